This design comes from an exercise in tuning for small area on the open sky130 flow, not from production work.
At most, simulation tests tie the RTL to the original design; equivalence was not proved.
The runs stand in the order in which they began. Some may have run side by side, so a run need not build on the results above it, and the first need not be the original design.
The series may have gaps, and a smaller design here may also do less where the tests do not look.
The RTL of runs 15, 17 and 19 was laid out without a check of its function.
Power and IR drop assume default switching activity.

<file path="run.sh">
#!/bin/bash
# synth_recipe.tcl (not shown) runs the flow's synth.tcl, then flattens the netlist and writes it again
# the make line also repeats each setting of config.mk as NAME=value (left out here)
make -C /OpenROAD-flow-scripts/flow DESIGN_CONFIG=/design/flow/config.mk WORK_HOME=/design/flow/orfs CLKGATE_MAP_FILE= SYNTH_SCRIPT=/design/flow/synth_recipe.tcl finish
</file>
<file path="config.mk">
export PLATFORM = sky130hd
export DESIGN_NAME = main_module
export DESIGN_NICKNAME = main_module
export VERILOG_FILES = /design/flow/design.v
export SDC_FILE = /design/flow/constraint.sdc
export NUM_CORES = 4
export LEC_CHECK = 0
export ABC_AREA = 1
export CAP_MARGIN = 20
export CORE_MARGIN = 2
export CORE_UTILIZATION = 40
export PLACE_DENSITY = 0.6
export SLEW_MARGIN = 20
</file>
<file path="constraint.sdc">
create_clock -name core_clock -period 14.0 [get_ports {clk}]
set_input_delay 2.8000 -clock core_clock [delete_from_list [all_inputs] [get_ports {clk}]]
set_output_delay 2.8000 -clock core_clock [all_outputs]
set_load 0.01 [all_outputs]
</file>
<file path="design.v">
`timescale 1ns / 1ps
module Sobel(
	 input fclk,
	 input rst,
    input [15:0] iaddress,
    input [7:0] idata,
    output reg [15:0] oaddress,
	 output reg [7:0]odata
    );
	 reg [7:0]KMap[2:0][2:0];
	 reg [1:0]counter;
	 reg signed [8:0]Gx;
	 reg signed [8:0]Gy;
	 always@(posedge fclk)begin
		if(rst)
			counter <= 0;
		else
			counter <= counter + 1;
	 end
	 always@(posedge fclk)begin
		if(rst)begin
			oaddress <= 0;
		end
		else begin
		case(counter)
			(2'd0):begin 
				oaddress <= (iaddress - 224) + 1;
				{KMap[0][2] , KMap[0][1] , KMap[0][0]} <= {KMap[0][1] , KMap[0][0] , idata};
			end
			(2'd1):begin 
				oaddress <= iaddress + 1;
				{KMap[1][2] , KMap[1][1] , KMap[1][0]} <= {KMap[1][1] , KMap[1][0] , idata};
			end
			(2'd2):begin 
				oaddress <= (iaddress + 224) + 1;
				{KMap[2][2] , KMap[2][1] , KMap[2][0]} <= {KMap[2][1] , KMap[2][0] , idata};
			end
			(2'd3):begin 
				odata <= odata_n;
			end
		endcase
		end
	 end
	 reg signed [8:0] gx_n;
	 reg signed [8:0] gy_n;
	 reg [7:0] odata_n;
	 always@(*)begin
		gx_n = (KMap[0][0] - KMap[0][2] + 2*KMap[1][0] - 2*KMap[1][2] + KMap[2][0] - KMap[2][2])/9;
		gy_n = (KMap[0][0] - KMap[2][0] + 2*KMap[0][1] - 2*KMap[2][1] + KMap[0][2] - KMap[2][2])/9;
		odata_n = (((gx_n < 0)?(-1*gx_n):(gx_n)) + ((gy_n < 0)?(-1*gy_n):(gy_n))) / 2;
	 end
endmodule
`timescale 1ns / 1ps
module VGA_SYNC(
	 input  sclk,				 
	 input  rst,				 
	 input  ce,				 
	 input  enable,			 
    output [9:0] X_PIX,				 
    output [9:0] Y_PIX,				 
    output Video_On,			 
    output reg HSync,				 
    output reg VSync,				 
	 input sel
    );
	 reg [10:0] HCounter;
	 reg [10:0] VCounter;
	 reg H_Video_On;
	 reg V_Video_On;
	 reg [9:0] xres;
	 reg [9:0] yres;
	 reg [5:0] xfporch;
	 reg [5:0] yfporch;
	 reg [7:0] xspulse;
	 reg [7:0] yspulse;
	 reg [6:0] xbporch;
	 reg [6:0] ybporch;
	 always@(posedge sclk)begin
		if(rst)
			HSync <= 1;
		else if(ce)begin
		if((HCounter >= (xres + xfporch) && HCounter < (xres + xfporch + xspulse)) || (!enable))
			HSync <= 0;
		else
			HSync <= 1;
		end
	 end
	 always@(posedge sclk)begin
		if(rst)
			VSync <= 1;
		else if(ce)begin
		if((VCounter >= (yres + yfporch) && VCounter < (yres + yfporch + yspulse)) || (!enable))
			VSync <= 0;
		else
			VSync <= 1;
		end
	 end
	 always@(posedge sclk)begin
		if(rst)
			H_Video_On <= 1;
		else if(ce)begin
		if(enable)begin
			if(HCounter < xres)
				H_Video_On <= 1;
			else
				H_Video_On <= 0;
		end
		else
			H_Video_On <= 0;
		end
	 end
	 always@(posedge sclk)begin
		if(rst)
			V_Video_On <= 1;
		else if(ce)begin
		if(enable)begin
			if(VCounter < yres)
				V_Video_On <= 1;
			else
				V_Video_On <= 0;
		end
		else
			V_Video_On <= 0;
		end
	 end
	 assign Video_On = H_Video_On & V_Video_On;
	 assign X_PIX = HCounter;
	 assign Y_PIX = VCounter;
	 reg [10:0] hc_n;
	 reg [10:0] vc_n;
	 always@(*)begin
		hc_n = HCounter;
		vc_n = VCounter;
		if(enable)begin
			hc_n = hc_n + 1;
			if(hc_n == xres + xfporch + xspulse + xbporch)begin
				hc_n = 0;
				vc_n = vc_n + 1;
			end
			if(vc_n == yres + yfporch + yspulse + ybporch)
				vc_n = 0;
		end
		else begin
			hc_n = 0;
			vc_n = 0;
		end
	 end
	 always@(posedge sclk)begin
		if(rst)begin
			HCounter <= 0;
			VCounter <= 0;
		end
		else if(ce)begin
			HCounter <= hc_n;
			VCounter <= vc_n;
		end
	 end
	 always@(posedge sclk)begin
		if(sel == 0)begin
			 xres <= 639;
			 xfporch <= 16;
			 xspulse <= 96;
			 xbporch <= 48;
			 yres <= 479;
			 yfporch <= 11;
			 yspulse <= 2;
			 ybporch <= 31;
		end
		else begin
			 xres <= 799;
			 xfporch <= 40;
			 xspulse <= 128;
			 xbporch <= 88;
			 yres <= 599;
			 yfporch <= 1;
			 yspulse <= 4;
			 ybporch <= 23;
		end
	 end
endmodule
`timescale 1ns / 1ps
module Pixel_Generator(
    input EDOC,
	 input data,
	 input [0:9] X_PIX,
	 input [0:9] Y_PIX,
    input Video_On,
    input clk,
	 input rst,
	 input ce,
	 output reg [15:0] address,
    output reg [1:0] R,
    output reg [1:0] G,
    output reg [1:0] B,
	 input sel
    );
	 reg [9:0] xres;
	 reg [9:0] yres;
	 parameter black = 6'b000000 , red = 6'b110000 , green = 6'b001100 , blue = 6'b000011;
	 always@(*)begin
		if(Video_On)begin
			if(X_PIX > ((xres - yres)/2) && X_PIX <= xres - ((xres - yres)/2))begin
				if((X_PIX >= ((xres/2) - 112)) && (X_PIX < ((xres/2) + 112)) && (Y_PIX >= ((yres/2) - 112)) && (Y_PIX < ((yres/2) + 112)))begin
					{R[0] , G[0] , B[0]} = {data , data , data};
					{R[1] , G[1] , B[1]} = {data , data , data};
				end
				else begin
					{R[0] , G[0] , B[0]} = 3'b000;
					{R[1] , G[1] , B[1]} = 3'b000;
				end
			end
			else begin
				{R , G , B} = black;
			end
		end
		else begin
			{R , G , B} = black;
		end
	 end
	 always@(posedge clk)begin
		if(rst)
			address <= 0;
		else if(ce)begin
		if(Video_On)begin
			if((X_PIX >= ((xres/2) - 112) && X_PIX < ((xres/2) + 112)) && (Y_PIX >= ((yres/2) - 112) && Y_PIX < ((yres/2) + 112)))
				address <= ((Y_PIX - ((yres/2) - 112)) * 224) + (X_PIX - ((xres/2) - 112));
			else
			address <= 0;
		end
		else begin
			address <= 0;
		end
		end
	 end
	 always@(posedge clk)begin
		if(sel == 0)begin
			xres <= 640;
			yres <= 480;
		end
		else begin
			xres <= 800;
			yres <= 600;
		end
	 end
endmodule
`timescale 1ns / 1ps
module VGA_controller(
	 input[7:0] Data,
    input vclk,
	 input rst,
	 input ce,
	 output[15:0] Address,
    output [1:0] R,
    output [1:0] G,
    output [1:0] B,
    output HSync,
    output VSync,
	 input DIP
    );
	 wire data;
	 wire [9:0]X_PIX;
	 wire [9:0]Y_PIX;
	 wire enable;
	 wire Video_On;
	 wire External_Data_Control;
	 assign External_Data_Control = 1'b0;
	 VGA_SYNC VGA_Sync (
		 .sclk(vclk),
		 .rst(rst),
		 .ce(ce),
		 .enable(enable),
		 .X_PIX(X_PIX),
		 .Y_PIX(Y_PIX),
		 .Video_On(Video_On),
		 .HSync(HSync),
		 .VSync(VSync),
		 .sel(DIP)
		 );
	 Pixel_Generator Pix_Gen (
		 .EDOC(External_Data_Control),
		 .data(data),
		 .X_PIX(X_PIX),
		 .Y_PIX(Y_PIX),
		 .Video_On(Video_On),
		 .clk(vclk),
		 .rst(rst),
		 .ce(ce),
		 .address(Address),
		 .R(R),
		 .G(G),
		 .B(B),
		 .sel(DIP)
		 );
	 assign data = (Data > 100);
	 assign enable = 1;
endmodule
`timescale 1ns / 1ps
module main_module(
	 input clk,
	 input rst,
	 input DIP,
    output [15:0] ROM_Address,
    input  [7:0]  ROM_Data,
    output VGA_VSync,
    output VGA_HSync,
    output [1:0]	VGA_R,
    output [1:0]	VGA_G,
    output [1:0]	VGA_B
    );
	 wire [15:0]SAddress;
	 wire [15:0]VAddress;
	 wire [7:0]SData;
	 wire [7:0]VData;
	 reg [1:0] phase;
	 always@(posedge clk)begin
		if(rst)
			phase <= 0;
		else
			phase <= phase + 1;
	 end
	 wire pix_ce = (phase == 2'd3);
	 assign ROM_Address = SAddress;
	 assign SData = ROM_Data;
	 VGA_controller VGA_Interface (
		 .Data(VData), 
		 .vclk(clk),
		 .rst(rst),
		 .ce(pix_ce),
		 .Address(VAddress), 
		 .R(VGA_R),
		 .G(VGA_G),
		 .B(VGA_B),
		 .HSync(VGA_HSync),
		 .VSync(VGA_VSync),
		 .DIP(DIP)
    );
	 Sobel calculator (
		 .fclk(clk),
		 .rst(rst),
		 .iaddress(VAddress),
		 .idata(SData),
		 .oaddress(SAddress),
		 .odata(VData)
    );
endmodule
</file>
==> impl_results.md, run 1 <==
* Global route overflow at 0
* Initial drt markers at 715
* Count leader, synth: nand2_1
* Post-cts resize count at 0
* Period minus WS final at 12.67 ns
* Synthesized area per cell at 7.45 µm²
* Clk Tree Root Cell: clkbuf_16
* Top area cells in the synthesized netlist: edfxtp_1, ha_1, nand2_1
* Die width at 205 µm
* GR peak layer: met2
* Via count at 13800
* TNS Setup at 0 ns
* Worst Hold Class: register to register
* Seq/Total Area, Yosys at 0.229
* Worst hold path endpoint: calculator.KMap[3][4]$_DFFE_PP_
* Largest net degree at the start of global routing at 41
* RSZ-0062 raised after global routing: false
* Starting Density at 0.405
* Layout cells sized above 1 at 0.0938
* Final Hold Vio Count at 0
* Critical Path Sink Type: register
* Met3 Resource Use GR at 0.0317
* Slew Limit Fails at 0
* Ys flop type: edfxtp_1
* Syn. warnings at 5
* # IOs at 35
* RR Startpoint: calculator.KMap[2][0]$_DFFE_PP_
* Vias in the first global route at 13700
* Post-synth top area cell: edfxtp_1
* Critical path depth at 91
* Final wirelength at 38.1 mm
* Clk slew on worst S/H paths at 0.06 ns
* Area delta synth->final at 10.1%
* Crit-path max cell delay at 0.50 ns
* WHS Path Cells at 0
* Buf+Inv Stages, Crit Path at 9
* Final nets at 2490
* Worst reg-to-reg path cell count at 91
* Hold path startpoint: calculator.KMap[4][4]$_DFFE_PP_
* Yosys reg bits at 144
* DRC at 0
* WL/cell at 13.8 µm
* GRT Total Usage at 0.191
* Clock Path Buffers at 2
* Row count at 73
* Worst slew pin tran at 0.777 ns
* Gpl congestion at 0.885
* CORE AREA at 0.0397 mm²
* MaxCap Viol Count at 0
* Chip height at 205 µm
* Drt first pass iters at 5
* Fill count at 4046
* TritonCTS clock tree: yes
* Met1 Use GR at 0.236
* Top cell type's share of synthesized area at 0.149
* Slowest CP cell: fa_1
* CP most frequent cell: nand2_1
* Initial antenna violation count at 0
* Outcome: no timing/DRC/antenna violations
* Fin Clk Skew at 0.0111 ns
* # diodes at 0
* Antenna Violating Nets Remaining at 0
* CP Max Fanout at 15
* Clock tree sinks at 144
* CTS Hold Bufs at 0
* Number of synthesized flops with an enable pin at 80
* Share of flip-flops with an asynchronous set or reset at 0
* # setup viols final at 0
* Syn Std Cell Area at 0.0161 mm²
* Final worst path period share at 0.905
* First-pass GRT wire length at 64.7 mm
* CP startpoint kind: register
* Reg2Reg Setup Slack at 1.33 ns
* Required time of the critical path at 14.22 ns
* Clock Latency Late Sink at 0.47 ns
* Max Clock Freq at 0.0789 GHz
* Met2 Usage GRT at 0.342
* Vias per std cell at 4.98
* CP arrival at 12.89 ns
* Critical path type: register to register
* Final HPWL DP at 30.5 mm
* Count of input and output buffers at 34
* Cells after Synth at 2160
* CTS buffer count at 17
* Setup repair bufs after CTS at 0
* Delay-heaviest family, CP: simple AND/OR/NAND/NOR gates
* H-tree depth at 4
* Library cells used by synthesis at 66
* Worst r2r dst: calculator.odata[6]$_DFFE_PP_
* Synth cell count leaders: nand2_1, inv_1, ha_1, nor2_1, nand3_1
* Die area at 0.0419 mm²
* Relative slew slack at 0.478
==> worst reg2reg max path, delay by kind of cell, from the launching register on <==
family          cells  cell delay, ns
buf+inv             9            0.61
fa+ha+maj          10            3.42
xor+xnor            4            0.68
simple gates       60            5.83
flops               1            0.47
compound gates      8            1.36
==> cell families (layout without fill, tap and decap cells) <==
kind of cell             Yosys count  after routing  share of synthesized area
buffers and inverters            426            470                      0.101
AND/OR/NAND/NOR                  915            915                      0.270
AO/OA/AOI/OAI                    304            304                      0.110
multiplexers                       2              2                    0.00171
XOR/XNOR                         116            116                     0.0631
adder cells (fa/ha/maj)          251            251                      0.224
flip-flops                       144            144                      0.229
other                              2             38                   0.000466
==> worst max-delay path by stage <==
stage / start / to / slack [ns]
final: calculator.KMap[2][0]$_DFFE_PP_ / calculator.odata[6]$_DFFE_PP_ / 1.33
after global routing: calculator.KMap[2][2]$_DFFE_PP_ / calculator.odata[7]$_DFFE_PP_ / 0.07
after CTS: calculator.KMap[2][0]$_DFFE_PP_ / calculator.odata[7]$_DFFE_PP_ / 1.08
after detailed placement: calculator.KMap[2][0]$_DFFE_PP_ / calculator.odata[7]$_DFFE_PP_ / 1.15
after global placement: calculator.KMap[2][0]$_DFFE_PP_ / calculator.odata[7]$_DFFE_PP_ / 1.31
after floorplan: calculator.KMap[8][0]$_DFFE_PP_ / calculator.odata[7]$_DFFE_PP_ / 2.79
==> flip-flops by register name, indices dropped and copies added (netlist names) <==
| name | flops |
|---|---|
| VGA_Interface.VGA_Sync.H_Video_On | 1 |
| calculator.counter | 2 |
| VGA_Interface.VGA_Sync.xres | 1 |
| calculator.KMap | 72 |
| calculator.oaddress | 16 |
| VGA_Interface.Pix_Gen.address | 16 |
| VGA_Interface.VGA_Sync.VSync | 1 |
| calculator.odata | 8 |
| VGA_Interface.VGA_Sync.HSync | 1 |
| VGA_Interface.Pix_Gen.yres | 1 |
| VGA_Interface.VGA_Sync.V_Video_On | 1 |
| VGA_Interface.VGA_Sync.VCounter | 11 |
| VGA_Interface.VGA_Sync.HCounter | 11 |
| phase | 2 |
==> routing by layer <==
| metal | vias to the layer above | share of wire |
|---|---|---|
| met5 | - | 0 |
| met4 | 0 | 0.014 |
| met3 | 28 | 0.027 |
| met2 | 171 | 0.50 |
| met1 | 6437 | 0.46 |
| li1 | 7144 | - |
==> area by class of cell <==
cell class,count,area [µm²],share of cell area
multi-input combinational,1626,10900,0.618
sequential,144,3680,0.208
timing repair buffer,41,388,0.0219
clock inverter,12,113,0.00636
clock buffer,19,433,0.0244
inverter,398,1500,0.0845
tap,525,657,0.0371
==> placed cells by master (no fill, tap or decap), types with 25 or more instances in the layout <==
master | netlist | final
ha_1 | 188 | 187
nor2_1 | 164 | 160
nand2_2 | 47 | 47
nand3_1 | 139 | 139
o21ai_0 | 75 | 74
dfxtp_1 | 64 | 64
nand4_1 | 38 | 38
nor3_1 | 25 | 25
clkdlybuf4s50_1 | 0 | 33
xor2_1 | 89 | 89
edfxtp_1 | 80 | 80
fa_1 | 63 | 63
xnor2_1 | 27 | 27
inv_1 | 349 | 349
a21oi_1 | 135 | 135
nand2_1 | 417 | 416
inv_2 | 44 | 44
conb_1 | 2 | 38
==> metrics by stage <==
step	setup WS (ns)	instance area [µm²]	utilization	instances	hold WS, ns
after CTS	1.08	17700	0.446	2765	0.413
final	1.33	17700	0.446	2765	0.412
after floorplan	2.79	16200	-	2196	0.399
after global placement	1.31	17200	0.432	2734	0.401
after detailed placement	1.15	17200	0.432	2734	0.405
after global routing	0.0714	17700	0.446	2765	0.421
Power of run 1 is left out: the tool's default activity adds up to more than one toggle a clock period on the data nets, which glitch-free logic cannot reach.
==> run 2, diff against run 1 <==
==> design.v (replaced) <==
`timescale 1ns / 1ps
module main_module(
    input clk,
    input rst,
    input DIP,
    output [15:0] ROM_Address,
    input  [7:0]  ROM_Data,
    output VGA_VSync,
    output VGA_HSync,
    output [1:0] VGA_R,
    output [1:0] VGA_G,
    output [1:0] VGA_B
    );
    reg [1:0] ph;
    always @(posedge clk)
        if (rst) ph <= 0; else ph <= ph + 1;
    wire ce = (ph == 2'd3);
    reg sel;
    always @(posedge clk) sel <= DIP;
    reg [10:0] H, V;
    reg HS, VS, HVO, VVO;
    wire [10:0] hmax = sel ? 11'd1055 : 11'd799;
    wire [10:0] vmax = sel ? 11'd627  : 11'd523;
    wire [10:0] h1 = H + 1'b1;
    wire hw = (h1 == hmax);
    wire [10:0] hn = hw ? 11'd0 : h1;
    wire [10:0] v1 = hw ? V + 1'b1 : V;
    wire [10:0] vn = (v1 == vmax) ? 11'd0 : v1;
    wire hs_n = sel ? (H >= 11'd839 && H < 11'd967) : (H >= 11'd655 && H < 11'd751);
    wire vs_n = sel ? (V >= 11'd600 && V < 11'd604) : (V >= 11'd490 && V < 11'd492);
    wire hvo_n = H < (sel ? 11'd799 : 11'd639);
    wire vvo_n = V < (sel ? 11'd599 : 11'd479);
    always @(posedge clk)
        if (rst) begin
            H <= 0; V <= 0; HS <= 1; VS <= 1; HVO <= 1; VVO <= 1;
        end else if (ce) begin
            H <= hn; V <= vn; HS <= ~hs_n; VS <= ~vs_n; HVO <= hvo_n; VVO <= vvo_n;
        end
    assign VGA_HSync = HS;
    assign VGA_VSync = VS;
    wire [9:0] X = H[9:0];
    wire [9:0] Y = V[9:0];
    wire winx = sel ? (X >= 10'd288 && X < 10'd512) : (X >= 10'd208 && X < 10'd432);
    wire winy = sel ? (Y >= 10'd188 && Y < 10'd412) : (Y >= 10'd128 && Y < 10'd352);
    wire win = HVO & VVO & winx & winy;
    reg f1, f2, m1, m2, rflag;
    always @(posedge clk) begin
        rflag <= rst;
        if (rst) begin
            f1 <= 0; f2 <= 0;
        end else if (ce) begin
            f1 <= win; f2 <= f1; m1 <= sel; m2 <= m1;
        end
    end
    wire p0s = (ph == 2'd0);
    wire f = p0s ? f2 : f1;
    wire m = p0s ? m2 : m1;
    wire [7:0] xs = m ? 8'd32 : 8'd208;      
    wire [7:0] ys = m ? 8'd188 : 8'd128;
    wire [7:0] xx = X[7:0] - xs - p0s;
    wire [7:0] yy = Y[7:0] - ys;
    wire [15:0] koff = (ph == 2'd1) ? 16'hFF20 : (ph == 2'd2) ? 16'd0 : 16'd224;
    wire [15:0] fa = yy * 16'd224 + xx + koff;
    assign ROM_Address = rflag ? 16'd0 : f ? fa : (16'd1 + koff);
    reg [7:0] p0, p1, p2, q1, q2;
    reg litp, lit;
    wire [7:0] q0 = ROM_Data;
    wire [11:0] Sx = 12'd3 * p0 - 12'd3 * p2 + q0 - q2;
    wire [11:0] Sy = p0 - q0 + 12'd2 * p1 - 12'd2 * q1 + p2 - q2;
    wire nx = Sx[11], ny = Sy[11];
    wire inx = (Sx >= 12'hF00) && (Sx <= 12'hF08);
    wire iny = (Sy >= 12'hF00) && (Sy <= 12'hF08);
    wire [9:0] P = ny ? Sx[9:0] : Sy[9:0];
    wire [5:0] rr = P[2:0] - P[5:3] + P[8:6] - P[9];
    wire [5:0] rr2 = rr[5] ? rr + 6'd9 : (rr >= 6'd9) ? rr - 6'd9 : rr;
    wire [12:0] Z = {Sx[11], Sx} + {Sy[11], Sy} + 13'd742 - rr2;
    wire lit_n = (nx & ny) ? ~(inx & iny) : (nx ^ ny) ? ~Z[12] : 1'b0;
    always @(posedge clk) begin
        if (!rst) begin
            if (ph == 2'd0) begin p0 <= ROM_Data; p1 <= p0; p2 <= p1; end
            if (ph == 2'd2) begin litp <= lit_n; q1 <= ROM_Data; q2 <= q1; end
            if (ph == 2'd3) lit <= litp;
        end
    end
    wire on = win & lit;
    assign VGA_R = {on, on};
    assign VGA_G = {on, on};
    assign VGA_B = {on, on};
endmodule
==> run 2 against run 1 <==
Against the previous run:
- first-iteration DRC count fell by 38%
- core utilization rose by 0.37 points
- hold slack improved by 0.033 ns
- critical path depth fell by 38
- critical path type is now input pin to register
- register-to-register slack improved by 3.4 ns
- synthesized cell count fell by 43%
==> impl_results.md, run 2 <==
* Clk slew on worst S/H paths at 0.06 ns
* Largest net degree at the start of global routing at 40
* Crit-path max cell delay at 0.52 ns
* CP Max Fanout at 17
* TNS Setup at 0 ns
* CTS buffer count at 9
* Yosys reg bits at 76
* Critical path type: input pin to register
* Final wirelength at 20.5 mm
* Vias per std cell at 4.82
* Worst hold slack at 0.445 ns
* Slowest CP cell: clkdlybuf4s50_1
* CP most frequent cell: nand2_1
* Ys flop type: edfxtp_1
* Global route overflow at 0
* DRC at 0
* Setup repair bufs after CTS at 0
* Top area cells in the synthesized netlist: ha_1, edfxtp_1, fa_1
* Final Hold Vio Count at 0
* Slew Limit Fails at 0
* Initial antenna violation count at 0
* Max Clock Freq at 0.0852 GHz
* Fill count at 2412
* Starting Density at 0.411
* Chip height at 160 µm
* Gpl congestion at 0.909
* Clk Tree Root Cell: clkbuf_16
* Fin Clk Skew at 0.00776 ns
* Drt first pass iters at 5
* # IOs at 35
* Post-cts resize count at 0
* Required time of the critical path at 14.10 ns
* Syn Std Cell Area at 0.00969 mm²
* Count of input and output buffers at 34
* Post-synthesis simple-gate area fraction at 0.183
* Post-synth top area cell: ha_1
* RR Startpoint: p0[0]$_DFFE_PP_
* # setup viols final at 0
* Largest family of logic cells by synthesized area: adder cells
* Row count at 56
* Library cells used by synthesis at 51
* Clock tree sinks at 76
* H-tree depth at 3
* Number of synthesized flops with an enable pin at 44
* WL/cell at 13.0 µm
* Period minus WS final at 11.73 ns
* Area delta synth->final at 9.51%
* Relative slew slack at 0.553
* Clock Path Buffers at 2
* Final nets at 1476
* Via count at 7612
* Antenna Violating Nets Remaining at 0
* Post-synthesis compound-gate area fraction at 0.107
* Top cell type's share of synthesized area at 0.186
* Most frequent cells in the layout: inv_1, nand2_1, ha_1
* CORE AREA at 0.0236 mm²
* Worst Hold Class: register to register
* CP startpoint kind: input pin
* Cell Area, Placed at 0.0103 mm²
* Multiplexer share of the synthesized area at 0
* Multi-input logic area at 0.00657 mm²
* Worst r2r dst: litp$_DFFE_PP_
* Layout cells sized above 1 at 0.0460
* First-pass GRT wire length at 36.0 mm
* Cells after Synth at 1232
* Synth Area in XOR/XNOR at 0.0660
* Outcome: no timing/DRC/antenna violations
* CP arrival at 11.83 ns
* Die width at 160 µm
* Synthesized area per cell at 7.87 µm²
* Synth cell count leaders: inv_1, nand2_1, ha_1, a21oi_1, nor2_1
* Crit path to: litp$_DFFE_PP_
* Die area at 0.0255 mm²
* Seq/Total Area, Yosys at 0.202
* Reg2Reg Setup Slack at 4.71 ns
* Crit path launch: ROM_Data[0]
* TritonCTS clock tree: yes
* Share of flip-flops with an asynchronous set or reset at 0
* Initial drt markers at 446
* Critical Path Sink Type: register
* Worst reg-to-reg path cell count at 53
* Worst slew pin tran at 0.663 ns
* Syn. warnings at 1
* Sequential cell area at 0.00196 mm²
* MaxCap Viol Count at 0
* Final worst path period share at 0.838
* RSZ-0062 raised after global routing: false
* Fin area at 0.0106 mm²
* Count leader, synth: inv_1
* Clock Latency Late Sink at 0.35 ns
* Synth Area in Adders at 0.322
* CTS Hold Bufs at 0
* WHS Path Cells at 0
* GRT Total Usage at 0.170
* Commonest non-fill, non-tap cell in the layout: inv_1
* Final HPWL DP at 16.6 mm
* # diodes at 0
* Vias in the first global route at 7737
[run 2: changes by cell type in the layout (fill, tap and decap cells not counted), sizes merged, moves of 32 or more]
| cell | change |
|---|---|
| dfxtp | -32 |
| conb | -38 |
| xor2 | -38 |
| nor2 | -95 |
| nand2 | -268 |
| o21ai | -43 |
| inv | -128 |
| nand3 | -98 |
| edfxtp | -36 |
| ha | -44 |
| a21oi | -44 |
[run 2: worst min-delay path by stage]
stage	start	to
3_3_place_gp	m1$_DFFE_PP_	m2$_DFFE_PP_
6_report	litp$_DFFE_PP_	lit$_DFFE_PP_
5_1_grt	m1$_DFFE_PP_	m2$_DFFE_PP_
2_1_floorplan	litp$_DFFE_PP_	lit$_DFFE_PP_
3_5_place_dp	litp$_DFFE_PP_	lit$_DFFE_PP_
4_1_cts	m1$_DFFE_PP_	m2$_DFFE_PP_
[run 2: logic make-up after synthesis]
logic type               after synthesis
AO/OA/AOI/OAI                        183
XOR/XNOR                              73
adder cells (fa/ha/maj)              210
buffers and inverters                297
flip-flops                            76
AND/OR/NAND/NOR                      393
[run 2: area by class of cell]
| cell class | count | area share |
|---|---|---|
| Inverter | 270 | 0.0955 |
| Tap cell | 319 | 0.0376 |
| Sequential cell | 76 | 0.185 |
| Multi-Input combinational cell | 859 | 0.619 |
| Clock buffer | 10 | 0.0216 |
| Clock inverter | 6 | 0.00601 |
| Timing Repair Buffer | 39 | 0.0356 |
[run 2: metrics by stage]
step	cells	setup slack, ns	utilization
floorplan	1232	3.27	-
CTS	1579	2.27	0.450
finish	1579	2.27	0.450
detailed placement	1563	1.92	0.437
global route	1579	1.34	0.450
global placement	1563	2.20	0.437
[run 2: critical path: cells and delay by family]
kind,cells,cell delay [ns]
compound gates,11,1.67
buf+inv,7,1.09
fa+ha+maj,10,3.25
simple gates,21,2.39
xor+xnor,4,0.60
[run 2: per-layer routing]
| layer | routed length, µm | vias up | track usage |
|---|---|---|---|
| li1 | - | 3983 | - |
| met1 | 9900 | 3512 | 0.224 |
| met3 | 623 | 22 | 0.0244 |
| met4 | 340 | 0 | 0.0455 |
| met2 | 9640 | 95 | 0.292 |
| met5 | 0 | - | 0 |
Power of run 2 is left out for the same reason.
==> run 3, diff against run 2 <==
==> design.v (replaced) <==
`timescale 1ns / 1ps
module rca #(parameter W = 8) (input [W-1:0] a, input [W-1:0] b, input ci, output [W-1:0] s);
    wire [W:0] c;
    assign c[0] = ci;
    genvar i;
    generate for (i = 0; i < W; i = i + 1) begin : g
        assign s[i] = a[i] ^ b[i] ^ c[i];
        assign c[i+1] = (a[i] & b[i]) | (c[i] & (a[i] ^ b[i]));
    end endgenerate
endmodule
module main_module(
    input clk,
    input rst,
    input DIP,
    output [15:0] ROM_Address,
    input  [7:0]  ROM_Data,
    output VGA_VSync,
    output VGA_HSync,
    output [1:0] VGA_R,
    output [1:0] VGA_G,
    output [1:0] VGA_B
    );
    function ge11;
        input [10:0] x;
        input [10:0] k;
        integer i;
        reg c;
        begin
            c = 1'b1;
            for (i = 0; i < 11; i = i + 1)
                c = k[i] ? (x[i] & c) : (x[i] | c);
            ge11 = c;
        end
    endfunction
    reg [1:0] ph;
    always @(posedge clk)
        if (rst) ph <= 0; else ph <= ph + 1'b1;
    wire ce = ph[1] & ph[0];
    reg sel;
    always @(posedge clk) sel <= DIP;
    reg [10:0] H, V;
    reg HS, VS, HVO, VVO;
    wire hw = sel ? (H == 11'd1054) : (H == 11'd798);           
    wire vw = sel ? (hw ? (V == 11'd626) : (V == 11'd627))
                  : (hw ? (V == 11'd522) : (V == 11'd523));     
    wire [11:0] hc;
    wire [11:0] vc;
    wire [10:0] hi, vi;
    assign hc[0] = ce;
    assign vc[0] = ce & hw;
    genvar gi;
    generate for (gi = 0; gi < 11; gi = gi + 1) begin : cnt
        assign hi[gi] = H[gi] ^ hc[gi];
        assign hc[gi+1] = H[gi] & hc[gi];
        assign vi[gi] = V[gi] ^ vc[gi];
        assign vc[gi+1] = V[gi] & vc[gi];
    end endgenerate
    wire hclr = rst | (ce & hw);
    wire vclr = rst | (ce & vw);
    wire hs_n = sel ? (ge11(H, 11'd839) & ~ge11(H, 11'd967)) : (ge11(H, 11'd655) & ~ge11(H, 11'd751));
    wire vs_n = sel ? (ge11(V, 11'd600) & ~ge11(V, 11'd604)) : (ge11(V, 11'd490) & ~ge11(V, 11'd492));
    wire hvo_n = sel ? ~ge11(H, 11'd799) : ~ge11(H, 11'd639);
    wire vvo_n = sel ? ~ge11(V, 11'd599) : ~ge11(V, 11'd479);
    always @(posedge clk) begin
        H <= hclr ? 11'd0 : hi;
        V <= vclr ? 11'd0 : vi;
        if (rst) begin
            HS <= 1; VS <= 1; HVO <= 1; VVO <= 1;
        end else if (ce) begin
            HS <= ~hs_n; VS <= ~vs_n; HVO <= hvo_n; VVO <= vvo_n;
        end
    end
    assign VGA_HSync = HS;
    assign VGA_VSync = VS;
    wire [10:0] X = {1'b0, H[9:0]};
    wire [10:0] Y = {1'b0, V[9:0]};
    wire winx = sel ? (ge11(X, 11'd288) & ~ge11(X, 11'd512)) : (ge11(X, 11'd208) & ~ge11(X, 11'd432));
    wire winy = sel ? (ge11(Y, 11'd188) & ~ge11(Y, 11'd412)) : (ge11(Y, 11'd128) & ~ge11(Y, 11'd352));
    wire win = HVO & VVO & winx & winy;
    reg f1, f2, m1, m2, rflag;
    always @(posedge clk) begin
        rflag <= rst;
        if (rst) begin
            f1 <= 0; f2 <= 0;
        end else if (ce) begin
            f1 <= win; f2 <= f1; m1 <= sel; m2 <= m1;
        end
    end
    wire p0s = ~ph[1] & ~ph[0];
    wire f = p0s ? f2 : f1;
    wire m = p0s ? m2 : m1;
    wire [7:0] xk = m ? (p0s ? 8'd223 : 8'd224) : (p0s ? 8'd47 : 8'd48);
    wire [7:0] xx;
    rca #(8) u_xx (.a(H[7:0]), .b(xk), .ci(1'b0), .s(xx));
    wire km = (ph == 2'd1);           
    wire kp = ph[1] & ph[0] | p0s;    
    wire [7:0] yb = V[7:0] ^ {~m, 7'd0};                
    wire [7:0] yk = m ? 8'd68 : 8'd0;
    wire [7:0] yy;
    rca #(8) u_yy (.a(yb), .b(yk), .ci(1'b0), .s(yy));
    wire [8:0] z;
    rca #(9) u_z (.a({1'b0, yy}), .b({9{km}}), .ci(kp), .s(z));
    wire [10:0] w;
    rca #(11) u_w (.a({z[7:0], xx[7:5]}), .b(~{{2{z[8]}}, z}), .ci(1'b1), .s(w));
    wire [15:0] fa = {w, xx[4:0]};
    wire [15:0] fz = km ? 16'hFF21 : kp ? 16'd225 : 16'd1;
    assign ROM_Address = rflag ? 16'd0 : f ? fa : fz;
    reg [7:0] p0;
    reg [9:0] e1, e2;
    reg [8:0] d1, d2;
    reg litp, lit;
    wire [7:0] q0 = ROM_Data;
    wire [8:0] d0;
    rca #(9) u_d0 (.a({1'b0, p0}), .b(~{1'b0, q0}), .ci(1'b1), .s(d0));
    wire [9:0] e0;
    rca #(10) u_e0 (.a({p0, 2'b00}), .b(~{d0[8], d0}), .ci(1'b1), .s(e0));
    wire [10:0] Sx;
    rca #(11) u_sx (.a({1'b0, e0}), .b(~{1'b0, e2}), .ci(1'b1), .s(Sx));
    wire [10:0] ya = {{2{d0[8]}}, d0};
    wire [10:0] yb2 = {d1[8], d1, 1'b0};
    wire [10:0] yc = {{2{d2[8]}}, d2};
    wire [10:0] ys_ = ya ^ yb2 ^ yc;
    wire [10:0] yc_ = (ya & yb2) | (ya & yc) | (yb2 & yc);
    wire [10:0] Sy;
    rca #(11) u_sy (.a(ys_), .b({yc_[9:0], 1'b0}), .ci(1'b0), .s(Sy));
    wire [11:0] M;
    rca #(12) u_m (.a({Sx[10], Sx}), .b({Sy[10], Sy}), .ci(1'b0), .s(M));
    wire nx = Sx[10], ny = Sy[10];
    wire inx = (Sx[10:4] == 7'b1110000) & (~Sx[3] | (Sx[2:0] == 3'd0));
    wire iny = (Sy[10:4] == 7'b1110000) & (~Sy[3] | (Sy[2:0] == 3'd0));
    wire [8:0] P = ny ? Sx[8:0] : Sy[8:0];
    wire [4:0] rr = {2'b00, P[2:0]} - {2'b00, P[5:3]} + {2'b00, P[8:6]};
    wire [3:0] t = rr[4] ? rr[3:0] + 4'd9 : (rr >= 5'd9) ? rr[3:0] - 4'd9 : rr[3:0];
    wire [10:0] mlo = M[10:0];
    wire mge742 = M[11] ? (mlo[10] & ge11(mlo, 11'h51A)) : 1'b1;
    wire mge734 = M[11] ? (mlo[10] & ge11(mlo, 11'h522)) : 1'b1;
    wire [1:0] kk = M[2:1] + 2'd3;
    wire tok = (t <= {kk, 1'b0});
    wire lit_n = (nx & ny) ? ~(inx & iny) : (nx ^ ny) ? (mge734 | (mge742 & tok)) : 1'b0;
    always @(posedge clk) begin
        if (!rst) begin
            if (ph == 2'd0) p0 <= ROM_Data;
            if (ph == 2'd2) begin litp <= lit_n; e1 <= e0; e2 <= e1; d1 <= d0; d2 <= d1; end
            if (ph == 2'd3) lit <= litp;
        end
    end
    wire on = win & lit;
    assign VGA_R = {on, on};
    assign VGA_G = {on, on};
    assign VGA_B = {on, on};
endmodule
==> run 3 against run 2 <==
Against the previous run:
- still clean
- design area shrank 34%
- register-to-register slack improved by 0.20 ns
- sequential share of layout area rose by 11 points
- wire length decreased by 43%
- flip-flop and latch count grew 4
- non-clock buffer count fell by 4
- via count decreased by 46%
- final cell count down 46%
- synthesized cell count down 49%
- critical endpoint unchanged
- largest cell class unchanged
==> impl_results.md, run 3 <==
* Outcome: no timing/DRC/antenna violations
* Worst Hold Class: register to register
* Seq/Total Area, Yosys at 0.337
* TritonCTS clock tree: yes
* Worst slew pin tran at 0.835 ns
* # setup viols final at 0
* Gpl congestion at 0.873
* Final Hold Vio Count at 0
* Setup repair bufs after CTS at 0
* CP arrival at 11.66 ns
* Max Clock Freq at 0.0864 GHz
* Most frequent cells in the layout: inv_1, fa_1, nand2_1
* Vias per std cell at 4.81
* MaxCap Viol Count at 0
* GRT Total Usage at 0.157
* Area delta synth->final at 13.0%
* Initial drt markers at 234
* Die width at 128 µm
* Yosys reg bits at 80
* Final wirelength at 11.8 mm
* Syn Std Cell Area at 0.00618 mm²
* Largest net degree at the start of global routing at 38
* Top cell type's share of synthesized area at 0.249
* Post-cts resize count at 0
* Synth cell count leaders: inv_1, fa_1, nand2_1, nor2_1, ha_1
* Critical Path Sink Type: register
* TNS Setup at 0 ns
* # IOs at 35
* Commonest non-fill, non-tap cell in the layout: inv_1
* CTS Hold Bufs at 0
* Clock Latency Late Sink at 0.34 ns
* Via count at 4124
* Slew Limit Fails at 0
* Required time of the critical path at 14.09 ns
* Drt first pass iters at 4
* Row count at 45
* Final HPWL DP at 9.54 mm
* Cells after Synth at 630
* Crit-path max cell delay at 0.61 ns
* CORE AREA at 0.0151 mm²
* RSZ-0062 raised after global routing: false
* Fill count at 1398
* First-pass GRT wire length at 20.4 mm
* Initial antenna violation count at 0
* Chip height at 128 µm
* # diodes at 0
* Die area at 0.0165 mm²
* Layout cells sized above 1 at 0.0403
* DRC at 0
* Ys flop type: edfxtp_1
* Starting Density at 0.408
* CP startpoint kind: input pin
* Library cells used by synthesis at 43
* Top area cells in the synthesized netlist: fa_1, edfxtp_1, dfxtp_1
* Post-synth top area cell: fa_1
* Synthesized area per cell at 9.82 µm²
* H-tree depth at 3
* Fin Clk Skew at 0.00842 ns
* CTS buffer count at 9
* Count leader, synth: inv_1
* Clock Path Buffers at 2
* Multi-input logic area at 0.00342 mm²
* Clk Tree Root Cell: clkbuf_16
* Slowest CP cell: fa_1
* Share of flip-flops with an asynchronous set or reset at 0
* Syn. warnings at 1
* Number of synthesized flops with an enable pin at 48
* Sequential cell area at 0.00208 mm²
* Final nets at 802
* Count of input and output buffers at 34
* Vias in the first global route at 4337
* Clk slew on worst S/H paths at 0.06 ns
* Critical path type: input pin to register
* Final worst path period share at 0.827
* Relative slew slack at 0.441
* Clock tree sinks at 80
* Period minus WS final at 11.58 ns
* CP Max Fanout at 12
* Global route overflow at 0
* Antenna Violating Nets Remaining at 0
* CP most frequent cell: fa_1
* WL/cell at 13.7 µm
-- run 3: layer usage --
layer / part of all wire / GRT usage / vias up
li1: - / - / 2028
met3: 0.042 / 0.0362 / 16
met4: 0.016 / 0.0478 / 0
met1: 0.47 / 0.208 / 2011
met2: 0.47 / 0.260 / 69
met5: 0 / 0 / -
-- run 3: final timing paths --
kind                   start               to  slack (ns)  cells past startpoint
min reg2reg  e1[9]$_DFFE_PP_  e2[9]$_DFFE_PP_        0.42                      0
max              ROM_Data[0]   litp$_DFFE_PP_        2.42                     39
min          e1[9]$_DFFE_PP_  e2[9]$_DFFE_PP_        0.42                      0
max reg2reg  p0[0]$_DFFE_PP_   litp$_DFFE_PP_        4.91                     39
-- run 3: cells by family (layout without fill, tap and decap cells) --
kind of cell,count (synthesis),count (layout),share of synthesized area
AND/OR/NAND/NOR,185,185,0.131
buffers and inverters,171,211,0.112
adder cells (fa/ha/maj),126,126,0.348
flip-flops,80,80,0.337
AO/OA/AOI/OAI,54,54,0.0516
XOR/XNOR,13,13,0.0184
multiplexers,1,1,0.00162
-- run 3: final cells by class --
cell class,instances,area share
flip-flops and latches,80,0.298
clock inverters,6,0.00716
inverters,160,0.0867
multi-input cells,379,0.489
clock buffers,10,0.0328
repair buffers,35,0.0527
well taps,188,0.0337
-- run 3: critical path, delay by kind of cell --
kind,cells,cell delay (ns)
XOR/XNOR,1,0.16
adder cells (fa/ha/maj),17,6.35
buffers and inverters,7,0.87
AND/OR/NAND/NOR,10,0.97
AO/OA/AOI/OAI,4,0.51
-- run 3: metrics by stage --
step                setup slack (ns)  hold slack (ns)  std cells   util  cell area, µm²
floorplan                       3.15            0.400        630      -            6180
global placement                2.29            0.401        841  0.441            6680
detailed placement              2.08            0.405        841  0.441            6680
CTS                             2.43            0.418        857  0.459            6960
global route                    1.81            0.426        858  0.461            6990
finish                          2.42            0.415        858  0.461            6990
Power of run 3 is not shown: the default activity estimate is doubtful for this run.
==> run 4, diff against run 3 <==
==> flow/run.sh (new file) <==
#!/bin/bash
# Standard layout, with the smallest buffer on the ports and a lean clock tree.
export BUFFER_PORTS_ARGS="-buffer_cell sky130_fd_sc_hd__buf_1"
export CTS_ARGS="-sink_clustering_enable -repair_clock_nets -buf_list sky130_fd_sc_hd__clkbuf_8 -dont_use_dummy_load"
bash standard.sh > standard.log 2>&1
==> standard.sh (new file) <==
#!/bin/bash
# synth_recipe.tcl (not shown) runs the flow's synth.tcl, then flattens the netlist and writes it again
# the make line also repeats each setting of config.mk as NAME=value (left out here)
make -C /OpenROAD-flow-scripts/flow DESIGN_CONFIG=/design/flow/config.mk WORK_HOME=/design/flow/orfs CLKGATE_MAP_FILE= SYNTH_SCRIPT=/design/flow/synth_recipe.tcl "${@:-finish}"
removed: run.sh
==> run 4 against run 3 <==
Against the previous run:
- still clean
- final cell count down 0.82%
- flip-flop and latch count unchanged
- hold slack better by 0.0063 ns
- global-route usage down 0.23 points
- design area down 5.3%
- count of clock-buffer cells in the layout down 1
- via count down 0.70%
- wire length down 0.70%
- clock skew up 0.0082 ns
- worst setup slack better by 0.41 ns
- non-clock buffer count unchanged
- fmax up 3.6%
- critical endpoint unchanged
==> impl_results.md, run 4 <==
* Reg2Reg Setup Slack at 4.89 ns
* Worst slew pin tran at 0.791 ns
* Hold path startpoint: e1[9]$_DFFE_PP_
* RR Startpoint: p0[0]$_DFFE_PP_
* Count of input and output buffers at 34
* TNS Setup at 0 ns
* Top cell type's share of synthesized area at 0.249
* Synthesized area per cell at 9.82 µm²
* Starting Density at 0.408
* Library cells used by synthesis at 43
* TritonCTS clock tree: yes
* Final wirelength at 11.7 mm
* Largest net degree at the start of global routing at 38
* # IOs at 35
* # diodes at 0
* Die area at 0.0165 mm²
* Yosys reg bits at 80
* Fin Clk Skew at 0.0166 ns
* Gpl congestion at 0.849
* Via count at 4095
* Layout cells sized above 1 at 0.0377
* CTS Hold Bufs at 0
* Synth cell count leaders: inv_1, fa_1, nand2_1, nor2_1, ha_1
* Slew Limit Fails at 0
* Post-synth top area cell: fa_1
* Ys flop type: edfxtp_1
* Final nets at 802
* Final HPWL DP at 9.57 mm
* Clock tree sinks at 80
* Syn. warnings at 1
* Drt first pass iters at 5
* Vias in the first global route at 4253
* Final worst path period share at 0.798
* Post-Layout Cell Count at 851
* # setup viols final at 0
* Final Hold Vio Count at 0
* Outcome: no timing/DRC/antenna violations
* First-pass GRT wire length at 20.0 mm
* Clock Path Buffers at 2
* Crit-path max cell delay at 0.60 ns
* Setup repair bufs after CTS at 0
* Worst reg-to-reg path cell count at 39
* WHS Path Cells at 0
* Critical Path Sink Type: register
* Clk Tree Root Cell: clkbuf_8
* Inst Count DP at 841
* Clock Latency Late Sink at 0.35 ns
* CP most frequent cell: fa_1
* MaxCap Viol Count at 0
* Period minus WS final at 11.17 ns
* Critical path type: input pin to register
* Initial drt markers at 245
* Top area cells in the synthesized netlist: fa_1, edfxtp_1, dfxtp_1
* Chip height at 128 µm
* H-tree depth at 3
* Die width at 128 µm
* Vias per std cell at 4.81
* WL/cell at 13.7 µm
* Worst Hold Class: register to register
* Slowest CP cell: fa_1
* Setup Slack @ Placement at 2.45 ns
* Required time of the critical path at 14.11 ns
* Row count at 45
* Syn Std Cell Area at 0.00618 mm²
* Count leader, synth: inv_1
* Relative slew slack at 0.471
* Final WS setup at 2.83 ns
* Share of flip-flops with an asynchronous set or reset at 0
* Area delta synth->final at 7.02%
* RSZ-0062 raised after global routing: false
* Initial antenna violation count at 0
* Antenna Violating Nets Remaining at 0
* Number of synthesized flops with an enable pin at 48
* CORE AREA at 0.0151 mm²
* DRC at 0
* Max Clock Freq at 0.0895 GHz
* Clk slew on worst S/H paths at 0.08 ns
* Seq/Total Area, Yosys at 0.337
* Post-cts resize count at 0
* Global route overflow at 0
* CP startpoint kind: input pin
* CP Max Fanout at 12
* Cells after Synth at 630
* Most frequent cells in the layout: inv_1, fa_1, nand2_1
* CTS buffer count at 9
* CP arrival at 11.28 ns
* GRT Total Usage at 0.155
* Commonest non-fill, non-tap cell in the layout: inv_1
* Worst hold path endpoint: e2[9]$_DFFE_PP_
* Worst r2r dst: litp$_DFFE_PP_
[run 4: cell types whose count changed in the layout (fill, tap and decap cells not counted), sizes merged]
cell,previous run,this run
buf,1,35
clkdlybuf4s50,34,0
clkinv,7,2
bufinv,1,0
clkbuf,10,9
[run 4: per-stage QoR]
| step | hold WS [ns] | cell area [µm²] | utilization |
|---|---|---|---|
| detailed placement | 0.405 | 6470 | 0.427 |
| finish | 0.422 | 6620 | 0.437 |
| floorplan | 0.400 | 6180 | - |
| global route | 0.431 | 6620 | 0.437 |
| CTS | 0.422 | 6590 | 0.435 |
| global placement | 0.401 | 6470 | 0.427 |
[run 4: worst max path at each step]
stage / start / endpoint / slack [ns] / cells past startpoint
after floorplan: ROM_Data[0] / litp$_DFFE_PP_ / 3.15 / 39
after global placement: ROM_Data[0] / litp$_DFFE_PP_ / 2.67 / 41
after detailed placement: ROM_Data[0] / litp$_DFFE_PP_ / 2.45 / 39
after CTS: ROM_Data[0] / litp$_DFFE_PP_ / 2.83 / 39
after global routing: ROM_Data[0] / litp$_DFFE_PP_ / 2.23 / 41
final: ROM_Data[0] / litp$_DFFE_PP_ / 2.83 / 39
[run 4: logic make-up after synthesis]
logic type | Yosys count | synth area share
AOI/OAI and AO/OA | 54 | 0.0516
buffers and inverters | 171 | 0.112
DFF | 80 | 0.337
and+or+nand+nor | 185 | 0.131
muxes | 1 | 0.00162
adders and majority gates | 126 | 0.348
xor gates and xnor gates | 13 | 0.0184
[run 4: worst max-delay path, delay by kind of cell]
kind                     cells  cell delay, ns
AND/OR/NAND/NOR             10            0.96
adder cells (fa/ha/maj)     17            6.36
XOR/XNOR                     1            0.14
AO/OA/AOI/OAI                4            0.54
buffers and inverters        7            0.48
[run 4: layer usage]
layer,track usage,part of all wire,vias up,wire (µm)
met1,0.208,0.47,2004,5530
li1,-,-,2020,-
met5,0,0,-,0
met3,0.0324,0.028,6,332
met2,0.256,0.49,65,5700
met4,0.0433,0.0097,0,113
[run 4: layout make-up]
class / instances / area, µm²
inverter: 160 / 606
sequential: 80 / 2080
timing repair buffer: 35 / 155
multi-input combinational: 379 / 3420
fill: 1432 / 8530
tap: 188 / 235
clock buffer: 9 / 124
Power of run 4 is not shown: the default activity estimate is doubtful for this run.
==> run 5, diff against run 4 <==
==> flow/run.sh (replaced) <==
#!/bin/bash
# Standard layout, with the smallest buffer on the ports and a lean clock tree.
export BUFFER_PORTS_ARGS="-buffer_cell sky130_fd_sc_hd__buf_1"
export CTS_ARGS="-sink_clustering_enable -repair_clock_nets -buf_list sky130_fd_sc_hd__clkbuf_8 -sink_clustering_size 30 -dont_use_dummy_load"
bash standard.sh > standard.log 2>&1
==> run 5 against run 4 <==
Against the previous run:
- still clean
- non-clock buffer count unchanged
- flip-flop and latch count unchanged
- first-iteration DRC count unchanged
- die area stayed put
- design area stayed put
- wire length is the same
- count of clock-buffer cells in the layout did not move
- fmax stayed put
- critical path depth did not move
- critical path type unchanged
==> impl_results.md, run 5 <==
* Outcome: no timing/DRC/antenna violations
* Clock Latency Late Sink at 0.35 ns
* Worst r2r dst: litp$_DFFE_PP_
* WL/cell at 13.7 µm
* Syn. warnings at 1
* Count leader, synth: inv_1
* Synth Area in XOR/XNOR at 0.0184
* Final nets at 802
* Row count at 45
* Via count at 4095
* TritonCTS clock tree: yes
* Largest family of logic cells by synthesized area: adder cells
* Clock Path Buffers at 2
* Slowest CP cell: fa_1
* Top cell type's share of synthesized area at 0.249
* Multi-input logic area at 0.00342 mm²
* Library cells used by synthesis at 43
* Final HPWL DP at 9.57 mm
* Synth cell count leaders: inv_1, fa_1, nand2_1, nor2_1, ha_1
* Synthesized area per cell at 9.82 µm²
* # setup viols final at 0
* Largest net degree at the start of global routing at 38
* Reg2Reg Setup Slack at 4.89 ns
* CP most frequent cell: fa_1
* Required time of the critical path at 14.11 ns
* Post-synthesis simple-gate area fraction at 0.131
* Gpl congestion at 0.849
* RSZ-0062 raised after global routing: false
* Fill count at 1432
* Starting Density at 0.408
* Delay-heaviest family, CP: adder cells
* First-pass GRT wire length at 20.0 mm
* Commonest non-fill, non-tap cell in the layout: inv_1
* Yosys reg bits at 80
* Seq/Total Area, Yosys at 0.337
* Die area at 0.0165 mm²
* Drt first pass iters at 5
* Layout cells sized above 1 at 0.0377
* Worst Hold Class: register to register
* Initial drt markers at 245
* Area delta synth->final at 7.02%
* Global route overflow at 0
* CP startpoint kind: input pin
* Clk slew on worst S/H paths at 0.08 ns
* Crit path launch: ROM_Data[0]
* Chip height at 128 µm
* CP Max Fanout at 12
* Share of flip-flops with an asynchronous set or reset at 0
* Die width at 128 µm
* Crit-path max cell delay at 0.60 ns
* Vias in the first global route at 4253
* Final worst path period share at 0.798
* Final Hold Vio Count at 0
* Initial antenna violation count at 0
* Number of synthesized flops with an enable pin at 48
* RR Startpoint: p0[0]$_DFFE_PP_
* Buf+Inv Stages, Crit Path at 7
* Worst reg-to-reg path cell count at 39
* Worst slew pin tran at 0.791 ns
* Post-synth top area cell: fa_1
* Fin Clk Skew at 0.0166 ns
* CORE AREA at 0.0151 mm²
* # diodes at 0
* TNS Setup at 0 ns
* Post-cts resize count at 0
* Slew Limit Fails at 0
* H-tree depth at 3
* Max Clock Freq at 0.0895 GHz
* Sequential cell area at 0.00208 mm²
* CTS Hold Bufs at 0
* Synth Area in Adders at 0.348
* Relative slew slack at 0.471
* Period minus WS final at 11.17 ns
* CTS buffer count at 9
* Antenna Violating Nets Remaining at 0
* Critical path depth at 39
* Multiplexer share of the synthesized area at 0.00162
* Clk Tree Root Cell: clkbuf_8
* Post-synthesis compound-gate area fraction at 0.0516
* CP arrival at 11.28 ns
* Crit path to: litp$_DFFE_PP_
* # IOs at 35
* Ys flop type: edfxtp_1
* Critical Path Sink Type: register
* Vias per std cell at 4.81
* GRT Total Usage at 0.155
* Final wirelength at 11.7 mm
* Clock tree sinks at 80
* MaxCap Viol Count at 0
* Critical path type: input pin to register
* Top area cells in the synthesized netlist: fa_1, edfxtp_1, dfxtp_1
* Cells after Synth at 630
* DRC at 0
* Count of input and output buffers at 34
* Most frequent cells in the layout: inv_1, fa_1, nand2_1
* Syn Std Cell Area at 0.00618 mm²
* Setup repair bufs after CTS at 0
-- run 5: cell counts after synthesis --
Identical to the previous run, type by type.
-- run 5: cell families (layout without fill, tap and decap cells) --
family	Yosys count	in the layout
buffers and inverters	171	204
DFF	80	80
AOI/OAI and AO/OA	54	54
muxes	1	1
xor gates and xnor gates	13	13
and+or+nand+nor	185	185
adders and majority gates	126	126
-- run 5: worst min path at each step --
stage	start	endpoint	cells past startpoint
after floorplan	e1[1]$_DFFE_PP_	e2[1]$_DFFE_PP_	0
after global placement	e1[1]$_DFFE_PP_	e2[1]$_DFFE_PP_	0
after detailed placement	e1[9]$_DFFE_PP_	e2[9]$_DFFE_PP_	0
after CTS	e1[9]$_DFFE_PP_	e2[9]$_DFFE_PP_	0
after global routing	e1[3]$_DFFE_PP_	e2[3]$_DFFE_PP_	0
final	e1[9]$_DFFE_PP_	e2[9]$_DFFE_PP_	0
-- run 5: metrics by stage --
stage          area, µm²  setup slack, ns  instances  utilization  hold WS, ns
6_report            6620             2.83        851        0.437        0.422
3_5_place_dp        6470             2.45        841        0.427        0.405
5_1_grt             6620             2.23        851        0.437        0.431
3_3_place_gp        6470             2.67        841        0.427        0.401
4_1_cts             6590             2.83        850        0.435        0.422
2_1_floorplan       6180             3.15        630            -        0.400
-- run 5: metal layers --
metal,GRT usage,routed length [µm]
met1,0.208,5530
met5,0,0
met2,0.256,5700
met3,0.0324,332
met4,0.0433,113
-- run 5: cell type report --
| cell class | count | share of cell area |
|---|---|---|
| Clock buffer | 9 | 0.0187 |
| Tap cell | 188 | 0.0355 |
| Inverter | 160 | 0.0915 |
| Multi-Input combinational cell | 379 | 0.516 |
| Timing Repair Buffer | 35 | 0.0234 |
| Sequential cell | 80 | 0.315 |
Power of run 5 is not shown: the default activity estimate is doubtful for this run.
==> run 6, diff against run 5 <==
--- a/config.mk
+++ b/config.mk
@@ -5,7 +5,7 @@
 export SDC_FILE = /design/flow/constraint.sdc
 export NUM_CORES = 4
 export LEC_CHECK = 0
-export ABC_AREA = 1
+export ABC_AREA = 0
 export CAP_MARGIN = 20
 export CORE_MARGIN = 2
 export CORE_UTILIZATION = 40
==> run 6 against run 5 <==
Against the previous run:
- still clean
- sequential share of layout area up 0.69 points
- clock skew is 0.013 ns higher
- non-clock buffer count did not move
- design area down 2.2%
- synthesized cell count is 12% lower
- critical path type unchanged
==> impl_results.md, run 6 <==
* Final Hold Vio Count at 0
* TritonCTS clock tree: yes
* Top cell type's share of synthesized area at 0.255
* Relative slew slack at 0.358
* Slowest CP cell: xnor2_2
* Row count at 44
* Required time of the critical path at 14.10 ns
* Buf+Inv Stages, Crit Path at 4
* Critical path type: input pin to register
* Final HPWL DP at 9.48 mm
* RSZ-0062 raised after global routing: false
* Ys flop type: edfxtp_1
* Largest net degree at the start of global routing at 38
* Cell Area, Placed at 0.00632 mm²
* Met2 wire len at 6.30 mm
* Gpl congestion at 0.811
* Fin Clk Skew at 0.0299 ns
* Crit-path max cell delay at 0.64 ns
* CTS Hold Bufs at 0
* Final nets at 720
* WL/cell at 15.2 µm
* Syn Std Cell Area at 0.00604 mm²
* Uppermost layer routed: met4
* Most frequent cells in the layout: inv_1, fa_1, ha_1
* Share of flip-flops with an asynchronous set or reset at 0
* CORE AREA at 0.0146 mm²
* Met1 WL at 4.96 mm
* CP startpoint kind: input pin
* GRT Total Usage at 0.156
* Met3 wire len at 237 µm
* Via count at 3827
* Clk slew on worst S/H paths at 0.08 ns
* Count leader, synth: inv_1
* Post-Layout Cell Count at 765
* Cells after Synth at 552
* Post-synthesis compound-gate area fraction at 0.0787
* Worst Hold Class: register to register
* CP Max Fanout at 19
* Largest family of logic cells by synthesized area: adder cells
* Final worst path period share at 0.853
* Post-synth top area cell: fa_1
* Drt first pass iters at 4
* Library cells used by synthesis at 48
* Slew Limit Fails at 0
* # diodes at 0
* Die width at 127 µm
* Yosys reg bits at 80
* Max Clock Freq at 0.0837 GHz
* Top area cells in the synthesized netlist: fa_1, edfxtp_1, dfxtp_1
* Clock Path Buffers at 2
* H-tree depth at 3
* Synth Area in Adders at 0.357
* Initial antenna violation count at 0
* First-pass GRT wire length at 19.7 mm
* Number of synthesized flops with an enable pin at 48
* Outcome: no timing/DRC/antenna violations
* Clock Latency Late Sink at 0.37 ns
* Die area at 0.0161 mm²
* Antenna Violating Nets Remaining at 0
* Period minus WS final at 11.95 ns
* Multiplexer share of the synthesized area at 0.00518
* Inst Count DP at 755
* Synth Area in XOR/XNOR at 0.0274
* Fin area at 0.00648 mm²
* Clk Tree Root Cell: clkbuf_8
* Critical Path Sink Type: register
* Post-cts resize count at 0
* # IOs at 35
* Vias in the first global route at 4079
* Worst slew pin tran at 0.959 ns
* DRC at 0
* Vias per std cell at 5.00
* Clock tree sinks at 80
* TNS Setup at 0 ns
* Global route overflow at 0
* MaxCap Viol Count at 0
* Post-synthesis simple-gate area fraction at 0.111
* Final wirelength at 11.6 mm
* CTS buffer count at 9
* Delay-heaviest family, CP: adder cells
* Commonest non-fill, non-tap cell in the layout: inv_1
* CP most frequent cell: fa_1
* Starting Density at 0.412
* CP arrival at 12.05 ns
* Syn. warnings at 1
* Seq/Total Area, Yosys at 0.345
* Synthesized area per cell at 10.9 µm²
* Area delta synth->final at 7.25%
* Initial drt markers at 188
* # setup viols final at 0
* Count of input and output buffers at 34
* Setup repair bufs after CTS at 0
* Chip height at 127 µm
* Synth cell count leaders: inv_1, fa_1, ha_1, edfxtp_1
* Fill count at 1377
* Layout cells sized above 1 at 0.0310
run 6: changes by cell type in the layout (fill, tap and decap cells not counted), sizes merged, moves of 6 or more:
cell / before / now
a21oi: 13 / 29
nand3: 25 / 14
and2: 0 / 23
inv: 158 / 101
nand2: 67 / 27
a31oi: 2 / 8
o21ai: 27 / 12
nor2: 69 / 32
run 6: worst paths after layout:
kind	from	end	slack, ns	cells past startpoint
setup / recovery	ROM_Data[0]	litp$_DFFE_PP_	2.05	32
hold reg to reg	e1[6]$_DFFE_PP_	e2[6]$_DFFE_PP_	0.42	0
hold / removal	e1[6]$_DFFE_PP_	e2[6]$_DFFE_PP_	0.42	0
setup reg to reg	p0[0]$_DFFE_PP_	litp$_DFFE_PP_	4.12	32
run 6: area by class of cell:
| type | instances | area (µm²) | share of cell area |
|---|---|---|---|
| inverters | 101 | 379 | 0.0585 |
| flip-flops and latches | 80 | 2080 | 0.321 |
| clock buffers | 9 | 124 | 0.0191 |
| well taps | 184 | 230 | 0.0355 |
| multi-input cells | 356 | 3510 | 0.541 |
| repair buffers | 35 | 155 | 0.0240 |
run 6: cells by family after synthesis:
family,Yosys count
XOR/XNOR,18
AO/OA/AOI/OAI,77
adder cells (fa/ha/maj),126
buffers and inverters,116
multiplexers,3
AND/OR/NAND/NOR,132
flip-flops,80
run 6: routing by layer:
metal / vias up / track usage
li1: 1876 / -
met1: 1905 / 0.189
met2: 36 / 0.286
met3: 10 / 0.0316
met4: 0 / 0.0388
met5: - / 0
run 6: through the flow:
stage / hold WS, ns / setup slack [ns] / util
final: 0.415 / 2.05 / 0.442
after global placement: 0.401 / 1.96 / 0.432
after global routing: 0.425 / 1.54 / 0.442
after CTS: 0.417 / 2.00 / 0.440
after detailed placement: 0.405 / 1.61 / 0.432
after floorplan: 0.400 / 2.44 / -
Power of run 6 is not shown: the default activity estimate is doubtful for this run.
==> run 7, diff against run 6 <==
--- a/design.v
+++ b/design.v
@@ -89,40 +89,41 @@
     wire p0s = ~ph[1] & ~ph[0];
     wire f = p0s ? f2 : f1;
     wire m = p0s ? m2 : m1;
+    wire km = ~ph[1] & ph[0];         
+    wire kz = ph[1] & ~ph[0];         
     wire [7:0] xk = m ? (p0s ? 8'd223 : 8'd224) : (p0s ? 8'd47 : 8'd48);
     wire [7:0] xx;
     rca #(8) u_xx (.a(H[7:0]), .b(xk), .ci(1'b0), .s(xx));
-    wire km = (ph == 2'd1);           
-    wire kp = ph[1] & ph[0] | p0s;    
-    wire [7:0] yb = V[7:0] ^ {~m, 7'd0};                
-    wire [7:0] yk = m ? 8'd68 : 8'd0;
-    wire [7:0] yy;
-    rca #(8) u_yy (.a(yb), .b(yk), .ci(1'b0), .s(yy));
-    wire [8:0] z;
-    rca #(9) u_z (.a({1'b0, yy}), .b({9{km}}), .ci(kp), .s(z));
+    wire [7:0] yk = m ? (km ? 8'd67 : kz ? 8'd68 : 8'd69) : (km ? 8'd127 : kz ? 8'd128 : 8'd129);
+    wire [7:0] z;
+    rca #(8) u_z (.a(V[7:0]), .b(yk), .ci(1'b0), .s(z));
+    wire zs = km & (&z);
     wire [10:0] w;
-    rca #(11) u_w (.a({z[7:0], xx[7:5]}), .b(~{{2{z[8]}}, z}), .ci(1'b1), .s(w));
+    rca #(11) u_w (.a({z, xx[7:5]}), .b(~{{3{zs}}, z}), .ci(1'b1), .s(w));
     wire [15:0] fa = {w, xx[4:0]};
-    wire [15:0] fz = km ? 16'hFF21 : kp ? 16'd225 : 16'd1;
+    wire [15:0] fz = km ? 16'hFF21 : kz ? 16'd1 : 16'd225;
     assign ROM_Address = rflag ? 16'd0 : f ? fa : fz;
     reg [7:0] p0;
-    reg [9:0] e1, e2;
-    reg [8:0] d1, d2;
+    reg [7:0] e1, e2;
+    reg [8:0] u1, u2;
     reg litp, lit;
     wire [7:0] q0 = ROM_Data;
-    wire [8:0] d0;
-    rca #(9) u_d0 (.a({1'b0, p0}), .b(~{1'b0, q0}), .ci(1'b1), .s(d0));
+    wire [8:0] u0;                        
+    rca #(9) u_d0 (.a({1'b0, p0}), .b({1'b0, ~q0}), .ci(1'b1), .s(u0));
+    wire [8:0] d0 = {~u0[8], u0[7:0]};
     wire [9:0] e0;
     rca #(10) u_e0 (.a({p0, 2'b00}), .b(~{d0[8], d0}), .ci(1'b1), .s(e0));
+    wire [9:0] e2f = {e2, u2[1] ^ u2[0], u2[0]};
     wire [10:0] Sx;
-    rca #(11) u_sx (.a({1'b0, e0}), .b(~{1'b0, e2}), .ci(1'b1), .s(Sx));
-    wire [10:0] ya = {{2{d0[8]}}, d0};
-    wire [10:0] yb2 = {d1[8], d1, 1'b0};
-    wire [10:0] yc = {{2{d2[8]}}, d2};
-    wire [10:0] ys_ = ya ^ yb2 ^ yc;
-    wire [10:0] yc_ = (ya & yb2) | (ya & yc) | (yb2 & yc);
-    wire [10:0] Sy;
-    rca #(11) u_sy (.a(ys_), .b({yc_[9:0], 1'b0}), .ci(1'b0), .s(Sy));
+    rca #(11) u_sx (.a({1'b0, e0}), .b(~{1'b0, e2f}), .ci(1'b1), .s(Sx));
+    wire [9:0] ya = {1'b0, u0};
+    wire [9:0] yb2 = {u1, 1'b0};
+    wire [9:0] yc = {1'b0, u2};
+    wire [9:0] ys_ = ya ^ yb2 ^ yc;
+    wire [9:0] yc_ = (ya & yb2) | (ya & yc) | (yb2 & yc);
+    wire [10:0] Su;
+    rca #(11) u_sy (.a({1'b0, ys_}), .b({yc_, 1'b0}), .ci(1'b0), .s(Su));
+    wire [10:0] Sy = {~Su[10], Su[9:0]};
     wire [11:0] M;
     rca #(12) u_m (.a({Sx[10], Sx}), .b({Sy[10], Sy}), .ci(1'b0), .s(M));
     wire nx = Sx[10], ny = Sy[10];
@@ -140,7 +141,7 @@
     always @(posedge clk) begin
         if (!rst) begin
             if (ph == 2'd0) p0 <= ROM_Data;
-            if (ph == 2'd2) begin litp <= lit_n; e1 <= e0; e2 <= e1; d1 <= d0; d2 <= d1; end
+            if (ph == 2'd2) begin litp <= lit_n; e1 <= e0[9:2]; e2 <= e1; u1 <= u0; u2 <= u1; end
             if (ph == 2'd3) lit <= litp;
         end
     end
==> flow/run.sh (replaced) <==
#!/bin/bash
# Standard layout, with the smallest buffer on the ports and a lean clock tree.
export BUFFER_PORTS_ARGS="-buffer_cell sky130_fd_sc_hd__buf_1"
export CTS_ARGS="-sink_clustering_enable -repair_clock_nets -buf_list sky130_fd_sc_hd__clkbuf_8 -dont_use_dummy_load"
bash standard.sh > standard.log 2>&1
==> run 7 against run 6 <==
Against the previous run:
- fmax increased by 2.1%
- critical path depth is 1 higher
- count of clock-buffer cells in the layout did not move
- worst setup slack better by 0.25 ns
- core utilization is 0.41 points lower
- design area decreased by 1.7%
- via count fell by 1.6%
- non-clock buffer count down 1
==> impl_results.md, run 7 <==
* Post-cts resize count at 0
* Row count at 44
* Antenna Violating Nets Remaining at 0
* Critical path type: input pin to register
* Critical Path Sink Type: register
* H-tree depth at 3
* Worst r2r dst: litp$_DFFE_PP_
* Die width at 126 µm
* Clock Latency Late Sink at 0.36 ns
* Most frequent cells in the layout: inv_1, fa_1, ha_1
* Seq/Total Area, Yosys at 0.339
* Clock Path Buffers at 2
* Max Clock Freq at 0.0855 GHz
* DRC at 0
* First-pass GRT wire length at 18.6 mm
* Period minus WS final at 11.70 ns
* Count of input and output buffers at 34
* CP arrival at 11.85 ns
* Worst reg-to-reg path cell count at 33
* Commonest non-fill, non-tap cell in the layout: inv_1
* Final Hold Vio Count at 0
* Worst Hold Class: register to register
* Syn. warnings at 1
* # diodes at 0
* CORE AREA at 0.0145 mm²
* Crit path to: litp$_DFFE_PP_
* # IOs at 35
* Layout cells sized above 1 at 0.0453
* Share of flip-flops with an asynchronous set or reset at 0
* Clock tree sinks at 78
* Yosys reg bits at 78
* Gpl congestion at 0.851
* Initial antenna violation count at 0
* Reg2Reg Setup Slack at 4.33 ns
* Top area cells in the synthesized netlist: fa_1, edfxtp_1, dfxtp_1
* Via count at 3765
* Initial drt markers at 222
* Library cells used by synthesis at 54
* Worst slew pin tran at 1.01 ns
* GRT Total Usage at 0.145
* TritonCTS clock tree: yes
* Syn Std Cell Area at 0.00597 mm²
* CP Max Fanout at 9
* RSZ-0062 raised after global routing: false
* Global route overflow at 0
* Die area at 0.0159 mm²
* CP most frequent cell: fa_1
* Slowest CP cell: fa_1
* Vias in the first global route at 3870
* CP startpoint kind: input pin
* Synthesized area per cell at 11.0 µm²
* Clk slew on worst S/H paths at 0.08 ns
* Final HPWL DP at 8.81 mm
* Drt first pass iters at 4
* Ys flop type: edfxtp_1
* Starting Density at 0.411
* Post-synth top area cell: fa_1
* Required time of the critical path at 14.15 ns
* Count leader, synth: inv_1
* WL/cell at 14.5 µm
* Largest net degree at the start of global routing at 36
* CTS buffer count at 9
* Slew Limit Fails at 0
* MaxCap Viol Count at 0
* Vias per std cell at 4.97
* Clk Tree Root Cell: clkbuf_8
* RR Startpoint: p0[0]$_DFFE_PP_
* Multi-input logic area at 0.00346 mm²
* Sequential cell area at 0.00202 mm²
* Final worst path period share at 0.836
* Relative slew slack at 0.323
* Fill count at 1377
* Chip height at 126 µm
* Setup repair bufs after CTS at 0
* Area delta synth->final at 6.69%
* Synth cell count leaders: inv_1, fa_1, ha_1, edfxtp_1, nor2_1
* Crit-path max cell delay at 0.67 ns
* Top cell type's share of synthesized area at 0.242
* Fin Clk Skew at 0.0196 ns
* Final nets at 708
* Final wirelength at 11.0 mm
* Number of synthesized flops with an enable pin at 46
* Outcome: no timing/DRC/antenna violations
* Crit path launch: ROM_Data[0]
* # setup viols final at 0
* Cells after Synth at 545
* CTS Hold Bufs at 0
* TNS Setup at 0 ns
-- run 7: changes by cell type in the layout (fill, tap and decap cells not counted), moves of 3 or more --
cell     delta
nor3b_1     -3
nand3_1    -10
mux2i_1    +11
and2_1     -10
and2_4      +9
inv_1       +6
fa_1        -5
a31oi_1     -3
nor2_1      +3
nand2_1     -3
nor3_1      -4
-- run 7: logic make-up (layout without fill, tap and decap cells) --
family,Yosys count,after routing,share of synthesized area
adder cells (fa/ha/maj),121,121,0.344
buffers and inverters,121,150,0.0824
multiplexers,14,14,0.0237
flip-flops,78,78,0.339
AND/OR/NAND/NOR,122,122,0.110
XOR/XNOR,16,16,0.0235
AO/OA/AOI/OAI,73,73,0.0772
-- run 7: critical path: cells and delay by family --
| family | cells | cell delay, ns |
|---|---|---|
| fa+ha+maj | 17 | 6.55 |
| compound gates | 5 | 0.92 |
| buf+inv | 7 | 0.68 |
| simple gates | 2 | 0.57 |
| mux | 1 | 0.16 |
| xor+xnor | 1 | 0.16 |
-- run 7: through the flow --
| stage | setup slack [ns] | utilization | hold slack (ns) | cell area, µm² | cells |
|---|---|---|---|---|---|
| floorplan | 2.77 | - | 0.400 | 5970 | 545 |
| global placement | 2.38 | 0.430 | 0.403 | 6240 | 749 |
| detailed placement | 1.92 | 0.430 | 0.405 | 6240 | 749 |
| CTS | 2.27 | 0.438 | 0.411 | 6370 | 758 |
| global route | 1.83 | 0.438 | 0.415 | 6370 | 758 |
| finish | 2.30 | 0.438 | 0.410 | 6370 | 758 |
-- run 7: routing by layer --
layer  GRT usage  vias up  share of wire
met4      0.0465        0          0.014
met5           0        -              0
li1            -     1843              -
met2       0.231       61           0.47
met3      0.0255       11          0.028
met1       0.201     1850           0.49
-- run 7: layout make-up --
type / count / share of cell area
Timing Repair Buffer: 34 / 0.0200
Inverter: 107 / 0.0631
Sequential cell: 78 / 0.318
Clock buffer: 9 / 0.0195
Multi-Input combinational cell: 346 / 0.544
Tap cell: 184 / 0.0362
-- run 7: worst min path at each step --
stage                    startpoint         endpoint  slack (ns)  depth (start not counted)
CTS                 e1[5]$_DFFE_PP_  e2[5]$_DFFE_PP_        0.41                          0
floorplan           e1[0]$_DFFE_PP_  e2[0]$_DFFE_PP_        0.40                          0
finish              e1[5]$_DFFE_PP_  e2[5]$_DFFE_PP_        0.41                          0
global route        e1[5]$_DFFE_PP_  e2[5]$_DFFE_PP_        0.41                          0
global placement    e1[6]$_DFFE_PP_  e2[6]$_DFFE_PP_        0.40                          0
detailed placement  e1[4]$_DFFE_PP_  e2[4]$_DFFE_PP_        0.41                          0
Power of run 7 is not shown: the default activity estimate is doubtful for this run.
==> run 8, diff against run 7 <==
==> flow/run.sh (replaced) <==
#!/bin/bash
# Standard layout, with the smallest buffer on the ports and a lean clock tree.
export BUFFER_PORTS_ARGS="-buffer_cell sky130_fd_sc_hd__buf_1"
export CTS_ARGS="-sink_clustering_enable -repair_clock_nets -buf_list sky130_fd_sc_hd__clkbuf_8 -sink_clustering_size 40 -sink_clustering_max_diameter 300 -dont_use_dummy_load"
bash standard.sh > standard.log 2>&1
==> run 8 against run 7 <==
Against the previous run:
- still clean
- final cell count unchanged
- clock skew did not move
- sequential share of layout area stayed put
- critical path type unchanged
==> impl_results.md, run 8 <==
* Row count at 44
* Max Clock Freq at 0.0855 GHz
* CTS buffer count at 9
* Post-cts resize count at 0
* Seq/Total Area, Yosys at 0.339
* Outcome: no timing/DRC/antenna violations
* Final Hold Vio Count at 0
* Critical path type: input pin to register
* Top area cells in the synthesized netlist: fa_1, edfxtp_1, dfxtp_1
* Fin area at 0.00637 mm²
* Final worst path period share at 0.836
* Met2 Usage GRT at 0.231
* Setup repair bufs after CTS at 0
* RSZ-0062 raised after global routing: false
* Most frequent cells in the layout: inv_1, fa_1, ha_1
* Count leader, synth: inv_1
* TNS Setup at 0 ns
* Clock Path Buffers at 2
* CP most frequent cell: fa_1
* Cells after Synth at 545
* Clock Latency Late Sink at 0.36 ns
* CP arrival at 11.85 ns
* Clk Tree Root Cell: clkbuf_8
* Share of flip-flops with an asynchronous set or reset at 0
* Relative slew slack at 0.323
* GRT Total Usage at 0.145
* Vias in the first global route at 3870
* CTS Hold Bufs at 0
* Commonest non-fill, non-tap cell in the layout: inv_1
* Area delta synth->final at 6.69%
* Final wirelength at 11.0 mm
* Yosys reg bits at 78
* Synth cell count leaders: inv_1, fa_1, ha_1, edfxtp_1, nor2_1
* Post-synth top area cell: fa_1
* # setup viols final at 0
* Synthesized area per cell at 11.0 µm²
* First-pass GRT wire length at 18.6 mm
* Delay-heaviest family, CP: adder cells
* Met3 Resource Use GR at 0.0255
* Buf+Inv Stages, Crit Path at 7
* # diodes at 0
* Syn. warnings at 1
* Post-Layout Cell Count at 758
* Inst Count DP at 749
* Worst Hold Class: register to register
* Crit-path max cell delay at 0.67 ns
* Clock tree sinks at 78
* DRC at 0
* TritonCTS clock tree: yes
* Clk slew on worst S/H paths at 0.08 ns
* # IOs at 35
* Slowest CP cell: fa_1
* Drt first pass iters at 4
* Die area at 0.0159 mm²
* Library cells used by synthesis at 54
* Post-layout util at 0.438
* Period minus WS final at 11.70 ns
* Initial antenna violation count at 0
* GR peak layer: met2
* Top cell type's share of synthesized area at 0.242
* Gpl congestion at 0.851
* Final HPWL DP at 8.81 mm
* Worst slew pin tran at 1.01 ns
* Vias per std cell at 4.97
* Global route overflow at 0
* MaxCap Viol Count at 0
* Ys flop type: edfxtp_1
* CP startpoint kind: input pin
* Antenna Violating Nets Remaining at 0
* Layout cells sized above 1 at 0.0453
* CP Max Fanout at 9
* Initial drt markers at 222
* Die width at 126 µm
* WL/cell at 14.5 µm
* Fin Clk Skew at 0.0196 ns
* Count of input and output buffers at 34
* Number of synthesized flops with an enable pin at 46
* Chip height at 126 µm
* CORE AREA at 0.0145 mm²
* Cell Area, Placed at 0.00624 mm²
* Met1 Use GR at 0.201
* Critical Path Sink Type: register
* Slew Limit Fails at 0
* Required time of the critical path at 14.15 ns
* Final nets at 708
* H-tree depth at 3
* Via count at 3765
* Largest net degree at the start of global routing at 36
* Starting Density at 0.411
* Syn Std Cell Area at 0.00597 mm²
## run 8: cell counts after synthesis
No cell type changed its count.
## run 8: logic make-up after synthesis
| group | count (synthesis) | share of synthesized area |
|---|---|---|
| simple gates | 122 | 0.110 |
| buf+inv | 121 | 0.0824 |
| fa+ha+maj | 121 | 0.344 |
| flops | 78 | 0.339 |
| compound gates | 73 | 0.0772 |
| xor+xnor | 16 | 0.0235 |
| mux | 14 | 0.0237 |
## run 8: final timing paths
kind                    from         endpoint  slack [ns]  cells past startpoint
max              ROM_Data[0]   litp$_DFFE_PP_        2.30                     33
max reg2reg  p0[0]$_DFFE_PP_   litp$_DFFE_PP_        4.33                     33
min          e1[5]$_DFFE_PP_  e2[5]$_DFFE_PP_        0.41                      0
min reg2reg  e1[5]$_DFFE_PP_  e2[5]$_DFFE_PP_        0.41                      0
## run 8: stage by stage
step / hold slack, ns / worst slack (ns)
final: 0.410 / 2.30
after global routing: 0.415 / 1.83
after CTS: 0.411 / 2.27
after detailed placement: 0.405 / 1.92
after global placement: 0.403 / 2.38
after floorplan: 0.400 / 2.77
## run 8: per-layer routing
layer  up-vias  routed length (µm)
met5         -                   0
met4         0                 156
met3        11                 306
met2        61                5190
met1      1850                5320
li1       1843                   -
## run 8: final cells by class
type	instances	area (µm²)
clock buffer	9	124
fill	1377	8170
inverter	107	402
multi-input combinational	346	3460
sequential	78	2020
tap	184	230
timing repair buffer	34	128
Power of run 8 is not shown: the default activity estimate is doubtful for this run.
==> run 9, diff against run 8 <==
--- a/design.v
+++ b/design.v
@@ -130,13 +130,106 @@
     wire inx = (Sx[10:4] == 7'b1110000) & (~Sx[3] | (Sx[2:0] == 3'd0));
     wire iny = (Sy[10:4] == 7'b1110000) & (~Sy[3] | (Sy[2:0] == 3'd0));
     wire [8:0] P = ny ? Sx[8:0] : Sy[8:0];
-    wire [4:0] rr = {2'b00, P[2:0]} - {2'b00, P[5:3]} + {2'b00, P[8:6]};
-    wire [3:0] t = rr[4] ? rr[3:0] + 4'd9 : (rr >= 5'd9) ? rr[3:0] - 4'd9 : rr[3:0];
-    wire [10:0] mlo = M[10:0];
-    wire mge742 = M[11] ? (mlo[10] & ge11(mlo, 11'h51A)) : 1'b1;
-    wire mge734 = M[11] ? (mlo[10] & ge11(mlo, 11'h522)) : 1'b1;
-    wire [1:0] kk = M[2:1] + 2'd3;
-    wire tok = (t <= {kk, 1'b0});
+    wire [3:0] r1;
+    rca #(4) u_r1 (.a({1'b0, P[2:0]}), .b({1'b0, P[8:6]}), .ci(1'b0), .s(r1));
+    wire [4:0] D;                       
+    rca #(5) u_dd (.a({1'b0, r1}), .b(~{2'b00, P[5:3]}), .ci(1'b1), .s(D));
+    wire mge742 = M[11] ? ge11(M[10:0], 11'h51A) : 1'b1;
+    wire mge734 = M[11] ? ge11(M[10:0], 11'h522) : 1'b1;
+    reg tok;
+    always @(*) begin
+        case ({M[2:1], D})
+            {2'd0, 5'd25}: tok = 1;
+            {2'd0, 5'd26}: tok = 1;
+            {2'd0, 5'd27}: tok = 1;
+            {2'd0, 5'd28}: tok = 1;
+            {2'd0, 5'd29}: tok = 1;
+            {2'd0, 5'd30}: tok = 0;
+            {2'd0, 5'd31}: tok = 0;
+            {2'd0, 5'd0}: tok = 1;
+            {2'd0, 5'd1}: tok = 1;
+            {2'd0, 5'd2}: tok = 1;
+            {2'd0, 5'd3}: tok = 1;
+            {2'd0, 5'd4}: tok = 1;
+            {2'd0, 5'd5}: tok = 1;
+            {2'd0, 5'd6}: tok = 1;
+            {2'd0, 5'd7}: tok = 0;
+            {2'd0, 5'd8}: tok = 0;
+            {2'd0, 5'd9}: tok = 1;
+            {2'd0, 5'd10}: tok = 1;
+            {2'd0, 5'd11}: tok = 1;
+            {2'd0, 5'd12}: tok = 1;
+            {2'd0, 5'd13}: tok = 1;
+            {2'd0, 5'd14}: tok = 1;
+            {2'd1, 5'd25}: tok = 0;
+            {2'd1, 5'd26}: tok = 0;
+            {2'd1, 5'd27}: tok = 0;
+            {2'd1, 5'd28}: tok = 0;
+            {2'd1, 5'd29}: tok = 0;
+            {2'd1, 5'd30}: tok = 0;
+            {2'd1, 5'd31}: tok = 0;
+            {2'd1, 5'd0}: tok = 1;
+            {2'd1, 5'd1}: tok = 0;
+            {2'd1, 5'd2}: tok = 0;
+            {2'd1, 5'd3}: tok = 0;
+            {2'd1, 5'd4}: tok = 0;
+            {2'd1, 5'd5}: tok = 0;
+            {2'd1, 5'd6}: tok = 0;
+            {2'd1, 5'd7}: tok = 0;
+            {2'd1, 5'd8}: tok = 0;
+            {2'd1, 5'd9}: tok = 1;
+            {2'd1, 5'd10}: tok = 0;
+            {2'd1, 5'd11}: tok = 0;
+            {2'd1, 5'd12}: tok = 0;
+            {2'd1, 5'd13}: tok = 0;
+            {2'd1, 5'd14}: tok = 0;
+            {2'd2, 5'd25}: tok = 1;
+            {2'd2, 5'd26}: tok = 0;
+            {2'd2, 5'd27}: tok = 0;
+            {2'd2, 5'd28}: tok = 0;
+            {2'd2, 5'd29}: tok = 0;
+            {2'd2, 5'd30}: tok = 0;
+            {2'd2, 5'd31}: tok = 0;
+            {2'd2, 5'd0}: tok = 1;
+            {2'd2, 5'd1}: tok = 1;
+            {2'd2, 5'd2}: tok = 1;
+            {2'd2, 5'd3}: tok = 0;
+            {2'd2, 5'd4}: tok = 0;
+            {2'd2, 5'd5}: tok = 0;
+            {2'd2, 5'd6}: tok = 0;
+            {2'd2, 5'd7}: tok = 0;
+            {2'd2, 5'd8}: tok = 0;
+            {2'd2, 5'd9}: tok = 1;
+            {2'd2, 5'd10}: tok = 1;
+            {2'd2, 5'd11}: tok = 1;
+            {2'd2, 5'd12}: tok = 0;
+            {2'd2, 5'd13}: tok = 0;
+            {2'd2, 5'd14}: tok = 0;
+            {2'd3, 5'd25}: tok = 1;
+            {2'd3, 5'd26}: tok = 1;
+            {2'd3, 5'd27}: tok = 1;
+            {2'd3, 5'd28}: tok = 0;
+            {2'd3, 5'd29}: tok = 0;
+            {2'd3, 5'd30}: tok = 0;
+            {2'd3, 5'd31}: tok = 0;
+            {2'd3, 5'd0}: tok = 1;
+            {2'd3, 5'd1}: tok = 1;
+            {2'd3, 5'd2}: tok = 1;
+            {2'd3, 5'd3}: tok = 1;
+            {2'd3, 5'd4}: tok = 1;
+            {2'd3, 5'd5}: tok = 0;
+            {2'd3, 5'd6}: tok = 0;
+            {2'd3, 5'd7}: tok = 0;
+            {2'd3, 5'd8}: tok = 0;
+            {2'd3, 5'd9}: tok = 1;
+            {2'd3, 5'd10}: tok = 1;
+            {2'd3, 5'd11}: tok = 1;
+            {2'd3, 5'd12}: tok = 1;
+            {2'd3, 5'd13}: tok = 1;
+            {2'd3, 5'd14}: tok = 0;
+            default: tok = 1'b0;
+        endcase
+    end
     wire lit_n = (nx & ny) ? ~(inx & iny) : (nx ^ ny) ? (mge734 | (mge742 & tok)) : 1'b0;
     always @(posedge clk) begin
         if (!rst) begin
==> flow/run.sh (replaced) <==
#!/bin/bash
# Standard layout, with the smallest buffer on the ports and a lean clock tree.
export BUFFER_PORTS_ARGS="-buffer_cell sky130_fd_sc_hd__buf_1"
export CTS_ARGS="-sink_clustering_enable -repair_clock_nets -buf_list sky130_fd_sc_hd__clkbuf_8 -dont_use_dummy_load"
bash standard.sh > standard.log 2>&1
==> run 9 against run 8 <==
Against the previous run:
- core utilization up 0.38 points
- still clean
- critical path type unchanged
- flip-flop and latch count stayed put
- critical endpoint unchanged
- critical path depth fell by 5
- largest cell class unchanged
- worst setup slack gained 0.95 ns
- register-to-register slack improved by 0.98 ns
- wire length increased by 2.6%
==> impl_results.md, run 9 <==
* Post-synth top area cell: fa_1
* Relative slew slack at 0.332
* # setup viols final at 0
* Crit-path max cell delay at 0.49 ns
* Gpl congestion at 0.830
* Worst Hold Class: register to register
* PD cells at 180 mW/mm²
* CP startpoint kind: input pin
* Multi-input logic area at 0.00326 mm²
* Vias in the first global route at 3765
* Final Hold Vio Count at 0
* Required time of the critical path at 14.09 ns
* Die width at 124 µm
* # diodes at 0
* Drt first pass iters at 5
* Largest net degree at the start of global routing at 36
* Layout cells sized above 1 at 0.0313
* Setup repair bufs after CTS at 0
* MaxCap Viol Count at 0
* Worst slew pin tran at 0.998 ns
* Period minus WS final at 10.75 ns
* Clk Tree Root Cell: clkbuf_8
* WL/cell at 15.5 µm
* Cells after Synth at 515
* CTS buffer count at 9
* Critical path type: input pin to register
* Sequential cell area at 0.00202 mm²
* Clk slew on worst S/H paths at 0.07 ns
* Critical Path Sink Type: register
* Initial drt markers at 286
* # IOs at 35
* Syn. warnings at 1
* Synthesized area per cell at 11.1 µm²
* Top cell type's share of synthesized area at 0.258
* Yosys reg bits at 78
* GRT Total Usage at 0.161
* CP arrival at 10.85 ns
* Fin area at 0.00616 mm²
* Cell Area, Placed at 0.00601 mm²
* Clock tree sinks at 78
* Syn Std Cell Area at 0.00574 mm²
* Slew Limit Fails at 0
* Starting Density at 0.412
* Final worst path period share at 0.768
* Max Clock Freq at 0.0930 GHz
* Worst IR drop on VDD at 102 µV
* Row count at 43
* Most frequent cells in the layout: inv_1, fa_1, edfxtp_1
* Leakage power at 2.57 nW
* Via count at 3745
* Hold path startpoint: e1[7]$_DFFE_PP_
* Clock Latency Late Sink at 0.35 ns
* Fin Clk Skew at 0.0139 ns
* TNS Setup at 0 ns
* Global route overflow at 0
* RR Startpoint: p0[0]$_DFFE_PP_
* RSZ-0062 raised after global routing: false
* CP most frequent cell: fa_1
* Crit path launch: ROM_Data[0]
* Library cells used by synthesis at 56
* Commonest non-fill, non-tap cell in the layout: inv_1
* First-pass GRT wire length at 18.8 mm
* CP Max Fanout at 16
* Count leader, synth: inv_1
* Post-cts resize count at 0
* Final nets at 671
* Count of input and output buffers at 34
* Vias per std cell at 5.17
* Synth cell count leaders: inv_1, fa_1, edfxtp_1, ha_1, dfxtp_1
* Antenna Violating Nets Remaining at 0
* Top area cells in the synthesized netlist: fa_1, edfxtp_1, dfxtp_1
* Total power at 1.11 mW
* H-tree depth at 3
* Final HPWL DP at 8.93 mm
* TritonCTS clock tree: yes
* Initial antenna violation count at 0
* Chip height at 124 µm
* Share of flip-flops with an asynchronous set or reset at 0
* Outcome: no timing/DRC/antenna violations
* Fill count at 1306
* Clock Path Buffers at 2
* Die area at 0.0153 mm²
* Ys flop type: edfxtp_1
* Slowest CP cell: fa_1
* Area delta synth->final at 7.28%
* Seq/Total Area, Yosys at 0.352
* CORE AREA at 0.0139 mm²
* Number of synthesized flops with an enable pin at 46
* DRC at 0
* Final wirelength at 11.3 mm
* CTS Hold Bufs at 0
-- run 9: cell types whose count changed after synthesis, moves of 5 or more --
cell     previous run  this run
ha_1               49        40
mux2i_1            13         3
nor2_1             35        30
nor3b_1             0        11
inv_1             103        98
nor4_1              3         9
and2_4              9         0
-- run 9: layout make-up --
cell class | instances | share of cell area
inverter | 99 | 0.0604
sequential | 78 | 0.328
timing repair buffer | 36 | 0.0252
clock buffer | 9 | 0.0201
multi-input combinational | 322 | 0.529
tap | 180 | 0.0366
-- run 9: critical path, delay by kind of cell --
| family | cells | cell delay (ns) |
|---|---|---|
| simple gates | 2 | 0.62 |
| buf+inv | 6 | 0.50 |
| fa+ha+maj | 17 | 6.43 |
| compound gates | 3 | 0.46 |
-- run 9: worst paths after layout --
path | to | slack, ns | depth (start not counted)
worst min register to register | e2[7]$_DFFE_PP_ | 0.40 | 0
worst max register to register | litp$_DFFE_PP_ | 5.31 | 28
worst min-delay path | e2[7]$_DFFE_PP_ | 0.40 | 0
worst max-delay path | litp$_DFFE_PP_ | 3.25 | 28
-- run 9: cell families after synthesis --
family | share of synthesized area
adders and majority gates | 0.345
xor gates and xnor gates | 0.0153
buffers and inverters | 0.0811
AOI/OAI and AO/OA | 0.0791
and+or+nand+nor | 0.118
DFF | 0.352
muxes | 0.00916
-- run 9: metrics by stage --
stage               hold slack, ns  instances   util  setup slack, ns
floorplan                    0.400        515      -             3.53
global placement             0.402        714  0.432             3.18
detailed placement           0.406        714  0.432             2.92
CTS                          0.405        723  0.440             3.30
global route                 0.404        724  0.442             2.99
finish                       0.405        724  0.442             3.25
-- run 9: where the power goes --
part	internal (mW)	switching [mW]	leakage, nW	total [mW]
combinational	0.301	0.411	1.83	0.712
clock	0.0575	0.0746	0.0647	0.132
sequential	0.259	0.00589	0.680	0.265
total	0.617	0.492	2.57	1.11
-- run 9: layer usage --
| layer | routed length (µm) | GRT usage | vias up |
|---|---|---|---|
| li1 | - | - | 1768 |
| met1 | 5140 | 0.216 | 1868 |
| met2 | 5440 | 0.257 | 93 |
| met3 | 482 | 0.0385 | 16 |
| met4 | 191 | 0.0568 | 0 |
| met5 | 0 | 0 | - |
==> run 10, diff against run 9 <==
--- a/design.v
+++ b/design.v
@@ -80,10 +80,11 @@
     reg f1, f2, m1, m2, rflag;
     always @(posedge clk) begin
         rflag <= rst;
+        f2 <= f1; m2 <= m1;
         if (rst) begin
-            f1 <= 0; f2 <= 0;
+            f1 <= 0;
         end else if (ce) begin
-            f1 <= win; f2 <= f1; m1 <= sel; m2 <= m1;
+            f1 <= win; m1 <= sel;
         end
     end
     wire p0s = ~ph[1] & ~ph[0];
@@ -232,11 +233,10 @@
     end
     wire lit_n = (nx & ny) ? ~(inx & iny) : (nx ^ ny) ? (mge734 | (mge742 & tok)) : 1'b0;
     always @(posedge clk) begin
-        if (!rst) begin
-            if (ph == 2'd0) p0 <= ROM_Data;
-            if (ph == 2'd2) begin litp <= lit_n; e1 <= e0[9:2]; e2 <= e1; u1 <= u0; u2 <= u1; end
-            if (ph == 2'd3) lit <= litp;
-        end
+        p0 <= ROM_Data;
+        litp <= lit_n;
+        if (ph == 2'd2) begin e1 <= e0[9:2]; e2 <= e1; u1 <= u0; u2 <= u1; end
+        if (ph == 2'd3) lit <= litp;
     end
     wire on = win & lit;
     assign VGA_R = {on, on};
==> run 10 against run 9 <==
Against the previous run:
- clock power is essentially flat
- die area shrank 0.99%
- total power shrank 1.4%
- critical path depth shrank 1
- non-clock buffer count shrank 1
- design area shrank 1.4%
- clock skew grew 0.0075 ns
- largest cell class unchanged
==> impl_results.md, run 10 <==
* Outcome: no timing/DRC/antenna violations
* Clk pwr share at 0.119
* CP most frequent cell: fa_1
* Top cell type's share of synthesized area at 0.261
* NetSw at 0.464 mW
* Drt first pass iters at 4
* Synth Area in Adders at 0.349
* Post-synthesis compound-gate area fraction at 0.0749
* Final wirelength at 9.56 mm
* Required time of the critical path at 14.27 ns
* Largest net degree at the start of global routing at 35
* Post-layout util at 0.437
* Leakage power at 2.62 nW
* Commonest non-fill, non-tap cell in the layout: inv_1
* Clock Latency Late Sink at 0.37 ns
* # setup viols final at 0
* Post-synth top area cell: fa_1
* Fill count at 1369
* Max Clock Freq at 0.0900 GHz
* Count of input and output buffers at 34
* Final nets at 660
* Clock Path Buffers at 2
* TNS Setup at 0 ns
* Setup Slack @ Placement at 2.49 ns
* Area delta synth->final at 6.89%
* Sw Share at 0.425
* Synthesized area per cell at 11.3 µm²
* Layout cells sized above 1 at 0.0600
* Multi-input logic area at 0.00329 mm²
* DRC at 0
* Crit-path max cell delay at 0.60 ns
* Worst IR drop on VDD at 111 µV
* Die width at 123 µm
* Starting Density at 0.409
* Worst Hold Class: register to register
* TritonCTS clock tree: yes
* Combinational power share at 0.639
* Vias per std cell at 4.84
* # IOs at 35
* Sequential cell area at 0.00192 mm²
* CP arrival at 11.39 ns
* Clk slew on worst S/H paths at 0.08 ns
* Global route overflow at 0
* CP Max Fanout at 12
* Cells after Synth at 503
* Critical Path Sink Type: register
* First-pass GRT wire length at 17.1 mm
* Synth Area in XOR/XNOR at 0.0185
* Top area cells in the synthesized netlist: fa_1, edfxtp_1, dfxtp_1
* Post-synthesis simple-gate area fraction at 0.124
* Chip height at 123 µm
* GRT Total Usage at 0.145
* Synth cell count leaders: inv_1, fa_1, dfxtp_1, ha_1, edfxtp_1
* Gpl congestion at 0.864
* Pint at 0.629 mW
* Initial drt markers at 184
* Number of synthesized flops with an enable pin at 36
* Sequential power share at 0.242
* Final WS setup at 2.88 ns
* CTS buffer count at 9
* Ys flop type: dfxtp_1
* Setup repair bufs after CTS at 0
* Most frequent cells in the layout: inv_1, fa_1, dfxtp_1
* RSZ-0062 raised after global routing: false
* Worst slew pin tran at 0.957 ns
* # diodes at 0
* Final HPWL DP at 7.64 mm
* CORE AREA at 0.0139 mm²
* CP startpoint kind: input pin
* Vias in the first global route at 3597
* Period minus WS final at 11.12 ns
* Syn Std Cell Area at 0.00568 mm²
* CTS Hold Bufs at 0
* Clock tree sinks at 78
* Post-cts resize count at 0
* Buf+Inv Stages, Crit Path at 5
* Relative slew slack at 0.359
* Seq/Total Area, Yosys at 0.338
* Final worst path period share at 0.794
* WL/cell at 13.4 µm
* Final Hold Vio Count at 0
* Largest family of logic cells by synthesized area: adder cells
* PD cells at 180 mW/mm²
* Critical path type: input pin to register
* Inst Count DP at 704
* Multiplexer share of the synthesized area at 0.0126
* Initial antenna violation count at 0
* Slew Limit Fails at 0
* Antenna Violating Nets Remaining at 0
* Via count at 3450
* H-tree depth at 3
* Yosys reg bits at 78
* Share of flip-flops with an asynchronous set or reset at 0
* Syn. warnings at 1
* MaxCap Viol Count at 0
* Fin Clk Skew at 0.0215 ns
* Row count at 43
* Delay-heaviest family, CP: adder cells
* Count leader, synth: inv_1
* Slowest CP cell: or4b_2
* Die area at 0.0152 mm²
* Library cells used by synthesis at 57
* Clk Tree Root Cell: clkbuf_8
* Post-Layout Cell Count at 713
## run 10: changes by cell type after synthesis, sizes merged, moves of 7 or more
cell | previous run | this run
and2 | 11 | 23
dfxtp | 32 | 42
edfxtp | 46 | 36
nor3b | 11 | 2
a21oi | 27 | 20
nor4 | 9 | 2
## run 10: power groups by stage
stage	registers (mW)	logic, mW	clock network (mW)
after floorplan	0.268	0.555	0
after global placement	0.270	0.673	0
after detailed placement	0.270	0.702	0
after CTS	0.265	0.705	0.136
after global routing	0.266	0.814	0.145
final	0.265	0.699	0.130
## run 10: worst paths after layout
check / startpoint / to / slack (ns) / cells after the start
hold reg to reg: m1$_DFFE_PP_ / m2$_DFF_P_ / 0.38 / 0
setup reg to reg: p0[0]$_DFF_P_ / litp$_DFF_P_ / 5.04 / 27
hold / removal: m1$_DFFE_PP_ / m2$_DFF_P_ / 0.38 / 0
setup / recovery: ROM_Data[0] / litp$_DFF_P_ / 2.88 / 27
## run 10: final cells by class
| type | count | share of cell area |
|---|---|---|
| Clock buffer | 9 | 0.0204 |
| Inverter | 100 | 0.0618 |
| Multi-Input combinational cell | 311 | 0.542 |
| Sequential cell | 78 | 0.317 |
| Tap cell | 180 | 0.0371 |
| Timing Repair Buffer | 35 | 0.0223 |
## run 10: cells by family (layout without fill, tap and decap cells)
kind of cell | Yosys count | count (layout)
multiplexers | 7 | 7
AND/OR/NAND/NOR | 118 | 118
adder cells (fa/ha/maj) | 114 | 114
XOR/XNOR | 12 | 12
AO/OA/AOI/OAI | 60 | 60
buffers and inverters | 114 | 144
flip-flops | 78 | 78
## run 10: per-layer routing
metal / vias to the layer above / global-route usage / routed length [µm]
met4: 0 / 0.0526 / 169
li1: 1701 / - / -
met1: 1680 / 0.186 / 4390
met3: 14 / 0.0351 / 357
met2: 55 / 0.238 / 4640
met5: - / 0 / 0
## run 10: through the flow
stage	hold slack (ns)	power (mW)	cell area (µm²)
2_1_floorplan	0.347	0.823	5680
3_3_place_gp	0.354	0.943	5950
3_5_place_dp	0.359	0.972	5950
4_1_cts	0.379	1.11	6070
5_1_grt	0.407	1.23	6070
6_report	0.379	1.09	6070
==> run 11, diff against run 10 <==
==> flow/run.sh (replaced) <==
#!/bin/bash
# Standard synthesis, then an area re-mapping of its combinational logic (registers
# untouched) and an adder polarity pass, then the standard layout with the smallest
# buffer on the ports and a lean clock tree.
set -euo pipefail
export BUFFER_PORTS_ARGS="-buffer_cell sky130_fd_sc_hd__buf_1"
export CTS_ARGS="-sink_clustering_enable -repair_clock_nets -buf_list sky130_fd_sc_hd__clkbuf_8 -dont_use_dummy_load"
bash standard.sh synth > synth.log 2>&1
R=$(pwd)/orfs/results/sky130hd/main_module/base
LIB=$FLOW_HOME/platforms/sky130hd/lib/sky130_fd_sc_hd__tt_025C_1v80.lib
YOSYS=$(command -v yosys || echo $FLOW_HOME/../tools/install/yosys/bin/yosys)
DU=""
for c in $(sed -n '/DONT_USE_CELLS/,/^#/p' $FLOW_HOME/platforms/sky130hd/config.mk | grep -o 'sky130_fd_sc_hd__[a-z0-9_]*'); do DU="$DU -dont_use $c"; done
cp $R/1_2_yosys.v std_netlist.v
sed -e "s#@LIB@#$LIB#g" -e "s#@IN@#std_netlist.v#" -e "s#@OUT@#remapped.v#" -e "s#@DONTUSE@#$DU#" flow/post.ys > post_run.ys
$YOSYS -s post_run.ys > post_yosys.log 2>&1
python3 flow/polar.py remapped.v polar.v > polar.log 2>&1
cp polar.v $R/1_2_yosys.v
rm -f $R/1_synth.odb
bash standard.sh > standard.log 2>&1
==> flow/polar.py (new file) <==
#!/usr/bin/env python3
# Inverter-aware polarity choice for full adders in a mapped sky130hd netlist.
# A full adder is self-dual: FA(~a,~b,~c) = (~sum, ~cout). For each fa_1 the script
# picks the polarity that needs the fewest inverters, then rebuilds all inverters.
import re, sys, collections
src = open(sys.argv[1]).read()
out_path = sys.argv[2]
cell_re = re.compile(r'^\s*(sky130_fd_sc_hd__\w+)\s+(\S+)\s*\((.*?)\);\s*$', re.S | re.M)
pin_re = re.compile(r'\.(\w+)\(\s*(.*?)\s*\)\s*(?:,|$)', re.S)
mod_start = src.index('module ')
cells = []
for m in cell_re.finditer(src):
    pins = [(p, n.strip()) for p, n in pin_re.findall(m.group(3))]
    cells.append([m.group(1), m.group(2), pins, m.start(), m.end()])
OUTP = {'X', 'Y', 'Q', 'Q_N', 'SUM', 'COUT', 'HI', 'LO'}
outports = set()
for m in re.finditer(r'^\s*output\s+(\[[^\]]*\])?\s*([^;]+);', src, re.M):
    for n in m.group(2).split(','):
        outports.add(n.strip())
def portbase(net):
    return re.sub(r'\s*\[\d+\]$', '', net).strip()
isinv = lambda t: re.match(r'sky130_fd_sc_hd__(clk)?inv_\d+$', t) is not None
driver = {}
for i, c in enumerate(cells):
    for p, n in c[2]:
        if p in OUTP: driver[n] = i
# inverters that drive output ports are kept as ordinary cells
fixed_inv = set()
for i, c in enumerate(cells):
    if isinv(c[0]):
        y = dict(c[2])['Y']
        if portbase(y) in outports: fixed_inv.add(i)
removable = set(i for i, c in enumerate(cells) if isinv(c[0]) and i not in fixed_inv)
def lit(net):
    par = 0
    seen = 0
    while net in driver and driver[net] in removable:
        net = dict(cells[driver[net]][2])['A']; par ^= 1
        seen += 1
        if seen > 50: break
    return net, par
fa = [i for i, c in enumerate(cells) if c[0] == 'sky130_fd_sc_hd__fa_1' and not any(n.startswith("1'") or n == '' for p, n in c[2])]
x = {i: 0 for i in fa}
faout = {}   # root net -> fa index
for i in fa:
    for p, n in cells[i][2]:
        if p in ('SUM', 'COUT'): faout[n] = i
# loads: (cell index, pin, root, parity)
loads = collections.defaultdict(list)
for i, c in enumerate(cells):
    if i in removable: continue
    for p, n in c[2]:
        if p in OUTP or n.startswith("1'") or n == '': continue
        r, par = lit(n)
        loads[r].append((i, p, par))
def prov(r):
    return x[faout[r]] if r in faout else 0
def need_inv(r):
    pr = prov(r)
    for i, p, par in loads[r]:
        req = par ^ (x[i] if i in x else 0)
        if req != pr: return 1
    return 0
roots_of = collections.defaultdict(set)
for r, ls in loads.items():
    for i, p, par in ls:
        if i in x: roots_of[i].add(r)
for r, i in faout.items(): roots_of[i].add(r)
cost0 = sum(need_inv(r) for r in loads)
improved = True
it = 0
while improved and it < 50:
    improved = False; it += 1
    for i in fa:
        rs = roots_of[i]
        before = sum(need_inv(r) for r in rs)
        x[i] ^= 1
        after = sum(need_inv(r) for r in rs)
        if after < before: improved = True
        else: x[i] ^= 1
cost1 = sum(need_inv(r) for r in loads)
# rebuild
newinv = {}
wires = []
conn = {}  # (cell index, pin) -> net
for r, ls in loads.items():
    pr = prov(r)
    for i, p, par in ls:
        req = par ^ (x[i] if i in x else 0)
        if req == pr: conn[(i, p)] = r
        else:
            if r not in newinv:
                w = 'pol_n%d' % len(newinv)
                newinv[r] = w; wires.append(w)
            conn[(i, p)] = newinv[r]
pieces = []
last = 0
for i, c in enumerate(cells):
    pieces.append(src[last:c[3]])
    last = c[4]
    if i in removable: continue
    pins = []
    for p, n in c[2]:
        if (i, p) in conn: n = conn[(i, p)]
        pins.append('    .%s(%s )' % (p, n))
    pieces.append('  %s %s (\n%s\n  );' % (c[0], c[1], ',\n'.join(pins)))
pieces.append(src[last:])
body = ''.join(pieces)
# the root of a flipped adder output carries the complement: nets keep their names
insts = ''.join('  sky130_fd_sc_hd__inv_1 pol_i%d (\n    .A(%s ),\n    .Y(%s )\n  );\n' % (k, r, w) for k, (r, w) in enumerate(newinv.items()))
decl = ''.join('  wire %s;\n' % w for w in wires)
k = body.index(';', body.index('module ')) + 1
body = body[:k] + '\n' + decl + body[k:]
body = body.replace('endmodule', insts + 'endmodule', 1)
open(out_path, 'w').write(body)
print('inverters: removable %d, needed before %d, after %d, flipped %d of %d adders' % (len(removable), cost0, cost1, sum(x.values()), len(fa)))
==> flow/post.ys (new file) <==
# Re-map the combinational logic of the standard synthesis netlist for area.
# Registers, adders and tie cells are kept exactly as synthesis made them.
read_liberty -ignore_miss_func @LIB@
read_verilog @IN@
hierarchy -top main_module
blackbox sky130_fd_sc_hd__dfxtp_1 sky130_fd_sc_hd__edfxtp_1 sky130_fd_sc_hd__fa_1 sky130_fd_sc_hd__ha_1
flatten
opt -purge
abc -liberty @LIB@ @DONTUSE@ -script +strash;dc2;dch,-f;amap;topo
opt_clean -purge
setundef -zero
hilomap -singleton -hicell sky130_fd_sc_hd__conb_1 HI -locell sky130_fd_sc_hd__conb_1 LO
insbuf -buf sky130_fd_sc_hd__buf_1 A X
splitnets
opt_clean -purge
check
tee -o post_stat.log stat -liberty @LIB@
write_verilog -noattr -nohex -nodec @OUT@
==> run 11 against run 10 <==
Against the previous run:
- via count grew 1.2%
- design area shrank 4.6%
- sequential share of layout area grew 1.5 points
- total power shrank 5.7%
- non-clock buffer count is the same
- hold slack lost 0.013 ns
- clock skew grew 0.0020 ns
- register-to-register slack lost 0.05 ns
- synthesized area shrank 6.1%
- fmax shrank 0.41%
- critical path depth grew 6
==> impl_results.md, run 11 <==
* Area delta synth->final at 8.63%
* Hold path startpoint: f1$_SDFFE_PP0P_
* Met1 Use GR at 0.195
* Met2 Usage GRT at 0.265
* Global route overflow at 0
* Vias in the first global route at 3711
* Period minus WS final at 11.16 ns
* Gpl congestion at 0.899
* Leakage power at 2.45 nW
* Final nets at 658
* Antenna Violating Nets Remaining at 0
* Pint at 0.590 mW
* Initial drt markers at 155
* CTS buffer count at 9
* Cells after Synth at 492
* Clk slew on worst S/H paths at 0.08 ns
* Slew Limit Fails at 0
* Synthesized area per cell at 10.8 µm²
* MaxCap Viol Count at 0
* RSZ-0062 raised after global routing: false
* CP arrival at 11.40 ns
* Sw Share at 0.428
* Max Clock Freq at 0.0896 GHz
* Slowest CP cell: fa_1
* WL/cell at 14.3 µm
* Syn. warnings at 1
* Outcome: no timing/DRC/antenna violations
* Critical path type: input pin to register
* Reg2Reg Setup Slack at 4.99 ns
* Largest net degree at the start of global routing at 35
* CTS Hold Bufs at 0
* Chip height at 119 µm
* Setup repair bufs after CTS at 0
* Crit path launch: ROM_Data[0]
* Row count at 42
* Worst hold path endpoint: f2$_DFF_P_
* TNS Setup at 0 ns
* Fin area at 0.00579 mm²
* Initial antenna violation count at 0
* NetSw at 0.441 mW
* # diodes at 0
* Setup Slack @ Placement at 2.42 ns
* Syn Std Cell Area at 0.00533 mm²
* First-pass GRT wire length at 17.4 mm
* RR Startpoint: p0[0]$_DFF_P_
* Combinational power share at 0.617
* Relative slew slack at 0.462
* DRC at 0
* GR peak layer: met2
* Clock tree sinks at 78
* H-tree depth at 3
* Crit-path max cell delay at 0.51 ns
* Count of input and output buffers at 34
* Sequential power share at 0.256
* Worst r2r dst: litp$_DFF_P_
* Final HPWL DP at 8.51 mm
* WHS Path Cells at 0
* Starting Density at 0.406
* CP startpoint kind: input pin
* Clk pwr share at 0.127
* PD cells at 178 mW/mm²
* Vias per std cell at 4.94
* Most frequent cells in the layout: inv_1, fa_1, dfxtp_1
* # IOs at 35
* Fin Clk Skew at 0.0235 ns
* CP most frequent cell: fa_1
* TritonCTS clock tree: yes
* Worst IR drop on VDD at 85.0 µV
* CP Max Fanout at 12
* Worst Hold Class: register to register
* Post-layout util at 0.441
* Required time of the critical path at 14.24 ns
* GRT Total Usage at 0.157
* # setup viols final at 0
* Final WS setup at 2.84 ns
* Drt first pass iters at 5
* Clock Latency Late Sink at 0.36 ns
* Met3 Resource Use GR at 0.0326
* Post-cts resize count at 0
* Via count at 3491
* Fill count at 1280
* Die width at 119 µm
* Final wirelength at 10.1 mm
* Cell Area, Placed at 0.00567 mm²
* Commonest non-fill, non-tap cell in the layout: inv_1
* Final Hold Vio Count at 0
* Multi-input logic area at 0.00301 mm²
* Worst reg-to-reg path cell count at 33
* Final worst path period share at 0.797
* Critical Path Sink Type: register
* Sequential cell area at 0.00192 mm²
* Die area at 0.0143 mm²
* Clk Tree Root Cell: clkbuf_8
* Clock Path Buffers at 2
* Layout cells sized above 1 at 0.0188
* Worst slew pin tran at 0.801 ns
* CORE AREA at 0.0131 mm²
[run 11: cell count changes in the layout (fill, tap and decap cells not counted), sizes merged, moves of 8 or more]
cell	before	now
nor2	29	37
nor2b	4	23
nand2	18	34
o21ai	8	17
a21oi	20	12
and2	23	0
[run 11: worst max-delay path: cells and delay by family]
kind | cells | cell delay, ns
AO/OA/AOI/OAI | 7 | 0.94
AND/OR/NAND/NOR | 5 | 0.52
buffers and inverters | 4 | 0.49
adder cells (fa/ha/maj) | 17 | 6.64
[run 11: worst max path at each step]
| stage | to |
|---|---|
| 3_5_place_dp | litp$_DFF_P_ |
| 2_1_floorplan | litp$_DFF_P_ |
| 6_report | litp$_DFF_P_ |
| 4_1_cts | litp$_DFF_P_ |
| 3_3_place_gp | litp$_DFF_P_ |
| 5_1_grt | litp$_DFF_P_ |
[run 11: layer usage]
metal,up-vias,part of all wire
li1,1686,-
met1,1669,0.42
met2,115,0.52
met3,21,0.046
met4,0,0.021
met5,-,0
[run 11: cell type report]
cell class              instances  area share
well taps                     176      0.0380
flip-flops and latches         78       0.332
multi-input cells             307       0.520
clock buffers                   9      0.0214
inverters                     102      0.0661
repair buffers                 35      0.0233
[run 11: per-stage QoR]
stage	cells	total power, mW	hold WS [ns]
floorplan	492	0.755	0.349
global placement	698	0.881	0.362
detailed placement	698	0.913	0.373
CTS	707	1.05	0.367
global route	707	1.15	0.393
finish	707	1.03	0.365
[run 11: power groups by stage]
stage,Combinational (mW),Clock [mW],Sequential [mW]
2_1_floorplan,0.488,0,0.267
3_3_place_gp,0.612,0,0.269
3_5_place_dp,0.643,0,0.270
4_1_cts,0.645,0.137,0.265
5_1_grt,0.736,0.146,0.266
6_report,0.636,0.131,0.264
==> run 12, diff against run 11 <==
--- a/flow/run.sh
+++ b/flow/run.sh
@@ -4,7 +4,7 @@
 # buffer on the ports and a lean clock tree.
 set -euo pipefail
 export BUFFER_PORTS_ARGS="-buffer_cell sky130_fd_sc_hd__buf_1"
-export CTS_ARGS="-sink_clustering_enable -repair_clock_nets -buf_list sky130_fd_sc_hd__clkbuf_8 -dont_use_dummy_load"
+export CTS_ARGS="-repair_clock_nets -buf_list sky130_fd_sc_hd__clkbuf_8 -dont_use_dummy_load"
 bash standard.sh synth > synth.log 2>&1
 R=$(pwd)/orfs/results/sky130hd/main_module/base
 LIB=$FLOW_HOME/platforms/sky130hd/lib/sky130_fd_sc_hd__tt_025C_1v80.lib
==> run 12 against run 11 <==
Against the previous run:
- via count unchanged
- die area unchanged
- critical path depth unchanged
- largest power group unchanged
==> impl_results.md, run 12 <==
* Vias in the first global route at 3711
* Final nets at 658
* # IOs at 35
* Fill count at 1280
* Row count at 42
* Initial drt markers at 155
* Clock tree sinks at 78
* Leakage power at 2.45 nW
* Vias per std cell at 4.94
* Global route overflow at 0
* WL/cell at 14.3 µm
* Starting Density at 0.406
* Clk Tree Root Cell: clkbuf_8
* Slowest CP cell: fa_1
* MaxCap Viol Count at 0
* Clock Path Buffers at 2
* CORE AREA at 0.0131 mm²
* Post-layout util at 0.441
* RSZ-0062 raised after global routing: false
* Period minus WS final at 11.16 ns
* # setup viols final at 0
* Critical Path Sink Type: register
* PD cells at 178 mW/mm²
* Drt first pass iters at 5
* Post-cts resize count at 0
* Critical path type: input pin to register
* Setup repair bufs after CTS at 0
* TritonCTS clock tree: yes
* First-pass GRT wire length at 17.4 mm
* Worst reg-to-reg path cell count at 33
* Worst Hold Class: register to register
* Worst slew pin tran at 0.801 ns
* Commonest non-fill, non-tap cell in the layout: inv_1
* CTS Hold Bufs at 0
* Antenna Violating Nets Remaining at 0
* Outcome: no timing/DRC/antenna violations
* CP startpoint kind: input pin
* # diodes at 0
* Via count at 3491
* Clock Latency Late Sink at 0.36 ns
* Setup Slack @ Placement at 2.42 ns
* Final worst path period share at 0.797
* Cells after Synth at 492
* Area delta synth->final at 8.63%
* Most frequent cells in the layout: inv_1, fa_1, dfxtp_1
* Chip height at 119 µm
* CP Max Fanout at 12
* CP arrival at 11.40 ns
* Largest net degree at the start of global routing at 35
* Max Clock Freq at 0.0896 GHz
* GRT Total Usage at 0.157
* Crit-path max cell delay at 0.51 ns
* Slew Limit Fails at 0
* WHS Path Cells at 0
* Required time of the critical path at 14.24 ns
* Clk slew on worst S/H paths at 0.08 ns
* Worst hold slack at 0.365 ns
* Die width at 119 µm
* Relative slew slack at 0.462
* Die area at 0.0143 mm²
* Initial antenna violation count at 0
* Gpl congestion at 0.899
* CTS buffer count at 9
* Syn. warnings at 1
* Final Hold Vio Count at 0
* Syn Std Cell Area at 0.00533 mm²
* Layout cells sized above 1 at 0.0188
* Count of input and output buffers at 34
* Fin Clk Skew at 0.0235 ns
* DRC at 0
* Final HPWL DP at 8.51 mm
* Synthesized area per cell at 10.8 µm²
* Final WS setup at 2.84 ns
* Worst IR drop on VDD at 85.0 µV
* Final wirelength at 10.1 mm
* TNS Setup at 0 ns
* H-tree depth at 3
* CP most frequent cell: fa_1
==> run 12: cell counts in the layout (fill, tap and decap cells not counted) <==
Identical to the previous run, type by type.
==> run 12: per-layer routing <==
metal  share of wire  routed length (µm)  up-vias  track usage
met4           0.021                 216        0       0.0647
met1            0.42                4210     1669        0.195
met3           0.046                 463       21       0.0326
li1                -                   -     1686            -
met5               0                   0        -            0
met2            0.52                5200      115        0.265
==> run 12: where the power goes <==
group / total (mW) / internal [mW] / switching [mW]
logic: 0.636 / 0.276 / 0.360
clock network: 0.131 / 0.0574 / 0.0736
registers: 0.264 / 0.257 / 0.00744
==> run 12: final cells by class <==
cell class	count	area (µm²)	share of cell area
Tap cell	176	220	0.0380
Multi-Input combinational cell	307	3010	0.520
Inverter	102	383	0.0661
Sequential cell	78	1920	0.332
Clock buffer	9	124	0.0214
Timing Repair Buffer	35	135	0.0233
==> run 12: path summary, 6_finish.rpt <==
| path | start | end | slack [ns] |
|---|---|---|---|
| worst max-delay path | ROM_Data[0] | litp$_DFF_P_ | 2.84 |
| worst min-delay path | f1$_SDFFE_PP0P_ | f2$_DFF_P_ | 0.37 |
| worst max register to register | p0[0]$_DFF_P_ | litp$_DFF_P_ | 4.99 |
| worst min register to register | f1$_SDFFE_PP0P_ | f2$_DFF_P_ | 0.37 |
==> run 12: critical path, delay by kind of cell <==
family / cells / cell delay, ns
buf+inv: 4 / 0.49
fa+ha+maj: 17 / 6.64
simple gates: 5 / 0.52
compound gates: 7 / 0.94
==> run 12: stage by stage <==
step / cell area, µm² / instances / power, mW
after floorplan: 5330 / 492 / 0.755
after detailed placement: 5670 / 698 / 0.913
after global placement: 5670 / 698 / 0.881
after global routing: 5790 / 707 / 1.15
after CTS: 5790 / 707 / 1.05
final: 5790 / 707 / 1.03
==> run 13, diff against run 12 <==
--- a/flow/run.sh
+++ b/flow/run.sh
@@ -4,7 +4,7 @@
 # buffer on the ports and a lean clock tree.
 set -euo pipefail
 export BUFFER_PORTS_ARGS="-buffer_cell sky130_fd_sc_hd__buf_1"
-export CTS_ARGS="-repair_clock_nets -buf_list sky130_fd_sc_hd__clkbuf_8 -dont_use_dummy_load"
+export CTS_ARGS="-sink_clustering_enable -repair_clock_nets -buf_list sky130_fd_sc_hd__clkbuf_16 -sink_clustering_size 80 -sink_clustering_max_diameter 500 -dont_use_dummy_load"
 bash standard.sh synth > synth.log 2>&1
 R=$(pwd)/orfs/results/sky130hd/main_module/base
 LIB=$FLOW_HOME/platforms/sky130hd/lib/sky130_fd_sc_hd__tt_025C_1v80.lib
==> run 13 against run 12 <==
Against the previous run:
- sequential power about the same
- hold slack better by 0.0032 ns
- non-clock buffer count unchanged
- fmax down 0.23%
- core utilization up 0.77 points
- total power up 6.4%
- combinational power about the same
==> impl_results.md, run 13 <==
* Outcome: no timing/DRC/antenna violations
* Area delta synth->final at 10.5%
* RR Startpoint: p0[0]$_DFF_P_
* Slowest CP cell: fa_1
* Count of input and output buffers at 34
* Slew Limit Fails at 0
* GRT Total Usage at 0.157
* Pint at 0.646 mW
* Worst reg-to-reg path cell count at 33
* Layout cells sized above 1 at 0.0188
* Sequential cell area at 0.00192 mm²
* # diodes at 0
* Fin Clk Skew at 0.0157 ns
* MaxCap Viol Count at 0
* Combinational power share at 0.583
* CP startpoint kind: input pin
* TritonCTS clock tree: yes
* Global route overflow at 0
* Post-layout util at 0.449
* Final HPWL DP at 8.51 mm
* WL/cell at 14.3 µm
* Fill count at 1265
* CTS Hold Bufs at 0
* # IOs at 35
* CP Max Fanout at 12
* Starting Density at 0.406
* Sw Share at 0.411
* Synthesized area per cell at 10.8 µm²
* Most frequent cells in the layout: inv_1, fa_1, dfxtp_1
* Clk Tree Root Cell: clkbuf_16
* Final WS setup at 2.81 ns
* Die area at 0.0143 mm²
* Worst Hold Class: register to register
* CORE AREA at 0.0131 mm²
* CP most frequent cell: fa_1
* Antenna Violating Nets Remaining at 0
* Critical path type: input pin to register
* Via count at 3504
* Fin area at 0.00590 mm²
* Crit-path max cell delay at 0.51 ns
* NetSw at 0.451 mW
* Clock tree sinks at 78
* Syn Std Cell Area at 0.00533 mm²
* Clock Latency Late Sink at 0.34 ns
* Final worst path period share at 0.799
* Vias per std cell at 4.96
* Setup Slack @ Placement at 2.42 ns
* Drt first pass iters at 5
* H-tree depth at 3
* CTS buffer count at 9
* Post-cts resize count at 0
* Initial drt markers at 174
* Cell Area, Placed at 0.00567 mm²
* RSZ-0062 raised after global routing: false
* Die width at 119 µm
* Required time of the critical path at 14.21 ns
* Commonest non-fill, non-tap cell in the layout: inv_1
* Clk slew on worst S/H paths at 0.06 ns
* Gpl congestion at 0.899
* Period minus WS final at 11.19 ns
* Reg2Reg Setup Slack at 5.00 ns
* Final Hold Vio Count at 0
* Chip height at 119 µm
* Worst slew pin tran at 0.797 ns
* Critical Path Sink Type: register
* Largest net degree at the start of global routing at 35
* Relative slew slack at 0.465
* CP arrival at 11.40 ns
* First-pass GRT wire length at 17.4 mm
* Crit path launch: ROM_Data[0]
* Clock Path Buffers at 2
* PD cells at 186 mW/mm²
* Worst r2r dst: litp$_DFF_P_
* DRC at 0
* TNS Setup at 0 ns
* Vias in the first global route at 3722
* Syn. warnings at 1
* Row count at 42
* Leakage power at 2.50 nW
* Initial antenna violation count at 0
* Max Clock Freq at 0.0894 GHz
* Final nets at 658
* Worst IR drop on VDD at 86.4 µV
* Crit path to: litp$_DFF_P_
* Sequential power share at 0.241
* Final wirelength at 10.1 mm
* Setup repair bufs after CTS at 0
* Clk pwr share at 0.176
* # setup viols final at 0
* Cells after Synth at 492
* Multi-input logic area at 0.00301 mm²
## run 13: worst min-delay path by stage
stage | startpoint | end | cells after the start
after floorplan | m1$_DFFE_PP_ | m2$_DFF_P_ | 0
after global placement | m1$_DFFE_PP_ | m2$_DFF_P_ | 0
after detailed placement | f1$_SDFFE_PP0P_ | f2$_DFF_P_ | 0
after CTS | f1$_SDFFE_PP0P_ | f2$_DFF_P_ | 0
after global routing | f1$_SDFFE_PP0P_ | f2$_DFF_P_ | 0
final | f1$_SDFFE_PP0P_ | f2$_DFF_P_ | 0
## run 13: worst max-delay path, delay by kind of cell
family	cells	cell delay, ns
compound gates	7	0.94
fa+ha+maj	17	6.65
buf+inv	4	0.50
simple gates	5	0.52
## run 13: metrics by stage
step | power (mW) | instances | hold WS [ns]
finish | 1.10 | 707 | 0.369
global route | 1.21 | 707 | 0.391
detailed placement | 0.913 | 698 | 0.373
global placement | 0.881 | 698 | 0.362
floorplan | 0.755 | 492 | 0.349
CTS | 1.11 | 707 | 0.369
## run 13: metal layers
metal  global-route usage  share of wire  vias up  routed length (µm)
li1                     -              -     1685                   -
met1                0.195           0.43     1695                4320
met2                0.265           0.51      102                5220
met3               0.0268          0.038       22                 387
met4               0.0735          0.021        0                 217
met5                    0              0        -                   0
## run 13: layout make-up
type / instances / share of cell area
Tap cell: 176 / 0.0374
Sequential cell: 78 / 0.326
Timing Repair Buffer: 35 / 0.0229
Inverter: 102 / 0.0649
Clock buffer: 9 / 0.0382
Multi-Input combinational cell: 307 / 0.511
## run 13: power groups by stage
| stage | Sequential (mW) | Combinational, mW | Clock, mW |
|---|---|---|---|
| after global routing | 0.266 | 0.736 | 0.208 |
| final | 0.264 | 0.639 | 0.193 |
| after CTS | 0.265 | 0.645 | 0.201 |
| after global placement | 0.269 | 0.612 | 0 |
| after detailed placement | 0.270 | 0.643 | 0 |
| after floorplan | 0.267 | 0.488 | 0 |
==> run 14, diff against run 13 <==
--- a/flow/run.sh
+++ b/flow/run.sh
@@ -4,7 +4,7 @@
 # buffer on the ports and a lean clock tree.
 set -euo pipefail
 export BUFFER_PORTS_ARGS="-buffer_cell sky130_fd_sc_hd__buf_1"
-export CTS_ARGS="-sink_clustering_enable -repair_clock_nets -buf_list sky130_fd_sc_hd__clkbuf_16 -sink_clustering_size 80 -sink_clustering_max_diameter 500 -dont_use_dummy_load"
+export CTS_ARGS="-sink_clustering_enable -repair_clock_nets -buf_list sky130_fd_sc_hd__clkbuf_4 -sink_clustering_size 8 -sink_clustering_max_diameter 60 -dont_use_dummy_load"
 bash standard.sh synth > synth.log 2>&1
 R=$(pwd)/orfs/results/sky130hd/main_module/base
 LIB=$FLOW_HOME/platforms/sky130hd/lib/sky130_fd_sc_hd__tt_025C_1v80.lib
--- a/flow/polar.py
+++ b/flow/polar.py
@@ -78,6 +78,26 @@
         after = sum(need_inv(r) for r in rs)
         if after < before: improved = True
         else: x[i] ^= 1
+# a short annealing pass from the greedy result (deterministic seed)
+import random
+rnd = random.Random(1)
+best = dict(x); cur = sum(need_inv(r) for r in loads); bestc = cur
+T = 1.0
+for step in range(20000):
+    if not fa: break
+    i = fa[rnd.randrange(len(fa))]
+    rs = roots_of[i]
+    before = sum(need_inv(r) for r in rs)
+    x[i] ^= 1
+    after = sum(need_inv(r) for r in rs)
+    d = after - before
+    if d <= 0 or rnd.random() < pow(2.718, -d / T):
+        cur += d
+        if cur < bestc: bestc = cur; best = dict(x)
+    else:
+        x[i] ^= 1
+    T = max(0.05, T * 0.9997)
+x = best
 cost1 = sum(need_inv(r) for r in loads)
 # rebuild
 newinv = {}
--- a/flow/post.ys
+++ b/flow/post.ys
@@ -1,9 +1,9 @@
 # Re-map the combinational logic of the standard synthesis netlist for area.
-# Registers, adders and tie cells are kept exactly as synthesis made them.
+# Registers, full adders and tie cells are kept exactly as synthesis made them.
 read_liberty -ignore_miss_func @LIB@
 read_verilog @IN@
 hierarchy -top main_module
-blackbox sky130_fd_sc_hd__dfxtp_1 sky130_fd_sc_hd__edfxtp_1 sky130_fd_sc_hd__fa_1 sky130_fd_sc_hd__ha_1
+blackbox sky130_fd_sc_hd__dfxtp_1 sky130_fd_sc_hd__edfxtp_1 sky130_fd_sc_hd__fa_1
 flatten
 opt -purge
 abc -liberty @LIB@ @DONTUSE@ -script +strash;dc2;dch,-f;amap;topo
==> run 14 against run 13 <==
Against the previous run:
- sequential power about the same
- count of clock-buffer cells in the layout unchanged
- wire length increased by 3.4%
- critical path depth down 3
- design area fell by 6.2%
- synthesized cell count up 5.3%
- die area is 3.8% lower
- synthesized area shrank 3.9%
- clock power fell by 49%
- critical path type unchanged
==> impl_results.md, run 14 <==
* Outcome: no timing/DRC/antenna violations
* Critical path type: input pin to register
* Worst slew pin tran at 0.978 ns
* Syn Std Cell Area at 0.00512 mm²
* CP Max Fanout at 11
* Gpl congestion at 0.873
* Final nets at 644
* Largest net degree at the start of global routing at 36
* Multi-input logic area at 0.00281 mm²
* Antenna Violating Nets Remaining at 0
* Row count at 41
* Relative slew slack at 0.347
* Clock tree sinks at 78
* Initial antenna violation count at 0
* Sequential cell area at 0.00192 mm²
* CORE AREA at 0.0126 mm²
* Max Clock Freq at 0.0933 GHz
* Worst Hold Class: register to register
* Final Hold Vio Count at 0
* TNS Setup at 0 ns
* Cells after Synth at 518
* Buf+Inv Stages, Crit Path at 5
* Setup repair bufs after CTS at 0
* Cell Area, Placed at 0.00546 mm²
* WL/cell at 14.4 µm
* Final HPWL DP at 8.54 mm
* Reg2Reg Setup Slack at 5.39 ns
* Layout cells sized above 1 at 0.0197
* Period minus WS final at 10.72 ns
* Count of input and output buffers at 34
* Vias per std cell at 5.03
* First-pass GRT wire length at 17.5 mm
* Final worst path period share at 0.765
* Starting Density at 0.408
* Global route overflow at 0
* Slowest CP cell: fa_1
* Fin area at 0.00553 mm²
* Final wirelength at 10.5 mm
* Post-cts resize count at 0
* Via count at 3665
* CTS Hold Bufs at 0
* Initial drt markers at 226
* Clock Path Buffers at 2
* Die area at 0.0137 mm²
* Die width at 117 µm
* Synthesized area per cell at 9.89 µm²
* Leakage power at 2.14 nW
* # diodes at 0
* PD cells at 174 mW/mm²
* Clk slew on worst S/H paths at 0.12 ns
* Clock Latency Late Sink at 0.43 ns
* Fill count at 1234
* Worst IR drop on VDD at 119 µV
* Clk Tree Root Cell: clkbuf_4
* Drt first pass iters at 4
* Final WS setup at 3.28 ns
* Delay-heaviest family, CP: adder cells
* Most frequent cells in the layout: inv_1, fa_1, nor2_1
* H-tree depth at 3
* CP arrival at 11.04 ns
* # IOs at 35
* Vias in the first global route at 3621
* DRC at 0
* Area delta synth->final at 7.94%
* Post-Layout Cell Count at 729
* CTS buffer count at 9
* Fin Clk Skew at 0.0278 ns
* Required time of the critical path at 14.33 ns
* TritonCTS clock tree: yes
* Crit-path max cell delay at 0.58 ns
* Critical Path Sink Type: register
* CP most frequent cell: fa_1
* Chip height at 117 µm
* Setup Slack @ Placement at 2.82 ns
* Syn. warnings at 1
* GRT Total Usage at 0.168
* Inst Count DP at 720
* RSZ-0062 raised after global routing: false
* Commonest non-fill, non-tap cell in the layout: inv_1
* # setup viols final at 0
* Slew Limit Fails at 0
* MaxCap Viol Count at 0
* CP startpoint kind: input pin
## run 14: per-layer routing
metal | up-vias | routed length (µm) | global-route usage
li1 | 1799 | - | -
met1 | 1790 | 4530 | 0.207
met5 | - | 0 | 0
met2 | 67 | 5390 | 0.288
met4 | 0 | 148 | 0.0431
met3 | 9 | 411 | 0.0525
## run 14: path summary, 6_finish.rpt
check,from,end,depth (start not counted)
setup / recovery,ROM_Data[1],litp$_DFF_P_,30
hold / removal,f1$_SDFFE_PP0P_,f2$_DFF_P_,0
setup reg to reg,p0[0]$_DFF_P_,litp$_DFF_P_,30
hold reg to reg,f1$_SDFFE_PP0P_,f2$_DFF_P_,0
## run 14: power breakdown
group	total [mW]	switching (mW)	internal [mW]
Combinational	0.598	0.350	0.248
Sequential	0.263	0.00744	0.256
Clock	0.0991	0.0692	0.0299
Total	0.960	0.426	0.534
## run 14: cell type report
| cell class | instances | area share |
|---|---|---|
| Clock buffer | 9 | 0.0122 |
| Inverter | 101 | 0.0686 |
| Multi-Input combinational cell | 334 | 0.508 |
| Sequential cell | 78 | 0.348 |
| Tap cell | 172 | 0.0389 |
| Timing Repair Buffer | 35 | 0.0244 |
## run 14: stage by stage
stage / hold slack [ns] / total power, mW / util
6_report: 0.415 / 0.960 / 0.440
4_1_cts: 0.416 / 0.975 / 0.440
2_1_floorplan: 0.377 / 0.728 / -
3_3_place_gp: 0.398 / 0.839 / 0.435
3_5_place_dp: 0.397 / 0.873 / 0.435
5_1_grt: 0.430 / 1.07 / 0.440
==> run 15, diff against run 14 <==
--- a/design.v
+++ b/design.v
@@ -39,7 +39,7 @@
     reg sel;
     always @(posedge clk) sel <= DIP;
     reg [10:0] H, V;
-    reg HS, VS, HVO, VVO;
+    reg HS, VS;
     wire hw = sel ? (H == 11'd1054) : (H == 11'd798);           
     wire vw = sel ? (hw ? (V == 11'd626) : (V == 11'd627))
                   : (hw ? (V == 11'd522) : (V == 11'd523));     
@@ -59,15 +59,13 @@
     wire vclr = rst | (ce & vw);
     wire hs_n = sel ? (ge11(H, 11'd839) & ~ge11(H, 11'd967)) : (ge11(H, 11'd655) & ~ge11(H, 11'd751));
     wire vs_n = sel ? (ge11(V, 11'd600) & ~ge11(V, 11'd604)) : (ge11(V, 11'd490) & ~ge11(V, 11'd492));
-    wire hvo_n = sel ? ~ge11(H, 11'd799) : ~ge11(H, 11'd639);
-    wire vvo_n = sel ? ~ge11(V, 11'd599) : ~ge11(V, 11'd479);
     always @(posedge clk) begin
         H <= hclr ? 11'd0 : hi;
         V <= vclr ? 11'd0 : vi;
         if (rst) begin
-            HS <= 1; VS <= 1; HVO <= 1; VVO <= 1;
+            HS <= 1; VS <= 1;
         end else if (ce) begin
-            HS <= ~hs_n; VS <= ~vs_n; HVO <= hvo_n; VVO <= vvo_n;
+            HS <= ~hs_n; VS <= ~vs_n;
         end
     end
     assign VGA_HSync = HS;
@@ -76,7 +74,7 @@
     wire [10:0] Y = {1'b0, V[9:0]};
     wire winx = sel ? (ge11(X, 11'd288) & ~ge11(X, 11'd512)) : (ge11(X, 11'd208) & ~ge11(X, 11'd432));
     wire winy = sel ? (ge11(Y, 11'd188) & ~ge11(Y, 11'd412)) : (ge11(Y, 11'd128) & ~ge11(Y, 11'd352));
-    wire win = HVO & VVO & winx & winy;
+    wire win = ~H[10] & ~V[10] & winx & winy;
     reg f1, f2, m1, m2, rflag;
     always @(posedge clk) begin
         rflag <= rst;
--- a/flow/run.sh
+++ b/flow/run.sh
@@ -4,7 +4,7 @@
 # buffer on the ports and a lean clock tree.
 set -euo pipefail
 export BUFFER_PORTS_ARGS="-buffer_cell sky130_fd_sc_hd__buf_1"
-export CTS_ARGS="-sink_clustering_enable -repair_clock_nets -buf_list sky130_fd_sc_hd__clkbuf_4 -sink_clustering_size 8 -sink_clustering_max_diameter 60 -dont_use_dummy_load"
+export CTS_ARGS="-sink_clustering_enable -repair_clock_nets -buf_list sky130_fd_sc_hd__clkbuf_8 -dont_use_dummy_load"
 bash standard.sh synth > synth.log 2>&1
 R=$(pwd)/orfs/results/sky130hd/main_module/base
 LIB=$FLOW_HOME/platforms/sky130hd/lib/sky130_fd_sc_hd__tt_025C_1v80.lib
==> run 15 against run 14 <==
Against the previous run:
- still clean
- first-iteration DRC count is 29% lower
- count of clock-buffer cells in the layout unchanged
- total power up 1.3%
- wire length down 9.3%
- sequential share of layout area rose by 0.11 points
- register-to-register slack improved by 0.30 ns
- largest cell class unchanged
- highest routed layer unchanged
==> impl_results.md, run 15 <==
* Outcome: no timing/DRC/antenna violations
* Clock Path Buffers at 2
* Final worst path period share at 0.747
* First-pass GRT wire length at 16.6 mm
* Clock tree sinks at 76
* Pint at 0.551 mW
* Worst IR drop on VDD at 122 µV
* Row count at 40
* Die width at 115 µm
* Clk Tree Root Cell: clkbuf_8
* PD cells at 180 mW/mm²
* Initial antenna violation count at 0
* Worst slew pin tran at 1.02 ns
* Final Hold Vio Count at 0
* Count of input and output buffers at 34
* Clk pwr share at 0.133
* Global route overflow at 0
* # setup viols final at 0
* Leakage power at 2.04 nW
* Antenna Violating Nets Remaining at 0
* Most frequent cells in the layout: inv_1, fa_1, nor2_1
* Setup repair bufs after CTS at 0
* WL/cell at 13.7 µm
* Final WS setup at 3.54 ns
* Critical path type: input pin to register
* Sequential power share at 0.264
* Gpl congestion at 0.903
* Max Clock Freq at 0.0956 GHz
* Buf+Inv Stages, Crit Path at 3
* Cell Area, Placed at 0.00527 mm²
* CTS Hold Bufs at 0
* CP startpoint kind: input pin
* # IOs at 35
* Fin Clk Skew at 0.0211 ns
* CP Max Fanout at 11
* Relative slew slack at 0.319
* Via count at 3411
* Vias per std cell at 4.91
* Slowest CP cell: fa_1
* # diodes at 0
* Synthesized area per cell at 10.1 µm²
* Sw Share at 0.433
* Die area at 0.0133 mm²
* Delay-heaviest family, CP: adder cells
* CP most frequent cell: fa_1
* Period minus WS final at 10.46 ns
* Fin area at 0.00540 mm²
* Initial drt markers at 161
* Clock Latency Late Sink at 0.36 ns
* Commonest non-fill, non-tap cell in the layout: inv_1
* GRT Total Usage at 0.160
* Inst Count DP at 686
* Chip height at 115 µm
* Post-layout util at 0.448
* Slew Limit Fails at 0
* Drt first pass iters at 5
* RSZ-0062 raised after global routing: false
* Post-cts resize count at 0
* Layout cells sized above 1 at 0.0190
* Combinational power share at 0.603
* Final nets at 614
* NetSw at 0.421 mW
* Post-Layout Cell Count at 695
* Vias in the first global route at 3529
* DRC at 0
* Reg2Reg Setup Slack at 5.69 ns
* TNS Setup at 0 ns
* Area delta synth->final at 9.10%
* Syn. warnings at 1
* Crit-path max cell delay at 0.65 ns
* Final HPWL DP at 7.68 mm
* CORE AREA at 0.0121 mm²
* TritonCTS clock tree: yes
* Fill count at 1144
* Setup Slack @ Placement at 3.21 ns
* Starting Density at 0.410
* Critical Path Sink Type: register
* Clk slew on worst S/H paths at 0.07 ns
* Final wirelength at 9.51 mm
* Required time of the critical path at 14.28 ns
* H-tree depth at 3
* CTS buffer count at 9
* CP arrival at 10.74 ns
* MaxCap Viol Count at 0
* Syn Std Cell Area at 0.00495 mm²
* Worst Hold Class: register to register
* Cells after Synth at 489
* Largest net degree at the start of global routing at 36
[run 15: cell types whose count changed in the layout (fill, tap and decap cells not counted), sizes merged, moves of 5 or more]
| cell | before | now |
|---|---|---|
| nor2 | 68 | 63 |
| inv | 101 | 94 |
| a31oi | 11 | 16 |
| nand3 | 17 | 8 |
| nor3 | 24 | 19 |
[run 15: power groups by stage]
stage / combinational [mW] / clock (mW) / sequential, mW
final: 0.586 / 0.130 / 0.256
after global routing: 0.681 / 0.144 / 0.258
after CTS: 0.589 / 0.136 / 0.257
after detailed placement: 0.587 / 0 / 0.261
after global placement: 0.562 / 0 / 0.261
after floorplan: 0.457 / 0 / 0.259
[run 15: worst paths after layout]
check	start	to	cells after the start
max	ROM_Data[0]	litp$_DFF_P_	25
min	f1$_SDFFE_PP0P_	f2$_DFF_P_	0
max reg2reg	p0[0]$_DFF_P_	litp$_DFF_P_	25
min reg2reg	f1$_SDFFE_PP0P_	f2$_DFF_P_	0
[run 15: routing by layer]
| metal | vias to the layer above | track usage | wire length (µm) |
|---|---|---|---|
| met1 | 1639 | 0.214 | 4510 |
| met5 | - | 0 | 0 |
| li1 | 1696 | - | - |
| met2 | 66 | 0.260 | 4540 |
| met4 | 0 | 0.0410 | 111 |
| met3 | 10 | 0.0438 | 347 |
[run 15: area by class of cell]
| class | instances | area (µm²) | share of cell area |
|---|---|---|---|
| multi-input cells | 314 | 2700 | 0.500 |
| flip-flops and latches | 76 | 1880 | 0.349 |
| inverters | 94 | 353 | 0.0654 |
| well taps | 168 | 210 | 0.0389 |
| repair buffers | 34 | 128 | 0.0236 |
| clock buffers | 9 | 124 | 0.0229 |
[run 15: per-stage QoR]
stage	hold slack, ns	total power [mW]
after floorplan	0.377	0.716
after global placement	0.389	0.824
after detailed placement	0.394	0.848
after CTS	0.397	0.981
after global routing	0.418	1.08
final	0.401	0.972
==> run 16, diff against run 15 <==
--- a/design.v
+++ b/design.v
@@ -39,7 +39,7 @@
     reg sel;
     always @(posedge clk) sel <= DIP;
     reg [10:0] H, V;
-    reg HS, VS;
+    reg HS, VS, HVO, VVO;
     wire hw = sel ? (H == 11'd1054) : (H == 11'd798);           
     wire vw = sel ? (hw ? (V == 11'd626) : (V == 11'd627))
                   : (hw ? (V == 11'd522) : (V == 11'd523));     
@@ -59,13 +59,15 @@
     wire vclr = rst | (ce & vw);
     wire hs_n = sel ? (ge11(H, 11'd839) & ~ge11(H, 11'd967)) : (ge11(H, 11'd655) & ~ge11(H, 11'd751));
     wire vs_n = sel ? (ge11(V, 11'd600) & ~ge11(V, 11'd604)) : (ge11(V, 11'd490) & ~ge11(V, 11'd492));
+    wire hvo_n = sel ? ~ge11(H, 11'd799) : ~ge11(H, 11'd639);
+    wire vvo_n = sel ? ~ge11(V, 11'd599) : ~ge11(V, 11'd479);
     always @(posedge clk) begin
         H <= hclr ? 11'd0 : hi;
         V <= vclr ? 11'd0 : vi;
         if (rst) begin
-            HS <= 1; VS <= 1;
+            HS <= 1; VS <= 1; HVO <= 1; VVO <= 1;
         end else if (ce) begin
-            HS <= ~hs_n; VS <= ~vs_n;
+            HS <= ~hs_n; VS <= ~vs_n; HVO <= hvo_n; VVO <= vvo_n;
         end
     end
     assign VGA_HSync = HS;
@@ -74,7 +76,7 @@
     wire [10:0] Y = {1'b0, V[9:0]};
     wire winx = sel ? (ge11(X, 11'd288) & ~ge11(X, 11'd512)) : (ge11(X, 11'd208) & ~ge11(X, 11'd432));
     wire winy = sel ? (ge11(Y, 11'd188) & ~ge11(Y, 11'd412)) : (ge11(Y, 11'd128) & ~ge11(Y, 11'd352));
-    wire win = ~H[10] & ~V[10] & winx & winy;
+    wire win = HVO & VVO & winx & winy;
     reg f1, f2, m1, m2, rflag;
     always @(posedge clk) begin
         rflag <= rst;
==> run 16 against run 15 <==
Against the previous run:
- largest power group unchanged
- sequential power is 3% higher
- synthesized cell count is 5.9% higher
- count of clock-buffer cells in the layout stayed put
- core utilization is 0.30 points lower
- worst setup slack worse by 0.32 ns
- critical path type unchanged
- final cell count is 4.9% higher
- clock skew is 0.0039 ns lower
- sequential share of layout area is 0.46 points lower
==> impl_results.md, run 16 <==
* Setup repair bufs after CTS at 0
* Worst slew pin tran at 0.970 ns
* Via count at 3705
* Clock tree sinks at 78
* Chip height at 117 µm
* Outcome: no timing/DRC/antenna violations
* Layout cells sized above 1 at 0.0197
* Final HPWL DP at 8.54 mm
* Vias per std cell at 5.08
* Final Hold Vio Count at 0
* Vias in the first global route at 3624
* CP most frequent cell: fa_1
* Clk slew on worst S/H paths at 0.08 ns
* Delay-heaviest family, CP: adder cells
* MaxCap Viol Count at 0
* WL/cell at 14.5 µm
* CTS buffer count at 9
* Fin Clk Skew at 0.0172 ns
* Clk pwr share at 0.133
* Hold path startpoint: f1$_SDFFE_PP0P_
* Antenna Violating Nets Remaining at 0
* Combinational power share at 0.603
* Clk Tree Root Cell: clkbuf_8
* Buf+Inv Stages, Crit Path at 5
* Reg2Reg Setup Slack at 5.40 ns
* Post-layout util at 0.445
* Worst Hold Class: register to register
* Max Clock Freq at 0.0927 GHz
* Slowest CP cell: fa_1
* CORE AREA at 0.0126 mm²
* Worst IR drop on VDD at 119 µV
* Final wirelength at 10.6 mm
* Inst Count DP at 720
* NetSw at 0.432 mW
* Critical path type: input pin to register
* Initial antenna violation count at 0
* Largest net degree at the start of global routing at 36
* Gpl congestion at 0.873
* CP startpoint kind: input pin
* Worst r2r dst: litp$_DFF_P_
* Sequential power share at 0.265
* Synthesized area per cell at 9.89 µm²
* Period minus WS final at 10.78 ns
* RR Startpoint: p0[0]$_DFF_P_
* # setup viols final at 0
* Most frequent cells in the layout: inv_1, fa_1, nor2_1
* # IOs at 35
* Critical Path Sink Type: register
* Post-cts resize count at 0
* Die width at 117 µm
* Syn. warnings at 1
* Count of input and output buffers at 34
* CTS Hold Bufs at 0
* Required time of the critical path at 14.26 ns
* Clock Latency Late Sink at 0.36 ns
* Final worst path period share at 0.770
* Initial drt markers at 255
* TritonCTS clock tree: yes
* GRT Total Usage at 0.169
* First-pass GRT wire length at 17.6 mm
* Crit path to: litp$_DFF_P_
* Final nets at 644
* Starting Density at 0.408
* Row count at 41
* Crit path launch: ROM_Data[1]
* Clock Path Buffers at 2
* Worst reg-to-reg path cell count at 30
* CP arrival at 11.04 ns
* Relative slew slack at 0.352
* Sw Share at 0.435
* Leakage power at 2.16 nW
* Commonest non-fill, non-tap cell in the layout: inv_1
* Pint at 0.562 mW
* Critical path depth at 30
* Die area at 0.0137 mm²
* Slew Limit Fails at 0
* Crit-path max cell delay at 0.58 ns
* H-tree depth at 3
* Cells after Synth at 518
* CP Max Fanout at 11
* TNS Setup at 0 ns
* RSZ-0062 raised after global routing: false
* Post-Layout Cell Count at 729
* Setup Slack @ Placement at 2.82 ns
* Worst hold slack at 0.410 ns
* Syn Std Cell Area at 0.00512 mm²
* Global route overflow at 0
* DRC at 0
* Drt first pass iters at 4
* PD cells at 178 mW/mm²
* Area delta synth->final at 9.04%
* Final WS setup at 3.22 ns
* # diodes at 0
==> run 16: cell count changes in the layout (fill, tap and decap cells not counted), sizes merged, moves of 3 or more <==
cell / before / now
nand3: 8 / 17
inv: 94 / 101
a31oi: 16 / 11
nor2: 63 / 68
nor3: 19 / 24
nor4: 9 / 6
o211ai: 1 / 4
o21ai: 21 / 24
o22ai: 9 / 6
or2: 5 / 2
==> run 16: how the worst min path moves through the flow <==
stage / endpoint / slack (ns) / cells past startpoint
global route: f2$_DFF_P_ / 0.42 / 0
finish: f2$_DFF_P_ / 0.41 / 0
global placement: f2$_DFF_P_ / 0.40 / 0
CTS: f2$_DFF_P_ / 0.41 / 0
floorplan: f2$_DFF_P_ / 0.38 / 0
detailed placement: f2$_DFF_P_ / 0.40 / 0
==> run 16: power by group through the flow <==
stage | registers (mW) | logic [mW] | clock network [mW]
finish | 0.263 | 0.599 | 0.132
global route | 0.265 | 0.690 | 0.146
CTS | 0.264 | 0.606 | 0.136
detailed placement | 0.268 | 0.605 | 0
global placement | 0.268 | 0.570 | 0
floorplan | 0.266 | 0.462 | 0
==> run 16: layout make-up <==
class,instances,area [µm²]
Fill cell,1218,6980
Multi-Input combinational cell,334,2810
Sequential cell,78,1920
Inverter,101,379
Tap cell,172,215
Timing Repair Buffer,35,135
Clock buffer,9,124
==> run 16: stage by stage <==
stage / instance area (µm²) / power, mW
after floorplan: 5120 / 0.728
after global placement: 5460 / 0.839
after detailed placement: 5460 / 0.873
after CTS: 5590 / 1.01
after global routing: 5590 / 1.10
final: 5590 / 0.994
==> run 16: routing by layer <==
layer,track usage,wire length (µm),vias up
li1,-,-,1799
met1,0.208,4470,1816
met2,0.289,5480,82
met3,0.0525,476,8
met4,0.0455,136,0
met5,0,0,-
==> run 17, diff against run 16 <==
--- a/design.v
+++ b/design.v
@@ -39,7 +39,7 @@
     reg sel;
     always @(posedge clk) sel <= DIP;
     reg [10:0] H, V;
-    reg HS, VS, HVO, VVO;
+    reg HS, VS;
     wire hw = sel ? (H == 11'd1054) : (H == 11'd798);           
     wire vw = sel ? (hw ? (V == 11'd626) : (V == 11'd627))
                   : (hw ? (V == 11'd522) : (V == 11'd523));     
@@ -59,15 +59,13 @@
     wire vclr = rst | (ce & vw);
     wire hs_n = sel ? (ge11(H, 11'd839) & ~ge11(H, 11'd967)) : (ge11(H, 11'd655) & ~ge11(H, 11'd751));
     wire vs_n = sel ? (ge11(V, 11'd600) & ~ge11(V, 11'd604)) : (ge11(V, 11'd490) & ~ge11(V, 11'd492));
-    wire hvo_n = sel ? ~ge11(H, 11'd799) : ~ge11(H, 11'd639);
-    wire vvo_n = sel ? ~ge11(V, 11'd599) : ~ge11(V, 11'd479);
     always @(posedge clk) begin
         H <= hclr ? 11'd0 : hi;
         V <= vclr ? 11'd0 : vi;
         if (rst) begin
-            HS <= 1; VS <= 1; HVO <= 1; VVO <= 1;
+            HS <= 1; VS <= 1;
         end else if (ce) begin
-            HS <= ~hs_n; VS <= ~vs_n; HVO <= hvo_n; VVO <= vvo_n;
+            HS <= ~hs_n; VS <= ~vs_n;
         end
     end
     assign VGA_HSync = HS;
@@ -76,7 +74,7 @@
     wire [10:0] Y = {1'b0, V[9:0]};
     wire winx = sel ? (ge11(X, 11'd288) & ~ge11(X, 11'd512)) : (ge11(X, 11'd208) & ~ge11(X, 11'd432));
     wire winy = sel ? (ge11(Y, 11'd188) & ~ge11(Y, 11'd412)) : (ge11(Y, 11'd128) & ~ge11(Y, 11'd352));
-    wire win = HVO & VVO & winx & winy;
+    wire win = ~H[10] & ~V[10] & winx & winy;
     reg f1, f2, m1, m2, rflag;
     always @(posedge clk) begin
         rflag <= rst;
--- a/flow/run.sh
+++ b/flow/run.sh
@@ -4,7 +4,7 @@
 # buffer on the ports and a lean clock tree.
 set -euo pipefail
 export BUFFER_PORTS_ARGS="-buffer_cell sky130_fd_sc_hd__buf_1"
-export CTS_ARGS="-sink_clustering_enable -repair_clock_nets -buf_list sky130_fd_sc_hd__clkbuf_8 -dont_use_dummy_load"
+export CTS_ARGS="-sink_clustering_enable -repair_clock_nets -buf_list sky130_fd_sc_hd__clkbuf_4 -sink_clustering_size 6 -sink_clustering_max_diameter 50 -dont_use_dummy_load"
 bash standard.sh synth > synth.log 2>&1
 R=$(pwd)/orfs/results/sky130hd/main_module/base
 LIB=$FLOW_HOME/platforms/sky130hd/lib/sky130_fd_sc_hd__tt_025C_1v80.lib
==> run 17 against run 16 <==
Against the previous run:
- still clean
- register-to-register slack gained 0.29 ns
- critical path depth shrank 5
- first-iteration DRC count shrank 34%
- total power shrank 5.5%
- design area shrank 4.4%
- global-route usage shrank 0.86 points
- fmax grew 4.0%
- hold slack lost 0.0053 ns
- critical endpoint unchanged
- largest cell class unchanged
==> impl_results.md, run 17 <==
* Clk Tree Root Cell: clkbuf_4
* Die width at 115 µm
* Worst IR drop on VDD at 123 µV
* Relative slew slack at 0.324
* MaxCap Viol Count at 0
* Clock tree sinks at 76
* Area delta synth->final at 7.97%
* Count of input and output buffers at 34
* TritonCTS clock tree: yes
* Fin Clk Skew at 0.0319 ns
* Syn Std Cell Area at 0.00495 mm²
* Gpl congestion at 0.903
* Fin area at 0.00534 mm²
* CTS buffer count at 9
* Chip height at 115 µm
* Drt first pass iters at 4
* Worst r2r dst: litp$_DFF_P_
* Setup repair bufs after CTS at 0
* First-pass GRT wire length at 16.6 mm
* Outcome: no timing/DRC/antenna violations
* Sequential cell area at 0.00188 mm²
* Initial drt markers at 169
* Syn. warnings at 1
* Post-Layout Cell Count at 695
* PD cells at 176 mW/mm²
* Layout cells sized above 1 at 0.0190
* Synthesized area per cell at 10.1 µm²
* Clock Latency Late Sink at 0.44 ns
* CP startpoint kind: input pin
* Required time of the critical path at 14.36 ns
* RR Startpoint: p0[0]$_DFF_P_
* Worst reg-to-reg path cell count at 25
* Antenna Violating Nets Remaining at 0
* Fill count at 1149
* Vias in the first global route at 3533
* Period minus WS final at 10.37 ns
* Slew Limit Fails at 0
* Worst hold path endpoint: f2$_DFF_P_
* Starting Density at 0.410
* Worst Hold Class: register to register
* Critical path type: input pin to register
* Initial antenna violation count at 0
* Multi-input logic area at 0.00270 mm²
* Row count at 40
* Most frequent cells in the layout: inv_1, fa_1, nor2_1
* Post-cts resize count at 0
* Inst Count DP at 686
* TNS Setup at 0 ns
* # IOs at 35
* GRT Total Usage at 0.160
* Cells after Synth at 489
* Final HPWL DP at 7.68 mm
* # setup viols final at 0
* Critical Path Sink Type: register
* Clk slew on worst S/H paths at 0.10 ns
* Vias per std cell at 4.87
* Total power at 0.939 mW
* Final WS setup at 3.63 ns
* Die area at 0.0133 mm²
* # diodes at 0
* Final nets at 614
* CP arrival at 10.73 ns
* Clock Path Buffers at 2
* Cell Area, Placed at 0.00527 mm²
* H-tree depth at 3
* Commonest non-fill, non-tap cell in the layout: inv_1
* RSZ-0062 raised after global routing: false
* Global route overflow at 0
* Final Hold Vio Count at 0
* Max Clock Freq at 0.0964 GHz
* Final worst path period share at 0.741
* CP Max Fanout at 11
* Leakage power at 2.02 nW
* Reg2Reg Setup Slack at 5.69 ns
* CORE AREA at 0.0121 mm²
* WL/cell at 13.6 µm
* Final wirelength at 9.47 mm
* Setup Slack @ Placement at 3.21 ns
* WHS Path Cells at 0
* Worst slew pin tran at 1.01 ns
* Via count at 3385
* DRC at 0
* Largest net degree at the start of global routing at 36
* CTS Hold Bufs at 0
* Hold path startpoint: f1$_SDFFE_PP0P_
## run 17: worst max path at each step
stage	from	to	slack [ns]	depth (start not counted)
final	ROM_Data[0]	litp$_DFF_P_	3.63	25
after global routing	ROM_Data[0]	litp$_DFF_P_	3.20	25
after CTS	ROM_Data[0]	litp$_DFF_P_	3.67	25
after floorplan	ROM_Data[1]	litp$_DFF_P_	3.81	24
after global placement	ROM_Data[1]	litp$_DFF_P_	3.46	25
after detailed placement	ROM_Data[1]	litp$_DFF_P_	3.21	25
## run 17: stage by stage
step	hold WS, ns	util
floorplan	0.377	-
global placement	0.389	0.437
detailed placement	0.394	0.437
CTS	0.397	0.443
global route	0.414	0.443
finish	0.404	0.443
## run 17: where the power goes
group | total, mW | internal, mW | switching, mW
clock | 0.0976 | 0.0299 | 0.0677
combinational | 0.585 | 0.243 | 0.342
sequential | 0.256 | 0.250 | 0.00650
## run 17: cell type report
| type | count | share of cell area |
|---|---|---|
| clock buffer | 9 | 0.0126 |
| multi-input combinational | 314 | 0.506 |
| tap | 168 | 0.0394 |
| timing repair buffer | 34 | 0.0239 |
| sequential | 76 | 0.352 |
| inverter | 94 | 0.0661 |
## run 17: layer usage
| layer | track usage | part of all wire | up-vias |
|---|---|---|---|
| met3 | 0.0327 | 0.037 | 17 |
| met1 | 0.213 | 0.46 | 1611 |
| met2 | 0.260 | 0.48 | 59 |
| li1 | - | - | 1698 |
| met4 | 0.0627 | 0.020 | 0 |
| met5 | 0 | 0 | - |
## run 17: critical path: stages
cell,delay (ns)
buf_1,0.10
nand2_1,0.09
fa_1,0.38
fa_1,0.39
fa_1,0.39
fa_1,0.39
fa_1,0.38
fa_1,0.58
fa_1,0.47
fa_1,0.45
fa_1,0.40
fa_1,0.40
fa_1,0.53
inv_1,0.28
o22ai_1,0.16
fa_1,0.42
inv_1,0.08
fa_1,0.44
fa_1,0.64
nor2_1,0.09
nor3_1,0.26
o22ai_1,0.11
a22oi_1,0.19
o21ai_0,0.11
a31oi_1,0.17
==> run 18, diff against run 17 <==
--- a/design.v
+++ b/design.v
@@ -39,7 +39,7 @@
     reg sel;
     always @(posedge clk) sel <= DIP;
     reg [10:0] H, V;
-    reg HS, VS;
+    reg VS;
     wire hw = sel ? (H == 11'd1054) : (H == 11'd798);           
     wire vw = sel ? (hw ? (V == 11'd626) : (V == 11'd627))
                   : (hw ? (V == 11'd522) : (V == 11'd523));     
@@ -57,18 +57,18 @@
     end endgenerate
     wire hclr = rst | (ce & hw);
     wire vclr = rst | (ce & vw);
-    wire hs_n = sel ? (ge11(H, 11'd839) & ~ge11(H, 11'd967)) : (ge11(H, 11'd655) & ~ge11(H, 11'd751));
     wire vs_n = sel ? (ge11(V, 11'd600) & ~ge11(V, 11'd604)) : (ge11(V, 11'd490) & ~ge11(V, 11'd492));
     always @(posedge clk) begin
         H <= hclr ? 11'd0 : hi;
         V <= vclr ? 11'd0 : vi;
         if (rst) begin
-            HS <= 1; VS <= 1;
+            VS <= 1;
         end else if (ce) begin
-            HS <= ~hs_n; VS <= ~vs_n;
+            VS <= ~vs_n;
         end
     end
-    assign VGA_HSync = HS;
+    wire hs_l = m1 ? (ge11(H, 11'd840) & ~ge11(H, 11'd968)) : (ge11(H, 11'd656) & ~ge11(H, 11'd752));
+    assign VGA_HSync = ~hs_l;
     assign VGA_VSync = VS;
     wire [10:0] X = {1'b0, H[9:0]};
     wire [10:0] Y = {1'b0, V[9:0]};
--- a/flow/run.sh
+++ b/flow/run.sh
@@ -4,7 +4,7 @@
 # buffer on the ports and a lean clock tree.
 set -euo pipefail
 export BUFFER_PORTS_ARGS="-buffer_cell sky130_fd_sc_hd__buf_1"
-export CTS_ARGS="-sink_clustering_enable -repair_clock_nets -buf_list sky130_fd_sc_hd__clkbuf_4 -sink_clustering_size 6 -sink_clustering_max_diameter 50 -dont_use_dummy_load"
+export CTS_ARGS="-sink_clustering_enable -repair_clock_nets -buf_list sky130_fd_sc_hd__clkbuf_8 -dont_use_dummy_load"
 bash standard.sh synth > synth.log 2>&1
 R=$(pwd)/orfs/results/sky130hd/main_module/base
 LIB=$FLOW_HOME/platforms/sky130hd/lib/sky130_fd_sc_hd__tt_025C_1v80.lib
==> run 18 against run 17 <==
Against the previous run:
- still clean on timing, DRC and antenna
- clock skew fell by 0.014 ns
- count of clock-buffer cells in the layout did not move
- design area rose by 0.70%
- worst setup slack got worse by 0.41 ns
- critical path depth rose by 4
- flip-flop and latch count fell by 1
- sequential power fell by 2%
- fmax fell by 3.8%
- synthesized area fell by 0.40%
- critical path type unchanged
==> impl_results.md, run 18 <==
* Cells after Synth at 487
* RSZ-0062 raised after global routing: false
* Post-layout util at 0.448
* # setup viols final at 0
* # IOs at 35
* CP most frequent cell: fa_1
* Most frequent cells in the layout: inv_1, fa_1, nor2_1
* Outcome: no timing/DRC/antenna violations
* Met1 Use GR at 0.231
* Commonest non-fill, non-tap cell in the layout: inv_1
* Worst IR drop on VDD at 77.2 µV
* Crit-path max cell delay at 0.58 ns
* WHS Path Cells at 0
* Inst Count DP at 664
* Clock tree sinks at 75
* Slew Limit Fails at 0
* Syn Std Cell Area at 0.00493 mm²
* Initial antenna violation count at 0
* Slowest CP cell: fa_1
* Die width at 115 µm
* Post-Layout Cell Count at 674
* Required time of the critical path at 14.23 ns
* Period minus WS final at 10.78 ns
* Worst slew pin tran at 0.765 ns
* Clock Path Buffers at 2
* Drt first pass iters at 4
* Clk Tree Root Cell: clkbuf_8
* Area delta synth->final at 9.17%
* PD cells at 173 mW/mm²
* MaxCap Viol Count at 0
* Synthesized area per cell at 10.1 µm²
* Die area at 0.0132 mm²
* Row count at 40
* Max Clock Freq at 0.0928 GHz
* Clk slew on worst S/H paths at 0.07 ns
* GRT Total Usage at 0.168
* Vias per std cell at 5.09
* # diodes at 0
* Met2 Usage GRT at 0.261
* CTS Hold Bufs at 0
* Final nets at 614
* DRC at 0
* H-tree depth at 3
* Met3 Resource Use GR at 0.0369
* Starting Density at 0.410
* Antenna Violating Nets Remaining at 0
* Syn. warnings at 1
* Gpl congestion at 0.869
* Count of input and output buffers at 34
* Leakage power at 2.06 nW
* Via count at 3429
* Worst reg-to-reg path cell count at 29
* CP startpoint kind: input pin
* Final wirelength at 9.85 mm
* Chip height at 115 µm
* Final Hold Vio Count at 0
* Initial drt markers at 174
* Vias in the first global route at 3504
* Critical path type: input pin to register
* Critical Path Sink Type: register
* WL/cell at 14.6 µm
* TNS Setup at 0 ns
* CORE AREA at 0.0120 mm²
* CP arrival at 11.01 ns
* Clock Latency Late Sink at 0.36 ns
* Total power at 0.931 mW
* GR peak layer: met2
* Fin area at 0.00538 mm²
* Layout cells sized above 1 at 0.0228
* Cell Area, Placed at 0.00524 mm²
* Global route overflow at 0
* First-pass GRT wire length at 17.0 mm
* Final HPWL DP at 8.11 mm
* TritonCTS clock tree: yes
* Relative slew slack at 0.486
* CP Max Fanout at 11
* Setup repair bufs after CTS at 0
* Worst Hold Class: register to register
* Post-cts resize count at 0
* CTS buffer count at 9
* Largest net degree at the start of global routing at 38
* Final worst path period share at 0.770
* Fin Clk Skew at 0.0182 ns
-- run 18: stage by stage --
stage               setup WS [ns]  hold WS (ns)
CTS                          3.20         0.407
finish                       3.22         0.404
global placement             3.04         0.401
global route                 2.74         0.421
detailed placement           2.82         0.397
floorplan                    3.46         0.377
-- run 18: final cells by class --
class                   count  area [µm²]
repair buffers             36         155
flip-flops and latches     75        1860
clock buffers               9         124
fillers                  1156        6630
well taps                 147         184
multi-input cells         313        2700
inverters                  94         353
-- run 18: path summary, 6_finish.rpt --
path	from	slack, ns	to
worst min-delay path	f1$_SDFFE_PP0P_	0.40	f2$_DFF_P_
worst max-delay path	ROM_Data[1]	3.22	litp$_DFF_P_
worst max register to register	p0[0]$_DFF_P_	5.38	litp$_DFF_P_
worst min register to register	f1$_SDFFE_PP0P_	0.40	f2$_DFF_P_
-- run 18: power by group --
group | switching, mW | internal [mW] | leakage [nW]
Clock | 0.0723 | 0.0574 | 0.0647
Combinational | 0.313 | 0.237 | 1.35
Sequential | 0.00631 | 0.245 | 0.649
Total | 0.391 | 0.540 | 2.06
-- run 18: layer usage --
metal | wire length, µm | up-vias | part of all wire
met5 | 0 | - | 0
met2 | 4640 | 62 | 0.47
met4 | 193 | 0 | 0.020
met3 | 392 | 14 | 0.040
met1 | 4620 | 1657 | 0.47
li1 | - | 1696 | -
-- run 18: critical path: cells and delay by family --
family	cells	cell delay, ns
fa+ha+maj	14	6.13
compound gates	6	0.72
simple gates	3	0.69
buf+inv	6	0.65
==> run 19, diff against run 18 <==
--- a/design.v
+++ b/design.v
@@ -123,8 +123,8 @@
     wire [10:0] Su;
     rca #(11) u_sy (.a({1'b0, ys_}), .b({yc_, 1'b0}), .ci(1'b0), .s(Su));
     wire [10:0] Sy = {~Su[10], Su[9:0]};
-    wire [11:0] M;
-    rca #(12) u_m (.a({Sx[10], Sx}), .b({Sy[10], Sy}), .ci(1'b0), .s(M));
+    wire [10:0] U;
+    rca #(11) u_m (.a({Sx[10], Sx[10:1]}), .b({Sy[10], Sy[10:1]}), .ci(Sx[0]), .s(U));
     wire nx = Sx[10], ny = Sy[10];
     wire inx = (Sx[10:4] == 7'b1110000) & (~Sx[3] | (Sx[2:0] == 3'd0));
     wire iny = (Sy[10:4] == 7'b1110000) & (~Sy[3] | (Sy[2:0] == 3'd0));
@@ -133,11 +133,11 @@
     rca #(4) u_r1 (.a({1'b0, P[2:0]}), .b({1'b0, P[8:6]}), .ci(1'b0), .s(r1));
     wire [4:0] D;                       
     rca #(5) u_dd (.a({1'b0, r1}), .b(~{2'b00, P[5:3]}), .ci(1'b1), .s(D));
-    wire mge742 = M[11] ? ge11(M[10:0], 11'h51A) : 1'b1;
-    wire mge734 = M[11] ? ge11(M[10:0], 11'h522) : 1'b1;
+    wire mge742 = U[10] ? ge11({1'b0, U[9:0]}, 11'h28D) : 1'b1;    
+    wire mge734 = U[10] ? ge11({1'b0, U[9:0]}, 11'h291) : 1'b1;    
     reg tok;
     always @(*) begin
-        case ({M[2:1], D})
+        case ({U[1:0], D})
             {2'd0, 5'd25}: tok = 1;
             {2'd0, 5'd26}: tok = 1;
             {2'd0, 5'd27}: tok = 1;
==> run 19 against run 18 <==
Against the previous run:
- clock skew shrank 0.012 ns
- register-to-register slack worse by 0.02 ns
- die area grew 1.3%
- global-route usage is 0.18 points higher
- core utilization is 0.40 points higher
- critical endpoint unchanged
==> impl_results.md, run 19 <==
* Most frequent cells in the layout: inv_1, fa_1, nor2_1
* Max Clock Freq at 0.0924 GHz
* Area delta synth->final at 9.57%
* Relative slew slack at 0.474
* TNS Setup at 0 ns
* Delay-heaviest family, CP: adder cells
* Slew Limit Fails at 0
* CP arrival at 11.04 ns
* Die area at 0.0134 mm²
* Crit-path max cell delay at 0.56 ns
* Fill count at 1177
* CP Max Fanout at 12
* Required time of the critical path at 14.22 ns
* First-pass GRT wire length at 17.5 mm
* Clock Latency Late Sink at 0.35 ns
* Final wirelength at 10.1 mm
* Reg2Reg Setup Slack at 5.36 ns
* Buf+Inv Stages, Crit Path at 5
* Worst Hold Class: register to register
* Die width at 116 µm
* Clock tree sinks at 75
* # IOs at 35
* Setup Slack @ Placement at 2.83 ns
* Crit path to: litp$_DFF_P_
* Worst slew pin tran at 0.782 ns
* Total power at 0.991 mW
* Gpl congestion at 0.867
* CTS buffer count at 9
* WL/cell at 14.2 µm
* RR Startpoint: p0[0]$_DFF_P_
* Leakage power at 2.12 nW
* H-tree depth at 3
* Worst reg-to-reg path cell count at 29
* Clk slew on worst S/H paths at 0.07 ns
* Critical path depth at 29
* Count of input and output buffers at 34
* Cell Area, Placed at 0.00533 mm²
* Critical path type: input pin to register
* Layout cells sized above 1 at 0.0221
* Synthesized area per cell at 9.93 µm²
* CP startpoint kind: input pin
* Vias per std cell at 4.92
* Critical Path Sink Type: register
* Drt first pass iters at 4
* Initial drt markers at 162
* RSZ-0062 raised after global routing: false
* Crit path launch: ROM_Data[1]
* Slowest CP cell: fa_1
* Final WS setup at 3.17 ns
* Sequential cell area at 0.00186 mm²
* DRC at 0
* Final HPWL DP at 8.36 mm
* Worst IR drop on VDD at 144 µV
* Cells after Synth at 503
* CTS Hold Bufs at 0
* Via count at 3495
* Period minus WS final at 10.83 ns
* Syn. warnings at 1
* GRT Total Usage at 0.170
* Chip height at 116 µm
* Final Hold Vio Count at 0
* Outcome: no timing/DRC/antenna violations
* PD cells at 181 mW/mm²
* Worst r2r dst: litp$_DFF_P_
* CORE AREA at 0.0121 mm²
* Vias in the first global route at 3658
* Final nets at 630
* Commonest non-fill, non-tap cell in the layout: inv_1
* Hold path startpoint: e1[4]$_DFFE_PN_
* Fin Clk Skew at 0.00619 ns
* Row count at 40
* Post-layout util at 0.452
* CP most frequent cell: fa_1
* Largest net degree at the start of global routing at 38
* Post-Layout Cell Count at 711
* Post-cts resize count at 0
* # setup viols final at 0
* Initial antenna violation count at 0
* MaxCap Viol Count at 0
* Multi-input logic area at 0.00277 mm²
* Setup repair bufs after CTS at 0
* # diodes at 0
* TritonCTS clock tree: yes
* Clk Tree Root Cell: clkbuf_8
* Syn Std Cell Area at 0.00499 mm²
* Starting Density at 0.412
* Global route overflow at 0
* Worst hold slack at 0.419 ns
* Final worst path period share at 0.773
* Antenna Violating Nets Remaining at 0
* Fin area at 0.00547 mm²
* Clock Path Buffers at 2
* Inst Count DP at 701
run 19: routing by layer:
layer  track usage  part of all wire  vias up
met5             0                 0        -
met4        0.0611             0.018        0
met3        0.0356             0.038       17
met2         0.278              0.48       62
met1         0.226              0.47     1682
li1              -                 -     1734
run 19: where the power goes:
part / leakage (nW) / internal, mW / switching, mW
logic: 1.40 / 0.254 / 0.356
registers: 0.650 / 0.246 / 0.00695
clock network: 0.0647 / 0.0574 / 0.0716
total: 2.12 / 0.557 / 0.434
run 19: worst min path at each step:
stage / cells after the start / slack (ns) / end
final: 0 / 0.42 / e2[4]$_DFFE_PN_
after global routing: 0 / 0.44 / e2[7]$_DFFE_PN_
after CTS: 0 / 0.42 / e2[7]$_DFFE_PN_
after detailed placement: 0 / 0.40 / e2[4]$_DFFE_PN_
after global placement: 0 / 0.40 / e2[6]$_DFFE_PN_
after floorplan: 0 / 0.38 / f2$_DFF_P_
run 19: cell type report:
type | count | share of cell area
well taps | 168 | 0.0384
repair buffers | 36 | 0.0283
clock buffers | 9 | 0.0226
flip-flops and latches | 75 | 0.340
multi-input cells | 329 | 0.506
inverters | 94 | 0.0645
==> run 20, diff against run 19 <==
--- a/design.v
+++ b/design.v
@@ -123,8 +123,8 @@
     wire [10:0] Su;
     rca #(11) u_sy (.a({1'b0, ys_}), .b({yc_, 1'b0}), .ci(1'b0), .s(Su));
     wire [10:0] Sy = {~Su[10], Su[9:0]};
-    wire [10:0] U;
-    rca #(11) u_m (.a({Sx[10], Sx[10:1]}), .b({Sy[10], Sy[10:1]}), .ci(Sx[0]), .s(U));
+    wire [11:0] M;
+    rca #(12) u_m (.a({Sx[10], Sx}), .b({Sy[10], Sy}), .ci(1'b0), .s(M));
     wire nx = Sx[10], ny = Sy[10];
     wire inx = (Sx[10:4] == 7'b1110000) & (~Sx[3] | (Sx[2:0] == 3'd0));
     wire iny = (Sy[10:4] == 7'b1110000) & (~Sy[3] | (Sy[2:0] == 3'd0));
@@ -133,11 +133,11 @@
     rca #(4) u_r1 (.a({1'b0, P[2:0]}), .b({1'b0, P[8:6]}), .ci(1'b0), .s(r1));
     wire [4:0] D;                       
     rca #(5) u_dd (.a({1'b0, r1}), .b(~{2'b00, P[5:3]}), .ci(1'b1), .s(D));
-    wire mge742 = U[10] ? ge11({1'b0, U[9:0]}, 11'h28D) : 1'b1;    
-    wire mge734 = U[10] ? ge11({1'b0, U[9:0]}, 11'h291) : 1'b1;    
+    wire mge742 = M[11] ? ge11(M[10:0], 11'h51A) : 1'b1;
+    wire mge734 = M[11] ? ge11(M[10:0], 11'h522) : 1'b1;
     reg tok;
     always @(*) begin
-        case ({U[1:0], D})
+        case ({M[2:1], D})
             {2'd0, 5'd25}: tok = 1;
             {2'd0, 5'd26}: tok = 1;
             {2'd0, 5'd27}: tok = 1;
==> flow/run.sh (replaced) <==
#!/bin/bash
# Standard synthesis, then an area re-mapping of its combinational logic (registers,
# full adders and tie cells untouched; the smallest of a few ABC scripts is kept) and
# a full-adder polarity pass, then the standard layout with the smallest buffer on the
# ports and a lean clock tree.
set -euo pipefail
export BUFFER_PORTS_ARGS="-buffer_cell sky130_fd_sc_hd__buf_1"
export CTS_ARGS="-sink_clustering_enable -repair_clock_nets -buf_list sky130_fd_sc_hd__clkbuf_8 -dont_use_dummy_load"
bash standard.sh synth > synth.log 2>&1
R=$(pwd)/orfs/results/sky130hd/main_module/base
LIB=$FLOW_HOME/platforms/sky130hd/lib/sky130_fd_sc_hd__tt_025C_1v80.lib
YOSYS=$(command -v yosys || echo $FLOW_HOME/../tools/install/yosys/bin/yosys)
DU=""
for c in $(sed -n '/DONT_USE_CELLS/,/^#/p' $FLOW_HOME/platforms/sky130hd/config.mk | grep -o 'sky130_fd_sc_hd__[a-z0-9_]*'); do DU="$DU -dont_use $c"; done
cp $R/1_2_yosys.v std_netlist.v
R2="balance;rewrite;refactor;balance;rewrite;rewrite,-z;balance;refactor,-z;rewrite,-z;balance"
SCRIPTS=("+strash;dc2;dch,-f;amap;topo" "+strash;dch,-f;amap;topo" "+strash;dc2;dch,-f;amap;strash;dch,-f;amap;topo" "+strash;$R2;dch,-f;amap;topo" "+strash;ifraig;dc2;dch,-f;amap;topo" "+strash;dc2;$R2;dc2;dch,-f;amap;topo")
best=""; besta=1e30
for i in "${!SCRIPTS[@]}"; do
  sed -e "s#@LIB@#$LIB#g" -e "s#@IN@#std_netlist.v#" -e "s#@OUT@#remapped_$i.v#" -e "s#@DONTUSE@#$DU#" \
      -e "s#@SCRIPT@#${SCRIPTS[$i]}#" -e "s#@STAT@#post_stat_$i.log#" flow/post.ys > post_run_$i.ys
  if $YOSYS -s post_run_$i.ys > post_yosys_$i.log 2>&1; then
    a=$(grep "Chip area" post_stat_$i.log | awk '{print $NF}')
    echo "script $i area $a" >> post_select.log
    if python3 -c "import sys; sys.exit(0 if float('$a') < float('$besta') else 1)"; then besta=$a; best=$i; fi
  fi
done
echo "kept script $best area $besta" >> post_select.log
python3 flow/polar.py remapped_$best.v polar.v > polar.log 2>&1
cp polar.v $R/1_2_yosys.v
rm -f $R/1_synth.odb
bash standard.sh > standard.log 2>&1
--- a/flow/post.ys
+++ b/flow/post.ys
@@ -6,7 +6,7 @@
 blackbox sky130_fd_sc_hd__dfxtp_1 sky130_fd_sc_hd__edfxtp_1 sky130_fd_sc_hd__fa_1
 flatten
 opt -purge
-abc -liberty @LIB@ @DONTUSE@ -script +strash;dc2;dch,-f;amap;topo
+abc -liberty @LIB@ @DONTUSE@ -script @SCRIPT@
 opt_clean -purge
 setundef -zero
 hilomap -singleton -hicell sky130_fd_sc_hd__conb_1 HI -locell sky130_fd_sc_hd__conb_1 LO
@@ -14,5 +14,5 @@
 splitnets
 opt_clean -purge
 check
-tee -o post_stat.log stat -liberty @LIB@
+tee -o @STAT@ stat -liberty @LIB@
 write_verilog -noattr -nohex -nodec @OUT@
==> run 20 against run 19 <==
Against the previous run:
- largest cell class unchanged
- highest routed layer unchanged
- first-iteration DRC count increased by 35%
- critical path depth unchanged
- synthesized cell count is 2.2% lower
- sequential share of layout area rose by 0.70 points
- largest power group unchanged
==> impl_results.md, run 20 <==
* Multi-input logic area at 0.00267 mm²
* Final worst path period share at 0.743
* Initial antenna violation count at 0
* Final nets at 618
* PD cells at 169 mW/mm²
* Max Clock Freq at 0.0962 GHz
* Post-cts resize count at 0
* Critical Path Sink Type: register
* Period minus WS final at 10.40 ns
* Hold path startpoint: e1[3]$_DFFE_PN_
* Total power at 0.908 mW
* Count of input and output buffers at 34
* Starting Density at 0.409
* # diodes at 0
* Met3 Resource Use GR at 0.0411
* Drt first pass iters at 4
* Global route overflow at 0
* Gpl congestion at 0.882
* First-pass GRT wire length at 16.6 mm
* Antenna Violating Nets Remaining at 0
* Slowest CP cell: fa_1
* Clock Path Buffers at 2
* Largest net degree at the start of global routing at 38
* Final Hold Vio Count at 0
* Fill count at 1151
* Post-layout util at 0.446
* Vias in the first global route at 3416
* H-tree depth at 3
* Crit-path max cell delay at 0.57 ns
* Final HPWL DP at 8.00 mm
* Required time of the critical path at 14.25 ns
* CTS buffer count at 9
* Buf+Inv Stages, Crit Path at 5
* DRC at 0
* TritonCTS clock tree: yes
* Syn Std Cell Area at 0.00491 mm²
* Layout cells sized above 1 at 0.0207
* RSZ-0062 raised after global routing: false
* CORE AREA at 0.0120 mm²
* Chip height at 115 µm
* Delay-heaviest family, CP: adder cells
* Setup repair bufs after CTS at 0
* Clock tree sinks at 75
* Leakage power at 2.07 nW
* Synthesized area per cell at 9.98 µm²
* WL/cell at 14.4 µm
* TNS Setup at 0 ns
* Clk Tree Root Cell: clkbuf_8
* Die width at 115 µm
* Syn. warnings at 1
* Inst Count DP at 668
* Most frequent cells in the layout: inv_1, fa_1, nor2_1
* Cells after Synth at 492
* Vias per std cell at 4.99
* Worst IR drop on VDD at 136 µV
* Area delta synth->final at 9.20%
* Worst slew pin tran at 0.622 ns
* Relative slew slack at 0.585
* CP most frequent cell: fa_1
* Outcome: no timing/DRC/antenna violations
* GR peak layer: met2
* CP startpoint kind: input pin
* Worst Hold Class: register to register
* Met1 Use GR at 0.218
* Initial drt markers at 219
* Final wirelength at 9.77 mm
* Clock Latency Late Sink at 0.35 ns
* # setup viols final at 0
* Via count at 3380
* Critical path type: input pin to register
* Clk slew on worst S/H paths at 0.08 ns
* Post-Layout Cell Count at 678
* CTS Hold Bufs at 0
* GRT Total Usage at 0.165
* Row count at 40
* RR Startpoint: p0[0]$_DFF_P_
* Die area at 0.0132 mm²
* Slew Limit Fails at 0
* MaxCap Viol Count at 0
* Commonest non-fill, non-tap cell in the layout: inv_1
* Met2 Usage GRT at 0.267
* # IOs at 35
* Crit path launch: ROM_Data[0]
* CP Max Fanout at 11
* Sequential cell area at 0.00186 mm²
* Fin Clk Skew at 0.0231 ns
* CP arrival at 10.65 ns
## run 20: worst register-to-register path: cells and delay by family, from the launching register on
kind                     cells  cell delay [ns]
AND/OR/NAND/NOR              3             0.26
AO/OA/AOI/OAI                7             0.87
buffers and inverters        5             0.59
adder cells (fa/ha/maj)     14             6.12
flip-flops                   1             0.33
## run 20: final cells by class
cell class                      count  share of cell area
Multi-Input combinational cell    315               0.499
Sequential cell                    75               0.347
Inverter                           97              0.0679
Clock buffer                        9              0.0231
Tap cell                          147              0.0343
Timing Repair Buffer               35              0.0289
## run 20: layer usage
metal | share of wire | wire (µm)
met1 | 0.46 | 4450
met2 | 0.50 | 4840
met3 | 0.036 | 352
met4 | 0.013 | 129
met5 | 0 | 0
## run 20: power by group
part | total (mW) | switching, mW | internal, mW
Sequential | 0.253 | 0.00722 | 0.245
Combinational | 0.527 | 0.305 | 0.223
Clock | 0.128 | 0.0705 | 0.0573
Total | 0.908 | 0.383 | 0.525
## run 20: final timing paths
kind | end | slack, ns | depth (start not counted)
worst max-delay path | litp$_DFF_P_ | 3.60 | 29
worst min-delay path | e2[3]$_DFFE_PN_ | 0.40 | 0
worst max register to register | litp$_DFF_P_ | 5.80 | 29
worst min register to register | e2[3]$_DFFE_PN_ | 0.40 | 0
## run 20: metrics by stage
step / cell area, µm² / hold WS, ns / worst slack, ns
detailed placement: 5210 / 0.405 / 3.26
CTS: 5340 / 0.405 / 3.63
global route: 5360 / 0.414 / 3.23
finish: 5360 / 0.404 / 3.60
floorplan: 4910 / 0.373 / 3.87
global placement: 5210 / 0.402 / 3.43
==> run 21, diff against run 20 <==
--- a/design.v
+++ b/design.v
@@ -40,6 +40,7 @@
     always @(posedge clk) sel <= DIP;
     reg [10:0] H, V;
     reg VS;
+    reg f1, f2, m1, m2, rflag;
     wire hw = sel ? (H == 11'd1054) : (H == 11'd798);           
     wire vw = sel ? (hw ? (V == 11'd626) : (V == 11'd627))
                   : (hw ? (V == 11'd522) : (V == 11'd523));     
@@ -75,7 +76,6 @@
     wire winx = sel ? (ge11(X, 11'd288) & ~ge11(X, 11'd512)) : (ge11(X, 11'd208) & ~ge11(X, 11'd432));
     wire winy = sel ? (ge11(Y, 11'd188) & ~ge11(Y, 11'd412)) : (ge11(Y, 11'd128) & ~ge11(Y, 11'd352));
     wire win = ~H[10] & ~V[10] & winx & winy;
-    reg f1, f2, m1, m2, rflag;
     always @(posedge clk) begin
         rflag <= rst;
         f2 <= f1; m2 <= m1;
==> run 21 against run 20 <==
Against the previous run:
- still clean
- total power unchanged
- global-route usage unchanged
- sequential share of layout area is the same
- die area did not move
- synthesized cell count did not move
- sequential power about the same
- clock power is essentially flat
- worst setup slack stayed put
- combinational power about the same
- core utilization is the same
- clock skew is the same
- fmax stayed put
- critical path type unchanged
- largest cell class unchanged
==> impl_results.md, run 21 <==
* Via count at 3380
* Gpl congestion at 0.882
* GRT Total Usage at 0.165
* Cells after Synth at 492
* # setup viols final at 0
* Clk slew on worst S/H paths at 0.08 ns
* CP startpoint kind: input pin
* Cell Area, Placed at 0.00521 mm²
* Vias in the first global route at 3416
* Sequential cell area at 0.00186 mm²
* Clock Path Buffers at 2
* Worst Hold Class: register to register
* Required time of the critical path at 14.25 ns
* MaxCap Viol Count at 0
* Multi-input logic area at 0.00267 mm²
* Outcome: no timing/DRC/antenna violations
* Final worst path period share at 0.743
* Final Hold Vio Count at 0
* First-pass GRT wire length at 16.6 mm
* CORE AREA at 0.0120 mm²
* Setup Slack @ Placement at 3.26 ns
* Syn Std Cell Area at 0.00491 mm²
* Layout cells sized above 1 at 0.0207
* Vias per std cell at 4.99
* Area delta synth->final at 9.20%
* CP Max Fanout at 11
* Synthesized area per cell at 9.98 µm²
* TritonCTS clock tree: yes
* Starting Density at 0.409
* Clock tree sinks at 75
* Initial drt markers at 219
* Leakage power at 2.07 nW
* Crit-path max cell delay at 0.57 ns
* Global route overflow at 0
* Post-cts resize count at 0
* Antenna Violating Nets Remaining at 0
* Clk Tree Root Cell: clkbuf_8
* Slew Limit Fails at 0
* CTS buffer count at 9
* Critical Path Sink Type: register
* Initial antenna violation count at 0
* H-tree depth at 3
* Critical path type: input pin to register
* PD cells at 169 mW/mm²
* Final HPWL DP at 8.00 mm
* DRC at 0
* Die area at 0.0132 mm²
* Die width at 115 µm
* Fin area at 0.00536 mm²
* Period minus WS final at 10.40 ns
* Setup repair bufs after CTS at 0
* Commonest non-fill, non-tap cell in the layout: inv_1
* Syn. warnings at 1
* Chip height at 115 µm
* Final nets at 618
* Count of input and output buffers at 34
* Worst IR drop on VDD at 136 µV
* CP arrival at 10.65 ns
* Slowest CP cell: fa_1
* WL/cell at 14.4 µm
* Most frequent cells in the layout: inv_1, fa_1, nor2_1
* Fin Clk Skew at 0.0231 ns
* Clock Latency Late Sink at 0.35 ns
* Largest net degree at the start of global routing at 38
* CP most frequent cell: fa_1
* Relative slew slack at 0.585
* TNS Setup at 0 ns
* # diodes at 0
* Drt first pass iters at 4
* Row count at 40
* RSZ-0062 raised after global routing: false
* Final WS setup at 3.60 ns
* Fill count at 1151
* Max Clock Freq at 0.0962 GHz
* # IOs at 35
* Final wirelength at 9.77 mm
* Worst slew pin tran at 0.622 ns
* CTS Hold Bufs at 0
-- run 21: cell counts in the layout (fill, tap and decap cells not counted) --
Identical to the previous run, type by type.
-- run 21: area by class of cell --
type | count | area share
Tap cell | 147 | 0.0343
Inverter | 97 | 0.0679
Clock buffer | 9 | 0.0231
Multi-Input combinational cell | 315 | 0.499
Timing Repair Buffer | 35 | 0.0289
Sequential cell | 75 | 0.347
-- run 21: routing by layer --
| metal | GRT usage | vias up | routed length, µm |
|---|---|---|---|
| li1 | - | 1684 | - |
| met1 | 0.218 | 1618 | 4450 |
| met2 | 0.267 | 70 | 4840 |
| met3 | 0.0411 | 8 | 352 |
| met4 | 0.0554 | 0 | 129 |
| met5 | 0 | - | 0 |
-- run 21: worst paths after layout --
check | from | depth (start not counted) | slack, ns | end
worst min register to register | e1[3]$_DFFE_PN_ | 0 | 0.40 | e2[3]$_DFFE_PN_
worst max-delay path | ROM_Data[0] | 29 | 3.60 | litp$_DFF_P_
worst min-delay path | e1[3]$_DFFE_PN_ | 0 | 0.40 | e2[3]$_DFFE_PN_
worst max register to register | p0[0]$_DFF_P_ | 29 | 5.80 | litp$_DFF_P_
-- run 21: worst max-delay path, delay by kind of cell --
kind                       cells  cell delay (ns)
AOI/OAI and AO/OA              7             0.84
and+or+nand+nor                3             0.26
buffers and inverters          5             0.62
adders and majority gates     14             6.11
-- run 21: through the flow --
stage,utilization,instances,power (mW),hold slack [ns]
global route,0.446,678,1.01,0.414
detailed placement,0.434,668,0.790,0.405
CTS,0.444,677,0.922,0.405
floorplan,-,492,0.674,0.373
finish,0.446,678,0.908,0.404
global placement,0.434,668,0.771,0.402
-- run 21: power breakdown --
group / internal [mW] / leakage, nW / switching (mW) / total (mW)
Sequential: 0.245 / 0.649 / 0.00722 / 0.253
Combinational: 0.223 / 1.35 / 0.305 / 0.527
Clock: 0.0573 / 0.0647 / 0.0705 / 0.128
Total: 0.525 / 2.07 / 0.383 / 0.908
==> run 22, diff against run 21 <==
--- a/design.v
+++ b/design.v
@@ -123,8 +123,8 @@
     wire [10:0] Su;
     rca #(11) u_sy (.a({1'b0, ys_}), .b({yc_, 1'b0}), .ci(1'b0), .s(Su));
     wire [10:0] Sy = {~Su[10], Su[9:0]};
-    wire [11:0] M;
-    rca #(12) u_m (.a({Sx[10], Sx}), .b({Sy[10], Sy}), .ci(1'b0), .s(M));
+    wire [10:0] U;
+    rca #(11) u_m (.a({Sx[10], Sx[10:1]}), .b({Sy[10], Sy[10:1]}), .ci(Sx[0]), .s(U));
     wire nx = Sx[10], ny = Sy[10];
     wire inx = (Sx[10:4] == 7'b1110000) & (~Sx[3] | (Sx[2:0] == 3'd0));
     wire iny = (Sy[10:4] == 7'b1110000) & (~Sy[3] | (Sy[2:0] == 3'd0));
@@ -133,11 +133,11 @@
     rca #(4) u_r1 (.a({1'b0, P[2:0]}), .b({1'b0, P[8:6]}), .ci(1'b0), .s(r1));
     wire [4:0] D;                       
     rca #(5) u_dd (.a({1'b0, r1}), .b(~{2'b00, P[5:3]}), .ci(1'b1), .s(D));
-    wire mge742 = M[11] ? ge11(M[10:0], 11'h51A) : 1'b1;
-    wire mge734 = M[11] ? ge11(M[10:0], 11'h522) : 1'b1;
+    wire mge742 = U[10] ? ge11({1'b0, U[9:0]}, 11'h28D) : 1'b1;    
+    wire mge734 = U[10] ? ge11({1'b0, U[9:0]}, 11'h291) : 1'b1;    
     reg tok;
     always @(*) begin
-        case ({M[2:1], D})
+        case ({U[1:0], D})
             {2'd0, 5'd25}: tok = 1;
             {2'd0, 5'd26}: tok = 1;
             {2'd0, 5'd27}: tok = 1;
==> run 22 against run 21 <==
Against the previous run:
- synthesized cell count down 1.2%
- flip-flop and latch count did not move
- clock skew barely moved
- total power up 4.3%
- fmax is 1.3% lower
- core utilization fell by 0.21 points
- register-to-register slack worse by 0.15 ns
- die area is essentially flat
- via count up 1.6%
- largest power group unchanged
==> impl_results.md, run 22 <==
* Outcome: no timing/DRC/antenna violations
* Vias in the first global route at 3434
* Row count at 40
* Clock tree sinks at 75
* Fill count at 1154
* Clk slew on worst S/H paths at 0.07 ns
* Post-cts resize count at 0
* Commonest non-fill, non-tap cell in the layout: inv_1
* Starting Density at 0.409
* Largest net degree at the start of global routing at 37
* Worst reg-to-reg path cell count at 27
* Die width at 115 µm
* Leakage power at 2.06 nW
* CP arrival at 10.77 ns
* Slowest CP cell: fa_1
* Syn. warnings at 1
* Cells after Synth at 486
* Most frequent cells in the layout: inv_1, fa_1, nor2_1
* CP most frequent cell: fa_1
* CTS buffer count at 9
* Antenna Violating Nets Remaining at 0
* Worst IR drop on VDD at 100 µV
* Initial drt markers at 235
* Slew Limit Fails at 0
* Die area at 0.0132 mm²
* Crit-path max cell delay at 0.57 ns
* Final Hold Vio Count at 0
* TritonCTS clock tree: yes
* H-tree depth at 3
* # diodes at 0
* GRT Total Usage at 0.164
* RSZ-0062 raised after global routing: false
* Via count at 3434
* Final wirelength at 9.81 mm
* Final worst path period share at 0.752
* Clk Tree Root Cell: clkbuf_8
* Clock Latency Late Sink at 0.36 ns
* WL/cell at 14.6 µm
* Period minus WS final at 10.53 ns
* Critical path type: input pin to register
* CP Max Fanout at 12
* Area delta synth->final at 8.63%
* Gpl congestion at 0.865
* Final nets at 611
* Worst slew pin tran at 1.03 ns
* Global route overflow at 0
* Reg2Reg Setup Slack at 5.65 ns
* Worst Hold Class: register to register
* Vias per std cell at 5.12
* Sequential cell area at 0.00186 mm²
* Initial antenna violation count at 0
* Worst hold slack at 0.423 ns
* CTS Hold Bufs at 0
* # setup viols final at 0
* CORE AREA at 0.0120 mm²
* Required time of the critical path at 14.24 ns
* Fin Clk Skew at 0.0228 ns
* CP startpoint kind: input pin
* # IOs at 35
* Layout cells sized above 1 at 0.0191
* Chip height at 115 µm
* Clock Path Buffers at 2
* Count of input and output buffers at 34
* DRC at 0
* Syn Std Cell Area at 0.00491 mm²
* TNS Setup at 0 ns
* PD cells at 177 mW/mm²
* Max Clock Freq at 0.0950 GHz
* MaxCap Viol Count at 0
* First-pass GRT wire length at 16.5 mm
* Drt first pass iters at 4
* Relative slew slack at 0.309
* Critical Path Sink Type: register
* Final HPWL DP at 8.00 mm
* Multi-input logic area at 0.00268 mm²
* Setup repair bufs after CTS at 0
* Synthesized area per cell at 10.1 µm²
* WHS Path Cells at 0
## run 22: layout make-up
| class | count | area share |
|---|---|---|
| Inverter | 95 | 0.0668 |
| Tap cell | 147 | 0.0345 |
| Sequential cell | 75 | 0.349 |
| Multi-Input combinational cell | 311 | 0.503 |
| Timing Repair Buffer | 34 | 0.0239 |
| Clock buffer | 9 | 0.0232 |
## run 22: through the flow
step           power [mW]   util  std cells  cell area [µm²]  setup WS, ns
2_1_floorplan       0.678      -        486             4910          3.81
3_3_place_gp        0.781  0.434        662             5210          3.40
3_5_place_dp        0.820  0.434        662             5210          3.09
4_1_cts             0.954  0.444        671             5340          3.50
5_1_grt              1.04  0.444        671             5340          3.01
6_report            0.947  0.444        671             5340          3.47
## run 22: layer usage
layer  wire, µm  track usage  share of wire  up-vias
met2       5030        0.276           0.51       68
met4         90       0.0458         0.0092        0
met1       4310        0.207           0.44     1688
met5          0            0              0        -
met3        376       0.0490          0.038       13
li1           -            -              -     1665
## run 22: final timing paths
path | from | end
min reg2reg | e1[3]$_DFFE_PN_ | e2[3]$_DFFE_PN_
min | e1[3]$_DFFE_PN_ | e2[3]$_DFFE_PN_
max reg2reg | p0[0]$_DFF_P_ | litp$_DFF_P_
max | ROM_Data[0] | litp$_DFF_P_
## run 22: report_power, final
group | switching (mW) | internal [mW] | leakage, nW
sequential | 0.00761 | 0.246 | 0.649
clock | 0.0721 | 0.0574 | 0.0647
combinational | 0.337 | 0.228 | 1.34
total | 0.417 | 0.531 | 2.06
## run 22: critical path, delay by kind of cell
family	cells	cell delay, ns
fa+ha+maj	14	6.11
buf+inv	4	0.52
simple gates	6	0.84
compound gates	3	0.49

[afterwards: timing with drivers on the ports]
The results above use ideal ports. As a check the final layouts listed here were re-extracted and re-timed, cells and wires unchanged. Step 1 assumes that a clkbuf_16 drives the clock port and a buf_2 every other input. Step 2, shift: input delay + t, output delay - t, t = (earliest + latest rising clock arrival at the registers) / 2. This alone moves slack from input paths to output paths. Slacks: ideal ports / drivers / drivers and shift; pairs: ideal ports / drivers.
run | t, ns | setup slack, ns | worst setup path at the end | worst slew at a driven data input, ns | cell pins on the clock port's net
run 1 | 0.526 | 1.325 / 1.325 / 1.325 | register to register | 0.06 | 1
run 2 | 0.388 | 2.268 / 2.285 / 1.897 | input to register | 0.04 | 1
run 3 | 0.375 | 2.424 / 2.440 / 2.065 | input to register | 0.05 | 1
run 4 | 0.379 | 2.829 / 2.834 / 2.455 | input to register | 0.04 | 1
run 5 | 0.379 | 2.829 / 2.834 / 2.455 | input to register | 0.04 | 1
run 6 | 0.392 | 2.052 / 2.061 / 1.669 | input to register | 0.03 | 1
run 7 | 0.382 | 2.300 / 2.306 / 1.924 | input to register | 0.03 | 1
run 8 | 0.382 | 2.300 / 2.306 / 1.924 | input to register | 0.03 | 1
run 9 | 0.385 | 3.247 / 3.258 / 2.873 | input to register | 0.04 | 1
run 10 | 0.388 | 2.883 / 2.893 / 2.506 | input to register | 0.03 | 1
run 11 | 0.387 | 2.837 / 2.852 / 2.466 | input to register | 0.03 | 1
run 12 | 0.387 | 2.837 / 2.852 / 2.466 | input to register | 0.03 | 1
run 13 | 0.371 | 2.811 / 2.832 / 2.461 | input to register | 0.03 | 1
run 14 | 0.450 | 3.284 / 3.295 / 2.845 | input to register | 0.04 | 1
run 15 | 0.383 | 3.538 / 3.545 / 3.162 | input to register | 0.03 | 1
run 16 | 0.385 | 3.216 / 3.231 / 2.846 | input to register | 0.04 | 1
run 17 | 0.455 | 3.630 / 3.637 / 3.182 | input to register | 0.03 | 1
run 18 | 0.385 | 3.223 / 3.228 / 2.843 | input to register | 0.04 | 1
run 19 | 0.379 | 3.174 / 3.180 / 2.802 | input to register | 0.03 | 1
run 20 | 0.380 | 3.601 / 3.614 / 3.234 | input to register | 0.03 | 1
run 21 | 0.380 | 3.601 / 3.614 / 3.234 | input to register | 0.03 | 1
run 22 | 0.381 | 3.469 / 3.477 / 3.097 | input to register | 0.04 | 1
After both steps setup and hold are still met in every run listed. For run 17, which loses most, drivers alone change the setup slack by +0.007 ns; drivers and shift together by -0.448 ns.
